This design comes from an exercise in tuning for small area on the open sky130 flow, not from production work.
In this exercise RTL edits were held to simulation tests only and were not proved equivalent to the original.
Runs are listed by start time; runs that overlapped did not see each other's results, and the first one shown may already differ from the original design.
Not every run is shown, and edits may drop behaviour that the tests do not exercise.
Power is estimated from default activity; no workload was simulated.

[constraint.sdc]
create_clock -name core_clock -period 40.0 [get_ports {CLK}]
set_input_delay 8.0000 -clock core_clock [delete_from_list [all_inputs] [get_ports {CLK}]]
set_output_delay 8.0000 -clock core_clock [all_outputs]
set_load 0.01 [all_outputs]
[run.sh]
#!/bin/bash
# synth_recipe.tcl (not shown) runs the flow's synth.tcl, then flattens the netlist and writes it again
# the make line also repeats each setting of config.mk as NAME=value (left out here)
make -C /OpenROAD-flow-scripts/flow DESIGN_CONFIG=/design/flow/config.mk WORK_HOME=/design/flow/orfs CLKGATE_MAP_FILE= SYNTH_SCRIPT=/design/flow/synth_recipe.tcl finish
[config.mk]
export PLATFORM = sky130hd
export DESIGN_NAME = SYS_TOP
export DESIGN_NICKNAME = SYS_TOP
export VERILOG_FILES = /design/flow/design.v
export SDC_FILE = /design/flow/constraint.sdc
export NUM_CORES = 4
export LEC_CHECK = 0
export CAP_MARGIN = 20
export CORE_MARGIN = 2
export CORE_UTILIZATION = 40
export SLEW_MARGIN = 20
[design.v]
module RST_SYNC #(parameter NUM_STAGES = 2) (
	input wire  CLK,
	input wire  RST,
	output wire SYNC_RST
);
reg [NUM_STAGES-1:0] sync_reg;
always @(posedge CLK or negedge RST) begin
	if(~RST) begin
		sync_reg <= 'b0;
	end
	else begin
		sync_reg <= {sync_reg[NUM_STAGES-2:0],1'b1};
	end
end
assign SYNC_RST = sync_reg[NUM_STAGES-1];
endmodule
module DATA_SYNC #(parameter BUS_WIDTH = 8, NUM_STAGES = 2) (
	input wire 				   CLK,
	input wire 				   RST,
	input wire 				   Bus_Enable,
	input wire [BUS_WIDTH-1:0] Unsync_Bus,
	output reg [BUS_WIDTH-1:0] Sync_Bus,
	output reg 				   Enable_Pulse
);
reg [NUM_STAGES-1:0] MultiFF;
wire Pulse_Gen;
reg enable_ff1;  
integer i;
always @(posedge CLK or negedge RST) begin
	if(~RST) begin
		MultiFF <= 'b0;
	end
	else begin
		MultiFF <= {MultiFF[NUM_STAGES-2:0],Bus_Enable};
	end
end
always @(posedge CLK or negedge RST) begin
	if(~RST) begin
		Sync_Bus <= 'b0;
	end
	else begin
		if (Pulse_Gen) begin
			for (i = 0; i < BUS_WIDTH; i = i + 1) begin
				Sync_Bus[i] <= Unsync_Bus[i];
			end
		end
	end
end
always @(posedge CLK or negedge RST) begin
	if(~RST) begin
		enable_ff1 <= 1'b0;
		Enable_Pulse <= 1'b0;
	end
	else begin
		enable_ff1 <= MultiFF[NUM_STAGES-1];
		Enable_Pulse <= Pulse_Gen;
	end
end
assign Pulse_Gen = (~enable_ff1) & (MultiFF[NUM_STAGES-1]);
endmodule
module DF_SYNC # (parameter BUS_WIDTH = 4)
(
	input wire CLK,
	input wire CE,
	input wire RST,
	input wire [BUS_WIDTH-1:0] ASYNC,
	output wire [BUS_WIDTH-1:0] SYNC
);
reg [BUS_WIDTH-1:0] sync_flop1;
reg [BUS_WIDTH-1:0] sync_flop2;
always @(posedge CLK or negedge RST) begin
	if(~RST) begin
		sync_flop1 <= 'b0;
        sync_flop2 <= 'b0;
	end
	else if (~CE) begin end	 
	else begin
		sync_flop1 <= ASYNC;
        sync_flop2 <= sync_flop1;
	end
end
assign SYNC = sync_flop2;
endmodule
module FIFO_MEM_CNTRL # (parameter ADDRESS_WIDTH = 3, ADDRESS_DEPTH = 8, DATA_WIDTH = 8)
(
	input wire wclk,
	input wire wrst,
	input wire wclken,
	input wire [DATA_WIDTH-1:0] wdata,
	input wire [ADDRESS_WIDTH-1:0] waddr,
	input wire [ADDRESS_WIDTH-1:0] raddr,
	output wire [DATA_WIDTH-1:0] rdata
);
reg [DATA_WIDTH-1:0] memory [ADDRESS_DEPTH-1:0];
integer i;
always @(posedge wclk or negedge wrst) begin
	if (~wrst) begin
		for(i = 0; i < ADDRESS_DEPTH; i = i + 1) begin
            memory[i] <= 'b0;
        end
	end
	else if(wclken) begin
		memory[waddr] <= wdata;
	end
end
assign rdata = memory[raddr];
endmodule
module FIFO_RD # (parameter ADDRESS_WIDTH = 3, ADDRESS_DEPTH = 8)
(
	input wire rclk,
	input wire CE,
	input wire rrst_n,
	input wire rinc,
	input wire [ADDRESS_WIDTH:0] rq2_wptr,
	output wire rempty,
	output wire [ADDRESS_WIDTH-1:0] raddr,
	output reg [ADDRESS_WIDTH:0] rptr
);
reg [ADDRESS_WIDTH:0] rptr_non_gray;
always @(posedge rclk or negedge rrst_n) begin
	if(~rrst_n) begin
    	rptr <= 0 ;
   	end
 	else if (~CE) begin end	 
 	else begin
   		case (rptr_non_gray)
   			4'b0000: rptr <= 4'b0000;
   			4'b0001: rptr <= 4'b0001;
		    4'b0010: rptr <= 4'b0011;
		    4'b0011: rptr <= 4'b0010;
		    4'b0100: rptr <= 4'b0110;
		    4'b0101: rptr <= 4'b0111;
		    4'b0110: rptr <= 4'b0101;
		    4'b0111: rptr <= 4'b0100;
		    4'b1000: rptr <= 4'b1100;
		    4'b1001: rptr <= 4'b1101;
		    4'b1010: rptr <= 4'b1111;
		    4'b1011: rptr <= 4'b1110;
		    4'b1100: rptr <= 4'b1010;
		    4'b1101: rptr <= 4'b1011;
		    4'b1110: rptr <= 4'b1001;
		    4'b1111: rptr <= 4'b1000;
   		endcase
  	end
end
assign rempty = (rptr == rq2_wptr);
always @(posedge rclk or negedge rrst_n) begin
	if(~rrst_n) begin
		rptr_non_gray <= 'b0;
	end
	else if (~CE) begin end	 
	else if (rinc && ~rempty) begin
		rptr_non_gray <= rptr_non_gray + 1;
	end
end
assign raddr = rptr_non_gray[ADDRESS_WIDTH-1:0];
endmodule
module FIFO_WR # (parameter ADDRESS_WIDTH = 3, ADDRESS_DEPTH = 8)
(
	input wire wclk,
	input wire wrst_n,
	input wire winc,
	input wire [ADDRESS_WIDTH:0] wq2_rptr,
	output wire wfull,
	output wire [ADDRESS_WIDTH-1:0] waddr,
	output reg [ADDRESS_WIDTH:0] wptr
);
reg [ADDRESS_WIDTH:0] wptr_non_gray;
always @(posedge wclk or negedge wrst_n) begin
	if(~wrst_n) begin
    	wptr <= 0 ;
   	end
 	else begin
   		case (wptr_non_gray)
   			4'b0000: wptr <= 4'b0000;
   			4'b0001: wptr <= 4'b0001;
		    4'b0010: wptr <= 4'b0011;
		    4'b0011: wptr <= 4'b0010;
		    4'b0100: wptr <= 4'b0110;
		    4'b0101: wptr <= 4'b0111;
		    4'b0110: wptr <= 4'b0101;
		    4'b0111: wptr <= 4'b0100;
		    4'b1000: wptr <= 4'b1100;
		    4'b1001: wptr <= 4'b1101;
		    4'b1010: wptr <= 4'b1111;
		    4'b1011: wptr <= 4'b1110;
		    4'b1100: wptr <= 4'b1010;
		    4'b1101: wptr <= 4'b1011;
		    4'b1110: wptr <= 4'b1001;
		    4'b1111: wptr <= 4'b1000;
   		endcase
  	end
end
assign wfull = ((wptr[1:0] == wq2_rptr[1:0]) && (wptr[2] != wq2_rptr[2]) && (wptr[3] != wq2_rptr[3]));
always @(posedge wclk or negedge wrst_n) begin
	if(~wrst_n) begin
		wptr_non_gray <= 'b0;
	end
	else if (winc && ~wfull) begin
		wptr_non_gray <= wptr_non_gray + 1;
	end
end
assign waddr = wptr_non_gray[ADDRESS_WIDTH-1:0];
endmodule
module ASYNC_FIFO # (parameter DATA_WIDTH = 8, ADDRESS_WIDTH = 3, ADDRESS_DEPTH = 8, BUS_WIDTH = ADDRESS_WIDTH+1)
(
	input wire W_CLK, W_RST, W_INC,
	input wire R_CLK, R_CE, R_RST, R_INC,
	input wire [DATA_WIDTH-1:0] WR_DATA,
	output wire [DATA_WIDTH-1:0] RD_DATA,
	output wire FULL, EMPTY
);
wire [ADDRESS_WIDTH:0] rptr;
wire [ADDRESS_WIDTH:0] wptr;
wire [ADDRESS_WIDTH-1:0] raddr;
wire [ADDRESS_WIDTH-1:0] waddr;
wire [ADDRESS_WIDTH:0] wq2_rptr;
wire [ADDRESS_WIDTH:0] rq2_wptr;
DF_SYNC #(.BUS_WIDTH(BUS_WIDTH)) sync_r2w (
.CLK  (W_CLK),
.CE   (1'b1),
.RST  (W_RST),
.ASYNC(rptr),
.SYNC (wq2_rptr)
);
DF_SYNC #(.BUS_WIDTH(BUS_WIDTH)) sync_w2r (
.CLK  (R_CLK),
.CE   (R_CE),
.RST  (R_RST),
.ASYNC(wptr),
.SYNC (rq2_wptr)
);
FIFO_MEM_CNTRL #(.ADDRESS_WIDTH(ADDRESS_WIDTH), .DATA_WIDTH(DATA_WIDTH), .ADDRESS_DEPTH(ADDRESS_DEPTH)) FIFO_Memory (
.wclk  (W_CLK),
.wrst  (W_RST),
.raddr (raddr),
.waddr (waddr),
.wdata (WR_DATA),
.wclken(W_INC & ~FULL),
.rdata (RD_DATA)
);
FIFO_RD #(.ADDRESS_WIDTH(ADDRESS_WIDTH), .ADDRESS_DEPTH(ADDRESS_DEPTH)) U_FIFO_RD (
.rclk    (R_CLK),
.CE      (R_CE),
.rrst_n  (R_RST),
.raddr   (raddr),
.rptr    (rptr),
.rq2_wptr(rq2_wptr),
.rinc    (R_INC),
.rempty  (EMPTY)
);
FIFO_WR #(.ADDRESS_WIDTH(ADDRESS_WIDTH), .ADDRESS_DEPTH(ADDRESS_DEPTH)) U_FIFO_WR (
.wclk    (W_CLK),
.wrst_n  (W_RST),
.waddr   (waddr),
.wptr    (wptr),
.wq2_rptr(wq2_rptr),
.winc    (W_INC),
.wfull   (FULL)
);
endmodule
module PULSE_GEN (
input  wire CLK,
input wire CE,
input  wire RST,
input  wire LVL_SIG,
output wire PULSE_SIG
);
reg Master_FF, Slave_FF;
always @(posedge CLK or negedge RST)
 begin
    if(~RST) begin
        Master_FF <= 1'b0;
        Slave_FF  <= 1'b0;	
    end
    else if (~CE) begin end	 
    else begin
        Master_FF <= LVL_SIG;
        Slave_FF  <= Master_FF;
    end  
 end
assign PULSE_SIG = Master_FF && ~Slave_FF;
endmodule
module CLK_DIV #(parameter Div_Ratio_Width = 8) (
	input wire 						 i_ref_clk,
	input wire 						 i_rst_n,
	input wire 						 i_clk_en,
	input wire [Div_Ratio_Width-1:0] i_div_ratio,
	output wire 					 o_div_clk,
	output wire 					 o_tick		 
);
wire ClK_DIV_EN;
assign ClK_DIV_EN = i_clk_en && (i_div_ratio != 'b0) && (i_div_ratio != 'b1);
wire Odd;
assign Odd = i_div_ratio[0];
wire [Div_Ratio_Width-2:0] half_div_ratio;
assign half_div_ratio = i_div_ratio >> 1;
wire [Div_Ratio_Width-2:0] half_div_ratio_plus1;
assign half_div_ratio_plus1 = (i_div_ratio >> 1) + 1;
reg div_clk;
assign o_div_clk = div_clk;
reg One_NotZero;
wire toggle_now;
assign toggle_now = Odd ? (One_NotZero ? (counter == half_div_ratio) : (counter == half_div_ratio_plus1))
                        : (counter == half_div_ratio);
assign o_tick = ClK_DIV_EN ? (toggle_now & ~div_clk) : 1'b1;
reg [Div_Ratio_Width-2:0] counter;
always @(posedge i_ref_clk or negedge i_rst_n) begin
	if(~i_rst_n) begin
		div_clk <= 1'b0;
		counter <= 'b1;
		One_NotZero <= 1'b0;
	end
	else if(ClK_DIV_EN) begin
		if (Odd) begin
			if (One_NotZero) begin
				counter <= counter + 1;
				if (counter == half_div_ratio) begin
					div_clk <= ~div_clk;
					counter <= 'b1;
					One_NotZero <= 1'b0;
				end
			end
			else begin
				counter <= counter + 1;
				if (counter == half_div_ratio_plus1) begin
					div_clk <= ~div_clk;
					counter <= 'b1;
					One_NotZero <= 1'b1;
				end
			end
		end
		else begin
			counter <= counter + 1;
			if (counter == half_div_ratio) begin
				div_clk <= ~div_clk;
				counter <= 'b1;
			end
		end
	end
end
endmodule
module CLKDIV_MUX (
input wire [5:0] PreScale,
output reg [7:0] Div_Ratio
);
always @(*) begin
	case(PreScale) 
		6'b100000 : begin
						Div_Ratio = 'd1;				 
					end
		6'b010000 : begin
						Div_Ratio = 'd2;				 
					end	
		6'b001000 : begin
						Div_Ratio = 'd4;				 
					end
		default   : begin
						Div_Ratio = 'd1;				 
					end					
	endcase
end	
endmodule
module Serializer # (parameter Data_Width = 8)
(
	input wire CLK,
	input wire CE,
	input wire RST,
	input wire [Data_Width-1:0] P_DATA,
	input wire Data_Valid,
	input wire Ser_En,
	input wire Busy,
	output wire Ser_Data,
	output reg Ser_Done
);
reg [Data_Width-1:0] Registered_Data;	 
reg [2:0] counter;
always @(posedge CLK or negedge RST) begin
	if (~RST) begin
		Ser_Done <= 1'b0;
		Registered_Data <= 'b0;
		counter <= 'b0;
	end
	else if (~CE) begin end	 
	else if (Data_Valid && ~Busy) begin
		Ser_Done <= 1'b0;
		Registered_Data <= P_DATA;
		counter <= 'b0;
	end
	else if (Ser_En && ~Ser_Done) begin
		Registered_Data <= Registered_Data >> 1;
		counter <= counter + 1;
		Ser_Done <= (counter == 3'b111);
	end
	else begin
		Ser_Done <= 1'b0;
		Registered_Data <= 'b0;
		counter <= 'b0;
	end
end
assign Ser_Data = Registered_Data[0];
endmodule
module Parity_Calc # (parameter Data_Width = 8)
(
	input wire CLK,
	input wire CE,
	input wire RST,
	input wire [Data_Width-1:0] P_DATA,
	input wire Busy,
	input wire PAR_TYP,
	input wire Data_Valid,
	output reg Par_Bit
);
reg [Data_Width-1:0] Hold_data;				 
always @(posedge CLK or negedge RST) begin
	if (~RST) begin
		Par_Bit <= 1'b0;
		Hold_data <= 'b0;
	end
	else if (~CE) begin end	 
	else if (Data_Valid && ~Busy) begin
		Hold_data <= P_DATA;
	end
	else if (PAR_TYP) begin
		Par_Bit <= ~^Hold_data;				 
	end
	else if (~PAR_TYP) begin
		Par_Bit <= ^Hold_data;				 
	end
end
endmodule
module MUX (
	input wire CLK,
	input wire CE,
	input wire RST,
	input wire [1:0] MUX_Sel,
	input wire Start_Bit,
	input wire Ser_Data,
	input wire Par_Bit,
	input wire Stop_Bit,
	output reg TX_OUT
);
always @(posedge CLK or negedge RST) begin
	if (~RST) begin
		TX_OUT <= 1'b0;
	end
	else if (~CE) begin end	 
	else begin
		case (MUX_Sel)
			2'b00 : TX_OUT <= Start_Bit;
			2'b01 : TX_OUT <= Ser_Data;
			2'b11 : TX_OUT <= Par_Bit;
			2'b10 : TX_OUT <= Stop_Bit;
		endcase
	end
end
endmodule
module TX_FSM (
	input wire CLK,
	input wire CE,
	input wire RST,
	input wire Data_Valid,
	input wire PAR_EN,
	input wire Ser_Done,
	output reg Ser_En,
	output reg [1:0] MUX_Sel,
	output reg Busy
);
localparam [1:0] START_Mux  = 2'b00,
				 DATA_Mux   = 2'b01,
				 PARITY_Mux = 2'b11,
				 STOP_Mux   = 2'b10;
typedef enum bit [2:0] {
		IDLE   = 3'b000,
		START  = 3'b001,
		DATA   = 3'b011,
		PARITY = 3'b010,
		STOP   = 3'b110
} state;
state current_state,next_state;
reg busy_comb;
always @(posedge CLK or negedge RST) begin
	if(~RST) begin
		current_state <= IDLE;
		Busy <= 1'b0;
	end 
	else if (~CE) begin end	 
	else begin
		current_state <= next_state;
		Busy <= busy_comb;
	end
end
always @(*) begin
	Ser_En = 1'b0;
	MUX_Sel = STOP_Mux;
	busy_comb = 1'b0;
	case (current_state)
		IDLE     : begin
					if (Data_Valid) begin
						next_state = START;
						MUX_Sel = START_Mux;
						busy_comb = 1'b1;
					end
					else begin
						next_state = IDLE;
					end
			       end
		START    : begin
					next_state = DATA;
					Ser_En = 1'b1;
					MUX_Sel = DATA_Mux;
					busy_comb = 1'b1;
			       end
		DATA     : begin
					if (Ser_Done && PAR_EN) begin
						next_state = PARITY;
						MUX_Sel = PARITY_Mux;
						busy_comb = 1'b1;
					end
					else if (Ser_Done && ~PAR_EN) begin
						next_state = STOP;
						MUX_Sel = STOP_Mux;
						busy_comb = 1'b1;
					end
					else begin
						next_state = DATA;
						Ser_En = 1'b1;
						MUX_Sel = DATA_Mux;
						busy_comb = 1'b1;
					end
			      end
		PARITY  : begin
					next_state = STOP;
					MUX_Sel = STOP_Mux;
					busy_comb = 1'b1;
			      end
		STOP    : begin
					next_state = IDLE;
			      end
		default : begin
					next_state = IDLE;
			   	  end
	endcase
end
endmodule
module UART_TX # (parameter Data_Width = 8)
(
	input wire clk,
	input wire CE,
	input wire rst,
	input wire [Data_Width-1:0] p_data,
	input wire data_valid,
	input wire par_en,
	input wire par_typ,
	output wire tx_out,
	output wire busy
);
wire ser_done,ser_en,ser_data,par_bit;
wire [1:0] mux_sel;
Serializer U_Serializer (
.CLK       (clk),
.CE         (CE),
.RST       (rst),
.Busy      (busy),
.P_DATA    (p_data),
.Data_Valid(data_valid),
.Ser_En    (ser_en),
.Ser_Data  (ser_data),
.Ser_Done  (ser_done)
);
TX_FSM U_FSM (
.CLK       (clk),
.CE         (CE),
.RST       (rst),
.Ser_En    (ser_en),
.Ser_Done  (ser_done),
.Data_Valid(data_valid),
.PAR_EN    (par_en),
.MUX_Sel   (mux_sel),
.Busy      (busy)
);
Parity_Calc U_Parity_Calc (
.CLK       (clk),
.CE         (CE),
.RST       (rst),
.Data_Valid(data_valid),
.Busy      (busy),
.P_DATA    (p_data),
.PAR_TYP   (par_typ),
.Par_Bit   (par_bit)
);
MUX U_MUX (
.CLK      (clk),
.CE         (CE),
.RST      (rst),
.MUX_Sel  (mux_sel),
.Par_Bit  (par_bit),
.Ser_Data (ser_data),
.Start_Bit(1'b0),
.Stop_Bit (1'b1),
.TX_OUT   (tx_out)
);
endmodule
module Data_Sampling (
	input wire clk,
	input wire CE,
	input wire rst,
	input wire data_samp_en,
	input wire [5:0] edge_cnt,
	input wire rx_in,
	input wire [5:0] prescalar,
	output reg sampled_bit
);
wire [5:0] before_middle_sample, middle_sample, after_middle_sample;
assign middle_sample = (prescalar >> 1);
assign before_middle_sample = middle_sample - 1;
assign after_middle_sample  = middle_sample + 1;
reg sample1, sample2, sample3;
always @(posedge clk or negedge rst) begin
	if(~rst) begin
		sampled_bit <= 1'b0;
		sample1 <= 1'b0;
		sample2 <= 1'b0;
		sample3 <= 1'b0;
	end
	else if (~CE) begin end	 
	else if (data_samp_en) begin
		if (edge_cnt == before_middle_sample) begin
            sample1 <= rx_in;
        end
        else if (edge_cnt == middle_sample) begin
            sample2 <= rx_in;
       	end
       	else if (edge_cnt == after_middle_sample) begin
            sample3 <= rx_in;
        end
        else if (edge_cnt == after_middle_sample + 1) begin
        	sampled_bit <= (sample1 & sample2) | (sample2 & sample3) | (sample1 & sample3);
        end
	end
end
endmodule
module Deserializer # (parameter Data_Width = 8)
(
	input wire clk,
	input wire CE,
	input wire rst,
	input wire deser_en,
	input wire sampled_bit,
	output reg [Data_Width-1:0] p_data	
);
always @(posedge clk or negedge rst) begin
	if (~rst) begin
		p_data <= 'b0;
	end
	else if (~CE) begin end	 
	else if (deser_en) begin
        p_data <= {sampled_bit, p_data[Data_Width-1:1]};
    end
end
endmodule
module Edge_Bit_Counter (
	input wire clk,
	input wire CE,
	input wire rst,
	input wire edge_bit_cnt_en,
	input wire [5:0] prescalar,
	output reg [3:0] bit_cnt,
	output reg [5:0] edge_cnt
);
always @(posedge clk or negedge rst) begin
	if(~rst) begin
		bit_cnt <= 4'b0;
		edge_cnt <= 6'b1;
	end
	else if (~CE) begin end	 
	else if (edge_bit_cnt_en) begin
		if (edge_cnt == prescalar) begin
			edge_cnt <= 6'b1;  			 
			bit_cnt <= bit_cnt + 1;
		end
		else begin
			edge_cnt <= edge_cnt + 1;
		end
	end
	else begin
		bit_cnt <= 4'b0;
		edge_cnt <= 6'b1;
	end
end
endmodule
module Par_Check # (parameter Data_Width = 8)
(
	input wire clk,
	input wire CE,
	input wire rst,
	input wire par_typ,
	input wire par_chk_en,
	input wire sampled_bit,
	input wire [Data_Width-1:0] p_data,
	output reg par_err
);
reg parity_bit;
always @(*) begin
	if (par_typ) begin
		parity_bit = ~^p_data;	 
	end
	else begin
		parity_bit = ^p_data;	 
	end
end
always @(posedge clk or negedge rst) begin
	if(~rst) begin
		par_err <= 1'b0;
	end
	else if (~CE) begin end	 
	else if(par_chk_en) begin
		par_err <= ~(sampled_bit == parity_bit);
	end
end
endmodule
module Start_Check (
	input wire clk,
	input wire CE,
	input wire rst,
	input wire start_chk_en,
	input wire sampled_bit,
	output reg start_glitch
);
always @(posedge clk or negedge rst) begin
	if(~rst) begin
		start_glitch <= 1'b0;
	end
	else if (~CE) begin end	 
	else if(start_chk_en) begin
		start_glitch <= sampled_bit;
	end
end
endmodule
module Stop_Check (
	input wire clk,
	input wire CE,
	input wire rst,
	input wire stop_chk_en,
	input wire sampled_bit,
	output reg stop_err
);
always @(posedge clk or negedge rst) begin
	if(~rst) begin
		stop_err <= 1'b0;
	end
	else if (~CE) begin end	 
	else if(stop_chk_en) begin
		stop_err <= ~sampled_bit;
	end
end
endmodule
module RX_FSM (
	input wire clk,
	input wire CE,
	input wire rst,
	input wire rx_in,
	input wire par_en,
	input wire [3:0] bit_cnt,
	input wire [5:0] edge_cnt,
	input wire [5:0] prescalar,
	input wire par_err,
	input wire start_glitch,
	input wire stop_err,
	output reg data_samp_en,
	output reg edge_bit_cnt_en,
	output reg par_chk_en, stop_chk_en, start_chk_en,
	output reg deser_en,
	output reg data_valid
);
typedef enum bit [2:0] {
		IDLE   	     = 3'b000,
		CHK_START    = 3'b001,
		RECEIVE_BITS = 3'b011,
		CHK_PARITY   = 3'b010,
		CHK_STOP_P   = 3'b110,
		CHK_STOP_NP  = 3'b111,
		SEND_DATA    = 3'b101
} state;
state current_state,next_state;
wire sample_ready;
assign sample_ready = (edge_cnt == ((prescalar >> 1) + 3));
reg data_valid_comb;
always @(posedge clk or negedge rst) begin
	if(~rst) begin
		current_state <= IDLE;
		data_valid <= 1'b0;
	end 
	else if (~CE) begin end	 
	else begin
		current_state <= next_state;
		data_valid <= data_valid_comb;
	end
end
always @(*) begin
	data_samp_en = 1'b1;
	edge_bit_cnt_en = 1'b1;
	par_chk_en = 1'b0;
	stop_chk_en = 1'b0;
	start_chk_en = 1'b0;
	deser_en = 1'b0;
	data_valid_comb = 1'b0;
	case (current_state)
		IDLE      : begin
						if (~rx_in) begin
							next_state = CHK_START;
						end
						else begin
							next_state = IDLE;
							data_samp_en = 1'b0;
							edge_bit_cnt_en = 1'b0;
						end
			        end
		CHK_START : begin
						if (bit_cnt == 4'd1) begin
							if (start_glitch) begin
								next_state = IDLE;
								data_samp_en = 1'b0;
								edge_bit_cnt_en = 1'b0;
							end
							else begin
								next_state = RECEIVE_BITS;
								deser_en = 1'b1;
							end
						end
						else begin
							next_state = CHK_START;
							if (sample_ready) begin
								start_chk_en = 1'b1;
							end
							else begin
								start_chk_en = 1'b0;
							end
						end
			        end
	    RECEIVE_BITS: begin
	    				if (bit_cnt == 4'd9) begin
                    		if (par_en) begin
                        		next_state = CHK_PARITY;
                    		end
                    		else begin
                        		next_state = CHK_STOP_NP;
                    		end
                    		deser_en = 1'b0;  
                		end
                		else begin
                    		next_state = RECEIVE_BITS;
                    		if (sample_ready) begin
                        		deser_en = 1'b1;
                    		end
                    		else begin
                        		deser_en = 1'b0;
                    		end
                		end
	    			  end
		CHK_PARITY: begin
						if (bit_cnt == 4'd10) begin
							if (par_err) begin
								next_state = IDLE;
								data_samp_en = 1'b0;
								edge_bit_cnt_en = 1'b0;
							end
							else begin
								next_state = CHK_STOP_P;
							end
						end
						else begin
							next_state = CHK_PARITY;
							if (sample_ready) begin
                        		par_chk_en = 1'b1;
                    		end
                    		else begin
                        		par_chk_en = 1'b0;
                    		end
						end
			        end
		CHK_STOP_NP  : begin
						if (bit_cnt == 4'd9 && edge_cnt == prescalar) begin
							if (stop_err) begin
								next_state = IDLE;
								data_samp_en = 1'b0;
								edge_bit_cnt_en = 1'b0;
							end
							else begin
								next_state = SEND_DATA;
								data_valid_comb = 1'b1;
								data_samp_en = 1'b0;
								edge_bit_cnt_en = 1'b0;
							end
						end
						else begin
							next_state = CHK_STOP_NP;
							if (sample_ready) begin
								stop_chk_en = 1'b1;
							end
							else begin
								stop_chk_en = 1'b0;
							end
						end
			        end
		CHK_STOP_P  : begin
						if (bit_cnt == 4'd10 && edge_cnt == prescalar) begin
							if (stop_err) begin
								next_state = IDLE;
								data_samp_en = 1'b0;
								edge_bit_cnt_en = 1'b0;
							end
							else begin
								next_state = SEND_DATA;
								data_valid_comb = 1'b1;
								data_samp_en = 1'b0;
								edge_bit_cnt_en = 1'b0;
							end
						end
						else begin
							next_state = CHK_STOP_P;
							if (sample_ready) begin
								stop_chk_en = 1'b1;
							end
							else begin
								stop_chk_en = 1'b0;
							end
						end
					  end
		SEND_DATA : begin
						next_state = IDLE;
						data_samp_en = 1'b0;
						edge_bit_cnt_en = 1'b0;
			        end
		default   : begin
						next_state = IDLE;
						data_samp_en = 1'b0;
						edge_bit_cnt_en = 1'b0;
			   	  	end
	endcase
end
endmodule
module UART_RX # (parameter Data_Width = 8)
(
	input wire CLK,
	input wire CE,
	input wire RST,
	input wire [5:0] PRESCALAR,
	input wire PAR_EN,
	input wire PAR_TYP,
	input wire RX_IN,
	output wire [Data_Width-1:0] P_DATA,
	output wire Parity_Error,
	output wire Stop_Error,
	output wire Data_Valid
);
wire deser_en, data_samp_en, edge_bit_cnt_en;
wire par_chk_en, stop_chk_en, start_chk_en;
wire sampled_bit;
wire [5:0] edge_cnt;
wire [3:0] bit_cnt;
wire start_glitch;
Deserializer U_Deserializer (
.deser_en   (deser_en),
.sampled_bit(sampled_bit),
.clk        (CLK),
.CE         (CE),
.rst        (RST),
.p_data     (P_DATA)
);
Data_Sampling U_Data_Sampling (
.sampled_bit (sampled_bit),
.clk         (CLK),
.CE         (CE),
.rst         (RST),
.edge_cnt    (edge_cnt),
.data_samp_en(data_samp_en),
.rx_in       (RX_IN),
.prescalar   (PRESCALAR)
);
Edge_Bit_Counter U_Edge_Bit_Counter (
.clk            (CLK),
.CE         (CE),
.rst            (RST),
.edge_cnt       (edge_cnt),
.prescalar      (PRESCALAR),
.bit_cnt        (bit_cnt),
.edge_bit_cnt_en(edge_bit_cnt_en)
);
RX_FSM U_FSM (
.clk            (CLK),
.CE         (CE),
.rst            (RST),
.edge_cnt       (edge_cnt),
.bit_cnt        (bit_cnt),
.deser_en       (deser_en),
.data_samp_en   (data_samp_en),
.edge_bit_cnt_en(edge_bit_cnt_en),
.rx_in          (RX_IN),
.prescalar      (PRESCALAR),
.par_chk_en     (par_chk_en),
.stop_chk_en    (stop_chk_en),
.start_chk_en   (start_chk_en),
.start_glitch   (start_glitch),
.par_en         (PAR_EN),
.par_err        (Parity_Error),
.stop_err       (Stop_Error),
.data_valid     (Data_Valid)
);
Par_Check U_Par_Check (
.clk        (CLK),
.CE         (CE),
.rst        (RST),
.p_data     (P_DATA),
.sampled_bit(sampled_bit),
.par_chk_en (par_chk_en),
.par_err    (Parity_Error),
.par_typ    (PAR_TYP)
);
Start_Check U_Start_Check (
.clk         (CLK),
.CE         (CE),
.rst         (RST),
.sampled_bit (sampled_bit),
.start_chk_en(start_chk_en),
.start_glitch(start_glitch)
);
Stop_Check U_Stop_Check (
.clk        (CLK),
.CE         (CE),
.rst        (RST),
.sampled_bit(sampled_bit),
.stop_chk_en(stop_chk_en),
.stop_err   (Stop_Error)
);
endmodule
module REG_FILE #(parameter Register_Depth = 16, Register_Width = 8, Address_Width = 4) (
	input wire 						 CLK,
	input wire 						 RST,
	input wire 						 WrEn,
	input wire 						 RdEn,
	input wire [Address_Width-1:0]   Address,
	input wire [Register_Width-1:0]  WrData,
	output reg [Register_Width-1:0]  RdData,
	output reg 						 RdData_Valid,
	output wire [Register_Width-1:0] REG0,
	output wire [Register_Width-1:0] REG1,
	output wire [Register_Width-1:0] REG2,
	output wire [Register_Width-1:0] REG3
);
reg [Register_Width-1:0] Register [Register_Depth-1:0];
integer i;
always @(posedge CLK or negedge RST)
 begin
	if(~RST) begin
		RdData <= 'b0;
		RdData_Valid <= 1'b0;
		for (i = 0; i < Register_Depth; i = i + 1) begin
			if (i == 2) begin
				Register[i] <= 'b100000_01;
			end
			else if (i == 3) begin
				Register[i] <= 'd32;
			end
			else begin
				Register[i] <= 'b0;
			end
		end
	end 
	else if(WrEn && ~RdEn) begin
		Register[Address] <= WrData;
	end
	else if (RdEn && ~WrEn) begin
		RdData <= Register[Address];
		RdData_Valid <= 1'b1;
	end
	else begin
		RdData_Valid <= 1'b0;
	end
 end
assign REG0 = Register[0];
assign REG1 = Register[1];
assign REG2 = Register[2];
assign REG3 = Register[3];
endmodule
module ALU #(parameter Operand_Width = 8, Output_Width = 2*Operand_Width) (
	input wire 		  			   CLK,
	input wire CE,
	input wire		  			   RST,
	input wire 					   EN,
	input wire [Operand_Width-1:0] A,
	input wire [Operand_Width-1:0] B,
	input wire [3:0]  			   ALU_FUN,
	output reg [Output_Width-1:0]  ALU_OUT,
	output reg 					   OUT_VALID
);
always @(posedge CLK or negedge RST)
 begin
 	if (~RST) begin
 		ALU_OUT   <= 'b0;
 		OUT_VALID <= 1'b0;
 	end
 	else if (~CE) begin end	 
 	else if (EN) begin
 		OUT_VALID <= 1'b1;
 		case (ALU_FUN)
			4'b0000 : begin
						ALU_OUT <= A + B;
					  end
			4'b0001 : begin
						ALU_OUT <= A - B;
					  end
			4'b0010 : begin
						ALU_OUT <= A * B;
				  	  end
			4'b0011 : begin
						ALU_OUT <= A / B;
				  	  end
			4'b0100 : begin
						ALU_OUT <= A & B;
				      end
			4'b0101 : begin
						ALU_OUT <= A | B;
				 	  end
			4'b0110 : begin
						ALU_OUT <= ~(A & B);
					  end
			4'b0111 : begin
						ALU_OUT <= ~(A | B);
					  end
			4'b1000 : begin
						ALU_OUT <= A ^ B;
					  end
			4'b1001 : begin
						ALU_OUT <= ~(A ^ B);
					  end
			4'b1010 : begin
						ALU_OUT <= (A == B);
					  end
			4'b1011 : begin
						if(A > B)
							ALU_OUT <= 'd2;
						else
							ALU_OUT <= 'b0;
					  end
			4'b1100 : begin
						if(A < B)
							ALU_OUT <= 'd3;
						else
							ALU_OUT <= 'b0;
					  end
			4'b1101 : begin
						ALU_OUT <= A >> 1;
					  end
			4'b1110 : begin
						ALU_OUT <= A << 1;
					  end
			default : begin
						OUT_VALID <= 'b0;
					  end
		endcase
 	end
 	else begin
 		OUT_VALID <= 1'b0;
 	end
 end
endmodule
module SYS_CTRL #(parameter Output_Width = 16, Register_Width = 8, Address_Width = 4) (
	input  wire 					 CLK,
	input  wire 					 RST,
	input  wire						 FIFO_FULL,
	input  wire [Output_Width-1:0]   ALU_OUT,
	input  wire 					 ALU_OUT_Valid,
	output  reg [3:0] 			     ALU_FUN,
	output  reg 					 ALU_EN,
	output  reg 					 CLK_Gate_EN,
	output  reg [Address_Width-1:0]  Address,
	output  reg 					 WrEn,
	output  reg 					 RdEn,
	output  reg [Register_Width-1:0] WrData,
	input  wire [Register_Width-1:0] RdData,
	input  wire 					 RdData_Valid,
	input  wire [Register_Width-1:0] RX_P_DATA,
	input  wire 					 RX_D_VLD,
	output  reg [Register_Width-1:0] TX_P_DATA,		 
	output  reg 					 TX_D_VLD		 
);
typedef enum bit [3:0] {
		IDLE   	     	= 4'b0000,
		WRITE_ADDR	 	= 4'b0001,
		WRITE_DATA		= 4'b0011,
		READ_ADDR		= 4'b0010,
		READ_DATA	 	= 4'b0110,
		OPERAND_A	 	= 4'b0111,
		OPERAND_B	 	= 4'b0101,
		FUNCTION_ALU	= 4'b0100,
		SEND_ALU_OUT_F1 = 4'b1100,
		SEND_ALU_OUT_F2 = 4'b1101
} state;
state current_state, next_state;
always @(posedge CLK or negedge RST) begin
	if(~RST) begin
		current_state <= IDLE;
	end 
	else begin
		current_state <= next_state;
	end
end
reg [Address_Width-1:0] RegFile_Address;
always @(posedge CLK or negedge RST) begin
	if (~RST) begin
		RegFile_Address <= 'b0;
	end
	else if ((current_state == WRITE_ADDR || READ_ADDR) && RX_D_VLD) begin
		RegFile_Address <= RX_P_DATA;
	end
end
reg [Address_Width-1:0] Hold_Func_ALU;
always @(posedge CLK or negedge RST) begin
	if (~RST) begin
		Hold_Func_ALU <= 'b0;
	end
	else if ((current_state == FUNCTION_ALU) && RX_D_VLD) begin
		Hold_Func_ALU <= RX_P_DATA;
	end
end
always @(*) begin
	ALU_FUN 	= 'b0;
	WrData 		= 'b0;
	TX_P_DATA	= 'b0;
	Address 	= 'b0;
	ALU_EN 		= 1'b0;
	CLK_Gate_EN = 1'b0;
	WrEn 		= 1'b0;
	RdEn 		= 1'b0;
	TX_D_VLD	= 1'b0;
	case (current_state)
		IDLE		: begin
						if (RX_D_VLD) begin
							if (RX_P_DATA == 'hAA) begin
								next_state = WRITE_ADDR;
							end
							else if (RX_P_DATA == 'hBB) begin
								next_state = READ_ADDR;
							end
							else if (RX_P_DATA == 'hCC) begin
								next_state = OPERAND_A;
							end
							else if (RX_P_DATA == 'hDD) begin
								next_state = FUNCTION_ALU;
							end
							else begin
								next_state = IDLE;
							end
						end
						else begin
							next_state = IDLE;
						end
				  	  end
		WRITE_ADDR 	: begin
						if (RX_D_VLD) begin
							next_state = WRITE_DATA;
						end
						else begin
							next_state = WRITE_ADDR;
						end
				  	  end
		WRITE_DATA 	: begin
						if (RX_D_VLD) begin
							next_state = IDLE;
							Address = RegFile_Address;
							WrData = RX_P_DATA;
							WrEn = 1'b1;
						end
						else begin
							next_state = WRITE_DATA;
						end
				  	  end
		READ_ADDR 	: begin
						if (RX_D_VLD) begin
							next_state = READ_DATA;
						end
						else begin
							next_state = READ_ADDR;
						end
				  	  end
		READ_DATA 	: begin
						RdEn = 1'b1;
						Address = RegFile_Address;
						if (RdData_Valid && ~FIFO_FULL) begin
							next_state = IDLE;
							TX_P_DATA = RdData;
							TX_D_VLD = RdData_Valid;
						end
						else begin
							next_state = READ_DATA;
						end
				  	  end
		OPERAND_A 	: begin
						if (RX_D_VLD) begin
							Address = 'h0;
							WrData = RX_P_DATA;
							WrEn = 1'b1;
							next_state = OPERAND_B;
						end
						else begin
							next_state = OPERAND_A;
						end
				  	  end
		OPERAND_B 	: begin
						if (RX_D_VLD) begin
							Address = 'h1;
							WrData = RX_P_DATA;
							WrEn = 1'b1;
							next_state = FUNCTION_ALU;
						end
						else begin
							next_state = OPERAND_B;
						end
				  	  end		  	  		  	  
		FUNCTION_ALU: begin
						CLK_Gate_EN = 1'b1;
						if (RX_D_VLD) begin
							ALU_FUN = RX_P_DATA;
							ALU_EN 	= 1'b1;
							next_state = SEND_ALU_OUT_F1;
						end
						else begin
							next_state = FUNCTION_ALU;
						end
				  	  end
	    SEND_ALU_OUT_F1: begin
	    					ALU_EN 		= 1'b1;
							CLK_Gate_EN = 1'b1;
							ALU_FUN = Hold_Func_ALU;
							if (ALU_OUT_Valid && ~FIFO_FULL) begin
								TX_P_DATA = ALU_OUT[7:0];
								TX_D_VLD = ALU_OUT_Valid;
								next_state = SEND_ALU_OUT_F2;
						 	end
						 	else begin
								next_state = SEND_ALU_OUT_F1;
							end
				  	  	 end
		SEND_ALU_OUT_F2: begin
							ALU_EN 		= 1'b1;
							CLK_Gate_EN = 1'b1;
							ALU_FUN = Hold_Func_ALU;
							TX_P_DATA = ALU_OUT[15:8];
							TX_D_VLD = ALU_OUT_Valid;
							next_state = IDLE;
				  	  	 end
		default 	: begin
						next_state = IDLE;
					  end 
	endcase
end
endmodule
module SYS_TOP #(parameter RST_SYNC_STAGES = 2, DATA_WIDTH = 8, Output_Width = 2*DATA_WIDTH , DATA_SYNC_STAGES = 2, Div_Ratio_Width = 8,
					FIFO_ADDRESS_WIDTH = 3, MEMORY_DEPTH = 8, POINTER_WIDTH = FIFO_ADDRESS_WIDTH + 1,REG_FILE_ADDRESS_WIDTH = 4,
					REG_FILE_DEPTH = 16)
(
 input  wire RST_N,
 input  wire CLK,
 input  wire UART_RX_IN,
 output wire UART_TX_O,
 output wire parity_error,
 output wire framing_error
);
wire [DATA_WIDTH-1:0] RX_Out_UnSync;
wire 				  RX_Valid_UnSync;
wire [DATA_WIDTH-1:0] RX_Out_Sync;
wire				  RX_Valid_Sync;
wire 							  ALU_EN;
wire [3:0] 						  ALU_FUN;
wire 							  CLK_Gate_EN;
wire 							  WrEn;
wire 							  RdEn;
wire [REG_FILE_ADDRESS_WIDTH-1:0] Reg_file_Address;
wire [DATA_WIDTH-1:0] 			  Reg_WrData;
wire [DATA_WIDTH-1:0] 			  FIFO_WR_DATA;		 
wire 							  WR_INC;			 
wire [Div_Ratio_Width-1:0] 		  RX_DIV_RATIO;
wire [Output_Width-1:0] ALU_OUT;
wire 					ALU_OUT_Valid;
wire [DATA_WIDTH-1:0] Reg_RdData;
wire 				  RdData_Valid;
wire [DATA_WIDTH-1:0] REG0;
wire [DATA_WIDTH-1:0] REG1;
wire [DATA_WIDTH-1:0] REG2;
wire [DATA_WIDTH-1:0] REG3;
wire 				  FULL;
wire 				  EMPTY;
wire [DATA_WIDTH-1:0] FIFO_RD_DATA;
wire Busy;
wire RD_INC;
wire TX_CE;
wire RX_CE;
wire SYNC_RST_REF;
wire SYNC_RST_UART;
RST_SYNC #(.NUM_STAGES(RST_SYNC_STAGES)) RST_SYNC_1 (
.CLK     (CLK),
.RST     (RST_N),
.SYNC_RST(SYNC_RST_REF)
);
assign SYNC_RST_UART = SYNC_RST_REF;
DATA_SYNC #(.NUM_STAGES(DATA_SYNC_STAGES), .BUS_WIDTH(DATA_WIDTH)) U_DATA_SYNC (
.CLK         (CLK),
.RST         (SYNC_RST_REF),
.Unsync_Bus  (RX_Out_UnSync),
.Sync_Bus    (RX_Out_Sync),
.Bus_Enable  (RX_Valid_UnSync),
.Enable_Pulse(RX_Valid_Sync)
);
ASYNC_FIFO #(.DATA_WIDTH(DATA_WIDTH), .ADDRESS_WIDTH(FIFO_ADDRESS_WIDTH), .BUS_WIDTH(POINTER_WIDTH), .ADDRESS_DEPTH(MEMORY_DEPTH)) U_ASYNC_FIFO (
.W_CLK  (CLK),
.W_RST  (SYNC_RST_REF),
.W_INC  (WR_INC),
.R_CLK  (CLK),
.R_CE   (TX_CE),
.R_RST  (SYNC_RST_UART),
.R_INC  (RD_INC),
.WR_DATA(FIFO_WR_DATA),
.RD_DATA(FIFO_RD_DATA),
.FULL   (FULL),
.EMPTY  (EMPTY)
);
PULSE_GEN U_PULSE_GEN (
.CLK      (CLK),
.CE       (TX_CE),
.RST      (SYNC_RST_UART),
.LVL_SIG  (Busy),
.PULSE_SIG(RD_INC)
);
CLK_DIV #(.Div_Ratio_Width(Div_Ratio_Width)) U_CLK_DIV_TX (
.i_ref_clk  (CLK),
.i_rst_n    (SYNC_RST_UART),
.i_clk_en   (1'b1),
.i_div_ratio(REG3),
.o_div_clk  (),
.o_tick     (TX_CE)
);
CLKDIV_MUX U_CLKDIV_MUX (
.PreScale (REG2[7:2]),
.Div_Ratio(RX_DIV_RATIO)
);
CLK_DIV #(.Div_Ratio_Width(Div_Ratio_Width)) U_CLK_DIV_RX (
.i_ref_clk  (CLK),
.i_rst_n    (SYNC_RST_UART),
.i_clk_en   (1'b1),
.i_div_ratio(RX_DIV_RATIO),
.o_div_clk  (),
.o_tick     (RX_CE)
);
UART_TX #(.Data_Width(DATA_WIDTH)) U_UART_TX (
.clk       (CLK),
.CE        (TX_CE),
.rst       (SYNC_RST_UART),
.p_data    (FIFO_RD_DATA),
.data_valid(~EMPTY),
.par_en    (REG2[0]),
.par_typ   (REG2[1]),
.tx_out    (UART_TX_O),
.busy      (Busy)
);
UART_RX #(.Data_Width(DATA_WIDTH)) U_UART_RX (
.CLK         (CLK),
.CE          (RX_CE),
.RST         (SYNC_RST_UART),
.PRESCALAR   (REG2[7:2]),
.PAR_EN      (REG2[0]),
.PAR_TYP     (REG2[1]),
.RX_IN       (UART_RX_IN),
.P_DATA      (RX_Out_UnSync),
.Data_Valid  (RX_Valid_UnSync),
.Parity_Error(parity_error),
.Stop_Error  (framing_error)
);
REG_FILE #(.Address_Width(REG_FILE_ADDRESS_WIDTH), .Register_Width(DATA_WIDTH), .Register_Depth(REG_FILE_DEPTH)) U_REG_FILE (
.CLK         (CLK),
.RST         (SYNC_RST_REF),
.WrEn        (WrEn),
.RdEn        (RdEn),
.Address     (Reg_file_Address),
.WrData      (Reg_WrData),
.RdData      (Reg_RdData),
.RdData_Valid(RdData_Valid),
.REG0        (REG0),
.REG1        (REG1),
.REG2        (REG2),
.REG3        (REG3)
);
ALU #(.Operand_Width(DATA_WIDTH), .Output_Width(Output_Width)) U_ALU (
.CLK      (CLK),
.CE       (CLK_Gate_EN),
.RST      (SYNC_RST_REF),
.EN       (ALU_EN),
.A        (REG0),
.B        (REG1),
.ALU_FUN  (ALU_FUN),
.ALU_OUT  (ALU_OUT),
.OUT_VALID(ALU_OUT_Valid)
);
SYS_CTRL #(.Output_Width(Output_Width), .Register_Width(DATA_WIDTH), .Address_Width(REG_FILE_ADDRESS_WIDTH)) U_SYS_CTRL (
.CLK          (CLK),
.RST          (SYNC_RST_REF),
.CLK_Gate_EN  (CLK_Gate_EN),
.FIFO_FULL    (FULL),
.ALU_FUN      (ALU_FUN),
.ALU_OUT      (ALU_OUT),
.ALU_OUT_Valid(ALU_OUT_Valid),
.ALU_EN       (ALU_EN),
.Address      (Reg_file_Address),
.RdEn         (RdEn),
.WrEn         (WrEn),
.RdData       (Reg_RdData),
.RdData_Valid (RdData_Valid),
.WrData       (Reg_WrData),
.RX_P_DATA    (RX_Out_Sync),
.RX_D_VLD     (RX_Valid_Sync),
.TX_P_DATA    (FIFO_WR_DATA),
.TX_D_VLD     (WR_INC)
);
endmodule
==> results of run 1 <==
through the flow:
stage / setup slack [ns] / hold slack, ns / std cells / instance area, µm² / util
4_1_cts: 8.57 / 0.348 / 3573 / 27200 / 0.441
2_1_floorplan: 12.53 / 0.331 / 2741 / 25000 / -
5_1_grt: 5.30 / 0.357 / 3574 / 27200 / 0.441
6_report: 8.17 / 0.319 / 3575 / 27200 / 0.441
3_3_place_gp: 9.83 / 0.332 / 3500 / 25900 / 0.420
3_5_place_dp: 8.73 / 0.335 / 3503 / 26000 / 0.421
layout make-up:
class | instances | share of cell area
well taps | 837 | 0.0385
repair buffers | 49 | 0.0146
diodes | 1 | 0.0000919
flip-flops and latches | 350 | 0.322
clock buffers | 59 | 0.0427
multi-input cells | 2146 | 0.562
clock inverters | 11 | 0.00313
inverters | 122 | 0.0168
layout by cell type, fill, tap and decap left out, types with 12 or more instances in the layout:
cell type,Yosys,routed
a211oi_1,17,17
a21o_1,35,35
a21oi_1,157,157
a221oi_1,17,17
a222oi_1,23,23
a22o_1,22,22
a22oi_1,45,45
a31oi_1,18,18
and2_1,16,16
and3_1,13,13
buf_4,3,38
clkbuf_16,0,40
dfrtp_1,344,343
fa_1,38,38
ha_1,193,193
inv_1,118,118
mux2_2,181,181
mux2i_1,12,12
nand2_1,311,311
nand2b_1,16,16
nand3_1,45,45
nand4_1,33,33
nor2_1,246,245
nor2b_1,19,19
nor3_1,84,82
nor4_1,18,18
o211ai_1,23,23
o21a_1,56,56
o21ai_0,163,162
o21bai_1,12,12
o22ai_1,21,21
o31ai_1,29,29
or2_2,12,12
or3_1,16,16
xnor2_1,69,69
xor2_1,62,62
how the worst min path moves through the flow:
stage / start / end
finish: RST_SYNC_1.sync_reg[1]$_DFF_PN0_ / U_REG_FILE.Register[3][7]$_DFFE_PN0P_
global route: U_ASYNC_FIFO.sync_r2w.sync_flop1[0]$_DFF_PN0_ / U_ASYNC_FIFO.sync_r2w.sync_flop2[0]$_DFF_PN0_
CTS: U_ASYNC_FIFO.sync_r2w.sync_flop1[2]$_DFF_PN0_ / U_ASYNC_FIFO.sync_r2w.sync_flop2[2]$_DFF_PN0_
detailed placement: U_ASYNC_FIFO.sync_r2w.sync_flop1[0]$_DFF_PN0_ / U_ASYNC_FIFO.sync_r2w.sync_flop2[0]$_DFF_PN0_
floorplan: RST_SYNC_1.sync_reg[0]$_DFF_PN0_ / RST_SYNC_1.sync_reg[1]$_DFF_PN0_
global placement: RST_SYNC_1.sync_reg[0]$_DFF_PN0_ / RST_SYNC_1.sync_reg[1]$_DFF_PN0_
per-layer routing:
layer	vias up	routed length [µm]	track usage
li1	9803	-	-
met1	10300	31300	0.297
met2	635	33500	0.368
met3	144	3810	0.0287
met4	0	2380	0.0743
met5	-	0	0
kinds of logic (layout without fill, tap and decap cells):
family,after synthesis,count (layout)
simple gates,866,866
compound gates,710,710
flops,350,350
buf+inv,245,241
fa+ha+maj,234,234
mux,196,196
xor+xnor,131,131
other cells,2,10
critical path, delay by kind of cell (launching register included):
kind	cells	cell delay, ns
DFF	1	0.63
buffers and inverters	4	0.49
and+or+nand+nor	35	6.18
adders and majority gates	15	4.77
muxes	9	3.00
AOI/OAI and AO/OA	69	16.56
==> impl_metrics.toml, run 1 <==
[drt]
num_vias = 20900
vias_per_cell = 5.84
antenna_left = 0
dr.pass1.iters = 6
drc = 0
drt_iter0_markers = 1650
drt-total-wl_mm = 71.0
wire_per_inst_um = 19.9

[clock_network]
cts_resized = 0
htree_levels = 2
cts_tree = "built"
cts.clk_slew.worst_paths_ns = 0.06
root_buffer = "clkbuf_16"
cts.sinks = 350
clock_latency_ns = 0.57
clockBufferDepth = 3
cts-hold-fix-buffers = 0
cts_buffers = 40
cts_setup_buffers = 0

[yosys]
yosysTopAreaCellShare = 0.345
synthFlopType = "dfrtp_1"
yosys-top-cells-area = "dfrtp_1 34%, ha_1 9.7%, mux2_2 8.2%"
synth_mux_area_frac = 0.0885
synth_area_mm2 = 0.0250
synth-simple-area-share = 0.159
avgSynthCellArea_um2 = 9.13
synth-xor-area-share = 0.0459
synth_edf_count = 0
yosysWarningCount = 25
yosys.area.top_type = "dfrtp_1"
ys_top_cells_by_count = "344 x dfrtp_1, 311 x nand2_1, 246 x nor2_1"
synth.most_common_cell = "dfrtp_1"
synth_top_family_by_area = "compound AO/OA/AOI/OAI gates"
ys_types = 89
yosys.area_share.adder = 0.128
synth-compound-area-share = 0.188
ys_ff_latch = 350
synth_seq_area_share = 0.351
synthCells = 2734
async_flop_share = 1.00

[global_route]
grt_antenna_before_repair = 0
grt_pass1_wl_mm = 114
grt_pass1_vias = 20600
grt_usage = 0.221
grt_max_degree = 155
grt_overflow = 0

[timing]
drv_slew = 0
skew_ns = 0.0286
post-route-period-util = 0.796
setup_tns_ns = 0
hold_violations = 0
fmax_mhz = 31.4
worstMarginPinSlew_ns = 1.07
slew_headroom = 0.280
rsz0062_at_grt = "no"
setup_viol = 0
min_period_ns = 31.83

[setup_path]
reg2reg_depth = 132
cp.required_ns = 40.41
end_kind = "flip-flop"
rrSetupSlack_ns = 8.17
rr_startpoint = "U_REG_FILE.Register[1][0]$_DFFE_PN0P_"
endpoint = "U_ALU.ALU_OUT[0]$_DFFE_PN0P_"
max_stage_delay_ns = 0.75
critPathArrivalTime_ns = 32.23
crit_type = "flip-flop to flip-flop"
slowest_stage = "a211oi_2"
r2r_end = "U_ALU.ALU_OUT[0]$_DFFE_PN0P_"
worstPathMaxFanout = 18
crit_top_cell = "o21a_1"
cp-start-kind = "flip-flop"
crit_path_start = "U_REG_FILE.Register[1][0]$_DFFE_PN0P_"

[final_layout]
seq_area_mm2 = 0.00877
largestRegisters = "U_REG_FILE.Register x128, U_ASYNC_FIFO.FIFO_Memory.memory x64, U_ALU.ALU_OUT x16"
largest_reg_flops = 128
multi_input_area_mm2 = 0.0153
drive_gt1_frac = 0.121
syn_to_final_growth_pct = 8.99
nets = 2943
top_register = "U_REG_FILE.Register"
fillers = 6026

[floorplan]
die_h_um = 254
start_util = 0.405
dieArea_mm2 = 0.0644
num_rows = 91
die_w_um = 254
ios = 6
core-area_mm2 = 0.0617

[placement]
hpwl_mm = 51.3
portBuffers = 5
gp_congestion = 0.972

[run]
drv_cap = 0

[worst_hold_path]
min_path_type = "flip-flop to asynchronous set/reset pin"

[status]
status = "finished clean"
Power of run 1 is not shown: default switching activity piles up to over one toggle a cycle in this logic, so the estimate is an artifact.
==> run 2: changes to the inputs <==
==> design.v (replaced) <==
module SYS_TOP (
 input  wire RST_N,
 input  wire CLK,
 input  wire UART_RX_IN,
 output wire UART_TX_O,
 output wire parity_error,
 output wire framing_error
);
reg  [7:0] reg0, reg1;
reg        r2_p32, r2_p16, r2_typ, r2_en;      
reg  [4:0] r3;                                
wire [7:0] REG2 = {r2_p32, r2_p16, ~(r2_p32 | r2_p16), 3'b000, r2_typ, r2_en};
wire [7:0] REG3 = {2'b00, (r3 == 5'd0), r3};
reg       ract;
reg [4:0] rtm;
reg [3:0] rbit;
reg [7:0] rsr;
reg       rpar;
reg       perr, ferr;
wire rx       = UART_RX_IN;
wire rsamp    = ract & (rtm == 5'd15);
wire r_start  = (rbit == 4'd0);
wire r_data   = (rbit != 4'd0) & (rbit <= 4'd8);
wire r_par    = r2_en & (rbit == 4'd9);
wire r_stop   = r2_en ? (rbit == 4'd10) : (rbit == 4'd9);
wire r_past   = (rbit >= 4'd10) & ~r_stop;
wire r_perr   = rx ^ rpar;
wire rx_valid = rsamp & r_stop & rx;
wire r_idle   = (r_start & rx) | (r_par & r_perr) | (r_stop & rx) | r_past;
always @(posedge CLK) begin
	rtm <= ract ? rtm + 5'd1 : 5'd0;
	if (~ract)
		rbit <= 4'd0;
	else if (rsamp)
		rbit <= rbit + 4'd1;
	if (rsamp & ~rbit[3])
		rsr <= {rx, rsr[7:1]};
	else if (rsamp & r_data)
		rsr <= {rx, rsr[7:1]};
	if (rsamp & r_start)
		rpar <= r2_typ;
	else if (rsamp & r_data)
		rpar <= rpar ^ rx;
end
always @(posedge CLK or negedge RST_N) begin
	if (~RST_N) begin
		ract <= 1'b0;
		perr <= 1'b0;
		ferr <= 1'b0;
	end
	else begin
		if (~ract)
			ract <= ~rx;
		else if (rsamp & r_idle)
			ract <= 1'b0;
		if (rsamp & r_par)
			perr <= r_perr;
		if (rsamp & r_stop)
			ferr <= ~rx;
	end
end
assign parity_error  = perr;
assign framing_error = ferr;
localparam [2:0] C_IDLE = 3'd0, C_WADDR = 3'd1, C_WDATA = 3'd2, C_RADDR = 3'd3,
                 C_OPA  = 3'd4, C_OPB   = 3'd5, C_FUNC  = 3'd6, C_STUCK = 3'd7;
reg [2:0] cst;
reg [3:0] pa;           
reg       wpend;        
reg       rpend;        
reg [3:0] fn;           
reg       ago;          
reg  [3:0] ph;
reg        rinit;
wire       match = (pa[3:2] == 2'b00) | (ph == pa);
reg  [95:0] ring;
wire [7:0]  ring_tail = ring[95:88];
wire        ring_we   = wpend & (ph == pa);
wire [7:0]  ring_head = ring_we ? rsr : (rinit ? ring_tail : 8'd0);
always @(posedge CLK)
	ring <= {ring[87:0], ring_head};
always @(posedge CLK or negedge RST_N) begin
	if (~RST_N) begin
		ph    <= 4'd4;
		rinit <= 1'b0;
	end
	else begin
		ph <= (ph == 4'd15) ? 4'd4 : ph + 4'd1;
		if (ph == 4'd15)
			rinit <= 1'b1;
	end
end
wire [7:0] rdat = (pa[3:2] != 2'b00) ? ring_tail :
                  pa[1] ? (pa[0] ? REG3 : REG2) : (pa[0] ? reg1 : reg0);
wire wr_now = wpend & match;
wire rd_now = rpend & match;
always @(posedge CLK) begin
	if (rx_valid) begin
		if (cst == C_WADDR || cst == C_RADDR)
			pa <= rsr[3:0];
		else if (cst == C_OPA)
			pa <= 4'd0;
		else if (cst == C_OPB)
			pa <= 4'd1;
		if (cst == C_FUNC)
			fn <= rsr[3:0];
	end
end
always @(posedge CLK or negedge RST_N) begin
	if (~RST_N) begin
		cst    <= C_IDLE;
		wpend  <= 1'b0;
		rpend  <= 1'b0;
		ago    <= 1'b0;
		reg0   <= 8'd0;
		reg1   <= 8'd0;
		r2_p32 <= 1'b1;
		r2_p16 <= 1'b0;
		r2_typ <= 1'b0;
		r2_en  <= 1'b1;
		r3     <= 5'd0;
	end
	else begin
		ago <= 1'b0;
		if (wr_now) begin
			wpend <= 1'b0;
			if (pa[3:2] == 2'b00) case (pa[1:0])
				2'd0: reg0 <= rsr;
				2'd1: reg1 <= rsr;
				2'd2: begin r2_p32 <= rsr[7]; r2_p16 <= rsr[6]; r2_typ <= rsr[1]; r2_en <= rsr[0]; end
				2'd3: r3 <= rsr[4:0];
			endcase
		end
		if (rd_now)
			rpend <= 1'b0;
		if (rx_valid) begin
			case (cst)
				C_IDLE : cst <= (rsr == 8'hAA) ? C_WADDR :
				                (rsr == 8'hBB) ? C_RADDR :
				                (rsr == 8'hCC) ? C_OPA :
				                (rsr == 8'hDD) ? C_FUNC : C_IDLE;
				C_WADDR: cst <= C_WDATA;
				C_WDATA: begin cst <= C_IDLE; wpend <= 1'b1; end
				C_RADDR: begin cst <= C_IDLE; rpend <= 1'b1; end
				C_OPA  : begin cst <= C_OPB;  wpend <= 1'b1; end
				C_OPB  : begin cst <= C_FUNC; wpend <= 1'b1; end
				C_FUNC : begin
				         	if (rsr[3:0] == 4'hF)
				         		cst <= C_STUCK;
				         	else begin
				         		cst <= C_IDLE;
				         		ago <= 1'b1;
				         	end
				         end
				default: cst <= C_STUCK;
			endcase
		end
	end
end
reg  [15:0] S;
reg         abusy;
reg  [2:0]  acnt;
wire [7:0] A = reg0;
wire [7:0] B = reg1;
reg  [7:0] ax, ay;
reg        asub;
always @(*) begin
	if (abusy & fn[0]) begin           
		ax = S[14:7]; ay = B; asub = 1'b1;
	end
	else if (abusy) begin              
		ax = S[15:8]; ay = S[0] ? A : 8'd0; asub = 1'b0;
	end
	else begin
		ax = A; ay = B; asub = (fn != 4'd0);
	end
end
wire [8:0] asum = {1'b0, ax} + {1'b0, ay ^ {8{asub}}} + {8'd0, asub};
wire a_eq = (asum[7:0] == 8'd0);
wire a_lt = ~asum[8];
reg [15:0] res;
always @(*) begin
	case (fn)
		4'd0 : res = {7'd0, asum[8:0]};
		4'd1 : res = {{8{~asum[8]}}, asum[7:0]};
		4'd2 : res = {8'd0, B};
		4'd3 : res = {8'd0, A};
		4'd4 : res = {8'h00, A & B};
		4'd5 : res = {8'h00, A | B};
		4'd6 : res = {8'hFF, ~(A & B)};
		4'd7 : res = {8'hFF, ~(A | B)};
		4'd8 : res = {8'h00, A ^ B};
		4'd9 : res = {8'hFF, ~(A ^ B)};
		4'd10: res = {15'd0, a_eq};
		4'd11: res = {14'd0, ~a_lt & ~a_eq, 1'b0};
		4'd12: res = {14'd0, a_lt, a_lt};
		4'd13: res = {9'd0, A[7:1]};
		default: res = {7'd0, A, 1'b0};
	endcase
end
wire d_nb   = S[15] | asum[8];              
wire a_last = (acnt == 3'd7);
wire a_seq  = (fn[3:1] == 3'b001);          
reg       tact;
reg [3:0] tbit;
reg [4:0] ttm;
reg       tmore, tpar;
wire tend    = (ttm == r3);
wire t_data  = (tbit != 4'd0) & (tbit <= 4'd8);
wire t_par   = r2_en & (tbit == 4'd9);
wire t_stop  = r2_en ? (tbit == 4'd10) : (tbit == 4'd9);
wire tx_alu  = (ago & ~a_seq) | (abusy & a_last);
wire tx_go   = tx_alu | rd_now;
always @(posedge CLK) begin
	if (rd_now)
		S[7:0] <= rdat;
	else if (ago)
		S <= res;
	else if (abusy & fn[0])
		S <= {(a_last ? 8'd0 : (d_nb ? asum[7:0] : ax)), S[6:0], d_nb};
	else if (abusy)
		S <= {asum, S[7:1]};
	else if (tact & tend & t_data)
		S <= {1'b0, S[15:1]};
	if (ago)
		acnt <= 3'd0;
	else
		acnt <= acnt + 3'd1;
	if (tx_go) begin
		tbit  <= 4'd0;
		ttm   <= 5'd1;
		tmore <= tx_alu;
	end
	else if (tact) begin
		ttm <= tend ? 5'd1 : ttm + 5'd1;
		if (tend) begin
			if (t_stop) begin
				tbit  <= 4'd0;
				tmore <= 1'b0;
			end
			else
				tbit <= tbit + 4'd1;
			if (tbit == 4'd0)
				tpar <= r2_typ;
			else if (t_data)
				tpar <= tpar ^ S[0];
		end
	end
end
always @(posedge CLK or negedge RST_N) begin
	if (~RST_N) begin
		abusy <= 1'b0;
		tact  <= 1'b0;
	end
	else begin
		if (ago)
			abusy <= a_seq;
		else if (a_last)
			abusy <= 1'b0;
		if (tx_go)
			tact <= 1'b1;
		else if (tact & tend & t_stop & ~tmore)
			tact <= 1'b0;
	end
end
assign UART_TX_O = ~tact | ((tbit != 4'd0) & (t_data ? S[0] : (t_par ? tpar : 1'b1)));
endmodule
==> run 2 against run 1 <==
Clock skew down 0.0093 ns. Critical path type is now flip-flop to primary output. Die area down 64%. Worst setup slack improved by 22 ns. Still clean. Critical endpoint is now UART_TX_O. Largest cell class is now flip-flops and latches. Wire length down 70%. Maximum frequency increased to 3.1 times the previous value. Final cell count down 67%. Via count down 68%.
==> impl_metrics.toml, run 2 <==
[drt]
dr.pass1.iters = 8
top_layer = "met4"
met1Wirelength_mm = 9.73
antenna_left = 0
dr_wl_met2_mm = 9.61
wire_per_inst_um = 17.9
num_vias = 6681
met3_length_mm = 1.38
drc = 0
vias_per_cell = 5.66
drt_iter0_markers = 707
drt-total-wl_mm = 21.1

[clock_network]
cts_setup_buffers = 0
cts_buffers = 17
cts.sinks = 193
clock_latency_ns = 0.44
cts_resized = 0
cts_tree = "built"
cts.clk_slew.worst_paths_ns = 0.09
htree_levels = 4
clockBufferDepth = 2
root_buffer = "clkbuf_16"
cts-hold-fix-buffers = 0

[timing]
worstMarginPinSlew_ns = 0.950
hold_violations = 0
rsz0062_at_grt = "no"
min_period_ns = 10.19
setup_viol = 0
drv_slew = 0
slew_headroom = 0.367
fmax_mhz = 98.1
skew_ns = 0.0193
post-route-period-util = 0.255
setup_tns_ns = 0

[yosys]
synthFlopType = "dfxtp_1"
synth_edf_count = 35
synthCells = 912
avgSynthCellArea_um2 = 9.78
synth_seq_area_share = 0.496
ys_ff_latch = 193
yosys.area.top_type = "dfxtp_1"
synth_area_mm2 = 0.00892
async_flop_share = 0.212
ys_top_cells_by_count = "117 x dfxtp_1, 79 x nand2_1, 72 x o21ai_0"
yosysTopAreaCellShare = 0.263
yosys-top-cells-area = "dfxtp_1 26%, edfxtp_1 12%, dfrtp_1 11%"
yosysWarningCount = 1
synth.most_common_cell = "dfxtp_1"
ys_types = 73

[global_route]
grt_usage = 0.184
grt_pass1_vias = 6216
grt_max_degree = 51
grt_overflow = 0
grt_pass1_wl_mm = 34.6
grt_antenna_before_repair = 0

[floorplan]
dieArea_mm2 = 0.0235
die_w_um = 153
start_util = 0.409
die_h_um = 153
num_rows = 54
ios = 6
core-area_mm2 = 0.0218

[final_layout]
final_cell_mix = "117 x dfxtp_1, 79 x nand2_1, 72 x o21ai_0"
largest_reg_flops = 96
nets = 927
diodes = 0
syn_to_final_growth_pct = 9.51
largestRegisters = "ring x96, S x16"
final_common_cell = "dfxtp_1"
drive_gt1_frac = 0.0744
top_register = "ring"

[setup_path]
cp.required_ns = 32.00
cpLargestDelayFamily = "buffers and inverters"
crit_path_cell_trace = "inv_1, ha_1, mux2_2, nor2_1, o21ai_0, clkdlybuf4s50_1"
end_kind = "primary output"
cp-start-kind = "flip-flop"
slowest_stage = "clkdlybuf4s50_1"
critPathArrivalTime_ns = 2.19
crit_type = "flip-flop to primary output"
path_buf_inv = 2
worstPathMaxFanout = 5
max_stage_delay_ns = 0.56

[status]
status = "finished clean"

[run]
drv_cap = 0

[worst_hold_path]
min_path_type = "flip-flop to flip-flop"

[placement]
gp_congestion = 0.889
hpwl_mm = 14.7
portBuffers = 5
run 2: final timing paths:
path	to	slack, ns	cells after the start	startpoint
setup reg to reg	S[8]$_DFFE_PP_	35.45	11	abusy$_DFFE_PN0P_
hold reg to reg	ring[19]$_DFF_P_	0.32	0	ring[11]$_DFF_P_
setup / recovery	UART_TX_O	29.81	6	tbit[0]$_SDFFE_PP0P_
min in group asynchronous	ph[0]$_DFF_PN0_	7.71	1	RST_N
hold / removal	ring[19]$_DFF_P_	0.32	0	ring[11]$_DFF_P_
max in group asynchronous	reg1[3]$_DFFE_PN0P_	31.70	1	RST_N
run 2: cell type report:
cell class	instances	area (µm²)
Tap cell	280	350
Fill cell	2092	12100
Multi-Input combinational cell	619	4100
Clock inverter	15	204
Clock buffer	17	425
Sequential cell	193	4420
Timing Repair Buffer	11	90.1
Inverter	45	169
run 2: cells by family after synthesis:
group,share of synthesized area
and+or+nand+nor,0.150
AOI/OAI and AO/OA,0.171
DFF,0.496
buffers and inverters,0.0442
xor gates and xnor gates,0.0413
adders and majority gates,0.0528
muxes,0.0441
run 2: worst reg2reg max path, cell delays in order, from the launching register on:
cell and delay, ns:
dfrtp_1 0.93, clkinv_1 0.60, a31oi_4 0.34, nand2_4 0.10
fa_1 0.43, nand2b_1 0.18, a21oi_1 0.20, o31ai_1 0.17
a21oi_2 0.59, o21ai_0 0.21, or4_1 0.43, a31oi_1 0.20
run 2: through the flow:
stage,cells,area (µm²),hold WS (ns),utilization,setup slack (ns)
finish,1180,9770,0.324,0.447,29.81
global route,1180,9770,0.325,0.447,29.63
global placement,1148,9130,0.310,0.418,30.09
detailed placement,1148,9130,0.312,0.418,30.00
floorplan,912,8920,0.310,-,30.81
CTS,1180,9760,0.326,0.447,29.77
run 2: routing by layer:
metal,track usage,up-vias
li1,-,3212
met1,0.264,3180
met2,0.283,258
met3,0.0340,31
met4,0.0600,0
met5,0,-
Power of run 2 is not shown: the default activity estimate is doubtful for this run.
==> run 3: changes to the inputs <==
--- a/config.mk
+++ b/config.mk
@@ -6,4 +6,5 @@
 export NUM_CORES = 4
 export LEC_CHECK = 0
+export ABC_AREA = 1
 export CAP_MARGIN = 20
 export CORE_MARGIN = 2
==> run 3 against run 2 <==
Still clean. Critical path depth is 3 higher. Via count is 2.5% higher. Core utilization is 0.23 points higher. Final area is 4.1% lower. Hold slack better by 0.00057 ns. Synthesized cell count is 7.2% higher. Final cell count is 7.7% higher. Synthesized area is 5.5% lower. Worst setup slack better by 0.013 ns. Register-to-register slack better by 0.25 ns. Wire length is 1.6% lower. Sequential share of layout area is 1.9 points higher.
==> impl_metrics.toml, run 3 <==
[clock_network]
cts_resized = 0
cts.clk_slew.worst_paths_ns = 0.08
cts_setup_buffers = 0
clockBufferDepth = 2
cts-hold-fix-buffers = 0
root_buffer = "clkbuf_16"
cts_tree = "built"
cts.sinks = 193
cts_buffers = 17
htree_levels = 4
clock_latency_ns = 0.44

[yosys]
synth_seq_area_share = 0.525
async_flop_share = 0.212
yosys-top-cells-area = "dfxtp_1 28%, edfxtp_1 12%, dfrtp_1 11%"
synth_edf_count = 35
synth-xor-area-share = 0.0145
synth-compound-area-share = 0.157
ys_ff_latch = 193
yosys.area.top_type = "dfxtp_1"
synth.most_common_cell = "nand2_1"
yosysTopAreaCellShare = 0.278
synth_top_family_by_area = "simple AND/OR/NAND/NOR gates"
synthCells = 978
synth_mux_area_frac = 0.00134
synth_area_mm2 = 0.00843
ys_top_cells_by_count = "187 x nand2_1, 117 x dfxtp_1, 111 x inv_1"
synthFlopType = "dfxtp_1"
synth-simple-area-share = 0.184
ys_types = 47
yosys.area_share.adder = 0.0558
yosysWarningCount = 1
avgSynthCellArea_um2 = 8.62

[drt]
antenna_left = 0
top_layer = "met4"
drc = 0
drt_iter0_markers = 688
met3_length_mm = 1.36
dr_wl_met2_mm = 9.38
dr.pass1.iters = 7
num_vias = 6846
wire_per_inst_um = 16.3
met1Wirelength_mm = 9.61
vias_per_cell = 5.39
drt-total-wl_mm = 20.8

[timing]
post-route-period-util = 0.254
worstMarginPinSlew_ns = 0.987
min_period_ns = 10.18
rsz0062_at_grt = "no"
setup_viol = 0
hold_violations = 0
slew_headroom = 0.342
drv_slew = 0
skew_ns = 0.0137
setup_tns_ns = 0
fmax_mhz = 98.2

[setup_path]
crit_type = "flip-flop to primary output"
critPathArrivalTime_ns = 2.18
end_kind = "primary output"
cp-start-kind = "flip-flop"
cp.required_ns = 32.00
worstPathMaxFanout = 5

[final_layout]
largest_reg_flops = 96
final_cell_mix = "187 x nand2_1, 117 x dfxtp_1, 111 x inv_1"
nets = 1023
drive_gt1_frac = 0.0532
seq_area_mm2 = 0.00442
syn_to_final_growth_pct = 11.1
largestRegisters = "ring x96, S x16"
final_common_cell = "nand2_1"
diodes = 0
top_register = "ring"
fillers = 2077
multi_input_area_mm2 = 0.00348

[floorplan]
num_rows = 53
core-area_mm2 = 0.0208
die_h_um = 149
start_util = 0.405
dieArea_mm2 = 0.0222
die_w_um = 149
ios = 6

[global_route]
grt_max_degree = 42
grt_pass1_wl_mm = 33.3
grt_usage = 0.193
grt_pass1_vias = 6347
grt_antenna_before_repair = 0
grt_overflow = 0

[pwr]
p_switching_uw = 126
clkPwrFrac = 0.397
ir_drop_uv = 28.9
swShare = 0.284
internal-power_uw = 318
p_total_uw = 443
p_seq_frac = 0.500
p_per_area_mw_per_mm2 = 47.3
p_leak_uw = 0.00408
combPwrFrac = 0.103

[run]
drv_cap = 0

[worst_hold_path]
min_path_type = "flip-flop to flip-flop"

[placement]
gp_congestion = 0.906
hpwl_mm = 15.0
portBuffers = 5

[status]
status = "finished clean"
## run 3: cell types whose count changed in the layout (fill, tap and decap cells not counted), sizes merged, moves of 11 or more
cell	change
inv	+69
xor2	-16
xnor2	-12
mux2	-11
and2	-12
nand2	+110
nor2b	-11
nor2	+30
nand2b	-14
o21ai	+26
mux2i	-19
## run 3: layer usage
| layer | GRT usage | up-vias |
|---|---|---|
| met5 | 0 | - |
| met4 | 0.0662 | 0 |
| met3 | 0.0391 | 29 |
| met2 | 0.302 | 238 |
| met1 | 0.267 | 3240 |
| li1 | - | 3339 |
## run 3: through the flow
stage               utilization  hold slack (ns)  worst slack (ns)  std cells  area [µm²]
global route              0.450            0.332             29.63       1271        9370
detailed placement        0.419            0.312             30.26       1239        8730
CTS                       0.450            0.328             29.78       1271        9370
global placement          0.419            0.310             30.28       1239        8730
finish                    0.450            0.325             29.82       1271        9370
floorplan                     -            0.310             30.84        978        8430
## run 3: worst paths after layout
check                                     start                end  slack, ns  depth (start not counted)
setup / recovery           tbit[0]$_SDFFE_PP0P_          UART_TX_O      29.82                          9
hold / removal                 ring[68]$_DFF_P_   ring[76]$_DFF_P_       0.32                          0
setup reg to reg                fn[0]$_DFFE_PP_    S[15]$_DFFE_PP_      35.70                         20
hold reg to reg                ring[68]$_DFF_P_   ring[76]$_DFF_P_       0.32                          0
max in group asynchronous                 RST_N  r3[1]$_DFFE_PN0P_      31.65                          1
min in group asynchronous                 RST_N    ph[0]$_DFF_PN0_       7.72                          1
## run 3: cell type report
type                    count  area share
repair buffers              5     0.00481
well taps                 275      0.0367
clock inverters            14      0.0211
multi-input cells         649       0.371
clock buffers              18      0.0469
inverters                 117      0.0469
flip-flops and latches    193       0.472
## run 3: power by group through the flow
stage | logic [µW] | registers [µW] | clock network [µW]
global placement | 44.7 | 226 | 0
global route | 53.8 | 223 | 187
detailed placement | 45.9 | 226 | 0
floorplan | 35.4 | 223 | 0
finish | 45.7 | 222 | 176
CTS | 46.1 | 222 | 181
## run 3: logic make-up after synthesis
family / Yosys count
compound gates: 229
xor+xnor: 14
fa+ha+maj: 37
buf+inv: 136
flops: 193
mux: 1
simple gates: 368
## run 3: critical path, stage by stage (launching register included)
cell             delay (ns)
dfxtp_1                0.40
inv_1                  0.10
ha_1                   0.23
a21oi_1                0.23
inv_1                  0.06
nand2_1                0.05
inv_1                  0.05
nand2_1                0.05
nand3_1                0.08
clkdlybuf4s50_1        0.49
==> run 4: changes to the inputs <==
==> design.v (replaced) <==
module SYS_TOP (
 input  wire RST_N,
 input  wire CLK,
 input  wire UART_RX_IN,
 output wire UART_TX_O,
 output wire parity_error,
 output wire framing_error
);
reg        r2_p32, r2_p16, r2_typ, r2_en;      
reg  [4:0] r3;                                
wire [7:0] REG2 = {r2_p32, r2_p16, ~(r2_p32 | r2_p16), 3'b000, r2_typ, r2_en};
wire [7:0] REG3 = {2'b00, ~|r3, r3};
reg [3:0] lo;
reg [1:0] hi;
reg       rinit;
always @(posedge CLK or negedge RST_N) begin
	if (~RST_N) begin
		lo    <= 4'd0;
		hi    <= 2'd1;
		rinit <= 1'b0;
	end
	else begin
		lo <= lo + 4'd1;
		if (lo == 4'd15) begin
			hi <= hi_n;
			if (hi == 2'd3)
				rinit <= 1'b1;
		end
	end
end
reg       ract;
reg [4:0] rtm;
reg [3:0] rbit;
reg [7:0] rsr;
reg       rpar;
reg       perr, ferr;
wire rx       = UART_RX_IN;
wire rsamp    = ract & (rtm == 5'd15);
wire r_start  = (rbit == 4'd0);
wire r_data   = (rbit != 4'd0) & (rbit <= 4'd8);
wire r_par    = r2_en & (rbit == 4'd9);
wire r_stop   = r2_en ? (rbit == 4'd10) : (rbit == 4'd9);
wire r_past   = (rbit >= 4'd10) & ~r_stop;
wire r_perr   = rx ^ rpar;
wire rx_valid = rsamp & r_stop & rx;
wire r_idle   = (r_start & rx) | (r_par & r_perr) | (r_stop & rx) | r_past;
wire wr_bit;            
always @(posedge CLK) begin
	rtm <= ract ? rtm + 5'd1 : 5'd0;
	if (~ract)
		rbit <= 4'd0;
	else if (rsamp)
		rbit <= rbit + 4'd1;
	if (wr_bit)
		rsr <= {rsr[0], rsr[7:1]};
	else if (rsamp & r_data)
		rsr <= {rx, rsr[7:1]};
	if (rsamp & r_start)
		rpar <= r2_typ;
	else if (rsamp & r_data)
		rpar <= rpar ^ rx;
end
always @(posedge CLK or negedge RST_N) begin
	if (~RST_N) begin
		ract <= 1'b0;
		perr <= 1'b0;
		ferr <= 1'b0;
	end
	else begin
		if (~ract)
			ract <= ~rx;
		else if (rsamp & r_idle)
			ract <= 1'b0;
		if (rsamp & r_par)
			perr <= r_perr;
		if (rsamp & r_stop)
			ferr <= ~rx;
	end
end
assign parity_error  = perr;
assign framing_error = ferr;
localparam [2:0] C_IDLE = 3'd0, C_WADDR = 3'd1, C_WDATA = 3'd2, C_RADDR = 3'd3,
                 C_OPA  = 3'd4, C_OPB   = 3'd5, C_FUNC  = 3'd6, C_STUCK = 3'd7;
localparam [2:0] E_IDLE = 3'd0, E_WW = 3'd1, E_WA = 3'd2, E_RW = 3'd3,
                 E_RA   = 3'd4, E_AW = 3'd5, E_AA = 3'd6;
reg [2:0] cst;
reg [2:0] est;
reg [3:0] pa;           
reg [3:0] fn;           
wire lowreg     = (pa[3:2] == 2'b00);
wire [1:0] hi_n = (hi == 2'd3) ? 2'd1 : hi + 2'd1;
wire [2:0] w_n  = lo[3] ? {hi_n, 1'b0} : {hi, 1'b1};
wire wstart     = (lo[2:0] == 3'd7) & (lowreg ? (lo[3] != pa[0]) : (w_n == pa[3:1]));
wire rd_end     = (lo[2:0] == 3'd7) & (lo[3] == (lowreg ? 1'b1 : ~pa[1]));
assign wr_bit = (est == E_WA);
reg  [15:0] r01;
reg  [47:0] ringA, ringB;
wire wr01 = wr_bit & lowreg;
wire wrA  = wr_bit & ~lowreg & ~pa[0];
wire wrB  = wr_bit & ~lowreg & pa[0];
always @(posedge CLK) begin
	r01   <= {wr01 ? rsr[0] : (rinit & r01[0]), r01[15:1]};
	ringA <= {ringA[46:0], wrA ? rsr[0] : (rinit & ringA[47])};
	ringB <= {ringB[46:0], wrB ? rsr[0] : (rinit & ringB[47])};
end
reg  [15:0] S;
reg         c, d, e;
reg  [3:0]  tbit;       
wire [3:0]  p = tbit;
wire is_mul  = (fn == 4'd2);
wire is_div  = (fn == 4'd3);
wire is_cmp  = (fn == 4'd10) | (fn == 4'd11) | (fn == 4'd12);
wire step    = (is_mul | is_div) & (p != 4'd0);
wire cmp_out = is_cmp & (p != 4'd0);
wire a_last  = is_mul ? (p == 4'd8) : is_div ? (p == 4'd9) : is_cmp ? (p == 4'd1) : 1'b1;
wire lowk = ~lo[3];
wire xg   = r01[0] & lowk;      
wire yg   = r01[8] & lowk;      
wire a1   = r01[1];             
wire a9   = r01[9];             
wire b1   = r01[1];             
reg  ax, ay;
always @(*) begin
	if (step & is_mul) begin
		ax = S[1];
		ay = a9 & d;
	end
	else if (step) begin
		ax = S[0];
		ay = (b1 & (lo != 4'd15)) ^ e;
	end
	else begin
		ax = xg;
		ay = ((fn == 4'd14) ? xg : yg) ^ ((fn == 4'd1) | is_cmp);
	end
end
wire sum  = ax ^ ay ^ c;
wire cout = (ax & ay) | (ax & c) | (ay & c);
reg alu_sin;
always @(*) begin
	if (step & is_mul)
		alu_sin = (lo == 4'd15) ? c : (lo >= 4'd7) ? sum : S[1];
	else if (step)
		alu_sin = (lo == 4'd0) ? e : ((p == 4'd9) & lo[3]) ? 1'b0 : d;
	else if (cmp_out)
		alu_sin = (lo == 4'd0) ? (((fn == 4'd10) & e) | ((fn == 4'd12) & ~c)) :
		          (lo == 4'd1) ? (((fn == 4'd11) & c & ~e) | ((fn == 4'd12) & ~c)) : 1'b0;
	else case (fn)
		4'd2   : alu_sin = yg;
		4'd3   : alu_sin = xg;
		4'd4   : alu_sin = xg & yg;
		4'd5   : alu_sin = xg | yg;
		4'd6   : alu_sin = ~(xg & yg);
		4'd7   : alu_sin = ~(xg | yg);
		4'd8   : alu_sin = xg ^ yg;
		4'd9   : alu_sin = ~(xg ^ yg);
		4'd13  : alu_sin = a1 & (lo < 4'd7);
		default: alu_sin = sum;
	endcase
end
wire [7:0] lreg = pa[0] ? REG3 : REG2;
wire rd_sin = ~lowreg ? (pa[0] ? ringB[47] : ringA[47]) :
              pa[1]   ? lreg[lo[2:0]] :
              pa[0]   ? r01[8] : r01[0];
reg       tact;
reg [4:0] ttm;
reg       tmore, tpar;
wire tend    = (ttm == r3);
wire t_data  = (tbit != 4'd0) & (tbit <= 4'd8);
wire t_par   = r2_en & (tbit == 4'd9);
wire t_stop  = r2_en ? (tbit == 4'd10) : (tbit == 4'd9);
wire rd_done  = (est == E_RA) & rd_end;
wire alu_done = (est == E_AA) & (lo == 4'd15) & a_last;
wire tx_go    = rd_done | alu_done;
wire sh  = (est == E_RA) | (est == E_AA) | (tact & tend & t_data);
wire sin = (est == E_RA) ? rd_sin : (est == E_AA) ? alu_sin : 1'b0;
always @(posedge CLK) begin
	if (sh)
		S <= {sin, S[15:1]};
	if (est == E_AW) begin
		c <= (fn == 4'd1) | is_cmp;
		e <= 1'b1;
	end
	else if (est == E_AA) begin
		if (step & (lo < 4'd7))
			c <= is_div & e;
		else if (~cmp_out)
			c <= cout;
		if (step & is_mul) begin
			if (lo == 4'd0)
				d <= S[0];
		end
		else
			d <= (lo >= 4'd7) ? sum : S[0];
		if (step & (lo == 4'd15))
			e <= ~sum;
		else if (is_cmp & ~cmp_out)
			e <= e & ~(xg ^ yg);
	end
	if (rx_valid) begin
		if (cst == C_WADDR || cst == C_RADDR)
			pa <= rsr[3:0];
		else if (cst == C_OPA)
			pa <= 4'd0;
		else if (cst == C_OPB)
			pa <= 4'd1;
		if (cst == C_FUNC)
			fn <= rsr[3:0];
	end
	if (tx_go) begin
		tbit  <= 4'd0;
		ttm   <= 5'd1;
		tmore <= alu_done;
	end
	else if (tact) begin
		ttm <= tend ? 5'd1 : ttm + 5'd1;
		if (tend) begin
			if (t_stop) begin
				tbit  <= 4'd0;
				tmore <= 1'b0;
			end
			else
				tbit <= tbit + 4'd1;
			if (tbit == 4'd0)
				tpar <= r2_typ;
			else if (t_data)
				tpar <= tpar ^ S[0];
		end
	end
	else if (est == E_AW)
		tbit <= 4'd0;
	else if ((est == E_AA) & (lo == 4'd15))
		tbit <= tbit + 4'd1;
end
always @(posedge CLK or negedge RST_N) begin
	if (~RST_N) begin
		cst    <= C_IDLE;
		est    <= E_IDLE;
		tact   <= 1'b0;
		r2_p32 <= 1'b1;
		r2_p16 <= 1'b0;
		r2_typ <= 1'b0;
		r2_en  <= 1'b1;
		r3     <= 5'd0;
	end
	else begin
		case (est)
			E_WW: begin
				if (pa[3:1] == 3'b001) begin
					if (pa[0])
						r3 <= rsr[4:0];
					else begin
						r2_p32 <= rsr[7];
						r2_p16 <= rsr[6];
						r2_typ <= rsr[1];
						r2_en  <= rsr[0];
					end
					est <= E_IDLE;
				end
				else if (wstart)
					est <= E_WA;
			end
			E_WA: if (lo[2:0] == 3'd7) est <= E_IDLE;
			E_RW: if (lowreg ? (lo == 4'd15) : wstart) est <= E_RA;
			E_RA: if (rd_end) est <= E_IDLE;
			E_AW: if (lo == 4'd15) est <= E_AA;
			E_AA: if (alu_done) est <= E_IDLE;
			default: ;
		endcase
		if (rx_valid) begin
			case (cst)
				C_IDLE : cst <= (rsr == 8'hAA) ? C_WADDR :
				                (rsr == 8'hBB) ? C_RADDR :
				                (rsr == 8'hCC) ? C_OPA :
				                (rsr == 8'hDD) ? C_FUNC : C_IDLE;
				C_WADDR: cst <= C_WDATA;
				C_WDATA: begin cst <= C_IDLE; est <= E_WW; end
				C_RADDR: begin cst <= C_IDLE; est <= E_RW; end
				C_OPA  : begin cst <= C_OPB;  est <= E_WW; end
				C_OPB  : begin cst <= C_FUNC; est <= E_WW; end
				C_FUNC : begin
				         	if (rsr[3:0] == 4'hF)
				         		cst <= C_STUCK;
				         	else begin
				         		cst <= C_IDLE;
				         		est <= E_AW;
				         	end
				         end
				default: cst <= C_STUCK;
			endcase
		end
		if (tx_go)
			tact <= 1'b1;
		else if (tact & tend & t_stop & ~tmore)
			tact <= 1'b0;
	end
end
assign UART_TX_O = ~tact | ((tbit != 4'd0) & (t_data ? S[0] : (t_par ? tpar : 1'b1)));
endmodule
==> run 4 against run 3 <==
Clock skew decreased by 0.0053 ns. Critical path depth decreased by 2. Largest cell class unchanged. Critical path type unchanged. Register-to-register slack improved by 1.2 ns. Wire length decreased by 35%. Via count decreased by 32%. Core utilization increased by 0.99 points. Die area decreased by 16%. Combinational power increased by 51%. Maximum frequency decreased by 3.0%. Final area decreased by 15%. Final cell count decreased by 25%. Still clean on timing, DRC and antenna. First-iteration DRC count decreased by 55%.
==> impl_metrics.toml, run 4 <==
[status]
status = "finished clean"

[final_layout]
fillers = 1638
final_common_cell = "dfxtp_1"
drive_gt1_frac = 0.125
utilization = 0.460
final_cell_mix = "131 x dfxtp_1, 119 x nand2_1, 75 x inv_1"
diodes = 0
nets = 739
fin_cells = 954
syn_to_final_growth_pct = 12.4
largestRegisters = "ringA x48, ringB x48"

[timing]
rsz0062_at_grt = "no"
drv_slew = 0
min_period_ns = 10.49
setup_tns_ns = 0
setup_viol = 0
worstMarginPinSlew_ns = 0.781
slew_headroom = 0.477
post-route-period-util = 0.262
skew_ns = 0.00833
hold_violations = 0
fmax_mhz = 95.3

[pwr]
p_per_area_mw_per_mm2 = 58.5
p_leak_uw = 0.00339
ir_drop_uv = 27.5
p_total_uw = 465

[yosys]
ys_ff_latch = 194
yosysWarningCount = 1
synthCells = 697
synthFlopType = "dfxtp_1"
synth.most_common_cell = "dfxtp_1"
avgSynthCellArea_um2 = 10.2
yosys-top-cells-area = "dfxtp_1 37%, edfxtp_1 16%, dfrtp_1 8.1%"
yosys.area.top_type = "dfxtp_1"
async_flop_share = 0.134
ys_types = 58
synth_area_mm2 = 0.00708
synth_edf_count = 37
ys_top_cells_by_count = "131 x dfxtp_1, 119 x nand2_1, 75 x inv_1"
yosysTopAreaCellShare = 0.371
synth_seq_area_share = 0.620

[clock_network]
cts_tree = "built"
cts-hold-fix-buffers = 0
root_buffer = "clkbuf_16"
htree_levels = 4
clock_latency_ns = 0.42
cts.sinks = 194
cts_resized = 0
cts.clk_slew.worst_paths_ns = 0.07
clockBufferDepth = 2
cts_setup_buffers = 0
cts_buffers = 17

[drt]
num_vias = 4656
drc = 0
antenna_left = 0
drt_iter0_markers = 313
dr.pass1.iters = 5
vias_per_cell = 4.88
drt-total-wl_mm = 13.5
wire_per_inst_um = 14.1

[floorplan]
dieArea_mm2 = 0.0188
start_util = 0.409
die_w_um = 137
core-area_mm2 = 0.0173
num_rows = 48
die_h_um = 137
ios = 6

[global_route]
grt_usage = 0.154
grt_max_degree = 27
grt_pass1_wl_mm = 22.3
grt_antenna_before_repair = 0
grt_overflow = 0
grt_pass1_vias = 4501

[setup_path]
cpLargestDelayFamily = "compound AO/OA/AOI/OAI gates"
cp.required_ns = 32.00
worstPathMaxFanout = 5
crit_path_cell_trace = "inv_1, ha_1, a21oi_1, a21oi_1, o21ai_0, nand2_1, clkdlybuf4s50_1"
max_stage_delay_ns = 0.49
critPathArrivalTime_ns = 2.49
slowest_stage = "clkdlybuf4s50_1"
path_buf_inv = 2
crit_type = "flip-flop to primary output"
crit_top_cell = "a21oi_1"
cp-start-kind = "flip-flop"
end_kind = "primary output"

[placement]
hpwl_mm = 9.75
portBuffers = 5
gp_congestion = 0.883
dp.cells = 923

[worst_hold_path]
min_path_type = "flip-flop to flip-flop"

[run]
drv_cap = 0
==> run 4: metrics by stage <==
step | hold slack, ns | setup slack, ns | instance area [µm²]
detailed placement | 0.312 | 30.03 | 7400
global route | 0.329 | 29.34 | 7950
floorplan | 0.310 | 30.82 | 7080
finish | 0.321 | 29.51 | 7950
global placement | 0.311 | 30.18 | 7390
CTS | 0.325 | 29.50 | 7950
==> run 4: layout make-up <==
| class | count | area [µm²] | area share |
|---|---|---|---|
| timing repair buffer | 6 | 57.6 | 0.00724 |
| inverter | 94 | 362 | 0.0455 |
| sequential | 194 | 4390 | 0.552 |
| tap | 225 | 282 | 0.0354 |
| clock buffer | 19 | 433 | 0.0544 |
| multi-input combinational | 404 | 2310 | 0.291 |
| clock inverter | 12 | 115 | 0.0145 |
==> run 4: report_power, final <==
group	switching [µW]	internal [µW]	leakage [µW]	total [µW]
sequential	17.2	221	0.00171	238
clock	75.8	82.3	0.000272	158
combinational	42.7	26.5	0.00140	69.2
==> run 4: path summary, 6_finish.rpt <==
kind	from	end	slack, ns	depth (start not counted)
setup reg to reg	tbit[0]$_SDFFE_PP0P_	S[15]$_DFFE_PP_	36.86	15
min in group asynchronous	RST_N	hi[1]$_DFFE_PN0P_	7.98	2
setup / recovery	tbit[0]$_SDFFE_PP0P_	UART_TX_O	29.51	7
hold / removal	r01[4]$_DFF_P_	r01[3]$_DFF_P_	0.32	0
max in group asynchronous	RST_N	r2_en$_DFFE_PN1P_	31.71	2
hold reg to reg	r01[4]$_DFF_P_	r01[3]$_DFF_P_	0.32	0
==> run 4: metal layers <==
layer  up-vias  part of all wire  GRT usage
li1       2357                 -          -
met2        70              0.47      0.246
met5         -                 0          0
met1      2216              0.49      0.207
met3        13             0.027     0.0356
met4         0             0.014     0.0481
==> run 4: cells by family (layout without fill, tap and decap cells) <==
group	count (synthesis)	after routing	synth area share
and+or+nand+nor	267	267	0.181
xor gates and xnor gates	11	11	0.0136
buffers and inverters	99	131	0.0561
muxes	1	1	0.00159
AOI/OAI and AO/OA	106	106	0.0930
DFF	194	194	0.620
adders and majority gates	19	19	0.0347
==> run 5: changes to the inputs <==
--- a/design.v
+++ b/design.v
@@ -14,4 +14,8 @@
 reg [1:0] hi;
 reg       rinit;
+reg       h;            
+always @(posedge CLK)
+	if (lo == 4'd15)
+		h <= ~h;
 always @(posedge CLK or negedge RST_N) begin
 	if (~RST_N) begin
@@ -30,5 +34,5 @@
 end
 reg       ract;
-reg [4:0] rtm;
+reg [1:0] rt;           
 reg [3:0] rbit;
 reg [7:0] rsr;
@@ -36,5 +40,5 @@
 reg       perr, ferr;
 wire rx       = UART_RX_IN;
-wire rsamp    = ract & (rtm == 5'd15);
+wire rsamp    = ract & ({h, lo[3]} == rt) & (lo[2:0] == 3'd0);
 wire r_start  = (rbit == 4'd0);
 wire r_data   = (rbit != 4'd0) & (rbit <= 4'd8);
@@ -43,9 +47,11 @@
 wire r_past   = (rbit >= 4'd10) & ~r_stop;
 wire r_perr   = rx ^ rpar;
-wire rx_valid = rsamp & r_stop & rx;
-wire r_idle   = (r_start & rx) | (r_par & r_perr) | (r_stop & rx) | r_past;
+wire r_good   = ~(r2_en & perr);      
+wire rx_valid = rsamp & r_stop & rx & r_good;
+wire r_idle   = (r_start & rx) | (r_stop & rx) | r_past;
 wire wr_bit;            
 always @(posedge CLK) begin
-	rtm <= ract ? rtm + 5'd1 : 5'd0;
+	if (~ract)
+		rt <= {h, lo[3]} + 2'd2;
 	if (~ract)
 		rbit <= 4'd0;
@@ -74,5 +80,5 @@
 		if (rsamp & r_par)
 			perr <= r_perr;
-		if (rsamp & r_stop)
+		if (rsamp & r_stop & r_good)
 			ferr <= ~rx;
 	end
@@ -82,15 +88,16 @@
 localparam [2:0] C_IDLE = 3'd0, C_WADDR = 3'd1, C_WDATA = 3'd2, C_RADDR = 3'd3,
                  C_OPA  = 3'd4, C_OPB   = 3'd5, C_FUNC  = 3'd6, C_STUCK = 3'd7;
-localparam [2:0] E_IDLE = 3'd0, E_WW = 3'd1, E_WA = 3'd2, E_RW = 3'd3,
-                 E_RA   = 3'd4, E_AW = 3'd5, E_AA = 3'd6;
+localparam [2:0] E_IDLE = 3'b000, E_WW = 3'b010, E_WA = 3'b011, E_RW = 3'b100,
+                 E_RA   = 3'b101, E_AW = 3'b110, E_AA = 3'b111;
 reg [2:0] cst;
 reg [2:0] est;
 reg [3:0] pa;           
-reg [3:0] fn;           
+wire [3:0] fn = pa;
 wire lowreg     = (pa[3:2] == 2'b00);
 wire [1:0] hi_n = (hi == 2'd3) ? 2'd1 : hi + 2'd1;
-wire [2:0] w_n  = lo[3] ? {hi_n, 1'b0} : {hi, 1'b1};
-wire wstart     = (lo[2:0] == 3'd7) & (lowreg ? (lo[3] != pa[0]) : (w_n == pa[3:1]));
-wire rd_end     = (lo[2:0] == 3'd7) & (lo[3] == (lowreg ? 1'b1 : ~pa[1]));
+wire wsel       = lowreg ? pa[0] : pa[1];
+wire wend       = (lo[2:0] == 3'd7) & (lo[3] != wsel);
+wire wstart     = wend & (lowreg | ((lo[3] ? hi_n : hi) == pa[3:2]));
+wire rd_end     = wend;
 assign wr_bit = (est == E_WA);
 reg  [15:0] r01;
@@ -111,7 +118,7 @@
 wire is_div  = (fn == 4'd3);
 wire is_cmp  = (fn == 4'd10) | (fn == 4'd11) | (fn == 4'd12);
-wire step    = (is_mul | is_div) & (p != 4'd0);
-wire cmp_out = is_cmp & (p != 4'd0);
-wire a_last  = is_mul ? (p == 4'd8) : is_div ? (p == 4'd9) : is_cmp ? (p == 4'd1) : 1'b1;
+wire step    = (is_mul & p[3]) | (is_div & (p[3] | (p[2:0] == 3'd7)));
+wire cmp_out = is_cmp & p[0];
+wire a_last  = (p == 4'd15);
 wire lowk = ~lo[3];
 wire xg   = r01[0] & lowk;      
@@ -142,5 +149,5 @@
 		alu_sin = (lo == 4'd15) ? c : (lo >= 4'd7) ? sum : S[1];
 	else if (step)
-		alu_sin = (lo == 4'd0) ? e : ((p == 4'd9) & lo[3]) ? 1'b0 : d;
+		alu_sin = (lo == 4'd0) ? e : (a_last & lo[3]) ? 1'b0 : d;
 	else if (cmp_out)
 		alu_sin = (lo == 4'd0) ? (((fn == 4'd10) & e) | ((fn == 4'd12) & ~c)) :
@@ -161,6 +168,5 @@
 wire [7:0] lreg = pa[0] ? REG3 : REG2;
 wire rd_sin = ~lowreg ? (pa[0] ? ringB[47] : ringA[47]) :
-              pa[1]   ? lreg[lo[2:0]] :
-              pa[0]   ? r01[8] : r01[0];
+              pa[1]   ? lreg[lo[2:0]] : r01[0];
 reg       tact;
 reg [4:0] ttm;
@@ -174,5 +180,5 @@
 wire tx_go    = rd_done | alu_done;
 wire sh  = (est == E_RA) | (est == E_AA) | (tact & tend & t_data);
-wire sin = (est == E_RA) ? rd_sin : (est == E_AA) ? alu_sin : 1'b0;
+wire sin = est[1] ? alu_sin : rd_sin;
 always @(posedge CLK) begin
 	if (sh)
@@ -199,5 +205,5 @@
 	end
 	if (rx_valid) begin
-		if (cst == C_WADDR || cst == C_RADDR)
+		if (cst == C_WADDR || cst == C_RADDR || cst == C_FUNC)
 			pa <= rsr[3:0];
 		else if (cst == C_OPA)
@@ -205,6 +211,4 @@
 		else if (cst == C_OPB)
 			pa <= 4'd1;
-		if (cst == C_FUNC)
-			fn <= rsr[3:0];
 	end
 	if (tx_go) begin
@@ -229,5 +233,5 @@
 	end
 	else if (est == E_AW)
-		tbit <= 4'd0;
+		tbit <= is_mul ? 4'd7 : is_div ? 4'd6 : is_cmp ? 4'd14 : 4'd15;
 	else if ((est == E_AA) & (lo == 4'd15))
 		tbit <= tbit + 4'd1;
@@ -262,5 +266,5 @@
 			end
 			E_WA: if (lo[2:0] == 3'd7) est <= E_IDLE;
-			E_RW: if (lowreg ? (lo == 4'd15) : wstart) est <= E_RA;
+			E_RW: if (wstart) est <= E_RA;
 			E_RA: if (rd_end) est <= E_IDLE;
 			E_AW: if (lo == 4'd15) est <= E_AA;
--- a/config.mk
+++ b/config.mk
@@ -10,3 +10,4 @@
 export CORE_MARGIN = 2
 export CORE_UTILIZATION = 40
+export CTS_BUF_LIST = sky130_fd_sc_hd__clkbuf_8
 export SLEW_MARGIN = 20
==> run 5 against run 4 <==
Still clean. Final area down 5.0%. Clock-buffer cell count down 2. Via count down 0.30%. Sequential share of layout area up 1.2 points. First-iteration DRC count up 22%. Highest routed layer unchanged.
==> impl_metrics.toml, run 5 <==
[final_layout]
diodes = 0
final_cell_mix = "141 x nand2_1, 126 x dfxtp_1, 72 x inv_1"
largestRegisters = "ringA x48, ringB x48"
final_common_cell = "nand2_1"
nets = 730
drive_gt1_frac = 0.0970
syn_to_final_growth_pct = 10.8

[drt]
drt-total-wl_mm = 13.4
vias_per_cell = 4.93
antenna_left = 0
drc = 0
dr.pass1.iters = 6
num_vias = 4642
drt_iter0_markers = 381
wire_per_inst_um = 14.2

[yosys]
synthFlopType = "dfxtp_1"
yosys.area.top_type = "dfxtp_1"
ys_top_cells_by_count = "141 x nand2_1, 126 x dfxtp_1, 72 x inv_1"
async_flop_share = 0.138
ys_types = 48
synth.most_common_cell = "nand2_1"
synthCells = 689
synth_area_mm2 = 0.00682
yosysTopAreaCellShare = 0.370
avgSynthCellArea_um2 = 9.89
yosys-top-cells-area = "dfxtp_1 37%, edfxtp_1 16%, dfrtp_1 8.4%"
synth_edf_count = 36
synth_seq_area_share = 0.625
ys_ff_latch = 188
yosysWarningCount = 1

[placement]
portBuffers = 5
hpwl_mm = 9.46
gp_congestion = 0.855

[setup_path]
cp-start-kind = "flip-flop"
crit_type = "flip-flop to primary output"
endpoint = "UART_TX_O"
cp.required_ns = 32.00
worstPathMaxFanout = 7
reg2reg_depth = 13
rr_startpoint = "pa[0]$_DFFE_PP_"
rrSetupSlack_ns = 36.97
end_kind = "primary output"
critPathArrivalTime_ns = 2.46
crit_path_start = "tbit[0]$_SDFFE_PP0P_"
r2r_end = "S[15]$_DFFE_PP_"

[clock_network]
cts_tree = "built"
clock_latency_ns = 0.46
cts.sinks = 188
cts_buffers = 17
root_buffer = "clkbuf_8"
cts.clk_slew.worst_paths_ns = 0.10
cts-hold-fix-buffers = 0
cts_resized = 0
clockBufferDepth = 2
cts_setup_buffers = 0
htree_levels = 4

[run]
drv_cap = 0

[floorplan]
num_rows = 47
dieArea_mm2 = 0.0181
die_w_um = 135
core-area_mm2 = 0.0166
start_util = 0.410
die_h_um = 135
ios = 6

[global_route]
grt_antenna_before_repair = 0
grt_overflow = 0
grt_usage = 0.160
grt_pass1_vias = 4555
grt_pass1_wl_mm = 22.6
grt_max_degree = 27

[timing]
skew_ns = 0.0135
min_period_ns = 10.46
fmax_mhz = 95.6
rsz0062_at_grt = "no"
setup_tns_ns = 0
post-route-period-util = 0.261
slew_headroom = 0.547
setup_viol = 0
drv_slew = 0
hold_violations = 0
worstMarginPinSlew_ns = 0.680

[status]
status = "finished clean"

[worst_hold_path]
min_path_type = "flip-flop to flip-flop"
## run 5: changes by cell type after synthesis, moves of 5 or more
cell     before  now
nand2_1     119  141
a21oi_1      25   34
inv_2        15    6
nor3_1       19   11
o21ai_0      34   40
dfxtp_1     131  126
## run 5: area by class of cell
| class | count | area (µm²) |
|---|---|---|
| Sequential cell | 188 | 4260 |
| Timing Repair Buffer | 8 | 72.6 |
| Multi-Input combinational cell | 415 | 2220 |
| Clock inverter | 15 | 193 |
| Inverter | 79 | 297 |
| Clock buffer | 17 | 234 |
| Fill cell | 1543 | 9090 |
| Tap cell | 220 | 275 |
## run 5: how the worst min path moves through the flow
stage | start | to | slack, ns | cells past startpoint
detailed placement | ringA[28]$_DFF_P_ | ringA[29]$_DFF_P_ | 0.31 | 0
CTS | ringA[45]$_DFF_P_ | ringA[46]$_DFF_P_ | 0.33 | 0
global placement | ringB[27]$_DFF_P_ | ringB[28]$_DFF_P_ | 0.31 | 0
floorplan | r01[11]$_DFF_P_ | r01[10]$_DFF_P_ | 0.31 | 0
finish | ringA[45]$_DFF_P_ | ringA[46]$_DFF_P_ | 0.33 | 0
global route | ringA[5]$_DFF_P_ | ringA[6]$_DFF_P_ | 0.34 | 0
## run 5: stage by stage
| step | std cells | utilization | hold WS, ns | worst slack, ns | cell area, µm² |
|---|---|---|---|---|---|
| after floorplan | 689 | - | 0.310 | 30.78 | 6820 |
| after global placement | 910 | 0.428 | 0.312 | 30.05 | 7120 |
| after CTS | 942 | 0.454 | 0.332 | 29.51 | 7550 |
| after detailed placement | 910 | 0.428 | 0.312 | 30.05 | 7120 |
| final | 942 | 0.454 | 0.330 | 29.54 | 7550 |
| after global routing | 942 | 0.454 | 0.339 | 29.47 | 7550 |
## run 5: layer usage
layer | vias to the layer above | GRT usage | wire (µm)
li1 | 2304 | - | -
met1 | 2207 | 0.210 | 6270
met2 | 99 | 0.253 | 6250
met3 | 32 | 0.0345 | 489
met4 | 0 | 0.0749 | 352
met5 | - | 0 | 0
## run 5: cell families after synthesis
group / Yosys count / synth area share
buffers and inverters: 86 / 0.0494
AOI/OAI and AO/OA: 103 / 0.0850
and+or+nand+nor: 281 / 0.188
DFF: 188 / 0.625
xor gates and xnor gates: 13 / 0.0189
adders and majority gates: 18 / 0.0341
## run 5: worst max-delay path, cell delays in order (launching register included)
cell             delay, ns
dfxtp_1               0.48
inv_1                 0.15
ha_1                  0.24
a21oi_1               0.19
inv_1                 0.10
o211ai_1              0.26
clkdlybuf4s50_1       0.60
Power of run 5 is not shown: the default activity estimate is doubtful for this run.
==> run 6: changes to the inputs <==
--- a/design.v
+++ b/design.v
@@ -86,10 +86,12 @@
 assign parity_error  = perr;
 assign framing_error = ferr;
-localparam [2:0] C_IDLE = 3'd0, C_WADDR = 3'd1, C_WDATA = 3'd2, C_RADDR = 3'd3,
-                 C_OPA  = 3'd4, C_OPB   = 3'd5, C_FUNC  = 3'd6, C_STUCK = 3'd7;
-localparam [2:0] E_IDLE = 3'b000, E_WW = 3'b010, E_WA = 3'b011, E_RW = 3'b100,
-                 E_RA   = 3'b101, E_AW = 3'b110, E_AA = 3'b111;
+localparam [2:0] C_IDLE = 3'd0, C_WADDR = 3'd1, C_RADDR = 3'd2, C_STUCK = 3'd3,
+                 C_OPA  = 3'd4, C_OPB   = 3'd5, C_WDATA = 3'd6, C_FUNC  = 3'd7;
 reg [2:0] cst;
-reg [2:0] est;
+reg [1:0] eph;
+wire op_a = (cst == C_FUNC);
+wire op_w = cst[2] & ~op_a;
+wire e_wait = eph[0];
+wire e_act  = eph[1];
 reg [3:0] pa;           
 wire [3:0] fn = pa;
@@ -100,5 +102,5 @@
 wire wstart     = wend & (lowreg | ((lo[3] ? hi_n : hi) == pa[3:2]));
 wire rd_end     = wend;
-assign wr_bit = (est == E_WA);
+assign wr_bit = e_act & op_w;
 reg  [15:0] r01;
 reg  [47:0] ringA, ringB;
@@ -145,4 +147,17 @@
 wire cout = (ax & ay) | (ax & c) | (ay & c);
 reg alu_sin;
+reg [3:0] lut;          
+always @(*) begin
+	case (fn)
+		4'd2   : lut = 4'b1010;
+		4'd3   : lut = 4'b1100;
+		4'd4   : lut = 4'b1000;
+		4'd5   : lut = 4'b1110;
+		4'd6   : lut = 4'b0111;
+		4'd7   : lut = 4'b0001;
+		4'd8   : lut = 4'b0110;
+		default: lut = 4'b1001;
+	endcase
+end
 always @(*) begin
 	if (step & is_mul)
@@ -153,16 +168,10 @@
 		alu_sin = (lo == 4'd0) ? (((fn == 4'd10) & e) | ((fn == 4'd12) & ~c)) :
 		          (lo == 4'd1) ? (((fn == 4'd11) & c & ~e) | ((fn == 4'd12) & ~c)) : 1'b0;
-	else case (fn)
-		4'd2   : alu_sin = yg;
-		4'd3   : alu_sin = xg;
-		4'd4   : alu_sin = xg & yg;
-		4'd5   : alu_sin = xg | yg;
-		4'd6   : alu_sin = ~(xg & yg);
-		4'd7   : alu_sin = ~(xg | yg);
-		4'd8   : alu_sin = xg ^ yg;
-		4'd9   : alu_sin = ~(xg ^ yg);
-		4'd13  : alu_sin = a1 & (lo < 4'd7);
-		default: alu_sin = sum;
-	endcase
+	else if (fn == 4'd13)
+		alu_sin = a1 & (lo < 4'd7);
+	else if ((fn[3:1] == 3'b000) | (fn[3:1] == 3'b101) | (fn[3:1] == 3'b110) | (fn == 4'd14))
+		alu_sin = sum;
+	else
+		alu_sin = lut[{xg, yg}];
 end
 wire [7:0] lreg = pa[0] ? REG3 : REG2;
@@ -176,17 +185,17 @@
 wire t_par   = r2_en & (tbit == 4'd9);
 wire t_stop  = r2_en ? (tbit == 4'd10) : (tbit == 4'd9);
-wire rd_done  = (est == E_RA) & rd_end;
-wire alu_done = (est == E_AA) & (lo == 4'd15) & a_last;
+wire rd_done  = e_act & ~op_w & ~op_a & rd_end;
+wire alu_done = e_act & op_a & (lo == 4'd15) & a_last;
 wire tx_go    = rd_done | alu_done;
-wire sh  = (est == E_RA) | (est == E_AA) | (tact & tend & t_data);
-wire sin = est[1] ? alu_sin : rd_sin;
+wire sh  = (e_act & ~op_w) | (tact & tend & t_data);
+wire sin = op_a ? alu_sin : rd_sin;
 always @(posedge CLK) begin
 	if (sh)
 		S <= {sin, S[15:1]};
-	if (est == E_AW) begin
+	if (e_wait) begin
 		c <= (fn == 4'd1) | is_cmp;
 		e <= 1'b1;
 	end
-	else if (est == E_AA) begin
+	else if (e_act) begin
 		if (step & (lo < 4'd7))
 			c <= is_div & e;
@@ -204,5 +213,5 @@
 			e <= e & ~(xg ^ yg);
 	end
-	if (rx_valid) begin
+	if (rx_valid & ~e_wait & ~e_act) begin
 		if (cst == C_WADDR || cst == C_RADDR || cst == C_FUNC)
 			pa <= rsr[3:0];
@@ -232,7 +241,7 @@
 		end
 	end
-	else if (est == E_AW)
+	else if (e_wait)
 		tbit <= is_mul ? 4'd7 : is_div ? 4'd6 : is_cmp ? 4'd14 : 4'd15;
-	else if ((est == E_AA) & (lo == 4'd15))
+	else if (e_act & (lo == 4'd15))
 		tbit <= tbit + 4'd1;
 end
@@ -240,5 +249,5 @@
 	if (~RST_N) begin
 		cst    <= C_IDLE;
-		est    <= E_IDLE;
+		eph    <= 2'd0;
 		tact   <= 1'b0;
 		r2_p32 <= 1'b1;
@@ -249,47 +258,34 @@
 	end
 	else begin
-		case (est)
-			E_WW: begin
-				if (pa[3:1] == 3'b001) begin
-					if (pa[0])
-						r3 <= rsr[4:0];
-					else begin
-						r2_p32 <= rsr[7];
-						r2_p16 <= rsr[6];
-						r2_typ <= rsr[1];
-						r2_en  <= rsr[0];
-					end
-					est <= E_IDLE;
+		if (e_wait) begin
+			if (op_w & (pa[3:1] == 3'b001)) begin
+				if (pa[0])
+					r3 <= rsr[4:0];
+				else begin
+					r2_p32 <= rsr[7];
+					r2_p16 <= rsr[6];
+					r2_typ <= rsr[1];
+					r2_en  <= rsr[0];
 				end
-				else if (wstart)
-					est <= E_WA;
 			end
-			E_WA: if (lo[2:0] == 3'd7) est <= E_IDLE;
-			E_RW: if (wstart) est <= E_RA;
-			E_RA: if (rd_end) est <= E_IDLE;
-			E_AW: if (lo == 4'd15) est <= E_AA;
-			E_AA: if (alu_done) est <= E_IDLE;
-			default: ;
-		endcase
-		if (rx_valid) begin
+			if (op_w & (pa[3:1] == 3'b001)) begin
+				eph <= 2'd0;
+				cst <= C_IDLE;
+			end
+			else if (op_a ? (lo == 4'd15) : wstart)
+				eph <= 2'd2;
+		end
+		if (e_act & (op_w ? (lo[2:0] == 3'd7) : op_a ? alu_done : rd_end)) begin
+			eph <= 2'd0;
+			cst <= (cst == C_OPA) ? C_OPB : (cst == C_OPB) ? C_FUNC : C_IDLE;
+		end
+		if (rx_valid & ~e_wait & ~e_act) begin
 			case (cst)
-				C_IDLE : cst <= (rsr == 8'hAA) ? C_WADDR :
-				                (rsr == 8'hBB) ? C_RADDR :
-				                (rsr == 8'hCC) ? C_OPA :
-				                (rsr == 8'hDD) ? C_FUNC : C_IDLE;
+				C_IDLE : if ((rsr[7:4] == rsr[3:0]) & rsr[3] & (rsr[2] ^ rsr[1]))
+				         	cst <= {rsr[2], rsr[0], ~(rsr[2] ^ rsr[0])};
 				C_WADDR: cst <= C_WDATA;
-				C_WDATA: begin cst <= C_IDLE; est <= E_WW; end
-				C_RADDR: begin cst <= C_IDLE; est <= E_RW; end
-				C_OPA  : begin cst <= C_OPB;  est <= E_WW; end
-				C_OPB  : begin cst <= C_FUNC; est <= E_WW; end
-				C_FUNC : begin
-				         	if (rsr[3:0] == 4'hF)
-				         		cst <= C_STUCK;
-				         	else begin
-				         		cst <= C_IDLE;
-				         		est <= E_AW;
-				         	end
-				         end
-				default: cst <= C_STUCK;
+				C_STUCK: ;
+				C_FUNC : if (rsr[3:0] == 4'hF) cst <= C_STUCK; else eph <= 2'd1;
+				default: eph <= 2'd1;
 			endcase
 		end
==> flow/run.sh (new file) <==
#!/bin/bash
# The standard layout (standard.sh, unchanged synthesis, floorplan,
# placement, routing and finishing), except that clock tree synthesis is told
# not to insert dummy loads. The clock tree still uses only clkbuf_8 cells.
set -o pipefail
cp standard.sh standard.sh.log
export CTS_ARGS="-sink_clustering_enable -repair_clock_nets -buf_list sky130_fd_sc_hd__clkbuf_8 -dont_use_dummy_load"
bash standard.sh > standard.log 2>&1
status=$?
tail -40 standard.log
exit $status
==> standard.sh (new file) <==
#!/bin/bash
# synth_recipe.tcl (not shown) runs the flow's synth.tcl, then flattens the netlist and writes it again
# the make line also repeats each setting of config.mk as NAME=value (left out here)
make -C /OpenROAD-flow-scripts/flow DESIGN_CONFIG=/design/flow/config.mk WORK_HOME=/design/flow/orfs CLKGATE_MAP_FILE= SYNTH_SCRIPT=/design/flow/synth_recipe.tcl "${@:-finish}"
removed: run.sh
==> run 6 against run 5 <==
Final area fell by 6.4%. Core utilization is 1.0 points lower. Global-route usage is 0.97 points lower. Maximum frequency up 2.2%. Clock skew rose by 0.017 ns. Critical endpoint unchanged. Largest cell class unchanged.
==> impl_metrics.toml, run 6 <==
[status]
status = "finished clean"

[timing]
hold_violations = 0
slew_headroom = 0.521
min_period_ns = 10.23
skew_ns = 0.0310
setup_tns_ns = 0
hold_ws_ns = 0.306
post-route-period-util = 0.256
setup_viol = 0
worstMarginPinSlew_ns = 0.714
drv_slew = 0
fmax_mhz = 97.8
rsz0062_at_grt = "no"

[final_layout]
nets = 672
drive_gt1_frac = 0.0661
fillers = 1516
final_cell_mix = "126 x dfxtp_1, 102 x nand2_1, 66 x inv_1"
fin_cells = 867
diodes = 0
syn_to_final_growth_pct = 7.82
largestRegisters = "ringA x48, ringB x48"
seq_area_mm2 = 0.00423
multi_input_area_mm2 = 0.00200
final_common_cell = "dfxtp_1"

[setup_path]
cp-start-kind = "flip-flop"
end_kind = "primary output"
critPathArrivalTime_ns = 2.23
crit_type = "flip-flop to primary output"
worstPathMaxFanout = 5
cp.required_ns = 32.00
rr_startpoint = "pa[0]$_DFFE_PP_"
crit_path_start = "tbit[0]$_SDFFE_PP0P_"

[drt]
num_vias = 4329
wire_per_inst_um = 14.2
drt-total-wl_mm = 12.3
antenna_left = 0
vias_per_cell = 4.99
drt_iter0_markers = 392
drc = 0
dr.pass1.iters = 8

[placement]
gp_congestion = 0.860
hpwl_mm = 8.85
portBuffers = 5
dp.cells = 850

[yosys]
synth_area_mm2 = 0.00656
synth_top_family_by_area = "simple AND/OR/NAND/NOR gates"
synth-xor-area-share = 0.0147
synth-compound-area-share = 0.0981
synthFlopType = "dfxtp_1"
yosysWarningCount = 1
ys_types = 49
yosysTopAreaCellShare = 0.385
yosys.area.top_type = "dfxtp_1"
synthCells = 635
yosys-top-cells-area = "dfxtp_1 38%, edfxtp_1 16%, dfrtp_1 8.4%"
yosys.area_share.adder = 0.0317
async_flop_share = 0.134
synth-simple-area-share = 0.158
ys_ff_latch = 187
avgSynthCellArea_um2 = 10.3
synth_mux_area_frac = 0.00172
synth_edf_count = 36
synth_seq_area_share = 0.646
ys_top_cells_by_count = "126 x dfxtp_1, 102 x nand2_1, 66 x inv_1"
synth.most_common_cell = "dfxtp_1"

[global_route]
grt_antenna_before_repair = 0
grt_overflow = 0
grt_usage = 0.150
grt_pass1_wl_mm = 20.8
grt_pass1_vias = 4163
grt_max_degree = 26

[worst_hold_path]
min_from = "ringA[40]$_DFF_P_"
min_path_type = "flip-flop to flip-flop"

[clock_network]
cts.clk_slew.worst_paths_ns = 0.09
cts_resized = 0
clock_latency_ns = 0.44
htree_levels = 4
cts_tree = "built"
cts.sinks = 187
clockBufferDepth = 2
root_buffer = "clkbuf_8"
cts_setup_buffers = 0
cts_buffers = 17
cts-hold-fix-buffers = 0

[floorplan]
die_h_um = 132
num_rows = 46
core-area_mm2 = 0.0159
dieArea_mm2 = 0.0174
die_w_um = 132
start_util = 0.411
ios = 6

[run]
drv_cap = 0
[run 6: final timing paths]
check,to,cells past startpoint,slack [ns]
max in group asynchronous,r2_p32$_DFFE_PN1P_,1,32.05
min in group asynchronous,ract$_DFF_PN0_,1,7.54
hold reg to reg,ringA[41]$_DFF_P_,0,0.31
setup / recovery,UART_TX_O,6,29.77
hold / removal,ringA[41]$_DFF_P_,0,0.31
setup reg to reg,S[15]$_DFFE_PP_,13,36.47
[run 6: cell families (layout without fill, tap and decap cells)]
kind of cell | Yosys count | count (layout)
xor+xnor | 11 | 11
mux | 1 | 1
buf+inv | 81 | 97
fa+ha+maj | 16 | 16
simple gates | 227 | 227
compound gates | 112 | 112
flops | 187 | 187
[run 6: critical path: stages (launching register included)]
cell and delay [ns]:
dfxtp_1 0.41, inv_1 0.13, ha_1 0.23, a21oi_1 0.19
inv_1 0.08, o221ai_1 0.19, clkdlybuf4s50_1 0.57
[run 6: final cells by class]
type,count,share of cell area
Clock buffer,17,0.0331
Tap cell,216,0.0382
Sequential cell,187,0.599
Inverter,74,0.0400
Timing Repair Buffer,6,0.00743
Multi-Input combinational cell,367,0.282
[run 6: per-stage QoR]
| stage | utilization | worst slack (ns) | instance area, µm² |
|---|---|---|---|
| 4_1_cts | 0.443 | 29.72 | 7060 |
| 6_report | 0.443 | 29.77 | 7070 |
| 5_1_grt | 0.443 | 29.56 | 7070 |
| 3_3_place_gp | 0.429 | 30.31 | 6840 |
| 3_5_place_dp | 0.428 | 30.20 | 6830 |
| 2_1_floorplan | - | 30.84 | 6560 |
[run 6: layer usage]
layer | vias up | GRT usage | wire (µm) | part of all wire
li1 | 2150 | - | - | -
met1 | 2056 | 0.210 | 6220 | 0.50
met2 | 103 | 0.216 | 5270 | 0.43
met3 | 20 | 0.0408 | 544 | 0.044
met4 | 0 | 0.0682 | 291 | 0.024
met5 | - | 0 | 0 | 0
Power of run 6 is not shown: the default activity estimate is doubtful for this run.
==> run 7: changes to the inputs <==
==> run.sh (new file) <==
#!/bin/bash
# synth_recipe.tcl (not shown) runs the flow's synth.tcl, then flattens the netlist and writes it again
# the make line also repeats each setting of config.mk as NAME=value (left out here)
make -C /OpenROAD-flow-scripts/flow DESIGN_CONFIG=/design/flow/config.mk WORK_HOME=/design/flow/orfs CLKGATE_MAP_FILE= SYNTH_SCRIPT=/design/flow/synth_recipe.tcl finish
removed: flow/run.sh
removed: standard.sh
==> run 7 against run 6 <==
Clock skew fell by 0.016 ns. Critical path type unchanged. Core utilization rose by 0.99 points. First-iteration DRC count fell by 11%. Synthesized cell count did not move. Still clean. Maximum frequency fell by 0.52%.
==> impl_metrics.toml, run 7 <==
[status]
status = "finished clean"

[placement]
hpwl_mm = 8.85
dpl_cell_area_mm2 = 0.00683
portBuffers = 5
gp_congestion = 0.860

[floorplan]
core-area_mm2 = 0.0159
start_util = 0.411
die_w_um = 132
ios = 6
num_rows = 46
dieArea_mm2 = 0.0174
die_h_um = 132

[yosys]
ys_top_cells_by_count = "126 x dfxtp_1, 102 x nand2_1, 66 x inv_1"
avgSynthCellArea_um2 = 10.3
yosysWarningCount = 1
synth_area_mm2 = 0.00656
ys_types = 49
synth_edf_count = 36
synthFlopType = "dfxtp_1"
synthCells = 635
async_flop_share = 0.134
yosysTopAreaCellShare = 0.385
yosys.area.top_type = "dfxtp_1"
synth.most_common_cell = "dfxtp_1"
synth_seq_area_share = 0.646
yosys-top-cells-area = "dfxtp_1 38%, edfxtp_1 16%, dfrtp_1 8.4%"
ys_ff_latch = 187

[clock_network]
htree_levels = 4
cts.clk_slew.worst_paths_ns = 0.10
root_buffer = "clkbuf_8"
cts_setup_buffers = 0
clockBufferDepth = 2
cts.sinks = 187
cts-hold-fix-buffers = 0
cts_tree = "built"
cts_resized = 0
cts_buffers = 17
clock_latency_ns = 0.45

[drt]
top_layer = "met4"
vias_per_cell = 5.00
wire_per_inst_um = 14.1
met1Wirelength_mm = 6.13
met3_length_um = 633
dr.pass1.iters = 10
antenna_left = 0
dr_wl_met2_mm = 5.37
drt-total-wl_mm = 12.4
num_vias = 4408
drc = 0
drt_iter0_markers = 348

[timing]
skew_ns = 0.0150
fmax_mhz = 97.3
setup_viol = 0
rsz0062_at_grt = "no"
drv_slew = 0
hold_violations = 0
slew_headroom = 0.519
setup_tns_ns = 0
hold_ws_ns = 0.327
min_period_ns = 10.28
post-route-period-util = 0.257
worstMarginPinSlew_ns = 0.717

[final_layout]
finalInstanceArea_mm2 = 0.00723
syn_to_final_growth_pct = 10.2
final_cell_mix = "126 x dfxtp_1, 102 x nand2_1, 67 x inv_1"
largestRegisters = "ringA x48, ringB x48"
diodes = 0
nets = 672
final_common_cell = "dfxtp_1"
drive_gt1_frac = 0.0842

[setup_path]
cp-start-kind = "flip-flop"
critPathArrivalTime_ns = 2.28
crit_type = "flip-flop to primary output"
cp.required_ns = 32.00
end_kind = "primary output"
worstPathMaxFanout = 5

[global_route]
grt_overflow = 0
grt_max_degree = 26
grt_usage = 0.152
grt_pass1_wl_mm = 21.0
grt_antenna_before_repair = 0
grt_pass1_vias = 4187

[worst_hold_path]
min_path_type = "flip-flop to flip-flop"

[run]
drv_cap = 0
run 7: layout make-up:
type | count | area, µm²
Fill cell | 1506 | 8720
Sequential cell | 187 | 4230
Clock inverter | 12 | 130
Clock buffer | 19 | 262
Timing Repair Buffer | 6 | 52.6
Multi-Input combinational cell | 367 | 2000
Tap cell | 216 | 270
Inverter | 74 | 283
run 7: per-layer routing:
layer	track usage	vias up
met4	0.0634	0
li1	-	2169
met2	0.218	121
met3	0.0454	25
met1	0.212	2093
met5	0	-
run 7: cell families (layout without fill, tap and decap cells):
logic type / Yosys count / count (layout) / share of synthesized area
simple gates: 227 / 227 / 0.158
compound gates: 112 / 112 / 0.0981
buf+inv: 81 / 111 / 0.0506
xor+xnor: 11 / 11 / 0.0147
flops: 187 / 187 / 0.646
fa+ha+maj: 16 / 16 / 0.0317
mux: 1 / 1 / 0.00172
run 7: worst max-delay path: stages (launching register included):
cell	delay, ns
dfxtp_1	0.43
inv_1	0.13
ha_1	0.23
a21oi_1	0.19
inv_1	0.08
o221ai_1	0.19
clkdlybuf4s50_1	0.57
run 7: per-stage QoR:
stage	instances	util	worst slack, ns
3_3_place_gp	850	0.429	30.31
6_report	881	0.453	29.72
3_5_place_dp	850	0.428	30.20
5_1_grt	881	0.453	29.51
2_1_floorplan	635	-	30.84
4_1_cts	881	0.453	29.68
run 7: final timing paths:
path                                      start           endpoint  slack [ns]  depth (start not counted)
hold reg to reg               ringA[16]$_DFF_P_  ringA[17]$_DFF_P_        0.33                          0
min in group asynchronous                 RST_N     ract$_DFF_PN0_        7.52                          1
setup / recovery           tbit[0]$_SDFFE_PP0P_          UART_TX_O       29.72                          6
hold / removal                ringA[16]$_DFF_P_  ringA[17]$_DFF_P_        0.33                          0
max in group asynchronous                 RST_N  hi[0]$_DFFE_PN1P_       32.09                          1
setup reg to reg                pa[0]$_DFFE_PP_    S[15]$_DFFE_PP_       36.42                         13
Power of run 7 is not shown: the default activity estimate is doubtful for this run.
==> run 8: changes to the inputs <==
--- a/design.v
+++ b/design.v
@@ -12,14 +12,10 @@
 wire [7:0] REG3 = {2'b00, ~|r3, r3};
 reg [3:0] lo;
-reg [1:0] hi;
+reg       h;
 reg       rinit;
-reg       h;            
-always @(posedge CLK)
-	if (lo == 4'd15)
-		h <= ~h;
 always @(posedge CLK or negedge RST_N) begin
 	if (~RST_N) begin
 		lo    <= 4'd0;
-		hi    <= 2'd1;
+		h     <= 1'b0;
 		rinit <= 1'b0;
 	end
@@ -27,6 +23,6 @@
 		lo <= lo + 4'd1;
 		if (lo == 4'd15) begin
-			hi <= hi_n;
-			if (hi == 2'd3)
+			h <= ~h;
+			if (h)
 				rinit <= 1'b1;
 		end
@@ -41,9 +37,9 @@
 wire rx       = UART_RX_IN;
 wire rsamp    = ract & ({h, lo[3]} == rt) & (lo[2:0] == 3'd0);
-wire r_start  = (rbit == 4'd0);
-wire r_data   = (rbit != 4'd0) & (rbit <= 4'd8);
-wire r_par    = r2_en & (rbit == 4'd9);
-wire r_stop   = r2_en ? (rbit == 4'd10) : (rbit == 4'd9);
-wire r_past   = (rbit >= 4'd10) & ~r_stop;
+wire r_start  = (rbit == 4'd7);
+wire r_data   = rbit[3];
+wire r_par    = r2_en & (rbit == 4'd0);
+wire r_stop   = r2_en ? (rbit == 4'd1) : (rbit == 4'd0);
+wire r_past   = (rbit == 4'd2) | (~r2_en & (rbit == 4'd1));
 wire r_perr   = rx ^ rpar;
 wire r_good   = ~(r2_en & perr);      
@@ -55,5 +51,5 @@
 		rt <= {h, lo[3]} + 2'd2;
 	if (~ract)
-		rbit <= 4'd0;
+		rbit <= 4'd7;
 	else if (rsamp)
 		rbit <= rbit + 4'd1;
@@ -97,19 +93,19 @@
 wire [3:0] fn = pa;
 wire lowreg     = (pa[3:2] == 2'b00);
-wire [1:0] hi_n = (hi == 2'd3) ? 2'd1 : hi + 2'd1;
-wire wsel       = lowreg ? pa[0] : pa[1];
-wire wend       = (lo[2:0] == 3'd7) & (lo[3] != wsel);
-wire wstart     = wend & (lowreg | ((lo[3] ? hi_n : hi) == pa[3:2]));
+wire wend       = (lo[2:0] == 3'd7) & (lo[3] != pa[0]);
+wire wstart     = wend & (lowreg | ((h ^ lo[3]) == pa[1]));
 wire rd_end     = wend;
 assign wr_bit = e_act & op_w;
 reg  [15:0] r01;
-reg  [47:0] ringA, ringB;
+reg  [31:0] ring1, ring2, ring3;       
 wire wr01 = wr_bit & lowreg;
-wire wrA  = wr_bit & ~lowreg & ~pa[0];
-wire wrB  = wr_bit & ~lowreg & pa[0];
+wire wr1  = wr_bit & (pa[3:2] == 2'd1);
+wire wr2  = wr_bit & (pa[3:2] == 2'd2);
+wire wr3  = wr_bit & (pa[3:2] == 2'd3);
 always @(posedge CLK) begin
 	r01   <= {wr01 ? rsr[0] : (rinit & r01[0]), r01[15:1]};
-	ringA <= {ringA[46:0], wrA ? rsr[0] : (rinit & ringA[47])};
-	ringB <= {ringB[46:0], wrB ? rsr[0] : (rinit & ringB[47])};
+	ring1 <= {ring1[30:0], wr1 ? rsr[0] : (rinit & ring1[31])};
+	ring2 <= {ring2[30:0], wr2 ? rsr[0] : (rinit & ring2[31])};
+	ring3 <= {ring3[30:0], wr3 ? rsr[0] : (rinit & ring3[31])};
 end
 reg  [15:0] S;
@@ -121,5 +117,5 @@
 wire is_cmp  = (fn == 4'd10) | (fn == 4'd11) | (fn == 4'd12);
 wire step    = (is_mul & p[3]) | (is_div & (p[3] | (p[2:0] == 3'd7)));
-wire cmp_out = is_cmp & p[0];
+wire cmp_out = is_cmp & (p == 4'd15);
 wire a_last  = (p == 4'd15);
 wire lowk = ~lo[3];
@@ -176,5 +172,5 @@
 end
 wire [7:0] lreg = pa[0] ? REG3 : REG2;
-wire rd_sin = ~lowreg ? (pa[0] ? ringB[47] : ringA[47]) :
+wire rd_sin = ~lowreg ? (pa[3] ? (pa[2] ? ring3[31] : ring2[31]) : ring1[31]) :
               pa[1]   ? lreg[lo[2:0]] : r01[0];
 reg       tact;
@@ -182,7 +178,8 @@
 reg       tmore, tpar;
 wire tend    = (ttm == r3);
-wire t_data  = (tbit != 4'd0) & (tbit <= 4'd8);
-wire t_par   = r2_en & (tbit == 4'd9);
-wire t_stop  = r2_en ? (tbit == 4'd10) : (tbit == 4'd9);
+wire t_start = (tbit == 4'd7);
+wire t_data  = tbit[3];
+wire t_par   = r2_en & (tbit == 4'd0);
+wire t_stop  = r2_en ? (tbit == 4'd1) : (tbit == 4'd0);
 wire rd_done  = e_act & ~op_w & ~op_a & rd_end;
 wire alu_done = e_act & op_a & (lo == 4'd15) & a_last;
@@ -200,4 +197,6 @@
 		if (step & (lo < 4'd7))
 			c <= is_div & e;
+		else if (~step & ~is_cmp & (lo == 4'd15))
+			c <= (fn == 4'd1);
 		else if (~cmp_out)
 			c <= cout;
@@ -222,5 +221,5 @@
 	end
 	if (tx_go) begin
-		tbit  <= 4'd0;
+		tbit  <= 4'd7;
 		ttm   <= 5'd1;
 		tmore <= alu_done;
@@ -230,10 +229,10 @@
 		if (tend) begin
 			if (t_stop) begin
-				tbit  <= 4'd0;
+				tbit  <= 4'd7;
 				tmore <= 1'b0;
 			end
 			else
 				tbit <= tbit + 4'd1;
-			if (tbit == 4'd0)
+			if (t_start)
 				tpar <= r2_typ;
 			else if (t_data)
@@ -242,5 +241,5 @@
 	end
 	else if (e_wait)
-		tbit <= is_mul ? 4'd7 : is_div ? 4'd6 : is_cmp ? 4'd14 : 4'd15;
+		tbit <= 4'd6;
 	else if (e_act & (lo == 4'd15))
 		tbit <= tbit + 4'd1;
@@ -296,4 +295,4 @@
 	end
 end
-assign UART_TX_O = ~tact | ((tbit != 4'd0) & (t_data ? S[0] : (t_par ? tpar : 1'b1)));
+assign UART_TX_O = ~tact | (~t_start & (t_data ? S[0] : (t_par ? tpar : 1'b1)));
 endmodule
==> flow/run.sh (new file) <==
#!/bin/bash
# The standard layout (standard.sh, unchanged synthesis, floorplan,
# placement, routing and finishing), except that clock tree synthesis is told
# not to insert dummy loads. The clock tree still uses only clkbuf_8 cells.
set -o pipefail
cp standard.sh standard.sh.log
export CTS_ARGS="-sink_clustering_enable -repair_clock_nets -buf_list sky130_fd_sc_hd__clkbuf_8 -dont_use_dummy_load"
bash standard.sh > standard.log 2>&1
status=$?
tail -40 standard.log
exit $status
==> standard.sh (new file) <==
#!/bin/bash
# synth_recipe.tcl (not shown) runs the flow's synth.tcl, then flattens the netlist and writes it again
# the make line also repeats each setting of config.mk as NAME=value (left out here)
make -C /OpenROAD-flow-scripts/flow DESIGN_CONFIG=/design/flow/config.mk WORK_HOME=/design/flow/orfs CLKGATE_MAP_FILE= SYNTH_SCRIPT=/design/flow/synth_recipe.tcl "${@:-finish}"
removed: run.sh
==> run 8 against run 7 <==
Worst setup slack better by 0.11 ns. Core utilization is 1.4 points lower. Final area is 4.1% lower. Hold slack worse by 0.035 ns. Non-clock buffer count stayed put. Global-route usage is 0.37 points higher. Flip-flop and latch count is 2 lower. Critical path depth is 2 lower. Still clean.
==> impl_metrics.toml, run 8 <==
[global_route]
grt_max_degree = 25
grt_antenna_before_repair = 0
grt_overflow = 0
grt_pass1_wl_mm = 20.1
grt_usage = 0.155
grt_pass1_vias = 3931

[drt]
drc = 0
num_vias = 4159
antenna_left = 0
drt_iter0_markers = 317
vias_per_cell = 4.89
dr.pass1.iters = 6
wire_per_inst_um = 14.0
drt-total-wl_mm = 11.9

[worst_hold_path]
min_path_cells = 0
min_from = "ring2[21]$_DFF_P_"
holdPathEnd = "ring2[22]$_DFF_P_"
min_path_type = "flip-flop to flip-flop"

[clock_network]
clock_latency_ns = 0.45
cts.sinks = 185
cts_buffers = 17
clockBufferDepth = 2
htree_levels = 4
cts-hold-fix-buffers = 0
cts_tree = "built"
root_buffer = "clkbuf_8"
cts.clk_slew.worst_paths_ns = 0.10
cts_setup_buffers = 0
cts_resized = 0

[setup_path]
reg2reg_depth = 17
rrSetupSlack_ns = 36.81
crit_path_cell_trace = "inv_1, o41ai_1, o211ai_1, clkdlybuf4s50_1"
worstPathMaxFanout = 6
cp-start-kind = "flip-flop"
rr_startpoint = "pa[2]$_SDFFCE_PN0P_"
r2r_end = "S[15]$_DFFE_PP_"
slowest_stage = "dfstp_2"
end_kind = "primary output"
crit_type = "flip-flop to primary output"
cp.required_ns = 32.00
max_stage_delay_ns = 0.58
critPathArrivalTime_ns = 2.18

[floorplan]
dieArea_mm2 = 0.0170
core-area_mm2 = 0.0158
num_rows = 46
die_w_um = 131
ios = 6
start_util = 0.406
die_h_um = 131

[yosys]
avgSynthCellArea_um2 = 10.4
synth_area_mm2 = 0.00640
synthFlopType = "dfxtp_1"
synth_edf_count = 35
synth_seq_area_share = 0.652
yosys-top-cells-area = "dfxtp_1 39%, edfxtp_1 16%, dfrtp_1 8.6%"
yosysWarningCount = 1
synthCells = 617
yosysTopAreaCellShare = 0.394
async_flop_share = 0.130
ys_ff_latch = 185
ys_top_cells_by_count = "126 x dfxtp_1, 89 x nand2_1, 73 x inv_1"
synth.most_common_cell = "dfxtp_1"
ys_types = 45
yosys.area.top_type = "dfxtp_1"

[final_layout]
final_common_cell = "dfxtp_1"
final_cell_mix = "126 x dfxtp_1, 89 x nand2_1, 73 x inv_1"
syn_to_final_growth_pct = 8.23
largestRegisters = "ring1 x32, ring2 x32, ring3 x32"
diodes = 0
fin_cells = 850
nets = 653
drive_gt1_frac = 0.0631

[status]
status = "finished clean"

[timing]
setup_viol = 0
post-route-period-util = 0.254
drv_slew = 0
rsz0062_at_grt = "no"
hold_ws_ns = 0.292
hold_violations = 0
min_period_ns = 10.18
fmax_mhz = 98.3
skew_ns = 0.0325
setup_tns_ns = 0
worstMarginPinSlew_ns = 0.545
slew_headroom = 0.637

[run]
drv_cap = 0

[placement]
gp_congestion = 0.868
hpwl_mm = 8.47
portBuffers = 5
dp.cells = 833
[run 8: cell types whose count changed in the layout (fill, tap and decap cells not counted), sizes merged, moves of 4 or more]
cell and delta:
nand2 -14, o21ai -8, o211ai +6, o31ai -5, nor2 +4, nor3 -4
[run 8: worst max-delay path by stage]
| stage | from | to | slack, ns | depth (start not counted) |
|---|---|---|---|---|
| after global routing | r2_en$_DFFE_PN1P_ | UART_TX_O | 29.70 | 4 |
| after detailed placement | r2_en$_DFFE_PN1P_ | UART_TX_O | 30.31 | 4 |
| final | r2_en$_DFFE_PN1P_ | UART_TX_O | 29.82 | 4 |
| after floorplan | r2_en$_DFFE_PN1P_ | UART_TX_O | 30.92 | 3 |
| after global placement | r2_en$_DFFE_PN1P_ | UART_TX_O | 30.38 | 4 |
| after CTS | r2_en$_DFFE_PN1P_ | UART_TX_O | 29.79 | 4 |
[run 8: layer usage]
| layer | vias up | global-route usage | wire length (µm) |
|---|---|---|---|
| met5 | - | 0 | 0 |
| met4 | 0 | 0.0607 | 185 |
| met3 | 16 | 0.0456 | 526 |
| met2 | 94 | 0.217 | 5030 |
| met1 | 1967 | 0.227 | 6150 |
| li1 | 2082 | - | - |
[run 8: through the flow]
| stage | setup WS [ns] | area (µm²) | util |
|---|---|---|---|
| 2_1_floorplan | 30.92 | 6400 | - |
| 3_3_place_gp | 30.38 | 6700 | 0.425 |
| 3_5_place_dp | 30.31 | 6700 | 0.425 |
| 4_1_cts | 29.79 | 6930 | 0.440 |
| 5_1_grt | 29.70 | 6930 | 0.439 |
| 6_report | 29.82 | 6930 | 0.439 |
[run 8: cells by family (layout without fill, tap and decap cells)]
group	count (synthesis)	count (layout)	share of synthesized area
multiplexers	3	3	0.00508
flip-flops	185	185	0.652
XOR/XNOR	14	14	0.0192
buffers and inverters	85	102	0.0518
AND/OR/NAND/NOR	215	215	0.150
adder cells (fa/ha/maj)	14	14	0.0285
AO/OA/AOI/OAI	101	101	0.0928
[run 8: critical path, delay by kind of cell, from the launching register on]
family,cells,cell delay [ns]
DFF,1,0.58
buffers and inverters,2,0.64
AOI/OAI and AO/OA,2,0.51
[run 8: cell type report]
class	count	area [µm²]
flip-flops and latches	185	4180
clock buffers	17	234
well taps	216	270
fillers	1516	8840
repair buffers	6	52.6
multi-input cells	347	1890
inverters	79	302
Power of run 8 is not shown: the default activity estimate is doubtful for this run.
==> run 9: changes to the inputs <==
==> flow/run.sh (replaced) <==
#!/bin/bash
# The standard layout (standard.sh: unchanged synthesis, floorplan,
# placement, CTS, routing, finishing) with two changes:
#  - after synthesis, OpenROAD's restructure re-maps the combinational logic
#    for area (flow/restructure.tcl, run as ORFS's POST_SYNTH_TCL hook);
#  - clock tree synthesis inserts no dummy loads (it still uses clkbuf_8).
# standard.sh's make output goes to standard.log; ORFS keeps each step's log
# under orfs/logs.
set -o pipefail
here=$(pwd)
cp standard.sh standard.sh.log
export POST_SYNTH_TCL="$here/flow/restructure.tcl"
export CTS_ARGS="-sink_clustering_enable -repair_clock_nets -buf_list sky130_fd_sc_hd__clkbuf_8 -dont_use_dummy_load"
bash standard.sh > standard.log 2>&1
status=$?
tail -40 standard.log
exit $status
==> flow/restructure.tcl (new file) <==
# Run by ORFS right after it reads the synthesized netlist (POST_SYNTH_TCL):
# re-map the combinational logic for area with OpenROAD's restructure (ABC).
# Registers are not touched, so they keep the standard synthesis's names
# and cell types.
if { [info exists ::env(LIB_FILES)] } {
  set rs_lib [lindex $::env(LIB_FILES) 0]
} else {
  set rs_lib /OpenROAD-flow-scripts/flow/platforms/sky130hd/lib/sky130_fd_sc_hd__tt_025C_1v80.lib
}
set rs_dir [file normalize restructure_work]
file mkdir $rs_dir
report_design_area
restructure -target area -liberty_file $rs_lib \
  -tielo_port sky130_fd_sc_hd__conb_1/LO -tiehi_port sky130_fd_sc_hd__conb_1/HI \
  -work_dir $rs_dir -abc_logfile $rs_dir/abc.log
report_design_area
==> run 9 against run 8 <==
The flow now stops in netlist read-in after synthesis (1_synth).
==> impl_metrics.toml, run 9 <==
[status]
status = "stopped before the end"
failing_step = "netlist read-in after synthesis (1_synth)"
stop_error = "Error: synth_odb.tcl, 7 can't create directory \"/OpenROAD-flow-scripts/flow/restructure_work\": read-only file system"

[yosys]
yosysWarningCount = 1
==> run 10: changes to the inputs <==
--- a/design.v
+++ b/design.v
@@ -32,19 +32,21 @@
 reg [1:0] rt;           
 reg [3:0] rbit;
-reg [7:0] rsr;
+reg [7:0] rxr;
 reg       rpar;
 reg       perr, ferr;
 wire rx       = UART_RX_IN;
-wire rsamp    = ract & ({h, lo[3]} == rt) & (lo[2:0] == 3'd0);
+reg  rjs;                
+wire rsamp    = ract & ~rjs & ({h, lo[3]} == rt) & (lo[2:0] == rbit[2:0]);
 wire r_start  = (rbit == 4'd7);
 wire r_data   = rbit[3];
-wire r_par    = r2_en & (rbit == 4'd0);
-wire r_stop   = r2_en ? (rbit == 4'd1) : (rbit == 4'd0);
-wire r_past   = (rbit == 4'd2) | (~r2_en & (rbit == 4'd1));
+wire r_par    = (rbit == 4'd0);
+wire r_stop   = (rbit == 4'd1);
+wire r_past   = (rbit == 4'd2);
 wire r_perr   = rx ^ rpar;
 wire r_good   = ~(r2_en & perr);      
 wire rx_valid = rsamp & r_stop & rx & r_good;
 wire r_idle   = (r_start & rx) | (r_stop & rx) | r_past;
-wire wr_bit;            
+wire [7:0] rsr  = {rxr[6:0], rxr[7]};
+wire [7:0] rsr2 = {rxr[5:0], rxr[7:6]};
 always @(posedge CLK) begin
 	if (~ract)
@@ -53,9 +55,7 @@
 		rbit <= 4'd7;
 	else if (rsamp)
-		rbit <= rbit + 4'd1;
-	if (wr_bit)
-		rsr <= {rsr[0], rsr[7:1]};
-	else if (rsamp & r_data)
-		rsr <= {rx, rsr[7:1]};
+		rbit <= (rbit == 4'd15) ? {3'b000, ~r2_en} : rbit + 4'd1;
+	rxr <= {(rsamp & r_data) ? rx : rxr[0], rxr[7:1]};
+	rjs <= rsamp;
 	if (rsamp & r_start)
 		rpar <= r2_typ;
@@ -96,5 +96,5 @@
 wire wstart     = wend & (lowreg | ((h ^ lo[3]) == pa[1]));
 wire rd_end     = wend;
-assign wr_bit = e_act & op_w;
+wire wr_bit = e_act & op_w;      
 reg  [15:0] r01;
 reg  [31:0] ring1, ring2, ring3;       
@@ -104,8 +104,8 @@
 wire wr3  = wr_bit & (pa[3:2] == 2'd3);
 always @(posedge CLK) begin
-	r01   <= {wr01 ? rsr[0] : (rinit & r01[0]), r01[15:1]};
-	ring1 <= {ring1[30:0], wr1 ? rsr[0] : (rinit & ring1[31])};
-	ring2 <= {ring2[30:0], wr2 ? rsr[0] : (rinit & ring2[31])};
-	ring3 <= {ring3[30:0], wr3 ? rsr[0] : (rinit & ring3[31])};
+	r01   <= {wr01 ? rxr[0] : (rinit & r01[0]), r01[15:1]};
+	ring1 <= {ring1[30:0], wr1 ? rxr[0] : (rinit & ring1[31])};
+	ring2 <= {ring2[30:0], wr2 ? rxr[0] : (rinit & ring2[31])};
+	ring3 <= {ring3[30:0], wr3 ? rxr[0] : (rinit & ring3[31])};
 end
 reg  [15:0] S;
@@ -260,10 +260,10 @@
 			if (op_w & (pa[3:1] == 3'b001)) begin
 				if (pa[0])
-					r3 <= rsr[4:0];
+					r3 <= rsr2[4:0];
 				else begin
-					r2_p32 <= rsr[7];
-					r2_p16 <= rsr[6];
-					r2_typ <= rsr[1];
-					r2_en  <= rsr[0];
+					r2_p32 <= rsr2[7];
+					r2_p16 <= rsr2[6];
+					r2_typ <= rsr2[1];
+					r2_en  <= rsr2[0];
 				end
 			end
--- a/flow/restructure.tcl
+++ b/flow/restructure.tcl
@@ -8,5 +8,6 @@
   set rs_lib /OpenROAD-flow-scripts/flow/platforms/sky130hd/lib/sky130_fd_sc_hd__tt_025C_1v80.lib
 }
-set rs_dir [file normalize restructure_work]
+# work files go to the run's folder (the parent of this script's flow/)
+set rs_dir [file normalize [file join [file dirname [file normalize [info script]]] .. restructure_work]]
 file mkdir $rs_dir
 report_design_area
==> run 10 against run 9 <==
The run now finishes clean.
==> impl_metrics.toml, run 10 <==
[final_layout]
largestRegisters = "ring1 x32, ring2 x32, ring3 x32"
nets = 551
final_cell_mix = "135 x dfxtp_1, 76 x clkinv_1, 43 x nor2_1"
syn_to_final_growth_pct = 8.71
diodes = 0
drive_gt1_frac = 0.0385
fillers = 1404
final_common_cell = "dfxtp_1"

[timing]
skew_ns = 0.0311
setup_viol = 0
rsz0062_at_grt = "no"
slew_headroom = 0.412
hold_violations = 0
min_period_ns = 10.37
fmax_mhz = 96.5
drv_slew = 0
post-route-period-util = 0.259
worstMarginPinSlew_ns = 0.876
worst_slack_ns = 29.63
setup_tns_ns = 0

[clock_network]
cts.sinks = 186
cts-hold-fix-buffers = 0
cts_tree = "built"
cts_resized = 0
root_buffer = "clkbuf_8"
cts.clk_slew.worst_paths_ns = 0.10
cts_buffers = 17
clock_latency_ns = 0.44
cts_setup_buffers = 0
htree_levels = 4
clockBufferDepth = 2

[floorplan]
start_util = 0.408
core-area_mm2 = 0.0145
die_w_um = 126
num_rows = 44
dieArea_mm2 = 0.0158
ios = 6
die_h_um = 126

[worst_hold_path]
min_path_type = "flip-flop to flip-flop"
min_from = "ring1[17]$_DFF_P_"

[setup_path]
slowest_stage = "dfstp_2"
critPathArrivalTime_ns = 2.37
rr_startpoint = "lo[0]$_DFF_PN0_"
crit_path_start = "r2_en$_DFFE_PN1P_"
crit_type = "flip-flop to primary output"
end_kind = "primary output"
max_stage_delay_ns = 0.58
cp.required_ns = 32.00
cp-start-kind = "flip-flop"
crit_path_cell_trace = "clkinv_1, or3_1, nor3_1, o221ai_1, clkdlybuf4s50_1"
worstPathMaxFanout = 4

[global_route]
grt_antenna_before_repair = 0
grt_pass1_wl_mm = 19.3
grt_overflow = 0
grt_pass1_vias = 3829
grt_max_degree = 25
grt_usage = 0.154

[drt]
wire_per_inst_um = 15.8
num_vias = 4043
antenna_left = 0
drt-total-wl_mm = 11.5
drt_iter0_markers = 291
drc = 0
vias_per_cell = 5.54
dr.pass1.iters = 5

[yosys]
avgSynthCellArea_um2 = 11.3
synthCells = 523
synth_area_mm2 = 0.00593
yosysWarningCount = 1

[run]
drv_cap = 0

[placement]
hpwl_mm = 7.97
gp_congestion = 0.902
dp_slack_ns = 29.96
portBuffers = 5

[status]
status = "finished clean"
run 10: final timing paths:
| path | slack (ns) | cells after the start | endpoint |
|---|---|---|---|
| worst max register to register | 35.39 | 21 | S[15]$_DFFE_PP_ |
| max in group asynchronous | 32.04 | 1 | lo[3]$_DFF_PN0_ |
| worst max-delay path | 29.63 | 5 | UART_TX_O |
| worst min register to register | 0.31 | 0 | ring1[18]$_DFF_P_ |
| min in group asynchronous | 7.55 | 1 | cst[1]$_DFF_PN0_ |
| worst min-delay path | 0.31 | 0 | ring1[18]$_DFF_P_ |
run 10: per-stage QoR:
stage,instances,hold slack [ns],cell area (µm²),util
global route,730,0.325,6450,0.444
detailed placement,713,0.312,6220,0.428
floorplan,523,0.310,5930,-
finish,730,0.306,6450,0.444
global placement,713,0.310,6220,0.428
CTS,730,0.311,6450,0.444
run 10: worst max-delay path: cells and delay by family (launching register included):
| family | cells | cell delay (ns) |
|---|---|---|
| and+or+nand+nor | 2 | 0.53 |
| DFF | 1 | 0.58 |
| buffers and inverters | 2 | 0.68 |
| AOI/OAI and AO/OA | 1 | 0.13 |
run 10: cell type report:
cell class	instances	area (µm²)	area share
flip-flops and latches	186	4120	0.638
well taps	184	230	0.0357
clock buffers	17	234	0.0363
inverters	76	285	0.0442
repair buffers	6	52.6	0.00815
multi-input cells	261	1530	0.238
run 10: layer usage:
| metal | up-vias | track usage | routed length, µm |
|---|---|---|---|
| met5 | - | 0 | 0 |
| met4 | 0 | 0.0633 | 217 |
| met3 | 16 | 0.0463 | 625 |
| met2 | 116 | 0.224 | 4940 |
| met1 | 1949 | 0.216 | 5730 |
| li1 | 1962 | - | - |
Power of run 10 is not shown: the default activity estimate is doubtful for this run.
==> run 11: changes to the inputs <==
==> run.sh (new file) <==
#!/bin/bash
# synth_recipe.tcl (not shown) runs the flow's synth.tcl, then flattens the netlist and writes it again
# the make line also repeats each setting of config.mk as NAME=value (left out here)
make -C /OpenROAD-flow-scripts/flow DESIGN_CONFIG=/design/flow/config.mk WORK_HOME=/design/flow/orfs CLKGATE_MAP_FILE= SYNTH_SCRIPT=/design/flow/synth_recipe.tcl finish
removed: flow/run.sh
removed: flow/restructure.tcl
removed: standard.sh
==> run 11 against run 10 <==
Still clean. Synthesized area rose by 9.3%. Synthesized cell count rose by 22%. First-iteration DRC count fell by 22%. Maximum frequency rose by 2.2%. Final area rose by 12%. Critical path depth fell by 1. Clock skew fell by 0.015 ns. Clock-buffer cell count did not move. Die area rose by 9.0%. Core utilization rose by 1.0 points. Via count rose by 5.6%. Sequential share of layout area fell by 6.8 points. Critical path type unchanged. Largest cell class unchanged.
==> impl_metrics.toml, run 11 <==
[status]
status = "finished clean"

[drt]
antenna_left = 0
drt-total-wl_mm = 12.1
wire_per_inst_um = 13.6
dr.pass1.iters = 5
num_vias = 4271
drt_iter0_markers = 226
vias_per_cell = 4.83
drc = 0

[placement]
dp.cells = 852
portBuffers = 5
hpwl_mm = 8.53
gp_congestion = 0.877
dpl_cell_area_mm2 = 0.00676

[yosys]
synth-compound-area-share = 0.0982
synth_area_mm2 = 0.00648
synth_mux_area_frac = 0
ys_ff_latch = 186
yosysWarningCount = 1
synth.most_common_cell = "dfxtp_1"
yosys.area_share.adder = 0.0282
avgSynthCellArea_um2 = 10.2
ys_top_cells_by_count = "135 x dfxtp_1, 94 x nand2_1, 55 x inv_1"
yosysTopAreaCellShare = 0.417
ys_types = 51
synth_seq_area_share = 0.635
synthCells = 637
synth_top_family_by_area = "simple AND/OR/NAND/NOR gates"
synth_edf_count = 27
synthFlopType = "dfxtp_1"
synth-xor-area-share = 0.0149
synth-simple-area-share = 0.174
yosys-top-cells-area = "dfxtp_1 42%, edfxtp_1 13%, dfrtp_1 8.5%"
async_flop_share = 0.129
yosys.area.top_type = "dfxtp_1"

[clock_network]
root_buffer = "clkbuf_8"
htree_levels = 4
clock_latency_ns = 0.47
cts_resized = 0
cts_setup_buffers = 0
cts.sinks = 186
cts.clk_slew.worst_paths_ns = 0.11
clockBufferDepth = 2
cts-hold-fix-buffers = 0
cts_tree = "built"
cts_buffers = 17

[setup_path]
crit_path_cell_trace = "inv_1, o41ai_1, o211ai_1, clkdlybuf4s50_1"
worstPathMaxFanout = 5
cp-start-kind = "flip-flop"
crit_path_start = "r2_en$_DFFE_PN1P_"
cpLargestDelayFamily = "flip-flops"
slowest_stage = "dfstp_2"
cp.required_ns = 32.00
end_kind = "primary output"
rr_startpoint = "lo[0]$_DFF_PN0_"
critPathArrivalTime_ns = 2.15
crit_type = "flip-flop to primary output"
max_stage_delay_ns = 0.63
path_buf_inv = 2

[timing]
skew_ns = 0.0160
setup_viol = 0
hold_violations = 0
min_period_ns = 10.15
setup_tns_ns = 0
drv_slew = 0
slew_headroom = 0.617
post-route-period-util = 0.254
fmax_mhz = 98.6
worstMarginPinSlew_ns = 0.573
rsz0062_at_grt = "no"

[final_layout]
nets = 672
final_cell_mix = "135 x dfxtp_1, 94 x nand2_1, 55 x inv_1"
fin_cells = 884
final_common_cell = "dfxtp_1"
utilization = 0.454
diodes = 0
syn_to_final_growth_pct = 11.3
largestRegisters = "ring1 x32, ring2 x32, ring3 x32"
drive_gt1_frac = 0.129
finalInstanceArea_mm2 = 0.00722

[floorplan]
die_h_um = 131
die_w_um = 131
core-area_mm2 = 0.0159
ios = 6
num_rows = 46
start_util = 0.408
dieArea_mm2 = 0.0172

[run]
drv_cap = 0

[worst_hold_path]
min_path_type = "flip-flop to flip-flop"
min_from = "r01[13]$_DFF_P_"

[global_route]
grt_usage = 0.148
grt_antenna_before_repair = 0
grt_pass1_wl_mm = 20.2
grt_overflow = 0
grt_pass1_vias = 4002
grt_max_degree = 25
==> run 11: cell count changes in the layout (fill, tap and decap cells not counted), moves of 15 or more <==
cell / previous run / this run
inv_1: 0 / 55
o22ai_1: 36 / 3
nand2_1: 22 / 94
nand3_1: 11 / 47
clkinv_1: 76 / 2
a21oi_1: 15 / 30
==> run 11: path summary, 6_finish.rpt <==
path                                      end  slack, ns  depth (start not counted)
min in group asynchronous    perr$_DFFE_PN0P_       7.51                          1
setup / recovery                    UART_TX_O      29.85                          4
max in group asynchronous  r2_p32$_DFFE_PN1P_      32.11                          1
setup reg to reg              S[15]$_DFFE_PP_      36.98                         16
hold reg to reg               r01[12]$_DFF_P_       0.33                          0
hold / removal                r01[12]$_DFF_P_       0.33                          0
==> run 11: worst reg2reg max path: stages, from the launching register on <==
cell	delay [ns]
dfrtp_1	0.54
ha_1	0.25
nand2_2	0.12
nor2_2	0.22
inv_2	0.13
nand2_1	0.10
xor2_1	0.14
a21oi_1	0.08
a32oi_1	0.20
fa_1	0.49
a21oi_1	0.17
nand2_1	0.07
nand2_1	0.06
nand2_1	0.06
nand2_1	0.05
nand2_1	0.06
a21oi_2	0.14
==> run 11: cells by family (layout without fill, tap and decap cells) <==
family	count (synthesis)	after routing
buf+inv	79	110
compound gates	109	109
flops	186	186
xor+xnor	11	11
fa+ha+maj	14	14
simple gates	238	238
==> run 11: final cells by class <==
class / count / area, µm²
Fill cell: 1534 / 8670
Sequential cell: 186 / 4120
Multi-Input combinational cell: 372 / 2050
Inverter: 72 / 275
Tap cell: 216 / 270
Clock buffer: 17 / 234
Clock inverter: 15 / 223
Timing Repair Buffer: 6 / 52.6
==> run 11: stage by stage <==
| stage | worst slack (ns) | hold WS (ns) |
|---|---|---|
| after floorplan | 30.94 | 0.310 |
| after global placement | 30.37 | 0.310 |
| after detailed placement | 30.35 | 0.312 |
| after CTS | 29.81 | 0.331 |
| after global routing | 29.69 | 0.341 |
| final | 29.85 | 0.328 |
==> run 11: metal layers <==
layer / up-vias / routed length, µm / track usage
li1: 2156 / - / -
met1: 2024 / 6240 / 0.212
met2: 76 / 5150 / 0.213
met3: 15 / 487 / 0.0451
met4: 0 / 183 / 0.0495
met5: - / 0 / 0
Power of run 11 is not shown: the default activity estimate is doubtful for this run.
==> run 12: changes to the inputs <==
==> flow/run.sh (new file) <==
#!/bin/bash
# The standard layout (standard.sh: unchanged synthesis, floorplan,
# placement, CTS, routing, finishing) with two changes:
#  - after synthesis, OpenROAD's restructure re-maps the combinational logic
#    for area (flow/restructure.tcl, run as ORFS's POST_SYNTH_TCL hook);
#  - clock tree synthesis inserts no dummy loads (it still uses clkbuf_8).
# standard.sh's make output goes to standard.log; ORFS keeps each step's log
# under orfs/logs.
set -o pipefail
here=$(pwd)
cp standard.sh standard.sh.log
export POST_SYNTH_TCL="$here/flow/restructure.tcl"
export CTS_ARGS="-sink_clustering_enable -repair_clock_nets -buf_list sky130_fd_sc_hd__clkbuf_8 -dont_use_dummy_load"
bash standard.sh > standard.log 2>&1
status=$?
tail -40 standard.log
exit $status
==> flow/restructure.tcl (new file) <==
# Run by ORFS right after it reads the synthesized netlist (POST_SYNTH_TCL):
# re-map the combinational logic for area with OpenROAD's restructure (ABC).
# Registers are not touched, so they keep the standard synthesis's names
# and cell types.
if { [info exists ::env(LIB_FILES)] } {
  set rs_lib [lindex $::env(LIB_FILES) 0]
} else {
  set rs_lib /OpenROAD-flow-scripts/flow/platforms/sky130hd/lib/sky130_fd_sc_hd__tt_025C_1v80.lib
}
# work files go to the run's folder (the parent of this script's flow/)
set rs_dir [file normalize [file join [file dirname [file normalize [info script]]] .. restructure_work]]
file mkdir $rs_dir
report_design_area
restructure -target area -liberty_file $rs_lib \
  -tielo_port sky130_fd_sc_hd__conb_1/LO -tiehi_port sky130_fd_sc_hd__conb_1/HI \
  -work_dir $rs_dir -abc_logfile $rs_dir/abc.log
report_design_area
==> standard.sh (new file) <==
#!/bin/bash
# synth_recipe.tcl (not shown) runs the flow's synth.tcl, then flattens the netlist and writes it again
# the make line also repeats each setting of config.mk as NAME=value (left out here)
make -C /OpenROAD-flow-scripts/flow DESIGN_CONFIG=/design/flow/config.mk WORK_HOME=/design/flow/orfs CLKGATE_MAP_FILE= SYNTH_SCRIPT=/design/flow/synth_recipe.tcl "${@:-finish}"
--- a/config.mk
+++ b/config.mk
@@ -9,5 +9,5 @@
 export CAP_MARGIN = 20
 export CORE_MARGIN = 2
-export CORE_UTILIZATION = 40
+export CORE_UTILIZATION = 60
 export CTS_BUF_LIST = sky130_fd_sc_hd__clkbuf_8
 export SLEW_MARGIN = 20
removed: run.sh
==> run 12 against run 11 <==
Critical path type unchanged. First-iteration DRC count increased by 90%. Worst setup slack lost 0.15 ns. Non-clock buffer count stayed put.
==> impl_metrics.toml, run 12 <==
[drt]
drt-total-wl_mm = 11.2
dr.pass1.iters = 8
top_layer = "met4"
drt_iter0_markers = 430
vias_per_cell = 5.86
antenna_left = 0
dr_wl_met2_mm = 4.98
met3_length_um = 781
met1Wirelength_mm = 5.24
wire_per_inst_um = 16.5
num_vias = 3981
drc = 0

[yosys]
yosysWarningCount = 1
synthCells = 523
avgSynthCellArea_um2 = 11.3
synth_area_mm2 = 0.00593

[timing]
slew_headroom = 0.413
min_period_ns = 10.29
rsz0062_at_grt = "no"
setup_tns_ns = 0
fmax_mhz = 97.1
post-route-period-util = 0.257
drv_slew = 0
setup_viol = 0
worstMarginPinSlew_ns = 0.874
skew_ns = 0.0325
hold_violations = 0

[clock_network]
cts_tree = "built"
cts_resized = 0
root_buffer = "clkbuf_8"
cts.clk_slew.worst_paths_ns = 0.10
cts_setup_buffers = 0
cts_buffers = 17
clockBufferDepth = 2
cts.sinks = 186
cts-hold-fix-buffers = 0
htree_levels = 4
clock_latency_ns = 0.45

[setup_path]
cp.required_ns = 32.00
critPathArrivalTime_ns = 2.29
end_kind = "primary output"
slowest_stage = "dfstp_2"
max_stage_delay_ns = 0.57
cp_num_cells = 5
reg2reg_depth = 22
cp-start-kind = "flip-flop"
rr_startpoint = "lo[0]$_DFF_PN0_"
crit_path_cell_trace = "clkinv_1, or3_1, nor3_1, o221ai_1, clkdlybuf4s50_1"
crit_path_start = "r2_en$_DFFE_PN1P_"
path_buf_inv = 2
worstPathMaxFanout = 4
cpLargestDelayFamily = "buffers and inverters"
crit_type = "flip-flop to primary output"

[placement]
hpwl_mm = 7.70
gp_congestion = 0.974
portBuffers = 5

[floorplan]
start_util = 0.613
die_w_um = 103
core-area_mm2 = 0.00968
dieArea_mm2 = 0.0107
die_h_um = 103
ios = 6
num_rows = 36

[final_layout]
syn_to_final_growth_pct = 7.63
final_common_cell = "dfxtp_1"
final_cell_mix = "135 x dfxtp_1, 76 x clkinv_1, 43 x nor2_1"
utilization = 0.660
nets = 551
diodes = 0
drive_gt1_frac = 0.0385
largestRegisters = "ring1 x32, ring2 x32, ring3 x32"

[global_route]
grt_pass1_vias = 3762
grt_usage = 0.226
grt_pass1_wl_mm = 18.1
grt_overflow = 0
grt_antenna_before_repair = 0
grt_max_degree = 25

[worst_hold_path]
min_from = "ring2[16]$_DFF_P_"
min_path_type = "flip-flop to flip-flop"
min_path_cells = 0

[run]
drv_cap = 0

[status]
status = "finished clean"
## run 12: layout make-up
type                            instances  area (µm²)
Sequential cell                       186        4120
Fill cell                             756        3300
Multi-Input combinational cell        261        1530
Inverter                               76         285
Clock buffer                           17         234
Tap cell                              133         166
Timing Repair Buffer                    6        52.6
## run 12: path summary, 6_finish.rpt
| check | endpoint | slack (ns) |
|---|---|---|
| min in group asynchronous | eph[0]$_DFF_PN0_ | 7.53 |
| max | UART_TX_O | 29.71 |
| max in group asynchronous | r2_p32$_DFFE_PN1P_ | 32.09 |
| min | ring2[17]$_DFF_P_ | 0.29 |
| max reg2reg | S[15]$_DFFE_PP_ | 35.46 |
| min reg2reg | ring2[17]$_DFF_P_ | 0.29 |
## run 12: through the flow
| step | hold slack [ns] | setup WS [ns] | cell area (µm²) | cells |
|---|---|---|---|---|
| floorplan | 0.310 | 30.74 | 5930 | 523 |
| detailed placement | 0.312 | 30.01 | 6160 | 662 |
| CTS | 0.296 | 29.65 | 6390 | 679 |
| global route | 0.289 | 29.55 | 6390 | 679 |
| finish | 0.291 | 29.71 | 6390 | 679 |
| global placement | 0.312 | 30.07 | 6160 | 662 |
## run 12: metal layers
metal	vias up	track usage
met3	27	0.0719
met4	0	0.0881
met5	-	0
met1	1834	0.306
li1	1963	-
met2	157	0.341
Power of run 12 is not shown: the default activity estimate is doubtful for this run.
==> run 13: changes to the inputs <==
==> flow/run.sh (replaced) <==
#!/bin/bash
# The standard layout (standard.sh: unchanged synthesis, floorplan,
# placement, CTS, routing, finishing) with two changes:
#  - after synthesis, OpenROAD's restructure re-maps the combinational logic
#    for area (flow/restructure.tcl, run as ORFS's POST_SYNTH_TCL hook);
#  - clock tree synthesis inserts no dummy loads; its buffers are clkbuf_8,
#    except the root, a clkbuf_2 that only drives the tree buffers.
# standard.sh's make output goes to standard.log; ORFS keeps each step's log
# under orfs/logs.
set -o pipefail
here=$(pwd)
cp standard.sh standard.sh.log
export POST_SYNTH_TCL="$here/flow/restructure.tcl"
export CTS_ARGS="-sink_clustering_enable -repair_clock_nets -buf_list sky130_fd_sc_hd__clkbuf_8 -root_buf sky130_fd_sc_hd__clkbuf_2 -dont_use_dummy_load"
bash standard.sh > standard.log 2>&1
status=$?
tail -40 standard.log
exit $status
--- a/config.mk
+++ b/config.mk
@@ -9,5 +9,5 @@
 export CAP_MARGIN = 20
 export CORE_MARGIN = 2
-export CORE_UTILIZATION = 60
+export CORE_UTILIZATION = 40
 export CTS_BUF_LIST = sky130_fd_sc_hd__clkbuf_8
 export SLEW_MARGIN = 20
==> run 13 against run 12 <==
Sequential share of layout area is 0.63 points lower. Critical path depth stayed put. Worst setup slack lost 0.40 ns. Still clean on timing, DRC and antenna. Non-clock buffer count unchanged. Global-route usage is 7.2 points lower. Core utilization decreased by 22 points.
==> impl_metrics.toml, run 13 <==
[status]
status = "finished clean"

[drt]
drt-total-wl_mm = 11.5
drc = 0
num_vias = 4059
drt_iter0_markers = 307
vias_per_cell = 5.54
wire_per_inst_um = 15.7
dr.pass1.iters = 5
antenna_left = 0

[setup_path]
worstPathMaxFanout = 4
cp-start-kind = "flip-flop"
cp.required_ns = 32.00
critPathArrivalTime_ns = 2.69
end_kind = "primary output"
crit_type = "flip-flop to primary output"

[final_layout]
largestRegisters = "ring1 x32, ring2 x32, ring3 x32"
fin_cells = 733
syn_to_final_growth_pct = 8.69
final_common_cell = "dfxtp_1"
drive_gt1_frac = 0.0385
finalInstanceArea_mm2 = 0.00645
final_cell_mix = "135 x dfxtp_1, 76 x clkinv_1, 43 x nor2_1"
nets = 551
fillers = 1402
utilization = 0.444

[clock_network]
cts.sinks = 186
cts-hold-fix-buffers = 0
clockBufferDepth = 2
root_buffer = "clkbuf_2"
cts_setup_buffers = 0
htree_levels = 4
cts.clk_slew.worst_paths_ns = 0.11
cts_tree = "built"
cts_buffers = 17
cts_resized = 0
clock_latency_ns = 0.76

[placement]
hpwl_mm = 7.97
dpl_cell_area_mm2 = 0.00622
portBuffers = 5
dp.cells = 713
gp_congestion = 0.902

[timing]
setup_viol = 0
worstMarginPinSlew_ns = 0.866
fmax_mhz = 93.5
skew_ns = 0.0357
drv_slew = 0
slew_headroom = 0.418
setup_tns_ns = 0
rsz0062_at_grt = "no"
hold_violations = 0
post-route-period-util = 0.267
min_period_ns = 10.69

[floorplan]
die_h_um = 126
start_util = 0.408
num_rows = 44
die_w_um = 126
ios = 6
core-area_mm2 = 0.0145
dieArea_mm2 = 0.0158

[global_route]
grt_antenna_before_repair = 1
grt_max_degree = 25
grt_pass1_wl_mm = 19.3
grt_usage = 0.154
grt_overflow = 0
grt_pass1_vias = 3827

[run]
drv_cap = 0

[yosys]
synth_area_mm2 = 0.00593
yosysWarningCount = 1
synthCells = 523
avgSynthCellArea_um2 = 11.3

[worst_hold_path]
min_path_type = "flip-flop to flip-flop"
[run 13: final cells by class]
cell class	instances	area, µm²	share of cell area
multi-input combinational	261	1530	0.238
antenna	3	7.51	0.00116
inverter	76	285	0.0442
timing repair buffer	6	52.6	0.00815
tap	184	230	0.0357
clock buffer	17	225	0.0349
sequential	186	4120	0.638
[run 13: final timing paths]
check / from / endpoint / slack (ns) / depth (start not counted)
worst max-delay path: r2_en$_DFFE_PN1P_ / UART_TX_O / 29.31 / 5
worst min-delay path: ring1[17]$_DFF_P_ / ring1[18]$_DFF_P_ / 0.31 / 0
worst max register to register: lo[0]$_DFF_PN0_ / S[15]$_DFFE_PP_ / 35.36 / 21
worst min register to register: ring1[17]$_DFF_P_ / ring1[18]$_DFF_P_ / 0.31 / 0
max in group asynchronous: RST_N / lo[3]$_DFF_PN0_ / 32.36 / 1
min in group asynchronous: RST_N / ferr$_DFFE_PN0P_ / 7.23 / 1
[run 13: per-layer routing]
| metal | global-route usage | part of all wire |
|---|---|---|
| met1 | 0.217 | 0.49 |
| met2 | 0.224 | 0.43 |
| met3 | 0.0463 | 0.059 |
| met4 | 0.0614 | 0.019 |
| met5 | 0 | 0 |
[run 13: through the flow]
step                      worst slack, ns  hold slack (ns)
final                               29.31            0.309
after CTS                           29.22            0.312
after global placement              30.13            0.310
after floorplan                     30.74            0.310
after global routing                29.12            0.326
after detailed placement            29.96            0.312
[run 13: worst max-delay path, cell delays in order, from the launching register on]
cell and delay, ns:
dfstp_2 0.58, clkinv_1 0.17, or3_1 0.37, nor3_1 0.16, o221ai_1 0.13, clkdlybuf4s50_1 0.51
Power of run 13 is not shown: the default activity estimate is doubtful for this run.
==> run 14: changes to the inputs <==
==> flow/run.sh (replaced) <==
#!/bin/bash
# The standard layout (standard.sh: unchanged synthesis, floorplan,
# placement, CTS, routing, finishing) with these changes:
#  - after synthesis, OpenROAD's restructure re-maps the combinational logic
#    for area (flow/restructure.tcl, run as ORFS's POST_SYNTH_TCL hook);
#  - clock tree synthesis inserts no dummy loads; its buffers are clkbuf_8,
#    except the root, a clkbuf_2 that only drives the tree buffers;
#  - every input and output port still gets its own buffer, but a buf_1
#    (buffer_ports' default pick here is clkdlybuf4s50_1).
# standard.sh's make output goes to standard.log; ORFS keeps each step's log
# under orfs/logs.
set -o pipefail
here=$(pwd)
cp standard.sh standard.sh.log
export POST_SYNTH_TCL="$here/flow/restructure.tcl"
export CTS_ARGS="-sink_clustering_enable -repair_clock_nets -buf_list sky130_fd_sc_hd__clkbuf_8 -root_buf sky130_fd_sc_hd__clkbuf_2 -dont_use_dummy_load"
export BUFFER_PORTS_ARGS="-buffer_cell sky130_fd_sc_hd__buf_1"
bash standard.sh > standard.log 2>&1
status=$?
tail -40 standard.log
exit $status
--- a/config.mk
+++ b/config.mk
@@ -7,7 +7,7 @@
 export LEC_CHECK = 0
 export ABC_AREA = 1
-export CAP_MARGIN = 20
+export CAP_MARGIN = 0
 export CORE_MARGIN = 2
 export CORE_UTILIZATION = 40
 export CTS_BUF_LIST = sky130_fd_sc_hd__clkbuf_8
-export SLEW_MARGIN = 20
+export SLEW_MARGIN = 0
==> run 14 against run 13 <==
Global-route usage fell by 0.18 points. Maximum frequency up 3.2%. Synthesized area did not move. Synthesized cell count unchanged. Critical path depth stayed put. Register-to-register slack improved by 0.13 ns. Clock skew is 0.0054 ns lower. Flip-flop and latch count stayed put. Via count is 1.5% lower. Die area did not move. Wire length shrank 1.0%. Hold slack got worse by 0.0038 ns. Highest routed layer unchanged.
==> impl_metrics.toml, run 14 <==
[floorplan]
dieArea_mm2 = 0.0158
num_rows = 44
die_w_um = 126
start_util = 0.408
die_h_um = 126
ios = 6
core-area_mm2 = 0.0145

[setup_path]
rr_startpoint = "lo[0]$_DFF_PN0_"
r2r_end = "S[15]$_DFFE_PP_"
cp-start-kind = "flip-flop"
critPathArrivalTime_ns = 2.35
end_kind = "primary output"
worstPathMaxFanout = 4
cp.required_ns = 32.00
crit_path_start = "r2_en$_DFFE_PN1P_"
reg2reg_depth = 21
rrSetupSlack_ns = 35.49
crit_type = "flip-flop to primary output"

[clock_network]
clock_latency_ns = 0.78
cts_setup_buffers = 0
htree_levels = 4
cts_buffers = 17
cts_tree = "built"
root_buffer = "clkbuf_2"
clockBufferDepth = 2
cts.sinks = 186
cts-hold-fix-buffers = 0
cts.clk_slew.worst_paths_ns = 0.11
cts_resized = 0

[run]
drv_cap = 0

[worst_hold_path]
min_path_type = "flip-flop to flip-flop"
min_from = "ring1[21]$_DFF_P_"
holdPathEnd = "ring1[22]$_DFF_P_"
min_path_cells = 0

[final_layout]
diodes = 0
drive_gt1_frac = 0.0384
final_cell_mix = "135 x dfxtp_1, 76 x clkinv_1, 43 x nor2_1"
final_common_cell = "dfxtp_1"
fillers = 1388
largestRegisters = "ring1 x32, ring2 x32, ring3 x32"
syn_to_final_growth_pct = 8.24
nets = 552

[placement]
dp_slack_ns = 30.32
gp_congestion = 0.885
hpwl_mm = 7.90
portBuffers = 5

[timing]
min_period_ns = 10.35
post-route-period-util = 0.259
setup_tns_ns = 0
worst_slack_ns = 29.65
setup_viol = 0
drv_slew = 0
worstMarginPinSlew_ns = 0.876
slew_headroom = 0.412
skew_ns = 0.0303
hold_violations = 0
rsz0062_at_grt = "no"
fmax_mhz = 96.6

[global_route]
grt_max_degree = 25
grt_pass1_wl_mm = 19.4
grt_usage = 0.152
grt_antenna_before_repair = 0
use_met3 = 0.0506
grt-busiest-layer = "met2"
met1_usage = 0.215
grt_pass1_vias = 3900
grt_overflow = 0
grt.met2_usage = 0.222

[drt]
antenna_left = 0
drt-total-wl_mm = 11.4
wire_per_inst_um = 15.6
drc = 0
dr.pass1.iters = 7
drt_iter0_markers = 437
vias_per_cell = 5.47
num_vias = 3998

[yosys]
yosysWarningCount = 1
avgSynthCellArea_um2 = 11.3
synth_area_mm2 = 0.00593
synthCells = 523

[status]
status = "finished clean"
run 14: worst max-delay path, cell delays in order, from the launching register on:
cell,delay [ns]
dfstp_2,0.58
clkinv_1,0.17
or3_1,0.38
nor3_1,0.16
o221ai_1,0.14
buf_1,0.16
run 14: worst max path at each step:
stage / to / slack [ns] / cells past startpoint
finish: UART_TX_O / 29.65 / 5
global route: UART_TX_O / 29.49 / 5
CTS: UART_TX_O / 29.57 / 5
detailed placement: cst[2]$_DFF_PN0_ / 30.32 / 8
global placement: UART_TX_O / 30.47 / 5
floorplan: UART_TX_O / 30.74 / 4
run 14: final cells by class:
type	instances	area [µm²]	area share
flip-flops and latches	186	4120	0.641
multi-input cells	261	1530	0.239
inverters	76	285	0.0444
well taps	184	230	0.0358
clock buffers	17	225	0.0351
repair buffers	7	33.8	0.00526
run 14: metal layers:
metal	share of wire	routed length (µm)
met4	0.015	177
met2	0.43	4920
met1	0.49	5560
met3	0.067	760
met5	0	0
run 14: metrics by stage:
step           instances  hold WS [ns]  area [µm²]  utilization
6_report             731         0.305        6420        0.442
5_1_grt              731         0.310        6420        0.442
4_1_cts              731         0.304        6420        0.442
3_5_place_dp         714         0.312        6200        0.426
3_3_place_gp         714         0.310        6200        0.426
2_1_floorplan        523         0.310        5930            -
Power of run 14 is not shown: the default activity estimate is doubtful for this run.

[afterwards: timing with drivers on the ports]
In the flow no input, the clock included, has a driving cell. The finished layouts below were timed again as built, in two steps.
Step 1, drivers: a clkbuf_16 drives CLK and a buf_2 each remaining input, both assumed.
Step 2 also shifts input and output timing later by t, the mid clock arrival at the registers, as if the neighbouring blocks saw the same clock.
a / b / c = no drivers / after step 1 / after step 2; a / b = the first two.
run	t (ns)	slack for setup (ns)	hold slack, ns	clock arrival spread, ns	cell pins on the clock port's net
run 1	0.600	8.173 / 8.173 / 8.173	0.319 / 0.319 / 0.319	0.031 / 0.030	1
run 2	0.476	29.808 / 29.760 / 30.007	0.324 / 0.324 / 0.324	0.019 / 0.019	1
run 3	0.477	29.821 / 29.778 / 30.254	0.325 / 0.325 / 0.325	0.017 / 0.017	1
run 4	0.461	29.512 / 29.473 / 29.934	0.321 / 0.321 / 0.321	0.013 / 0.012	1
run 5	0.491	29.543 / 29.507 / 29.998	0.330 / 0.330 / 0.330	0.016 / 0.016	1
run 6	0.460	29.772 / 29.738 / 30.198	0.306 / 0.306 / 0.306	0.034 / 0.034	1
run 7	0.482	29.718 / 29.683 / 30.165	0.327 / 0.327 / 0.327	0.016 / 0.016	1
run 8	0.477	29.823 / 29.787 / 30.264	0.292 / 0.292 / 0.292	0.045 / 0.045	1
run 10	0.467	29.634 / 29.599 / 29.945	0.306 / 0.306 / 0.306	0.040 / 0.040	1
run 11	0.495	29.854 / 29.820 / 30.315	0.328 / 0.328 / 0.328	0.017 / 0.016	1
run 12	0.469	29.706 / 29.672 / 29.923	0.291 / 0.291 / 0.291	0.037 / 0.037	1
run 13	0.786	29.309 / 29.274 / 29.936	0.309 / 0.309 / 0.309	0.046 / 0.045	1
run 14	0.788	29.645 / 29.614 / 30.266	0.305 / 0.305 / 0.305	0.038 / 0.037	1
After both steps setup and hold are still met in every run listed.
